Source: an optimization exercise on an open RTL-to-GDS flow (aim: small area, a short achievable clock period and few clock cycles). Production flows keep margins and buffers that such runs may drop. Only simulation tests tie the RTL to the original design; equivalence was not proved. Order is by start time. A run may have started before the one above it ended, and the first run may already hold edits. Some runs may be left out. An edit can pass the tests and still lose a function that they never use. No activity file was given, so power comes from the tool's default toggle rates.

### config.mk
export PLATFORM = sky130hd
export DESIGN_NAME = scr1_pipe_ialu
export DESIGN_NICKNAME = scr1_pipe_ialu
export VERILOG_FILES = /design/flow/design.v
export SDC_FILE = /design/flow/constraint.sdc
export NUM_CORES = 4
export LEC_CHECK = 0
export CAP_MARGIN = 20
export CORE_MARGIN = 2
export CORE_UTILIZATION = 40
export SLEW_MARGIN = 20
### constraint.sdc
create_clock -name core_clock -period 17.0 [get_ports {clk}]
set_input_delay 3.4000 -clock core_clock [delete_from_list [all_inputs] [get_ports {clk}]]
set_output_delay 3.4000 -clock core_clock [all_outputs]
set_load 0.01 [all_outputs]
### design.v
localparam SCR1_IALU_CMD_ALL_NUM_E    = 23;
localparam SCR1_IALU_CMD_WIDTH_E      = $clog2(SCR1_IALU_CMD_ALL_NUM_E);
typedef enum logic [SCR1_IALU_CMD_WIDTH_E-1:0] {
    SCR1_IALU_CMD_NONE  = '0,    
    SCR1_IALU_CMD_AND,           
    SCR1_IALU_CMD_OR,            
    SCR1_IALU_CMD_XOR,           
    SCR1_IALU_CMD_ADD,           
    SCR1_IALU_CMD_SUB,           
    SCR1_IALU_CMD_SUB_LT,        
    SCR1_IALU_CMD_SUB_LTU,       
    SCR1_IALU_CMD_SUB_EQ,        
    SCR1_IALU_CMD_SUB_NE,        
    SCR1_IALU_CMD_SUB_GE,        
    SCR1_IALU_CMD_SUB_GEU,       
    SCR1_IALU_CMD_SLL,           
    SCR1_IALU_CMD_SRL,           
    SCR1_IALU_CMD_SRA,           
    SCR1_IALU_CMD_MUL,           
    SCR1_IALU_CMD_MULHU,         
    SCR1_IALU_CMD_MULHSU,        
    SCR1_IALU_CMD_MULH,          
    SCR1_IALU_CMD_DIV,           
    SCR1_IALU_CMD_DIVU,          
    SCR1_IALU_CMD_REM,           
    SCR1_IALU_CMD_REMU           
} type_scr1_ialu_cmd_sel_e;
/*verilator coverage_on*/
module scr1_pipe_ialu (
    input   logic                           clk,                         
    input   logic                           rst_n,                       
    input   logic                           exu2ialu_rvm_cmd_vd_i,       
    output  logic                           ialu2exu_rvm_res_rdy_o,      
    input   logic [32-1:0]          exu2ialu_main_op1_i,         
    input   logic [32-1:0]          exu2ialu_main_op2_i,         
    input   logic [SCR1_IALU_CMD_WIDTH_E-1:0] exu2ialu_cmd_i,            
    output  logic [32-1:0]          ialu2exu_main_res_o,         
    output  logic                           ialu2exu_cmp_res_o,          
    input   logic [32-1:0]          exu2ialu_addr_op1_i,         
    input   logic [32-1:0]          exu2ialu_addr_op2_i,         
    output  logic [32-1:0]          ialu2exu_addr_res_o          
);
localparam SCR1_MUL_WIDTH     = 32;
localparam SCR1_MUL_RES_WIDTH = 2 * 32;
localparam SCR1_MDU_SUM_WIDTH = 32 + 1;
localparam SCR1_DIV_WIDTH     = 1;
localparam SCR1_DIV_CNT_INIT  = 32'b1 << (32/SCR1_DIV_WIDTH - 2);
typedef struct packed {
    logic       z;       
    logic       s;       
    logic       o;       
    logic       c;       
} type_scr1_ialu_flags_s;
typedef enum logic [1:0] {
    SCR1_IALU_MDU_FSM_IDLE,
    SCR1_IALU_MDU_FSM_ITER,
    SCR1_IALU_MDU_FSM_CORR
} type_scr1_ialu_fsm_state;
typedef enum logic [1:0] {
   SCR1_IALU_MDU_NONE,
   SCR1_IALU_MDU_MUL,
   SCR1_IALU_MDU_DIV
} type_scr1_ialu_mdu_cmd;
logic        [32:0]                 main_sum_res;        
type_scr1_ialu_flags_s                      main_sum_flags;      
logic                                       main_sum_pos_ovflw;  
logic                                       main_sum_neg_ovflw;  
logic                                       main_ops_diff_sgn;   
logic                                       main_ops_non_zero;   
logic                                       ialu_cmd_shft;       
logic signed [32-1:0]               shft_op1;            
logic        [4:0]                          shft_op2;            
logic        [1:0]                          shft_cmd;            
logic        [32-1:0]               shft_res;            
logic                                       mdu_cmd_is_iter;     
logic                                       mdu_iter_req;        
logic                                       mdu_iter_rdy;        
logic                                       mdu_corr_req;        
logic                                       div_corr_req;        
logic                                       rem_corr_req;        
type_scr1_ialu_fsm_state                    mdu_fsm_ff;          
type_scr1_ialu_fsm_state                    mdu_fsm_next;        
logic                                       mdu_fsm_idle;        
logic                                       mdu_fsm_corr;        
type_scr1_ialu_mdu_cmd                      mdu_cmd;             
logic                                       mdu_cmd_mul;         
logic                                       mdu_cmd_div;         
logic        [1:0]                          mul_cmd;             
logic                                       mul_cmd_hi;          
logic        [1:0]                          div_cmd;             
logic                                       div_cmd_div;         
logic                                       div_cmd_rem;         
logic                                       mul_op1_is_sgn;      
logic                                       mul_op2_is_sgn;      
logic                                       mul_op1_sgn;         
logic                                       mul_op2_sgn;         
logic signed [32:0]                 mul_op1;             
logic signed [SCR1_MUL_WIDTH:0]             mul_op2;             
logic signed [SCR1_MUL_RES_WIDTH-1:0]       mul_res;             
logic                                       div_ops_are_sgn;
logic                                       div_op1_is_neg;
logic                                       div_op2_is_neg;
logic                                       div_res_rem_c;
logic        [32-1:0]               div_res_rem;
logic        [32-1:0]               div_res_quo;
logic                                       div_quo_bit;
logic                                       div_dvdnd_lo_upd;
logic        [32-1:0]               div_dvdnd_lo_ff;
logic        [32-1:0]               div_dvdnd_lo_next;
logic                                       mdu_sum_sub;         
logic signed [SCR1_MDU_SUM_WIDTH-1:0]       mdu_sum_op1;         
logic signed [SCR1_MDU_SUM_WIDTH-1:0]       mdu_sum_op2;         
logic signed [SCR1_MDU_SUM_WIDTH-1:0]       mdu_sum_res;         
logic                                       mdu_iter_cnt_en;
logic        [32-1:0]               mdu_iter_cnt;
logic        [32-1:0]               mdu_iter_cnt_next;
logic                                       mdu_res_upd;
logic                                       mdu_res_c_ff;
logic                                       mdu_res_c_next;
logic        [32-1:0]               mdu_res_hi_ff;
logic        [32-1:0]               mdu_res_hi_next;
logic        [32-1:0]               mdu_res_lo_ff;
logic        [32-1:0]               mdu_res_lo_next;
always_comb begin
    main_sum_res = (exu2ialu_cmd_i != SCR1_IALU_CMD_ADD)
                 ? ({1'b0, exu2ialu_main_op1_i} - {1'b0, exu2ialu_main_op2_i})    
                 : ({1'b0, exu2ialu_main_op1_i} + {1'b0, exu2ialu_main_op2_i});   
    main_sum_pos_ovflw = ~exu2ialu_main_op1_i[32-1]
                       &  exu2ialu_main_op2_i[32-1]
                       &  main_sum_res[32-1];
    main_sum_neg_ovflw =  exu2ialu_main_op1_i[32-1]
                       & ~exu2ialu_main_op2_i[32-1]
                       & ~main_sum_res[32-1];
    main_sum_flags.c = main_sum_res[32];
    main_sum_flags.z = ~|main_sum_res[32-1:0];
    main_sum_flags.s = main_sum_res[32-1];
    main_sum_flags.o = main_sum_pos_ovflw | main_sum_neg_ovflw;
end
assign ialu2exu_addr_res_o = exu2ialu_addr_op1_i + exu2ialu_addr_op2_i;
assign ialu_cmd_shft = (exu2ialu_cmd_i == SCR1_IALU_CMD_SLL)
                     | (exu2ialu_cmd_i == SCR1_IALU_CMD_SRL)
                     | (exu2ialu_cmd_i == SCR1_IALU_CMD_SRA);
assign shft_cmd      = ialu_cmd_shft
                     ? {(exu2ialu_cmd_i != SCR1_IALU_CMD_SLL),
                        (exu2ialu_cmd_i == SCR1_IALU_CMD_SRA)}
                     : 2'b00;
always_comb begin
    shft_op1 = exu2ialu_main_op1_i;
    shft_op2 = exu2ialu_main_op2_i[4:0];
    case (shft_cmd)
        2'b10   : shft_res = shft_op1  >> shft_op2;
        2'b11   : shft_res = shft_op1 >>> shft_op2;
        default : shft_res = shft_op1  << shft_op2;
    endcase
end
assign mdu_cmd_div = (exu2ialu_cmd_i == SCR1_IALU_CMD_DIV)
                   | (exu2ialu_cmd_i == SCR1_IALU_CMD_DIVU)
                   | (exu2ialu_cmd_i == SCR1_IALU_CMD_REM)
                   | (exu2ialu_cmd_i == SCR1_IALU_CMD_REMU);
assign mdu_cmd_mul = (exu2ialu_cmd_i == SCR1_IALU_CMD_MUL)
                   | (exu2ialu_cmd_i == SCR1_IALU_CMD_MULH)
                   | (exu2ialu_cmd_i == SCR1_IALU_CMD_MULHU)
                   | (exu2ialu_cmd_i == SCR1_IALU_CMD_MULHSU);
assign mdu_cmd     = mdu_cmd_div ? SCR1_IALU_MDU_DIV
                   : mdu_cmd_mul ? SCR1_IALU_MDU_MUL
                                 : SCR1_IALU_MDU_NONE;
assign main_ops_non_zero = |exu2ialu_main_op1_i & |exu2ialu_main_op2_i;
assign main_ops_diff_sgn = exu2ialu_main_op1_i[32-1]
                         ^ exu2ialu_main_op2_i[32-1];
    assign mdu_cmd_is_iter = mdu_cmd_div;
assign mdu_iter_req = mdu_cmd_is_iter ? (main_ops_non_zero & mdu_fsm_idle) : 1'b0;
assign mdu_iter_rdy = mdu_iter_cnt[0];
assign div_cmd_div = (div_cmd == 2'b00);
assign div_cmd_rem = div_cmd[1];
assign div_corr_req = div_cmd_div & main_ops_diff_sgn;
assign rem_corr_req = div_cmd_rem & |div_res_rem & (div_op1_is_neg ^ div_res_rem_c);
assign mdu_corr_req = mdu_cmd_div & (div_corr_req | rem_corr_req);
assign mdu_iter_cnt_en = exu2ialu_rvm_cmd_vd_i & ~ialu2exu_rvm_res_rdy_o;
always_ff @(posedge clk) begin
    if (mdu_iter_cnt_en) begin
        mdu_iter_cnt <= mdu_iter_cnt_next;
    end
end
assign mdu_iter_cnt_next = ~mdu_fsm_idle ? mdu_iter_cnt >> 1
                         : mdu_cmd_div   ? SCR1_DIV_CNT_INIT
                                         : mdu_iter_cnt;
always_ff @(posedge clk, negedge rst_n) begin
    if (~rst_n) begin
        mdu_fsm_ff <= SCR1_IALU_MDU_FSM_IDLE;
    end else begin
        mdu_fsm_ff <= mdu_fsm_next;
    end
end
/*verilator lint_off CASEINCOMPLETE*/
always_comb begin
    mdu_fsm_next = SCR1_IALU_MDU_FSM_IDLE;
    if (exu2ialu_rvm_cmd_vd_i) begin
        case (mdu_fsm_ff)
            SCR1_IALU_MDU_FSM_IDLE : begin
                mdu_fsm_next = mdu_iter_req  ? SCR1_IALU_MDU_FSM_ITER
                                             : SCR1_IALU_MDU_FSM_IDLE;
            end
            SCR1_IALU_MDU_FSM_ITER : begin
                mdu_fsm_next = ~mdu_iter_rdy ? SCR1_IALU_MDU_FSM_ITER
                             : mdu_corr_req  ? SCR1_IALU_MDU_FSM_CORR
                                             : SCR1_IALU_MDU_FSM_IDLE;
            end
            SCR1_IALU_MDU_FSM_CORR : begin
                mdu_fsm_next = SCR1_IALU_MDU_FSM_IDLE;
            end
        endcase
    end
end
assign mdu_fsm_idle = (mdu_fsm_ff == SCR1_IALU_MDU_FSM_IDLE);
assign mdu_fsm_corr = (mdu_fsm_ff == SCR1_IALU_MDU_FSM_CORR);
assign mul_cmd  = {((exu2ialu_cmd_i == SCR1_IALU_CMD_MULHU) | (exu2ialu_cmd_i == SCR1_IALU_CMD_MULHSU)),
                   ((exu2ialu_cmd_i == SCR1_IALU_CMD_MULHU) | (exu2ialu_cmd_i == SCR1_IALU_CMD_MULH))};
assign mul_cmd_hi     = |mul_cmd;
assign mul_op1_is_sgn = ~&mul_cmd;
assign mul_op2_is_sgn = ~mul_cmd[1];
assign mul_op1_sgn    = mul_op1_is_sgn & exu2ialu_main_op1_i[32-1];
assign mul_op2_sgn    = mul_op2_is_sgn & exu2ialu_main_op2_i[32-1];
assign mul_op1 = mdu_cmd_mul ? $signed({mul_op1_sgn, exu2ialu_main_op1_i}) : '0;
assign mul_op2 = mdu_cmd_mul ? $signed({mul_op2_sgn, exu2ialu_main_op2_i}) : '0;
assign mul_res = mdu_cmd_mul ? mul_op1 * mul_op2                           : $signed({64{1'b0}});
assign div_cmd  = {((exu2ialu_cmd_i == SCR1_IALU_CMD_REM)   | (exu2ialu_cmd_i == SCR1_IALU_CMD_REMU)),
                   ((exu2ialu_cmd_i == SCR1_IALU_CMD_REMU)  | (exu2ialu_cmd_i == SCR1_IALU_CMD_DIVU))};
assign div_ops_are_sgn = ~div_cmd[0];
assign div_op1_is_neg  = div_ops_are_sgn & exu2ialu_main_op1_i[32-1];
assign div_op2_is_neg  = div_ops_are_sgn & exu2ialu_main_op2_i[32-1];
always_comb begin
    div_res_rem_c = '0;
    div_res_rem   = '0;
    div_res_quo   = '0;
    div_quo_bit   = 1'b0;
    if (mdu_cmd_div & ~mdu_fsm_corr) begin
        div_res_rem_c = mdu_sum_res[SCR1_MDU_SUM_WIDTH-1];
        div_res_rem   = mdu_sum_res[SCR1_MDU_SUM_WIDTH-2:0];
        div_quo_bit   = ~(div_op1_is_neg ^ div_res_rem_c)
                      | (div_op1_is_neg & ({mdu_sum_res, div_dvdnd_lo_next} == '0));
        div_res_quo   = mdu_fsm_idle
                      ? {{31{1'b0}}, div_quo_bit}
                      : {mdu_res_lo_ff[32-2:0], div_quo_bit};
    end
end
assign div_dvdnd_lo_upd = exu2ialu_rvm_cmd_vd_i & ~ialu2exu_rvm_res_rdy_o;
always_ff @(posedge clk) begin
    if (div_dvdnd_lo_upd) begin
        div_dvdnd_lo_ff <= div_dvdnd_lo_next;
    end
end
assign div_dvdnd_lo_next = (~mdu_cmd_div | mdu_fsm_corr) ? '0
                         : mdu_fsm_idle                  ? exu2ialu_main_op1_i << 1
                                                         : div_dvdnd_lo_ff     << 1;
always_comb begin
    mdu_sum_sub    = 1'b0;
    mdu_sum_op1    = '0;
    mdu_sum_op2    = '0;
    case (mdu_cmd)
        SCR1_IALU_MDU_DIV : begin
            logic           sgn;
            logic           inv;
            sgn         = mdu_fsm_corr ? div_op1_is_neg ^ mdu_res_c_ff
                        : mdu_fsm_idle ? 1'b0
                                       : ~mdu_res_lo_ff[0];
            inv         = div_ops_are_sgn & main_ops_diff_sgn;
            mdu_sum_sub = ~inv ^ sgn;
            mdu_sum_op1 = mdu_fsm_corr ? $signed({1'b0, mdu_res_hi_ff})
                        : mdu_fsm_idle ? $signed({{31{div_op1_is_neg}},div_op1_is_neg, exu2ialu_main_op1_i[32-1]})
                                       : $signed({mdu_res_hi_ff, div_dvdnd_lo_ff[32-1]});
            mdu_sum_op2 = $signed({div_op2_is_neg, exu2ialu_main_op2_i});
        end
        default : begin end
    endcase
    mdu_sum_res = mdu_sum_sub
                ? (mdu_sum_op1 - mdu_sum_op2)
                : (mdu_sum_op1 + mdu_sum_op2);
end
assign mdu_res_upd = exu2ialu_rvm_cmd_vd_i & ~ialu2exu_rvm_res_rdy_o;
always_ff @(posedge clk) begin
    if (mdu_res_upd) begin
        mdu_res_c_ff  <= mdu_res_c_next;
        mdu_res_hi_ff <= mdu_res_hi_next;
        mdu_res_lo_ff <= mdu_res_lo_next;
    end
end
assign mdu_res_c_next  = mdu_cmd_div ? div_res_rem_c : mdu_res_c_ff;
assign mdu_res_hi_next = mdu_cmd_div ? div_res_rem
                                     : mdu_res_hi_ff;
assign mdu_res_lo_next = mdu_cmd_div ? div_res_quo
                                     : mdu_res_lo_ff;
always_comb begin
    ialu2exu_main_res_o    = '0;
    ialu2exu_cmp_res_o     = 1'b0;
    ialu2exu_rvm_res_rdy_o = 1'b1;
    case (exu2ialu_cmd_i)
        SCR1_IALU_CMD_AND : begin
            ialu2exu_main_res_o = exu2ialu_main_op1_i & exu2ialu_main_op2_i;
        end
        SCR1_IALU_CMD_OR : begin
            ialu2exu_main_res_o = exu2ialu_main_op1_i | exu2ialu_main_op2_i;
        end
        SCR1_IALU_CMD_XOR : begin
            ialu2exu_main_res_o = exu2ialu_main_op1_i ^ exu2ialu_main_op2_i;
        end
        SCR1_IALU_CMD_ADD : begin
            ialu2exu_main_res_o = main_sum_res[32-1:0];
        end
        SCR1_IALU_CMD_SUB : begin
            ialu2exu_main_res_o = main_sum_res[32-1:0];
        end
        SCR1_IALU_CMD_SUB_LT : begin
            ialu2exu_main_res_o = 32'({{31{1'b0}},main_sum_flags.s ^ main_sum_flags.o});
            ialu2exu_cmp_res_o  = main_sum_flags.s ^ main_sum_flags.o;
        end
        SCR1_IALU_CMD_SUB_LTU : begin
            ialu2exu_main_res_o = 32'(main_sum_flags.c);
            ialu2exu_cmp_res_o  = main_sum_flags.c;
        end
        SCR1_IALU_CMD_SUB_EQ : begin
            ialu2exu_main_res_o = 32'(main_sum_flags.z);
            ialu2exu_cmp_res_o  = main_sum_flags.z;
        end
        SCR1_IALU_CMD_SUB_NE : begin
            ialu2exu_main_res_o = 32'({{31{1'b0}},~main_sum_flags.z});
            ialu2exu_cmp_res_o  = ~main_sum_flags.z;
        end
        SCR1_IALU_CMD_SUB_GE : begin
            ialu2exu_main_res_o = 32'({{31{1'b0}}, ~(main_sum_flags.s ^ main_sum_flags.o)});
            ialu2exu_cmp_res_o  = ~(main_sum_flags.s ^ main_sum_flags.o);
        end
        SCR1_IALU_CMD_SUB_GEU : begin
            ialu2exu_main_res_o = 32'({{31{1'b0}}, ~main_sum_flags.c});
            ialu2exu_cmp_res_o  = ~main_sum_flags.c;
        end
        SCR1_IALU_CMD_SLL,
        SCR1_IALU_CMD_SRL,
        SCR1_IALU_CMD_SRA: begin
            ialu2exu_main_res_o = shft_res;
        end
        SCR1_IALU_CMD_MUL,
        SCR1_IALU_CMD_MULHU,
        SCR1_IALU_CMD_MULHSU,
        SCR1_IALU_CMD_MULH : begin
            ialu2exu_main_res_o = mul_cmd_hi
                                ? mul_res[SCR1_MUL_RES_WIDTH-1:32]
                                : mul_res[32-1:0];
        end
        SCR1_IALU_CMD_DIV,
        SCR1_IALU_CMD_DIVU,
        SCR1_IALU_CMD_REM,
        SCR1_IALU_CMD_REMU : begin
            case (mdu_fsm_ff)/*verilator lint_off CASEINCOMPLETE*/
                SCR1_IALU_MDU_FSM_IDLE : begin
                    ialu2exu_main_res_o    = (|exu2ialu_main_op2_i | div_cmd_rem)
                                           ? exu2ialu_main_op1_i
                                           : '1;
                    ialu2exu_rvm_res_rdy_o = ~mdu_iter_req;
                end
                SCR1_IALU_MDU_FSM_ITER : begin
                    ialu2exu_main_res_o    = div_cmd_rem ? div_res_rem : div_res_quo;
                    ialu2exu_rvm_res_rdy_o = mdu_iter_rdy & ~mdu_corr_req;
                end
                SCR1_IALU_MDU_FSM_CORR : begin
                    ialu2exu_main_res_o    = div_cmd_rem
                                           ? mdu_sum_res[32-1:0]
                                           : -mdu_res_lo_ff[32-1:0];
                    ialu2exu_rvm_res_rdy_o = 1'b1;
                end
            endcase
        end
        default : begin end
    endcase
end
endmodule
/*verilator coverage_off*/
### run.sh
#!/bin/bash
# synth_recipe.tcl (not shown) runs the flow's synth.tcl, then flattens the netlist and writes it again
# the make line also repeats each setting of config.mk as NAME=value (left out here)
make -C /OpenROAD-flow-scripts/flow DESIGN_CONFIG=/design/flow/config.mk WORK_HOME=/design/flow/orfs CLKGATE_MAP_FILE= SYNTH_SCRIPT=/design/flow/synth_recipe.tcl finish
==> summary.txt, run 1 <==
Logic synthesis
  – Synth area leaders: fa_1 (38%), ha_1 (8.0%), inv_1 (7.9%)
  – Register bit total from synthesis: 129
  – Mean post-synth cell area: 8.35 um2
  – EDFF count, synth: 127
  – Synth cell types: 95
  – Area leader, netlist: fa_1
  – Yosys warns: 1
  – Top FF cell, synth: edfxtp_1
  – Synth top area share: 38.5%
  – Cell Area, Synth: 58700 um2
  – Sequential-to-total area share from yosys stat: 6.58%
  – Post-Syn Instances: 7034
  – Async SR Flop Fraction: 1.55%
  – Synth Net Count: 8675

STA
  – Worst slew pin tran: 1150 ps
  – Hold Vio Cnt, Final: 0
  – Clock Skew: 17.5 ps
  – Fin Hold WS: 514 ps
  – RSZ-0062 raised after global routing: no
  – Slew Limit Headroom: 23.2%
  – Period utilisation layout: 98.5%
  – Fmax: 59.7 MHz
  – Fin crit period: 16740 ps
  – Final Max Slew Viols: 0
  – Setup violators final: 0

Routing
  – Total Wirelength: 235000 um
  – DR WL/cell: 25.8 um
  – DR pass1 iterations: 6
  – Iter 0 DRT Violations: 5168
  – Via count: 52032
  – Residual DRC: 0
  – Via density: 5.73
  – ANT nets after route: 0

Finish
  – Finished Layout Cells: 9078
  – Fin util: 44.7%
  – Fin area: 65100 um2
  – Commonest non-fill, non-tap cell in the layout: inv_1
  – Fillers: 14525
  – Share of layout cells above drive strength 1: 7.33%
  – Synth-to-Final Area Change: 10.9%
  – Nets: 8780
  – FF/Latch Area: 3870 um2
  – Footprint of the multi-input gates: 48800 um2
  – Commonest cells after routing, fill and taps aside: inv_1 (1242), fa_1 (1126), nand2_1 (823)

Clock tree
  – CTS root buf: clkbuf_16
  – CTS clk-pin slew, worst paths: 60 ps
  – Worst skew pair latency: 450 ps
  – Clk sinks: 129
  – CTS tree: built
  – Clk buf depth: 2
  – Cts bufs inserted: 17
  – Htree depth: 4

Critical path
  – Worst R2R Path Depth: 21
  – Crit-path leading delay family: adder cells
  – Critical path class: in -> out
  – CP max FO: 24
  – Largest stage delay, worst path: 570 ps
  – Crit end category: primary output
  – Slowest stage cell, crit path: fa_1
  – Critical R2R Launch: mdu_fsm_ff[0]
  – R2r endpoint: mdu_res_lo_ff[2]
  – Critical Path Start: exu2ialu_cmd_i[4]
  – Crit-path most repeated cell: fa_1
  – Critical Path AT: 13340 ps
  – Worst path depth: 36
  – CP required: 13600 ps
  – R2R setup slack: 7880 ps
  – Type of origin of the critical path: input pin
  – Buf/Inv on CP: 10

Global routing
  – Vias in the first global route: 53360
  – Initial antenna violation count: 20
  – Gr usage total: 31.2%
  – Gr ovfl total: 0
  – First-pass GRT wire length: 350000 um
  – Largest net degree at the start of global routing: 69

Floorplanning
  – Ports: 202
  – Starting Density: 40.3%
  – Row count: 140
  – Die width: 387 um
  – Core area: 146000 um2
  – Area of the die: 150000 um2
  – DIE HEIGHT: 387 um

Pwr
  – Combinational share of power: 84.0%
  – Sequential share of power: 7.8%
  – Pwr Total: 4520 uW
  – Worst vdd ir: 0.0000725 V
  – Net Sw Frac: 55.5%
  – Clk network pwr share: 8.2%
  – Sw Pwr: 2510 uW
  – Internal cell power: 2020 uW
  – Leak: 0.0312 uW
  – Cell Pwr Density: 69.5 nW/um2

Placed design
  – Final GP Congestion: 1.03
  – Final HPWL DP: 189000 um
  – Number of I/O port buffers: 201
  – Post-DP Area: 64400 um2
  – Placed cells: 9034

Min path
  – Worst Min Path Start: mdu_iter_cnt[16]
  – Worst hold stages: 1
  – WHS Endpoint: mdu_iter_cnt[15]
  – Worst Hold Class: reg -> reg

Run status
  – Status: finished clean

Job
  – Max cap viols: 0
==> what timing repair did <==
item | 4_1_cts | 5_1_grt
hold buffers | 0 | 0
pin swaps | 0 | 3
setup buffers | 0 | 3
gates resized for setup | 5 | 26
endpoints found under the setup margin | 2 | 21
==> power by group through the flow <==
stage          Combinational [uW]  Clock, uW  Sequential [uW]
3_3_place_gp                 3670          0              358
6_report                     3800        371              351
4_1_cts                      3710        375              351
2_1_floorplan                2100          0              357
5_1_grt                      4100        385              351
3_5_place_dp                 3690          0              358
==> logic make-up (layout without fill, tap and decap cells) <==
logic type                 Yosys count  after routing  synth area share, %
adders and majority gates         1505           1505                 46.5
buffers and inverters             1692           1810                 10.8
AOI/OAI and AO/OA                 1131           1131                 12.1
muxes                              104            104                 2.08
other                                0              9                    0
xor gates and xnor gates           212            212                 3.16
DFF                                129            129                 6.58
and+or+nand+nor                   2261           2261                 18.7
==> registers in the layout (all words and copies together) (netlist names) <==
| signal | count |
|---|---|
| mdu_res_hi_ff | 32 |
| mdu_res_lo_ff | 32 |
| mdu_fsm_ff | 2 |
| mdu_iter_cnt | 31 |
| div_dvdnd_lo_ff | 31 |
| mdu_res_c_ff | 1 |
==> layout make-up <==
| cell class | count | share of cell area, % |
|---|---|---|
| antenna | 9 | 0.0346 |
| clock buffer | 18 | 0.659 |
| clock inverter | 14 | 0.219 |
| inverter | 1248 | 7.19 |
| multi-input combinational | 5213 | 75.0 |
| sequential | 129 | 5.94 |
| tap | 1917 | 3.68 |
| timing repair buffer | 530 | 7.25 |
==> layer usage <==
layer | track usage [%] | share of wire (%) | up-vias
met4 | 16.3 | 6.1 | 8
met5 | 0 | 0.020 | -
met2 | 49.4 | 45 | 2583
met3 | 5.83 | 8.9 | 564
li1 | - | - | 22506
met1 | 40.8 | 40 | 26371
==> cell usage after synthesis, types with 28 or more instances <==
cell and count:
inv_1 1243, fa_1 1128, nand2_1 829, and2_1 520
clkbuf_1 414, nor2_1 397, a21oi_1 385, ha_1 377
o21ai_0 263, xnor2_1 149, edfxtp_1 127, and3_1 117
mux2i_1 85, nor3_1 84, nand3_1 80, a21o_1 71
xor2_1 63, nand2b_1 50, o211ai_1 46, a221oi_1 39
a31oi_1 38, nand4_1 36, a211oi_1 34, o22ai_1 34
nor4_1 33, buf_1 28
==> through the flow <==
step | setup TNS (ps) | setup WS, ps
5_1_grt | 0 | 7.00
3_3_place_gp | -89.3 | -89.3
4_1_cts | 0 | 28.3
6_report | 0 | 262
2_1_floorplan | 0 | 1520
3_5_place_dp | -44.8 | -44.8
==> how the worst max path moves through the flow <==
stage	endpoint	slack [ps]
floorplan	ialu2exu_main_res_o[24]	1520
global placement	ialu2exu_main_res_o[24]	-90
detailed placement	ialu2exu_main_res_o[24]	-40
CTS	ialu2exu_main_res_o[24]	30
global route	ialu2exu_main_res_o[22]	7
finish	ialu2exu_main_res_o[24]	260
Testbench counts, summed over its fixed seeds: cycles 48,913.
==> inputs of run 2 (changes only) <==
==> design.v (replaced) <==
localparam SCR1_IALU_CMD_ALL_NUM_E    = 23;
localparam SCR1_IALU_CMD_WIDTH_E      = $clog2(SCR1_IALU_CMD_ALL_NUM_E);
typedef enum logic [SCR1_IALU_CMD_WIDTH_E-1:0] {
    SCR1_IALU_CMD_NONE  = '0,    
    SCR1_IALU_CMD_AND,           
    SCR1_IALU_CMD_OR,            
    SCR1_IALU_CMD_XOR,           
    SCR1_IALU_CMD_ADD,           
    SCR1_IALU_CMD_SUB,           
    SCR1_IALU_CMD_SUB_LT,        
    SCR1_IALU_CMD_SUB_LTU,       
    SCR1_IALU_CMD_SUB_EQ,        
    SCR1_IALU_CMD_SUB_NE,        
    SCR1_IALU_CMD_SUB_GE,        
    SCR1_IALU_CMD_SUB_GEU,       
    SCR1_IALU_CMD_SLL,           
    SCR1_IALU_CMD_SRL,           
    SCR1_IALU_CMD_SRA,           
    SCR1_IALU_CMD_MUL,           
    SCR1_IALU_CMD_MULHU,         
    SCR1_IALU_CMD_MULHSU,        
    SCR1_IALU_CMD_MULH,          
    SCR1_IALU_CMD_DIV,           
    SCR1_IALU_CMD_DIVU,          
    SCR1_IALU_CMD_REM,           
    SCR1_IALU_CMD_REMU           
} type_scr1_ialu_cmd_sel_e;
module scr1_pipe_ialu (
    input   logic                           clk,
    input   logic                           rst_n,
    input   logic                           exu2ialu_rvm_cmd_vd_i,
    output  logic                           ialu2exu_rvm_res_rdy_o,
    input   logic [32-1:0]          exu2ialu_main_op1_i,
    input   logic [32-1:0]          exu2ialu_main_op2_i,
    input   logic [SCR1_IALU_CMD_WIDTH_E-1:0] exu2ialu_cmd_i,
    output  logic [32-1:0]          ialu2exu_main_res_o,
    output  logic                           ialu2exu_cmp_res_o,
    input   logic [32-1:0]          exu2ialu_addr_op1_i,
    input   logic [32-1:0]          exu2ialu_addr_op2_i,
    output  logic [32-1:0]          ialu2exu_addr_res_o
);
logic [31:0] op1, op2;
logic [4:0]  cmd;
assign op1 = exu2ialu_main_op1_i;
assign op2 = exu2ialu_main_op2_i;
assign cmd = exu2ialu_cmd_i;
assign ialu2exu_addr_res_o = exu2ialu_addr_op1_i + exu2ialu_addr_op2_i;
logic        sum_sub;
logic [32:0] sum_res;
logic        ltu, lt, eq;
assign sum_sub = (cmd != SCR1_IALU_CMD_ADD);
assign sum_res = {1'b0, op1} + {1'b0, op2 ^ {32{sum_sub}}} + {32'd0, sum_sub};
assign ltu     = ~sum_res[32];
assign lt      = ltu ^ op1[31] ^ op2[31];
assign eq      = (op1 == op2);
logic [31:0] shl_res, shr_res;
assign shl_res = op1 << op2[4:0];
assign shr_res = 32'($signed({(cmd == SCR1_IALU_CMD_SRA) & op1[31], op1}) >>> op2[4:0]);
logic cmd_mul, cmd_div, div_rem, div_sgn;
assign cmd_mul = (cmd == SCR1_IALU_CMD_MUL)  | (cmd == SCR1_IALU_CMD_MULHU)
               | (cmd == SCR1_IALU_CMD_MULHSU) | (cmd == SCR1_IALU_CMD_MULH);
assign cmd_div = (cmd == SCR1_IALU_CMD_DIV)  | (cmd == SCR1_IALU_CMD_DIVU)
               | (cmd == SCR1_IALU_CMD_REM)  | (cmd == SCR1_IALU_CMD_REMU);
assign div_rem = (cmd == SCR1_IALU_CMD_REM)  | (cmd == SCR1_IALU_CMD_REMU);
assign div_sgn = (cmd == SCR1_IALU_CMD_DIV)  | (cmd == SCR1_IALU_CMD_REM);
logic st_m1, st_m2, st_it, st_fix;
logic st_idle;
assign st_idle = ~(st_m1 | st_m2 | st_it | st_fix);
logic [33:0] x_ff;
logic [32:0] y_ff;
logic [32:0] z_ff;
logic        pl17_ff;
logic [4:0]  cnt_ff;
logic        fix_ff;              
logic        mul_a_sgn, mul_b_sgn;
logic [18:0] mul_y;               
logic [32:0] mul_mc;
logic [50:0] mul_p;
logic [31:0] mul_res;
assign mul_a_sgn = ((cmd == SCR1_IALU_CMD_MULH) | (cmd == SCR1_IALU_CMD_MULHSU)) & op1[31];
assign mul_b_sgn = (cmd == SCR1_IALU_CMD_MULH) & op2[31];
assign mul_y  = st_m2 ? {{3{y_ff[32]}}, y_ff[32:17]} : {y_ff[17:0], 1'b0};
assign mul_mc = st_m2 ? z_ff : 33'd0;
always_comb begin
    logic [34:0] a1, a2, pp;
    logic        b0, b1, b2, neg, one, two;
    logic [50:0] acc;
    a1  = {{2{x_ff[32]}}, x_ff[32:0]};
    a2  = {x_ff[32], x_ff[32:0], 1'b0};
    acc = 51'(-(51'd1 << 32));
    for (int i = 0; i < 9; i++) begin
        acc = acc - (51'd1 << (34 + 2*i));
    end
    acc = acc + {18'd0, ~mul_mc[32], mul_mc[31:0]};
    for (int i = 0; i < 9; i++) begin
        b0  = mul_y[2*i];
        b1  = mul_y[2*i+1];
        b2  = mul_y[2*i+2];
        neg = b2 & ~(b1 & b0);
        one = b1 ^ b0;
        two = (b2 & ~b1 & ~b0) | (~b2 & b1 & b0);
        pp  = ({35{one}} & a1) | ({35{two}} & a2);
        pp  = pp ^ {35{neg}};
        acc = acc + ({16'd0, ~pp[34], pp[33:0]} << (2*i)) + ({50'd0, neg} << (2*i));
    end
    mul_p = acc;
end
assign mul_res = (cmd == SCR1_IALU_CMD_MUL) ? {mul_p[13:0], pl17_ff, y_ff[16:0]} : mul_p[45:14];
logic        a_neg, b_neg;
logic [31:0] a_abs, b_abs;
logic [31:0] a_x, b_x;
logic [5:0]  a_lz, b_lz;
logic        b_zero;
logic        div_triv;
logic [5:0]  div_sh;
logic [33:0] div_d0;
assign a_neg  = div_sgn & op1[31];
assign b_neg  = div_sgn & op2[31];
assign a_abs  = a_neg ? -op1 : op1;
assign b_abs  = b_neg ? -op2 : op2;
assign a_x    = op1 ^ {32{a_neg}};
assign b_x    = op2 ^ {32{b_neg}};
always_comb begin
    a_lz = 6'd32;
    b_lz = 6'd32;
    for (int i = 0; i < 32; i++) begin
        if (a_x[i]) a_lz = 6'd31 - 6'(i);
        if (b_x[i]) b_lz = 6'd31 - 6'(i);
    end
end
assign b_zero = (op2 == 32'd0);
assign div_triv = b_zero | (a_lz > (b_lz + {5'd0, a_neg}));
assign div_sh   = (b_lz - a_lz + {5'd0, a_neg}) | 6'd1;
assign div_d0   = {2'b00, b_abs} << div_sh;
logic [34:0] div_t1, div_t2;
logic        div_q1, div_q2;
logic [31:0] div_r1, div_r2;
logic [31:0] div_qn;
logic        div_last;
logic [31:0] div_res_it;
logic [31:0] div_res_fix;
logic [31:0] div_res_triv;
assign div_t1 = {3'b000, z_ff[31:0]} - {1'b0, x_ff};
assign div_q1 = ~div_t1[34];
assign div_r1 = div_q1 ? div_t1[31:0] : z_ff[31:0];
assign div_t2 = {3'b000, div_r1} - {2'b00, x_ff[33:1]};
assign div_q2 = ~div_t2[34];
assign div_r2 = div_q2 ? div_t2[31:0] : div_r1;
assign div_qn = {y_ff[29:0], div_q1, div_q2};
assign div_last     = (cnt_ff == 5'd0);
assign div_res_it   = div_rem ? div_r2 : div_qn;
assign div_res_fix  = -(div_rem ? z_ff[31:0] : y_ff[31:0]);
assign div_res_triv = div_rem ? op1 : {32{b_zero}};
always_ff @(posedge clk) begin
    if (st_idle) begin
        x_ff   <= cmd_div ? div_d0 : {1'b0, mul_a_sgn, op1};
        y_ff   <= cmd_div ? 33'd0  : {mul_b_sgn, op2};
        z_ff   <= {1'b0, a_abs};
        cnt_ff <= 5'(div_sh >> 1);
        fix_ff <= div_rem ? a_neg : (a_neg ^ b_neg);
    end else if (st_m1) begin
        y_ff[16:0] <= mul_p[16:0];
        pl17_ff    <= mul_p[17];
        z_ff       <= mul_p[50:18];
    end else if (st_it) begin
        x_ff   <= {2'b00, x_ff[33:2]};
        y_ff   <= {1'b0, div_qn};
        z_ff   <= {1'b0, div_r2};
        cnt_ff <= cnt_ff - 5'd1;
    end
end
always_ff @(posedge clk, negedge rst_n) begin
    if (~rst_n) begin
        st_m1  <= 1'b0;
        st_m2  <= 1'b0;
        st_it  <= 1'b0;
        st_fix <= 1'b0;
    end else begin
        st_m1  <= exu2ialu_rvm_cmd_vd_i & st_idle & cmd_mul;
        st_m2  <= exu2ialu_rvm_cmd_vd_i & st_m1;
        st_it  <= exu2ialu_rvm_cmd_vd_i & ((st_idle & cmd_div & ~div_triv) | (st_it & ~div_last));
        st_fix <= exu2ialu_rvm_cmd_vd_i & st_it & div_last & fix_ff;
    end
end
always_comb begin
    ialu2exu_main_res_o    = '0;
    ialu2exu_cmp_res_o     = 1'b0;
    ialu2exu_rvm_res_rdy_o = 1'b1;
    case (cmd)
        SCR1_IALU_CMD_AND : ialu2exu_main_res_o = op1 & op2;
        SCR1_IALU_CMD_OR  : ialu2exu_main_res_o = op1 | op2;
        SCR1_IALU_CMD_XOR : ialu2exu_main_res_o = op1 ^ op2;
        SCR1_IALU_CMD_ADD,
        SCR1_IALU_CMD_SUB : ialu2exu_main_res_o = sum_res[31:0];
        SCR1_IALU_CMD_SUB_LT : begin
            ialu2exu_main_res_o = {31'd0, lt};
            ialu2exu_cmp_res_o  = lt;
        end
        SCR1_IALU_CMD_SUB_LTU : begin
            ialu2exu_main_res_o = {31'd0, ltu};
            ialu2exu_cmp_res_o  = ltu;
        end
        SCR1_IALU_CMD_SUB_EQ : begin
            ialu2exu_main_res_o = {31'd0, eq};
            ialu2exu_cmp_res_o  = eq;
        end
        SCR1_IALU_CMD_SUB_NE : begin
            ialu2exu_main_res_o = {31'd0, ~eq};
            ialu2exu_cmp_res_o  = ~eq;
        end
        SCR1_IALU_CMD_SUB_GE : begin
            ialu2exu_main_res_o = {31'd0, ~lt};
            ialu2exu_cmp_res_o  = ~lt;
        end
        SCR1_IALU_CMD_SUB_GEU : begin
            ialu2exu_main_res_o = {31'd0, ~ltu};
            ialu2exu_cmp_res_o  = ~ltu;
        end
        SCR1_IALU_CMD_SLL : ialu2exu_main_res_o = shl_res;
        SCR1_IALU_CMD_SRL,
        SCR1_IALU_CMD_SRA : ialu2exu_main_res_o = shr_res;
        SCR1_IALU_CMD_MUL,
        SCR1_IALU_CMD_MULHU,
        SCR1_IALU_CMD_MULHSU,
        SCR1_IALU_CMD_MULH : begin
            ialu2exu_main_res_o    = mul_res;
            ialu2exu_rvm_res_rdy_o = st_m2;
        end
        SCR1_IALU_CMD_DIV,
        SCR1_IALU_CMD_DIVU,
        SCR1_IALU_CMD_REM,
        SCR1_IALU_CMD_REMU : begin
            if (st_fix) begin
                ialu2exu_main_res_o    = div_res_fix;
            end else if (st_it) begin
                ialu2exu_main_res_o    = div_res_it;
                ialu2exu_rvm_res_rdy_o = div_last & ~fix_ff;
            end else begin
                ialu2exu_main_res_o    = div_res_triv;
                ialu2exu_rvm_res_rdy_o = div_triv;
            end
        end
        default : begin end
    endcase
end
endmodule
==> run 2 against run 1 <==
  * Wire length decreased by 14%
  * Synthesized cell count decreased by 25%
  * Critical endpoint is now ialu2exu_main_res_o[0]
  * Clock skew decreased by 1.3 ps
  * Via count decreased by 17%
==> summary.txt, run 2 <==
Clock tree
  – Clk buf depth: 2
  – Htree depth: 3
  – CTS tree: built
  – Clk sinks: 111
  – Post-CTS setup buffers: 0
  – CTS clk-pin slew, worst paths: 90 ps
  – CTS root buf: clkbuf_16
  – Number of buffers inserted by hold repair at cts: 0
  – Cts bufs inserted: 9
  – Post-cts resize count: 0
  – Worst skew pair latency: 390 ps

STA
  – RSZ-0062 raised after global routing: no
  – Final worst slack: 2450 ps
  – Fmax: 68.7 MHz
  – Worst slew pin tran: 1350 ps
  – Slew Limit Headroom: 9.73%
  – Setup TNS: 0 ps
  – Hold Vio Cnt, Final: 0
  – Fin crit period: 14550 ps
  – Period utilisation layout: 85.6%
  – Clock Skew: 16.2 ps
  – Setup violators final: 0
  – Final Max Slew Viols: 0

Global routing
  – Initial antenna violation count: 9
  – Gr usage total: 38.0%
  – Largest net degree at the start of global routing: 70
  – Gr ovfl total: 0
  – Vias in the first global route: 41028
  – First-pass GRT wire length: 292000 um

Finish
  – Fin util: 44.2%
  – Largest registers: x_ff (34), y_ff (33), z_ff (33)
  – Share of layout cells above drive strength 1: 6.35%
  – Nets: 5983
  – Max FFs per register: 34
  – Synth-to-Final Area Change: 9.23%
  – Fin area: 44300 um2
  – Commonest cells after routing, fill and taps aside: inv_1 (393), nand2_1 (387), ha_1 (362)
  – Reg with most FFs: x_ff
  – Commonest non-fill, non-tap cell in the layout: inv_1

Logic synthesis
  – Async SR Flop Fraction: 3.60%
  – Top FF cell, synth: edfxtp_1
  – Top post-synthesis cells by count: inv_1 (394), nand2_1 (388), ha_1 (363), nor2_1 (363), xnor2_1 (355)
  – Mean post-synth cell area: 7.68 um2
  – Area leader, netlist: fa_1
  – Synth top area share: 12.9%
  – EDFF count, synth: 106
  – Cell Area, Synth: 40600 um2
  – Synth area leaders: fa_1 (13%), ha_1 (11%), edfxtp_1 (7.8%)
  – Most frequent cell after synthesis: inv_1
  – Register bit total from synthesis: 111
  – Post-Syn Instances: 5281
  – Yosys warns: 1
  – Synth cell types: 91
  – Sequential-to-total area share from yosys stat: 8.14%
  – Synth Net Count: 6042

Floorplanning
  – Row count: 116
  – DIE HEIGHT: 322 um
  – Ports: 202
  – Area of the die: 104000 um2
  – Core area: 100000 um2
  – Die width: 322 um
  – Starting Density: 40.4%

Routing
  – Total Wirelength: 202000 um
  – DR WL/cell: 30.7 um
  – Iter 0 DRT Violations: 5615
  – Via count: 43204
  – ANT nets after route: 0
  – Via density: 6.56
  – DR pass1 iterations: 8
  – Residual DRC: 0

Min path
  – Worst hold stages: 2
  – WHS Endpoint: z_ff[32]
  – Worst Hold Class: reg -> reg
  – Worst Min Path Start: z_ff[32]

Critical path
  – Type of origin of the critical path: input pin
  – CP max FO: 31
  – Critical R2R Launch: st_m2
  – Critical Path AT: 11150 ps
  – Worst R2R Path Depth: 26
  – Crit end category: primary output
  – R2r endpoint: z_ff[29]
  – Critical Path Start: exu2ialu_cmd_i[1]
  – CP required: 13600 ps
  – Critical path class: in -> out
  – R2R setup slack: 7060 ps

Placed design
  – Final GP Congestion: 1.05
  – Post-DP Area: 44000 um2
  – Place WS: 2670 ps
  – Final HPWL DP: 157000 um
  – Number of I/O port buffers: 201

Run status
  – Status: finished clean

Job
  – Max cap viols: 0
## run 2: cell types whose count changed after synthesis, moves of 161 or more
cell     previous run  this run
fa_1             1128       262
and2_1            520        50
xor2_1             63       224
nand2_1           829       388
a22oi_1            16       330
xnor2_1           149       355
inv_1            1243       394
## run 2: logic make-up (layout without fill, tap and decap cells)
logic type / count (synthesis) / count (layout) / share of synthesized area [%]
adders and majority gates: 625 / 625 / 24.1
xor gates and xnor gates: 582 / 582 / 12.6
DFF: 111 / 111 / 8.14
other: 0 / 3 / 0
and+or+nand+nor: 1339 / 1339 / 15.4
muxes: 184 / 184 / 5.41
AOI/OAI and AO/OA: 1602 / 1602 / 26.4
buffers and inverters: 838 / 784 / 7.81
## run 2: routing by layer
| metal | wire, um | global-route usage [%] | up-vias |
|---|---|---|---|
| met5 | 34 | 0 | - |
| met4 | 11900 | 18.6 | 6 |
| met3 | 23200 | 9.08 | 542 |
| met2 | 86100 | 57.6 | 2906 |
| met1 | 81200 | 50.4 | 20972 |
| li1 | - | - | 18778 |
## run 2: worst max path at each step
stage | to | depth (start not counted) | slack [ps]
after floorplan | ialu2exu_main_res_o[0] | 20 | 5330
after global placement | ialu2exu_main_res_o[0] | 20 | 2710
after detailed placement | ialu2exu_main_res_o[0] | 20 | 2670
after CTS | ialu2exu_main_res_o[0] | 20 | 2640
after global routing | ialu2exu_main_res_o[0] | 20 | 2290
final | ialu2exu_main_res_o[0] | 20 | 2450
## run 2: final cells by class
cell class | instances | area (um2)
Clock inverter | 7 | 53.8
Multi-Input combinational cell | 4332 | 34300
Fill cell | 10237 | 56000
Clock buffer | 9 | 225
Antenna cell | 3 | 7.51
Inverter | 415 | 1560
Timing Repair Buffer | 353 | 3130
Sequential cell | 111 | 3310
Tap cell | 1357 | 1700
## run 2: critical path, stage by stage
cell and delay (ps):
clkdlybuf4s50_1 770, or4b_4 870, nor2_4 130, buf_4 480, xnor2_1 190, ha_1 290, nor2b_1 150, o21ai_0 180
a21boi_0 180, o21ai_0 350, a21oi_1 160, o41ai_2 930, o221a_2 430, o211ai_1 160, a2111oi_0 850, nor2_1 200
o221ai_1 270, a32o_1 390, nand4b_1 170, clkdlybuf4s50_1 550
## run 2: per-stage QoR
stage,hold WS (ps),std cells
global route,514,6585
global placement,465,6566
detailed placement,478,6566
CTS,491,6582
finish,493,6587
floorplan,447,5281
Testbench counts for the RTL of run 2, summed over its fixed seeds: cycles 22,713.
Power of run 2 is not shown: default switching activity piles up to over one toggle a cycle in this logic, so the estimate is an artifact.
==> inputs of run 3 (changes only) <==
--- a/design.v
+++ b/design.v
@@ -48,14 +48,28 @@
 logic        sum_sub;
 logic [32:0] sum_res;
 logic        ltu, lt, eq;
-assign sum_sub = (cmd != SCR1_IALU_CMD_ADD);
+assign sum_sub = cmd[3] | cmd[1] | cmd[0];
 assign sum_res = {1'b0, op1} + {1'b0, op2 ^ {32{sum_sub}}} + {32'd0, sum_sub};
 assign ltu     = ~sum_res[32];
 assign lt      = ltu ^ op1[31] ^ op2[31];
 assign eq      = (op1 == op2);
+logic        shft_left;
+logic [31:0] shft_in, shft_out, shft_rev;
+assign shft_left = ~cmd[1] & ~cmd[0];    
+always_comb begin
+    for (int i = 0; i < 32; i++) begin
+        shft_rev[i] = op1[31-i];
+    end
+end
+assign shft_in  = shft_left ? shft_rev : op1;
+assign shft_out = 32'($signed({(cmd == SCR1_IALU_CMD_SRA) & op1[31], shft_in}) >>> op2[4:0]);
 logic [31:0] shl_res, shr_res;
-assign shl_res = op1 << op2[4:0];
-assign shr_res = 32'($signed({(cmd == SCR1_IALU_CMD_SRA) & op1[31], op1}) >>> op2[4:0]);
+always_comb begin
+    for (int i = 0; i < 32; i++) begin
+        shl_res[i] = shft_out[31-i];
+    end
+end
+assign shr_res = shft_out;
 logic cmd_mul, cmd_div, div_rem, div_sgn;
 assign cmd_mul = (cmd == SCR1_IALU_CMD_MUL)  | (cmd == SCR1_IALU_CMD_MULHU)
                | (cmd == SCR1_IALU_CMD_MULHSU) | (cmd == SCR1_IALU_CMD_MULH);
--- a/config.mk
+++ b/config.mk
@@ -8,4 +8,5 @@
 export CAP_MARGIN = 20
 export CORE_MARGIN = 2
 export CORE_UTILIZATION = 40
+export SETUP_SLACK_MARGIN = 5
 export SLEW_MARGIN = 20
==> run 3 against run 2 <==
  * Still clean
  * Clock-buffer cell count is the same
  * First-iteration DRC count increased by 19%
  * Area after synthesis down 1.7%
  * Hold slack got worse by 37 ps
  * Utilization is 3.3 points higher
  * Clock skew rose by 2.8 ps
  * Non-clock buffer count rose by 140
  * Die area shrank 1.7%
==> summary.txt, run 3 <==
Run status
  – Status: finished clean

STA
  – Clock Skew: 18.9 ps
  – Worst slew pin tran: 1290 ps
  – Slew Limit Headroom: 13.1%
  – Fin Hold WS: 456 ps
  – Fin crit period: 11940 ps
  – Setup TNS: 0 ps
  – Period utilisation layout: 70.2%
  – Setup violators final: 0
  – Fmax: 83.7 MHz
  – Final worst slack: 5060 ps
  – Hold Vio Cnt, Final: 0
  – Final Max Slew Viols: 0
  – RSZ-0062 raised after global routing: yes

Finish
  – FF/Latch Area: 3310 um2
  – Synth-to-Final Area Change: 17.4%
  – Commonest non-fill, non-tap cell in the layout: inv_1
  – Fillers: 9732
  – Largest registers: x_ff (34), y_ff (33), z_ff (33)
  – Share of layout cells above drive strength 1: 12.2%
  – Nets: 5973
  – Footprint of the multi-input gates: 34800 um2
  – Max FFs per register: 34
  – Commonest cells after routing, fill and taps aside: inv_1 (395), xnor2_1 (352), ha_1 (351)
  – Reg with most FFs: x_ff

Routing
  – Via count: 43503
  – Residual DRC: 0
  – Iter 0 DRT Violations: 6686
  – ANT nets after route: 0
  – Total Wirelength: 201000 um
  – DR pass1 iterations: 8
  – Via density: 6.68
  – DR WL/cell: 30.9 um

Placed design
  – Final HPWL DP: 149000 um
  – Place WS: 3170 ps
  – Number of I/O port buffers: 201
  – Final GP Congestion: 1.07

Critical path
  – Crit-path most repeated cell: fa_1
  – Type of origin of the critical path: flip-flop
  – Critical path class: reg -> out
  – Critical R2R Launch: y_ff[3]
  – Worst R2R Path Depth: 33
  – Slowest stage cell, crit path: edfxtp_1
  – R2R setup slack: 8640 ps
  – Largest stage delay, worst path: 840 ps
  – Critical Path AT: 8540 ps
  – CP max FO: 8
  – CP required: 13600 ps
  – R2r endpoint: z_ff[32]
  – Crit end category: primary output

Logic synthesis
  – Register bit total from synthesis: 111
  – Most frequent cell after synthesis: inv_1
  – Mean post-synth cell area: 7.78 um2
  – Synth top area share: 13.2%
  – EDFF count, synth: 106
  – Sequential-to-total area share from yosys stat: 8.29%
  – Synth cell types: 103
  – Yosys warns: 1
  – Top FF cell, synth: edfxtp_1
  – Synth Net Count: 5885
  – Async SR Flop Fraction: 3.60%
  – Post-Syn Instances: 5125
  – Top post-synthesis cells by count: inv_1 (405), xnor2_1 (366), ha_1 (362)
  – Cell Area, Synth: 39800 um2
  – Area leader, netlist: fa_1
  – Synth area leaders: fa_1 (13%), ha_1 (11%), xnor2_1 (8.0%)

Min path
  – Worst Hold Class: reg -> reg
  – WHS Endpoint: z_ff[32]
  – Worst Min Path Start: z_ff[32]
  – Worst hold stages: 2

Floorplanning
  – Die width: 320 um
  – Ports: 202
  – DIE HEIGHT: 320 um
  – Core area: 98600 um2
  – Area of the die: 102000 um2
  – Starting Density: 40.4%
  – Row count: 115

Global routing
  – Vias in the first global route: 40422
  – Gr usage total: 37.8%
  – Largest net degree at the start of global routing: 61
  – Gr ovfl total: 0
  – Initial antenna violation count: 11
  – First-pass GRT wire length: 286000 um

Clock tree
  – Htree depth: 3
  – Clk sinks: 111
  – Number of buffers inserted by hold repair at cts: 0
  – Worst skew pair latency: 430 ps
  – Cts bufs inserted: 9
  – CTS clk-pin slew, worst paths: 90 ps
  – CTS root buf: clkbuf_16
  – Clk buf depth: 2
  – CTS tree: built

Job
  – Max cap viols: 0
[run 3: timing repair]
item                       CTS  global route
gates resized for setup    244           252
cloned                      12            10
pin swaps                   42            75
setup endpoints to repair   34            34
setup buffers               70            61
[run 3: kinds of logic after synthesis]
family | after synthesis | synth area share [%]
buf+inv | 834 | 8.07
flops | 111 | 8.29
mux | 194 | 5.31
xor+xnor | 583 | 12.9
compound gates | 1597 | 26.7
simple gates | 1182 | 14.2
fa+ha+maj | 624 | 24.5
[run 3: worst max-delay path: cells and delay by family, from the launching register on]
family | cells | cell delay [ps]
adders and majority gates | 6 | 2710
AOI/OAI and AO/OA | 11 | 2070
buffers and inverters | 8 | 1090
and+or+nand+nor | 6 | 980
DFF | 1 | 840
xor gates and xnor gates | 1 | 220
muxes | 1 | 170
[run 3: worst max-delay path by stage]
stage,cells after the start,slack (ps),from,endpoint
2_1_floorplan,30,5720,st_m2,ialu2exu_main_res_o[31]
3_3_place_gp,30,3250,st_m2,ialu2exu_main_res_o[20]
3_5_place_dp,33,3170,st_m2,ialu2exu_main_res_o[31]
4_1_cts,35,4950,st_m2,ialu2exu_main_res_o[31]
5_1_grt,32,4890,z_ff[0],ialu2exu_main_res_o[9]
6_report,33,5060,y_ff[3],ialu2exu_main_res_o[30]
[run 3: through the flow]
step                util (%)  area, um2  std cells
floorplan                  -      39800       5125
global placement        43.7      43100       6333
detailed placement      43.7      43100       6333
CTS                     45.9      45200       6431
global route            47.4      46800       6505
finish                  47.4      46800       6509
[run 3: layer usage]
layer / GRT usage, % / vias up / wire length, um
met2: 55.1 / 3179 / 83300
li1: - / 18589 / -
met1: 49.9 / 21035 / 78100
met3: 11.1 / 690 / 25900
met4: 20.6 / 10 / 14000
met5: 0.236 / - / 63
[run 3: layout make-up]
class / count / share of cell area (%)
antenna: 4 / 0.0214
clock buffer: 9 / 0.482
clock inverter: 7 / 0.174
inverter: 414 / 3.46
multi-input combinational: 4184 / 74.4
sequential: 111 / 7.08
tap: 1287 / 3.44
timing repair buffer: 493 / 11.0
Testbench counts for the RTL of run 3, summed over its fixed seeds: cycles 22,713.
Power of run 3 is left out for the same reason.
==> inputs of run 4 (changes only) <==
--- a/design.v
+++ b/design.v
@@ -81,20 +81,30 @@
 logic st_idle;
 assign st_idle = ~(st_m1 | st_m2 | st_it | st_fix);
 logic [33:0] x_ff;
-logic [32:0] y_ff;
+logic [36:0] y_ff;
 logic [32:0] z_ff;
-logic        pl17_ff;
 logic [4:0]  cnt_ff;
+logic        mul1_ff;             
 logic        fix_ff;              
 logic        mul_a_sgn, mul_b_sgn;
 logic [18:0] mul_y;               
 logic [32:0] mul_mc;
 logic [50:0] mul_p;
 logic [31:0] mul_res;
-assign mul_a_sgn = ((cmd == SCR1_IALU_CMD_MULH) | (cmd == SCR1_IALU_CMD_MULHSU)) & op1[31];
-assign mul_b_sgn = (cmd == SCR1_IALU_CMD_MULH) & op2[31];
-assign mul_y  = st_m2 ? {{3{y_ff[32]}}, y_ff[32:17]} : {y_ff[17:0], 1'b0};
-assign mul_mc = st_m2 ? z_ff : 33'd0;
+assign mul_a_sgn = ((cmd == SCR1_IALU_CMD_MUL) | (cmd == SCR1_IALU_CMD_MULH)
+                 |  (cmd == SCR1_IALU_CMD_MULHSU)) & op1[31];
+assign mul_b_sgn = ((cmd == SCR1_IALU_CMD_MUL) | (cmd == SCR1_IALU_CMD_MULH)) & op2[31];
+logic [32:0] mul_a33, mul_b33, mul_xs, mul_ys;
+logic        mul_a_small, mul_b_small, mul_swap;
+assign mul_a33     = {mul_a_sgn, op1};
+assign mul_b33     = {mul_b_sgn, op2};
+assign mul_a_small = (mul_a33[32:17] == '0) | (mul_a33[32:17] == '1);
+assign mul_b_small = (mul_b33[32:17] == '0) | (mul_b33[32:17] == '1);
+assign mul_swap    = ~mul_b_small & mul_a_small;
+assign mul_xs      = mul_swap ? mul_b33 : mul_a33;    
+assign mul_ys      = mul_swap ? mul_a33 : mul_b33;    
+assign mul_y  = y_ff[18:0];
+assign mul_mc = z_ff;
 always_comb begin
     logic [34:0] a1, a2, pp;
     logic        b0, b1, b2, neg, one, two;
@@ -119,7 +129,13 @@
     end
     mul_p = acc;
 end
-assign mul_res = (cmd == SCR1_IALU_CMD_MUL) ? {mul_p[13:0], pl17_ff, y_ff[16:0]} : mul_p[45:14];
+always_comb begin
+    if (st_m2) begin
+        mul_res = (cmd == SCR1_IALU_CMD_MUL) ? {mul_p[13:0], y_ff[36:19]} : mul_p[45:14];
+    end else begin
+        mul_res = (cmd == SCR1_IALU_CMD_MUL) ? mul_p[31:0] : {{13{mul_p[50]}}, mul_p[50:32]};
+    end
+end
 logic        a_neg, b_neg;
 logic [31:0] a_abs, b_abs;
 logic [31:0] a_x, b_x;
@@ -163,23 +179,28 @@
 assign div_qn = {y_ff[29:0], div_q1, div_q2};
 assign div_last     = (cnt_ff == 5'd0);
 assign div_res_it   = div_rem ? div_r2 : div_qn;
-assign div_res_fix  = -(div_rem ? z_ff[31:0] : y_ff[31:0]);
+assign div_res_fix  = div_t1[31:0];
 assign div_res_triv = div_rem ? op1 : {32{b_zero}};
 always_ff @(posedge clk) begin
     if (st_idle) begin
-        x_ff   <= cmd_div ? div_d0 : {1'b0, mul_a_sgn, op1};
-        y_ff   <= cmd_div ? 33'd0  : {mul_b_sgn, op2};
-        z_ff   <= {1'b0, a_abs};
+        x_ff   <= cmd_div ? div_d0 : {1'b0, mul_xs};
+        y_ff   <= cmd_div ? 37'd0  : {3'd0, mul_ys, 1'b0};
+        mul1_ff <= mul_a_small | mul_b_small;
+        z_ff   <= cmd_div ? {1'b0, a_abs} : 33'd0;
         cnt_ff <= 5'(div_sh >> 1);
         fix_ff <= div_rem ? a_neg : (a_neg ^ b_neg);
     end else if (st_m1) begin
-        y_ff[16:0] <= mul_p[16:0];
-        pl17_ff    <= mul_p[17];
+        y_ff       <= {mul_p[17:0], {3{y_ff[33]}}, y_ff[33:18]};
         z_ff       <= mul_p[50:18];
     end else if (st_it) begin
-        x_ff   <= {2'b00, x_ff[33:2]};
-        y_ff   <= {1'b0, div_qn};
-        z_ff   <= {1'b0, div_r2};
+        if (div_last & fix_ff) begin
+            x_ff <= {2'b00, div_res_it};
+            z_ff <= 33'd0;
+        end else begin
+            x_ff <= {2'b00, x_ff[33:2]};
+            z_ff <= {1'b0, div_r2};
+        end
+        y_ff   <= {5'd0, div_qn};
         cnt_ff <= cnt_ff - 5'd1;
     end
 end
@@ -191,7 +212,7 @@
         st_fix <= 1'b0;
     end else begin
         st_m1  <= exu2ialu_rvm_cmd_vd_i & st_idle & cmd_mul;
-        st_m2  <= exu2ialu_rvm_cmd_vd_i & st_m1;
+        st_m2  <= exu2ialu_rvm_cmd_vd_i & st_m1 & ~mul1_ff;
         st_it  <= exu2ialu_rvm_cmd_vd_i & ((st_idle & cmd_div & ~div_triv) | (st_it & ~div_last));
         st_fix <= exu2ialu_rvm_cmd_vd_i & st_it & div_last & fix_ff;
     end
@@ -238,7 +259,7 @@
         SCR1_IALU_CMD_MULHSU,
         SCR1_IALU_CMD_MULH : begin
             ialu2exu_main_res_o    = mul_res;
-            ialu2exu_rvm_res_rdy_o = st_m2;
+            ialu2exu_rvm_res_rdy_o = st_m2 | (st_m1 & mul1_ff);
         end
         SCR1_IALU_CMD_DIV,
         SCR1_IALU_CMD_DIVU,
--- a/config.mk
+++ b/config.mk
@@ -5,6 +5,7 @@
 export SDC_FILE = /design/flow/constraint.sdc
 export NUM_CORES = 4
 export LEC_CHECK = 0
+export ABC_AREA = 1
 export CAP_MARGIN = 20
 export CORE_MARGIN = 2
 export CORE_UTILIZATION = 40
==> run 4 against run 3 <==
  * Cell count grew 9.5%
  * Critical path depth shrank 7
  * First-iteration DRC count shrank 9.8%
  * Sequential share of layout area grew 0.71 points
  * Worst setup slack gained 15 ps
  * Die area shrank 2.0%
  * Cell area shrank 5.6%
  * Clock-buffer cell count grew 8
  * Synthesized cell count grew 13%
  * Register-to-register slack gained 680 ps
  * Critical path type unchanged
==> summary.txt, run 4 <==
Run status
  – Status: finished clean

Logic synthesis
  – Synth top area share: 13.4%
  – Sequential-to-total area share from yosys stat: 8.79%
  – Synth area leaders: fa_1 (13%), ha_1 (12%), xor2_1 (11%)
  – Synth Net Count: 6531
  – Synth cell types: 74
  – Register bit total from synthesis: 115
  – Cell Area, Synth: 39100 um2
  – Top FF cell, synth: edfxtp_1
  – Yosys warns: 1
  – Most frequent cell after synthesis: nand2_1
  – Post-Syn Instances: 5773
  – EDFF count, synth: 111
  – Async SR Flop Fraction: 3.48%
  – Area leader, netlist: fa_1
  – Mean post-synth cell area: 6.76 um2
  – Top post-synthesis cells by count: nand2_1 (1066), inv_1 (654), o21ai_0 (597)

Floorplanning
  – Ports: 202
  – Area of the die: 100000 um2
  – DIE HEIGHT: 316 um
  – Starting Density: 40.4%
  – Core area: 96700 um2
  – Row count: 114
  – Die width: 316 um

Critical path
  – CP max FO: 27
  – Type of origin of the critical path: flip-flop
  – Critical Path AT: 8530 ps
  – Largest stage delay, worst path: 660 ps
  – CP required: 13600 ps
  – Slowest stage cell, crit path: fa_1
  – Crit end category: primary output
  – R2R setup slack: 9320 ps
  – Critical path class: reg -> out
  – Crit-path most repeated cell: fa_1

STA
  – Slew Limit Headroom: 18.3%
  – Hold Vio Cnt, Final: 0
  – Worst slew pin tran: 1220 ps
  – Final Max Slew Viols: 0
  – Fmax: 83.8 MHz
  – Fin crit period: 11930 ps
  – Final worst slack: 5070 ps
  – RSZ-0062 raised after global routing: yes
  – Clock Skew: 15.1 ps
  – Setup violators final: 0
  – Period utilisation layout: 70.2%
  – Fin Hold WS: 457 ps
  – Setup TNS: 0 ps

Clock tree
  – Worst skew pair latency: 460 ps
  – Clk buf depth: 2
  – Cts bufs inserted: 17
  – CTS root buf: clkbuf_16
  – CTS clk-pin slew, worst paths: 60 ps
  – CTS tree: built
  – Htree depth: 4
  – Number of buffers inserted by hold repair at cts: 0
  – Clk sinks: 115

Finish
  – Commonest non-fill, non-tap cell in the layout: nand2_1
  – Nets: 6595
  – Finished Layout Cells: 7130
  – Largest registers: y_ff (37), x_ff (34), z_ff (33)
  – Share of layout cells above drive strength 1: 6.58%
  – Synth-to-Final Area Change: 13.0%
  – Commonest cells after routing, fill and taps aside: nand2_1 (1059), inv_1 (647), o21ai_0 (565)
  – Max FFs per register: 37
  – Reg with most FFs: y_ff

Job
  – Max cap viols: 0

Global routing
  – Vias in the first global route: 42785
  – First-pass GRT wire length: 306000 um
  – Initial antenna violation count: 14
  – Gr usage total: 42.4%
  – Largest net degree at the start of global routing: 69
  – Gr ovfl total: 0

Routing
  – Iter 0 DRT Violations: 6030
  – Residual DRC: 0
  – DR pass1 iterations: 6
  – DR WL/cell: 30.5 um
  – Total Wirelength: 217000 um
  – Via density: 6.30
  – Via count: 44942
  – ANT nets after route: 0

Placed design
  – Placed cells: 7054
  – Final GP Congestion: 1.10
  – Place WS: 3290 ps
  – Number of I/O port buffers: 201
  – Final HPWL DP: 169000 um

Min path
  – Worst Hold Class: reg -> reg
[run 4: cell count changes in the layout (fill, tap and decap cells not counted), moves of 72 or more]
cell / delta
inv_1: +252
a21o_1: -76
mux2i_1: -133
nor2_1: +87
buf_4: -85
nand2_1: +730
o22ai_1: +290
a21oi_1: +72
xor2_1: +290
o21ai_0: +290
a22oi_1: -323
xnor2_1: -295
[run 4: worst paths after layout]
check                      cells past startpoint     start                       to
setup / recovery                              26  y_ff[17]  ialu2exu_main_res_o[11]
hold / removal                                 1   mul1_ff                    st_m2
setup reg to reg                              27   y_ff[4]                 z_ff[24]
hold reg to reg                                1   mul1_ff                    st_m2
max in group asynchronous                      1     rst_n                    st_m1
min in group asynchronous                      1     rst_n                    st_it
[run 4: timing repair]
item	4_1_cts	5_1_grt
gates resized for setup	98	117
cloned	4	1
endpoints found under the setup margin	34	34
pin swaps	9	13
setup buffers	20	13
[run 4: logic make-up after synthesis]
kind of cell | Yosys count | synth area share, %
compound gates | 1659 | 24.8
xor+xnor | 563 | 12.6
buf+inv | 1060 | 10.4
mux | 12 | 0.311
simple gates | 1742 | 18.2
fa+ha+maj | 622 | 25.0
flops | 115 | 8.79
[run 4: layer usage]
metal	routed length (um)	global-route usage (%)	part of all wire, %
met1	77800	49.2	36
met2	93900	66.2	43
met5	109	0	0.050
met3	22400	10.0	10
met4	23200	35.4	11
[run 4: worst max-delay path, delay by kind of cell (launching register included)]
kind	cells	cell delay, ps
compound gates	7	1450
buf+inv	6	1360
simple gates	4	680
fa+ha+maj	7	3570
flops	1	520
xor+xnor	2	470
[run 4: stage by stage]
| stage | area, um2 | utilization (%) |
|---|---|---|
| 2_1_floorplan | 39100 | - |
| 3_3_place_gp | 42500 | 43.9 |
| 3_5_place_dp | 42500 | 43.9 |
| 4_1_cts | 43600 | 45.1 |
| 5_1_grt | 44100 | 45.6 |
| 6_report | 44100 | 45.6 |
[run 4: cell type report]
class	instances	area, um2
Tap cell	1276	1600
Sequential cell	115	3430
Fill cell	10236	52600
Clock inverter	15	195
Antenna cell	4	10.0
Timing Repair inverter	1	5.00
Timing Repair Buffer	369	3490
Clock buffer	17	425
Inverter	732	2810
Multi-Input combinational cell	4601	32200
Testbench counts for the RTL of run 4, summed over its fixed seeds: cycles 20,636.
Power of run 4 is left out for the same reason.
==> inputs of run 5 (changes only) <==
--- a/design.v
+++ b/design.v
@@ -159,7 +159,15 @@
     end
 end
 assign b_zero = (op2 == 32'd0);
-assign div_triv = b_zero | (a_lz > (b_lz + {5'd0, a_neg}));
+logic [32:0] triv_a, triv_sm;
+assign triv_a = a_neg ? {a_x, 1'b1} : {1'b0, a_x};
+always_comb begin
+    triv_sm = triv_a;
+    for (int k = 1; k < 33; k = k * 2) begin
+        triv_sm = triv_sm | (triv_sm >> k);
+    end
+end
+assign div_triv = b_zero | (|({1'b0, b_x} & ~triv_sm));
 assign div_sh   = (b_lz - a_lz + {5'd0, a_neg}) | 6'd1;
 assign div_d0   = {2'b00, b_abs} << div_sh;
 logic [34:0] div_t1, div_t2;
==> flow/run.sh (new file) <==
#!/bin/bash
set -euo pipefail
bash standard.sh SETUP_SLACK_MARGIN=6 finish > standard_flow.log 2>&1
==> standard.sh (new file) <==
#!/bin/bash
# synth_recipe.tcl (not shown) runs the flow's synth.tcl, then flattens the netlist and writes it again
# the make line also repeats each setting of config.mk as NAME=value (left out here)
make -C /OpenROAD-flow-scripts/flow DESIGN_CONFIG=/design/flow/config.mk WORK_HOME=/design/flow/orfs CLKGATE_MAP_FILE= SYNTH_SCRIPT=/design/flow/synth_recipe.tcl "${@:-finish}"
--- a/config.mk
+++ b/config.mk
@@ -9,5 +9,4 @@
 export CAP_MARGIN = 20
 export CORE_MARGIN = 2
 export CORE_UTILIZATION = 40
-export SETUP_SLACK_MARGIN = 5
 export SLEW_MARGIN = 20
removed: run.sh
==> run 5 against run 4 <==
  * Still clean
  * First-iteration DRC count up 1.5%
  * Synthesized cell count grew 2.7%
  * Wire length up 5.2%
  * Cell area grew 9.7%
  * Critical endpoint is now ialu2exu_main_res_o[19]
  * Highest routed layer unchanged
==> summary.txt, run 5 <==
Run status
  – Status: finished clean

Finish
  – Largest registers: y_ff (37), x_ff (34), z_ff (33)
  – Footprint of the multi-input gates: 34600 um2
  – Commonest cells after routing, fill and taps aside: nand2_1 (1123), inv_1 (593), o21ai_0 (495)
  – Fillers: 9985
  – Share of layout cells above drive strength 1: 13.4%
  – Reg with most FFs: y_ff
  – Fin util: 49.2%
  – Synth-to-Final Area Change: 22.2%
  – Nets: 6880
  – Fin area: 48400 um2
  – Max FFs per register: 37
  – Commonest non-fill, non-tap cell in the layout: nand2_1
  – FF/Latch Area: 3430 um2

STA
  – Period utilisation layout: 65.4%
  – Setup TNS: 0 ps
  – Fin crit period: 11130 ps
  – Slew Limit Headroom: 19.2%
  – Hold Vio Cnt, Final: 0
  – Final Max Slew Viols: 0
  – Fmax: 89.9 MHz
  – Clock Skew: 20.5 ps
  – Worst slew pin tran: 1200 ps
  – RSZ-0062 raised after global routing: yes
  – Setup violators final: 0
  – Final worst slack: 5870 ps

Floorplanning
  – Starting Density: 40.3%
  – DIE HEIGHT: 319 um
  – Area of the die: 102000 um2
  – Die width: 319 um
  – Core area: 98300 um2
  – Ports: 202
  – Row count: 115

Critical path
  – CP max FO: 7
  – Worst R2R Path Depth: 39
  – Crit-path cells: clkdlybuf4s50_1, clkinvlp_4, o21ai_0, nand2_1, nand2_1, inv_1, nand2_1, o21ai_0, nand2_1, o21ai_0, a221oi_1, nand2_1, o2111ai_2, a21oi_1, o21ai_1, clkdlybuf4s15_1
  – Crit-path most repeated cell: nand2_1
  – Crit end category: primary output
  – Critical path class: in -> out
  – Critical Path AT: 7730 ps
  – CP required: 13600 ps
  – Type of origin of the critical path: input pin
  – Largest stage delay, worst path: 860 ps
  – Slowest stage cell, crit path: clkdlybuf4s50_1

Clock tree
  – CTS root buf: clkbuf_16
  – CTS tree: built
  – Htree depth: 4
  – CTS clk-pin slew, worst paths: 70 ps
  – Cts bufs inserted: 17
  – Worst skew pair latency: 470 ps
  – Clk buf depth: 2
  – Clk sinks: 115

Logic synthesis
  – Register bit total from synthesis: 115
  – Area leader, netlist: fa_1
  – Mean post-synth cell area: 6.68 um2
  – Adder and majority cell fraction of the synthesized area: 24.4%
  – Yosys warns: 1
  – Post-synthesis mux area share: 0.281%
  – Async SR Flop Fraction: 3.48%
  – Synth Area in XOR/XNOR: 12.0%
  – Top FF cell, synth: edfxtp_1
  – Top post-synthesis cells by count: nand2_1 (1177), inv_1 (622), o21ai_0 (573)
  – Synth Net Count: 6682
  – Cell Area, Synth: 39600 um2
  – EDFF count, synth: 111
  – Sequential-to-total area share from yosys stat: 8.67%
  – Most frequent cell after synthesis: nand2_1
  – Post-Syn Instances: 5931
  – Synth Area in Compound Gates: 24.3%
  – Synth top area share: 13.2%
  – Largest family of logic cells by synthesized area: adder cells
  – Synth area leaders: fa_1 (13%), nand2_1 (11%), ha_1 (11%)
  – Synth cell types: 64
  – Simple-gate area share of the yosys netlist: 20.3%

Global routing
  – Initial antenna violation count: 9
  – First-pass GRT wire length: 316000 um
  – Gr usage total: 42.7%
  – Vias in the first global route: 44510
  – Gr ovfl total: 0
  – Largest net degree at the start of global routing: 81

Routing
  – DR pass1 iterations: 8
  – ANT nets after route: 0
  – Iter 0 DRT Violations: 6119
  – Residual DRC: 0
  – Via density: 6.36
  – DR WL/cell: 30.8 um
  – Total Wirelength: 229000 um
  – Via count: 47276

Placed design
  – Number of I/O port buffers: 201
  – Final HPWL DP: 169000 um
  – Post-DP Area: 43000 um2
  – Final GP Congestion: 1.06
  – Place WS: 4290 ps

Min path
  – Worst Hold Class: reg -> reg
  – Worst hold stages: 1

Job
  – Max cap viols: 0
-- run 5: worst paths after layout --
kind                                    startpoint  slack [ps]                      end
max in group asynchronous                    rst_n       13430                    st_m1
min in group asynchronous                    rst_n        3250                    st_it
min reg2reg                                mul1_ff         530                    st_m2
min                                        mul1_ff         530                    st_m2
max reg2reg                                y_ff[4]        9940                 z_ff[29]
max                        exu2ialu_main_op1_i[14]        5870  ialu2exu_main_res_o[19]
-- run 5: stage by stage --
step / hold WS [ps] / std cells
after floorplan: 415 / 5931
after global placement: 520 / 7222
after detailed placement: 503 / 7222
after CTS: 514 / 7338
after global routing: 514 / 7429
final: 526 / 7434
-- run 5: layer usage --
layer	global-route usage, %	wire [um]	vias to the layer above
met5	0	52	-
met4	35.6	24300	10
met3	8.90	24700	975
met2	66.1	97900	3370
met1	50.8	81800	22355
li1	-	-	20566
-- run 5: logic make-up (layout without fill, tap and decap cells) --
family / Yosys count / after routing
DFF: 115 / 115
other: 0 / 5
adders and majority gates: 615 / 615
muxes: 11 / 11
buffers and inverters: 1041 / 1249
and+or+nand+nor: 1959 / 1962
AOI/OAI and AO/OA: 1646 / 1646
xor gates and xnor gates: 544 / 544
-- run 5: layout make-up --
| type | instances | share of cell area [%] |
|---|---|---|
| Multi-Input combinational cell | 4778 | 71.4 |
| Antenna cell | 5 | 0.0259 |
| Tap cell | 1287 | 3.33 |
| Sequential cell | 115 | 7.10 |
| Clock buffer | 19 | 0.915 |
| Inverter | 709 | 5.87 |
| Timing Repair inverter | 2 | 0.0284 |
| Clock inverter | 13 | 0.377 |
| Timing Repair Buffer | 506 | 10.9 |
-- run 5: critical path, delay by kind of cell --
family	cells	cell delay [ps]
and+or+nand+nor	5	510
buffers and inverters	4	1730
AOI/OAI and AO/OA	7	2090
-- run 5: repair_timing --
item,CTS,global route
endpoints found under the setup margin,34,41
hold buffers,0,0
resized for setup,482,364
setup buffers,69,79
cloned,15,11
pin swaps,66,135
endpoints found under the hold margin,0,0
Testbench counts for the RTL of run 5, summed over its fixed seeds: cycles 20,636.
Power of run 5 is left out for the same reason.
==> inputs of run 6 (changes only) <==
--- a/design.v
+++ b/design.v
@@ -103,11 +103,29 @@
 assign mul_swap    = ~mul_b_small & mul_a_small;
 assign mul_xs      = mul_swap ? mul_b33 : mul_a33;    
 assign mul_ys      = mul_swap ? mul_a33 : mul_b33;    
+logic [18:0] enc_y;
+logic [26:0] enc_sel;
+logic [26:0] sel_ff;              
+assign enc_y = st_idle ? {mul_ys[17:0], 1'b0} : {{3{y_ff[33]}}, y_ff[33:18]};
+always_comb begin
+    logic b0, b1, b2;
+    for (int i = 0; i < 9; i++) begin
+        b0 = enc_y[2*i];
+        b1 = enc_y[2*i+1];
+        b2 = enc_y[2*i+2];
+        enc_sel[3*i+2] = b2 & ~(b1 & b0);
+        enc_sel[3*i+1] = (b2 & ~b1 & ~b0) | (~b2 & b1 & b0);
+        enc_sel[3*i]   = b1 ^ b0;
+    end
+end
+always_ff @(posedge clk) begin
+    sel_ff <= enc_sel;
+end
 assign mul_y  = y_ff[18:0];
 assign mul_mc = z_ff;
 always_comb begin
     logic [34:0] a1, a2, pp;
-    logic        b0, b1, b2, neg, one, two;
+    logic        neg, one, two;
     logic [50:0] acc;
     a1  = {{2{x_ff[32]}}, x_ff[32:0]};
     a2  = {x_ff[32], x_ff[32:0], 1'b0};
@@ -117,12 +135,9 @@
     end
     acc = acc + {18'd0, ~mul_mc[32], mul_mc[31:0]};
     for (int i = 0; i < 9; i++) begin
-        b0  = mul_y[2*i];
-        b1  = mul_y[2*i+1];
-        b2  = mul_y[2*i+2];
-        neg = b2 & ~(b1 & b0);
-        one = b1 ^ b0;
-        two = (b2 & ~b1 & ~b0) | (~b2 & b1 & b0);
+        neg = sel_ff[3*i+2];
+        two = sel_ff[3*i+1];
+        one = sel_ff[3*i];
         pp  = ({35{one}} & a1) | ({35{two}} & a2);
         pp  = pp ^ {35{neg}};
         acc = acc + ({16'd0, ~pp[34], pp[33:0]} << (2*i)) + ({50'd0, neg} << (2*i));
@@ -225,65 +240,45 @@
         st_fix <= exu2ialu_rvm_cmd_vd_i & st_it & div_last & fix_ff;
     end
 end
-always_comb begin
-    ialu2exu_main_res_o    = '0;
-    ialu2exu_cmp_res_o     = 1'b0;
+logic s_and, s_or, s_xor, s_sum, s_cmp, s_shl, s_shr;
+logic s_mul, s_dit, s_dfix, s_dtriv;
+logic cmp_inv, cmp_bit;
+logic [31:0] res_early;
+assign s_and   = (cmd == SCR1_IALU_CMD_AND);
+assign s_or    = (cmd == SCR1_IALU_CMD_OR);
+assign s_xor   = (cmd == SCR1_IALU_CMD_XOR);
+assign s_sum   = (cmd == SCR1_IALU_CMD_ADD) | (cmd == SCR1_IALU_CMD_SUB);
+assign s_cmp   = (cmd >= SCR1_IALU_CMD_SUB_LT) & (cmd <= SCR1_IALU_CMD_SUB_GEU);
+assign s_shl   = (cmd == SCR1_IALU_CMD_SLL);
+assign s_shr   = (cmd == SCR1_IALU_CMD_SRL) | (cmd == SCR1_IALU_CMD_SRA);
+assign s_mul   = cmd_mul;
+assign s_dit   = cmd_div & st_it;
+assign s_dfix  = cmd_div & st_fix;
+assign s_dtriv = cmd_div & ~st_it & ~st_fix;
+assign cmp_inv = (cmd == SCR1_IALU_CMD_SUB_NE) | (cmd == SCR1_IALU_CMD_SUB_GE)
+               | (cmd == SCR1_IALU_CMD_SUB_GEU);
+assign cmp_bit = cmp_inv ^ ((((cmd == SCR1_IALU_CMD_SUB_LT)  | (cmd == SCR1_IALU_CMD_SUB_GE))  & lt)
+                          | (((cmd == SCR1_IALU_CMD_SUB_LTU) | (cmd == SCR1_IALU_CMD_SUB_GEU)) & ltu)
+                          | (((cmd == SCR1_IALU_CMD_SUB_EQ)  | (cmd == SCR1_IALU_CMD_SUB_NE))  & eq));
+assign res_early = ({32{s_and}}   & (op1 & op2))
+                 | ({32{s_or}}    & (op1 | op2))
+                 | ({32{s_xor}}   & (op1 ^ op2))
+                 | ({32{s_shl}}   & shl_res)
+                 | ({32{s_shr}}   & shr_res)
+                 | ({32{s_dfix}}  & div_res_fix)
+                 | ({32{s_dtriv}} & div_res_triv);
+assign ialu2exu_main_res_o = res_early
+                           | ({32{s_sum}} & sum_res[31:0])
+                           | ({32{s_mul}} & mul_res)
+                           | ({32{s_dit}} & div_res_it)
+                           | {31'd0, s_cmp & cmp_bit};
+assign ialu2exu_cmp_res_o  = s_cmp & cmp_bit;
+always_comb begin
     ialu2exu_rvm_res_rdy_o = 1'b1;
-    case (cmd)
-        SCR1_IALU_CMD_AND : ialu2exu_main_res_o = op1 & op2;
-        SCR1_IALU_CMD_OR  : ialu2exu_main_res_o = op1 | op2;
-        SCR1_IALU_CMD_XOR : ialu2exu_main_res_o = op1 ^ op2;
-        SCR1_IALU_CMD_ADD,
-        SCR1_IALU_CMD_SUB : ialu2exu_main_res_o = sum_res[31:0];
-        SCR1_IALU_CMD_SUB_LT : begin
-            ialu2exu_main_res_o = {31'd0, lt};
-            ialu2exu_cmp_res_o  = lt;
-        end
-        SCR1_IALU_CMD_SUB_LTU : begin
-            ialu2exu_main_res_o = {31'd0, ltu};
-            ialu2exu_cmp_res_o  = ltu;
-        end
-        SCR1_IALU_CMD_SUB_EQ : begin
-            ialu2exu_main_res_o = {31'd0, eq};
-            ialu2exu_cmp_res_o  = eq;
-        end
-        SCR1_IALU_CMD_SUB_NE : begin
-            ialu2exu_main_res_o = {31'd0, ~eq};
-            ialu2exu_cmp_res_o  = ~eq;
-        end
-        SCR1_IALU_CMD_SUB_GE : begin
-            ialu2exu_main_res_o = {31'd0, ~lt};
-            ialu2exu_cmp_res_o  = ~lt;
-        end
-        SCR1_IALU_CMD_SUB_GEU : begin
-            ialu2exu_main_res_o = {31'd0, ~ltu};
-            ialu2exu_cmp_res_o  = ~ltu;
-        end
-        SCR1_IALU_CMD_SLL : ialu2exu_main_res_o = shl_res;
-        SCR1_IALU_CMD_SRL,
-        SCR1_IALU_CMD_SRA : ialu2exu_main_res_o = shr_res;
-        SCR1_IALU_CMD_MUL,
-        SCR1_IALU_CMD_MULHU,
-        SCR1_IALU_CMD_MULHSU,
-        SCR1_IALU_CMD_MULH : begin
-            ialu2exu_main_res_o    = mul_res;
-            ialu2exu_rvm_res_rdy_o = st_m2 | (st_m1 & mul1_ff);
-        end
-        SCR1_IALU_CMD_DIV,
-        SCR1_IALU_CMD_DIVU,
-        SCR1_IALU_CMD_REM,
-        SCR1_IALU_CMD_REMU : begin
-            if (st_fix) begin
-                ialu2exu_main_res_o    = div_res_fix;
-            end else if (st_it) begin
-                ialu2exu_main_res_o    = div_res_it;
-                ialu2exu_rvm_res_rdy_o = div_last & ~fix_ff;
-            end else begin
-                ialu2exu_main_res_o    = div_res_triv;
-                ialu2exu_rvm_res_rdy_o = div_triv;
-            end
-        end
-        default : begin end
-    endcase
+    if (cmd_mul) begin
+        ialu2exu_rvm_res_rdy_o = st_m2 | (st_m1 & mul1_ff);
+    end else if (cmd_div) begin
+        ialu2exu_rvm_res_rdy_o = st_fix | (st_it & div_last & ~fix_ff) | (~st_it & div_triv);
+    end
 end
 endmodule
==> flow/run.sh (replaced) <==
#!/bin/bash
set -euo pipefail
bash standard.sh SETUP_SLACK_MARGIN=6 "BUFFER_PORTS_ARGS=-buffer_cell sky130_fd_sc_hd__buf_4" finish > standard_flow.log 2>&1
==> run 6 against run 5 <==
  * Still clean on timing, DRC and antenna
  * Via count fell by 4.1%
  * Register-to-register slack lost 480 ps
  * Utilization shrank 3.2 points
  * Critical endpoint is now ialu2exu_main_res_o[28]
==> summary.txt, run 6 <==
Run status
  – Status: finished clean

Finish
  – Share of layout cells above drive strength 1: 11.8%
  – Fillers: 10238
  – Footprint of the multi-input gates: 32900 um2
  – Commonest cells after routing, fill and taps aside: nand2_1 (1171), inv_1 (613), o21ai_0 (551)
  – Max FFs per register: 37
  – FF/Latch Area: 3990 um2
  – Synth-to-Final Area Change: 14.2%
  – Nets: 6660
  – Reg with most FFs: y_ff
  – Commonest non-fill, non-tap cell in the layout: nand2_1
  – Largest registers: y_ff (37), x_ff (34), z_ff (33)

Clock tree
  – Worst skew pair latency: 470 ps
  – Htree depth: 4
  – CTS tree: built
  – Clk sinks: 142
  – Cts bufs inserted: 17
  – Clk buf depth: 2
  – CTS root buf: clkbuf_16
  – CTS clk-pin slew, worst paths: 80 ps
  – Number of buffers inserted by hold repair at cts: 0

Global routing
  – Gr usage total: 42.5%
  – First-pass GRT wire length: 313000 um
  – Vias in the first global route: 43445
  – Initial antenna violation count: 11
  – Gr ovfl total: 0
  – Largest net degree at the start of global routing: 71

Logic synthesis
  – Synth area leaders: fa_1 (13%), nand2_1 (11%), ha_1 (11%)
  – Top FF cell, synth: edfxtp_1
  – Synth cell types: 71
  – EDFF count, synth: 111
  – Post-Syn Instances: 5846
  – Synth top area share: 13.3%
  – Yosys warns: 1
  – Synth Net Count: 6597
  – Most frequent cell after synthesis: nand2_1
  – Mean post-synth cell area: 6.77 um2
  – Register bit total from synthesis: 142
  – Async SR Flop Fraction: 2.82%
  – Cell Area, Synth: 39600 um2
  – Area leader, netlist: fa_1
  – Sequential-to-total area share from yosys stat: 10.0%
  – Top post-synthesis cells by count: nand2_1 (1187), inv_1 (628), o21ai_0 (586)

STA
  – Setup violators final: 0
  – Fin crit period: 11020 ps
  – Period utilisation layout: 64.8%
  – RSZ-0062 raised after global routing: yes
  – Worst slew pin tran: 1240 ps
  – Fmax: 90.8 MHz
  – Clock Skew: 18.9 ps
  – Slew Limit Headroom: 16.6%
  – Setup TNS: 0 ps
  – Hold Vio Cnt, Final: 0
  – Final Max Slew Viols: 0

Floorplanning
  – Core area: 98300 um2
  – Ports: 202
  – Area of the die: 101000 um2
  – DIE HEIGHT: 319 um
  – Starting Density: 40.3%
  – Die width: 319 um
  – Row count: 115

Critical path
  – Largest stage delay, worst path: 970 ps
  – Critical R2R Launch: x_ff[2]
  – CP max FO: 39
  – Type of origin of the critical path: input pin
  – Crit-path most repeated cell: buf_4
  – Crit-path cells: buf_4, inv_4, nor2_1, nor2_1, nor2_2, buf_4, clkinv_1, buf_4, nand2_2, nand2_8, clkinv_8, o21ai_0, nand4_1, nor4_1, nand3_1, buf_4
  – CP required: 13600 ps
  – Slowest stage cell, crit path: clkinv_1
  – Critical path class: in -> out
  – Critical Path AT: 7620 ps
  – Critical Path Start: exu2ialu_cmd_i[1]
  – Crit end category: primary output

Routing
  – Iter 0 DRT Violations: 5607
  – Residual DRC: 0
  – Total Wirelength: 224000 um
  – DR WL/cell: 31.1 um
  – DR pass1 iterations: 10
  – ANT nets after route: 0
  – Via count: 45341
  – Via density: 6.28

Placed design
  – Final HPWL DP: 173000 um
  – Final GP Congestion: 1.11
  – Number of I/O port buffers: 201

Min path
  – Worst Hold Class: reg -> reg
  – Worst Min Path Start: mul1_ff

Job
  – Max cap viols: 0
==> run 6: cell count changes after synthesis, moves of 27 or more <==
cell	before	now
dfxtp_1	0	27
a21oi_1	417	366
nor2_1	421	366
buf_1	24	71
clkbuf_1	291	243
clkinv_1	73	45
==> run 6: area by class of cell <==
type                       count  share of cell area (%)
clock inverter                15                   0.304
multi-input combinational   4679                    72.7
inverter                     688                    6.04
clock buffer                  17                   0.941
antenna                        9                  0.0498
timing repair inverter         6                  0.0747
tap                         1287                    3.56
timing repair buffer         375                    7.46
sequential                   142                    8.83
==> run 6: worst paths after layout <==
kind                       depth (start not counted)  slack (ps)                       to
min                                                1         480                    st_m2
max in group asynchronous                          1       14110                    st_m1
max                                               16        5980  ialu2exu_main_res_o[28]
max reg2reg                                       30        9460                  x_ff[9]
min reg2reg                                        1         480                    st_m2
min in group asynchronous                          1        2750                    st_m1
==> run 6: per-stage QoR <==
step | hold slack [ps] | std cells | worst slack, ps | utilization [%] | instance area [um2]
3_3_place_gp | 462 | 7104 | 4460 | 43.0 | 42200
5_1_grt | 494 | 7210 | 5930 | 46.0 | 45200
2_1_floorplan | 413 | 5846 | 6650 | - | 39600
3_5_place_dp | 464 | 7104 | 4440 | 43.0 | 42200
4_1_cts | 481 | 7147 | 5960 | 44.2 | 43500
6_report | 481 | 7218 | 5980 | 46.0 | 45200
==> run 6: kinds of logic after synthesis <==
logic type                 after synthesis  synth area share, %
and+or+nand+nor                       1898                 19.7
AOI/OAI and AO/OA                     1618                 23.8
buffers and inverters                 1026                 9.92
adders and majority gates              615                 24.4
xor gates and xnor gates               532                 11.8
DFF                                    142                 10.0
muxes                                   15                0.379
==> run 6: timing repair <==
item,4_1_cts,5_1_grt
pin swaps,11,84
hold endpoints to repair,0,0
resized for setup,156,251
buffers inserted,10,51
endpoints found under the setup margin,35,64
gates cloned,1,11
==> run 6: metal layers <==
metal	GRT usage [%]	wire, um	vias to the layer above
li1	-	-	19923
met1	51.8	83300	21603
met2	66.0	97300	2950
met3	8.06	21700	857
met4	33.0	22100	8
met5	0	52	-
==> run 6: critical path, delay by kind of cell <==
family          cells  cell delay (ps)
buf+inv             7             2540
simple gates        8             1480
compound gates      1               90
Testbench counts for the RTL of run 6, summed over its fixed seeds: cycles 20,636.
Power of run 6 is left out for the same reason.
==> inputs of run 7 (changes only) <==
==> flow/run.sh (replaced) <==
#!/bin/bash
set -euo pipefail
PORTS="BUFFER_PORTS_ARGS=-buffer_cell sky130_fd_sc_hd__buf_4"
bash standard.sh SETUP_SLACK_MARGIN=6 "$PORTS" cts > standard_flow_cts.log 2>&1
bash standard.sh SETUP_SLACK_MARGIN=0 "$PORTS" finish > standard_flow_finish.log 2>&1
--- a/config.mk
+++ b/config.mk
@@ -8,5 +8,5 @@
 export ABC_AREA = 1
 export CAP_MARGIN = 20
 export CORE_MARGIN = 2
-export CORE_UTILIZATION = 40
+export CORE_UTILIZATION = 55
 export SLEW_MARGIN = 20
==> run 7 against run 6 <==
  * Still clean on timing, DRC and antenna
  * Sequential share of layout area rose by 0.51 points
  * First-iteration DRC count rose by 32%
  * Clock-buffer cell count rose by 1
  * Via count rose by 2.7%
  * Sequential cell count did not move
  * Critical path type is now reg -> out
  * Largest cell class unchanged
==> summary.txt, run 7 <==
Job
  – Max cap viols: 0

Clock tree
  – Worst skew pair latency: 460 ps
  – Clk buf depth: 2
  – Htree depth: 4
  – CTS tree: built
  – CTS root buf: clkbuf_16
  – Number of buffers inserted by hold repair at cts: 0
  – Cts bufs inserted: 17
  – Clk sinks: 142
  – CTS clk-pin slew, worst paths: 70 ps

Routing
  – Via density: 6.85
  – Iter 0 DRT Violations: 7383
  – DR WL/cell: 30.7 um
  – Residual DRC: 0
  – DR pass1 iterations: 9
  – ANT nets after route: 0
  – Total Wirelength: 209000 um
  – Via count: 46584

Floorplanning
  – Area of the die: 74100 um2
  – DIE HEIGHT: 272 um
  – Die width: 272 um
  – Starting Density: 55.5%
  – Row count: 98
  – Ports: 202
  – Core area: 71400 um2

Min path
  – Worst Hold Class: reg -> reg

Logic synthesis
  – Synth top area share: 13.3%
  – Cell Area, Synth: 39600 um2
  – Simple-gate area share of the yosys netlist: 19.7%
  – EDFF count, synth: 111
  – Area leader, netlist: fa_1
  – Synth area leaders: fa_1 (13%), nand2_1 (11%), ha_1 (11%)
  – Register bit total from synthesis: 142
  – Synth cell types: 71
  – Most frequent cell after synthesis: nand2_1
  – Adder and majority cell fraction of the synthesized area: 24.4%
  – Async SR Flop Fraction: 2.82%
  – Largest family of logic cells by synthesized area: adder cells
  – Post-synthesis mux area share: 0.379%
  – Yosys warns: 1
  – Top FF cell, synth: edfxtp_1
  – Synth Area in XOR/XNOR: 11.8%
  – Synth Net Count: 6597
  – Top post-synthesis cells by count: nand2_1 (1187), inv_1 (628), o21ai_0 (586)
  – Mean post-synth cell area: 6.77 um2
  – Post-Syn Instances: 5846
  – Sequential-to-total area share from yosys stat: 10.0%
  – Synth Area in Compound Gates: 23.8%

Placed design
  – Number of I/O port buffers: 201
  – Final HPWL DP: 158000 um
  – Place WS: 5080 ps
  – Final GP Congestion: 1.20

Finish
  – Commonest non-fill, non-tap cell in the layout: nand2_1
  – Max FFs per register: 37
  – Commonest cells after routing, fill and taps aside: nand2_1 (1184), inv_1 (621), o21ai_0 (577)
  – Largest registers: y_ff (37), x_ff (34), z_ff (33)
  – Share of layout cells above drive strength 1: 7.80%
  – Nets: 6573
  – Fin util: 59.8%
  – Reg with most FFs: y_ff
  – Synth-to-Final Area Change: 7.81%

Global routing
  – Gr usage total: 55.0%
  – Largest net degree at the start of global routing: 70
  – Vias in the first global route: 43446
  – Gr ovfl total: 0
  – First-pass GRT wire length: 298000 um
  – Initial antenna violation count: 30

STA
  – Clock Skew: 12.5 ps
  – Final worst slack: 5600 ps
  – Fin crit period: 11400 ps
  – Final Max Slew Viols: 0
  – Setup violators final: 0
  – RSZ-0062 raised after global routing: no
  – Worst slew pin tran: 1410 ps
  – Period utilisation layout: 67.0%
  – Hold Vio Cnt, Final: 0
  – Fmax: 87.7 MHz
  – Slew Limit Headroom: 5.40%
  – Setup TNS: 0 ps

Critical path
  – CP required: 13600 ps
  – Critical Path AT: 8000 ps
  – Crit end category: primary output
  – Slowest stage cell, crit path: o311ai_1
  – Type of origin of the critical path: flip-flop
  – CP max FO: 19
  – Largest stage delay, worst path: 540 ps
  – Buf/Inv on CP: 7
  – Crit-path leading delay family: adder cells
  – R2R setup slack: 8850 ps
  – Critical path class: reg -> out

Run status
  – Status: finished clean
[run 7: final cells by class]
cell class,count,area [um2]
Antenna cell,20,50.0
Clock buffer,18,429
Clock inverter,14,159
Fill cell,6849,28700
Inverter,688,2650
Multi-Input combinational cell,4678,31900
Sequential cell,142,3980
Tap cell,950,1190
Timing Repair Buffer,294,2300
Timing Repair inverter,1,7.51
[run 7: worst paths after layout]
path	from	endpoint	cells after the start
max	x_ff[26]	ialu2exu_main_res_o[15]	28
min	mul1_ff	st_m2	1
max reg2reg	x_ff[24]	x_ff[30]	31
min reg2reg	mul1_ff	st_m2	1
max in group asynchronous	rst_n	st_m1	1
min in group asynchronous	rst_n	st_it	1
[run 7: what timing repair did]
item	in CTS	in global routing
gates resized for setup	78	0
buffers inserted	8	0
endpoints found under the setup margin	33	0
[run 7: worst register-to-register path: cells and delay by family (launching register included)]
family | cells | cell delay [ps]
AOI/OAI and AO/OA | 16 | 4600
xor gates and xnor gates | 1 | 90
adders and majority gates | 3 | 1170
and+or+nand+nor | 7 | 790
DFF | 1 | 450
buffers and inverters | 4 | 770
[run 7: kinds of logic after synthesis]
logic type	after synthesis
AO/OA/AOI/OAI	1618
buffers and inverters	1026
AND/OR/NAND/NOR	1898
adder cells (fa/ha/maj)	615
flip-flops	142
multiplexers	15
XOR/XNOR	532
[run 7: per-stage QoR]
| stage | instance area, um2 | hold slack (ps) | std cells |
|---|---|---|---|
| 3_5_place_dp | 41600 | 441 | 6743 |
| 3_3_place_gp | 41600 | 439 | 6743 |
| 6_report | 42700 | 457 | 6805 |
| 5_1_grt | 42600 | 468 | 6786 |
| 2_1_floorplan | 39600 | 413 | 5846 |
| 4_1_cts | 42500 | 455 | 6784 |
[run 7: per-layer routing]
metal  global-route usage (%)  vias to the layer above  routed length (um)
met5                    0.642                        -                 178
met4                     51.6                       16               25100
met3                     21.4                     1305               30100
met2                     80.1                     4083               84900
met1                     61.4                    21398               68400
li1                         -                    19782                   -
Power of run 7 is left out for the same reason.
==> inputs of run 8 (changes only) <==
==> flow/run.sh (replaced) <==
#!/bin/bash
set -euo pipefail
PORTS="BUFFER_PORTS_ARGS=-buffer_cell sky130_fd_sc_hd__buf_4"
bash standard.sh SETUP_SLACK_MARGIN=6.5 "$PORTS" cts > standard_flow_cts.log 2>&1
bash standard.sh SETUP_SLACK_MARGIN=0 "$PORTS" finish > standard_flow_finish.log 2>&1
==> run 8 against run 7 <==
  * Still clean
  * Area after synthesis did not move
  * Cell area increased by 4.8%
  * Sequential share of layout area down 0.39 points
  * Sequential cell count stayed put
  * Critical path depth is 3 lower
  * Hold slack hardly changed
  * Global-route usage up 1.5 points
  * Utilization up 2.9 points
  * Cell count increased by 1.3%
  * First-iteration DRC count grew 2.9%
  * Critical endpoint is now ialu2exu_main_res_o[2]
  * Highest routed layer unchanged
==> summary.txt, run 8 <==
Run status
  – Status: finished clean

Clock tree
  – CTS clk-pin slew, worst paths: 70 ps
  – Htree depth: 4
  – Cts bufs inserted: 17
  – Worst skew pair latency: 470 ps
  – Number of buffers inserted by hold repair at cts: 0
  – CTS root buf: clkbuf_16
  – Clk sinks: 142
  – CTS tree: built
  – Clk buf depth: 2

Logic synthesis
  – Top FF cell, synth: edfxtp_1
  – Post-Syn Instances: 5846
  – Most frequent cell after synthesis: nand2_1
  – Register bit total from synthesis: 142
  – Synth top area share: 13.3%
  – Yosys warns: 1
  – Synth Net Count: 6597
  – Synth area leaders: fa_1 (13%), nand2_1 (11%), ha_1 (11%)
  – Mean post-synth cell area: 6.77 um2
  – Async SR Flop Fraction: 2.82%
  – Area leader, netlist: fa_1
  – Synth cell types: 71
  – Top post-synthesis cells by count: nand2_1 (1187), inv_1 (628), o21ai_0 (586)
  – EDFF count, synth: 111
  – Cell Area, Synth: 39600 um2
  – Sequential-to-total area share from yosys stat: 10.0%

Job
  – Max cap viols: 0

Critical path
  – Worst R2R Path Depth: 30
  – CP max FO: 10
  – R2R setup slack: 9420 ps
  – Critical R2R Launch: x_ff[24]
  – Crit end category: primary output
  – Critical path class: reg -> out
  – Critical Path AT: 7820 ps
  – Type of origin of the critical path: flip-flop
  – CP required: 13600 ps
  – R2r endpoint: x_ff[30]

Finish
  – Largest registers: y_ff (37), x_ff (34), z_ff (33)
  – Reg with most FFs: y_ff
  – Commonest non-fill, non-tap cell in the layout: nand2_1
  – Nets: 6659
  – Commonest cells after routing, fill and taps aside: nand2_1 (1173), inv_1 (612), o21ai_0 (557)
  – Fin util: 62.6%
  – Share of layout cells above drive strength 1: 11.3%
  – Synth-to-Final Area Change: 13.0%
  – Max FFs per register: 37

Routing
  – Via count: 47647
  – Total Wirelength: 214000 um
  – Via density: 6.91
  – DR pass1 iterations: 10
  – ANT nets after route: 0
  – Iter 0 DRT Violations: 7595
  – Residual DRC: 0
  – DR WL/cell: 31.0 um

Floorplanning
  – Core area: 71400 um2
  – Starting Density: 55.5%
  – Ports: 202
  – Area of the die: 74100 um2
  – Die width: 272 um
  – Row count: 98
  – DIE HEIGHT: 272 um

STA
  – Fmax: 89.1 MHz
  – Clock Skew: 13.0 ps
  – Final Max Slew Viols: 0
  – Worst slew pin tran: 1310 ps
  – Final worst slack: 5780 ps
  – Fin Hold WS: 457 ps
  – Fin crit period: 11220 ps
  – Slew Limit Headroom: 11.6%
  – Setup TNS: 0 ps
  – Hold Vio Cnt, Final: 0
  – RSZ-0062 raised after global routing: no
  – Setup violators final: 0
  – Period utilisation layout: 66.0%

Global routing
  – Initial antenna violation count: 28
  – First-pass GRT wire length: 306000 um
  – Vias in the first global route: 44654
  – Gr ovfl total: 0
  – Gr usage total: 56.5%
  – Largest net degree at the start of global routing: 70

Min path
  – WHS Endpoint: st_m2
  – Worst Hold Class: reg -> reg
  – Worst hold stages: 1
  – Worst Min Path Start: mul1_ff

Placed design
  – Final GP Congestion: 1.20
  – Final HPWL DP: 158000 um
  – Number of I/O port buffers: 201
  – Place WS: 5080 ps
-- run 8: cell types whose count changed in the layout (fill, tap and decap cells not counted), sizes merged --
cell	delta
buf	+71
bufbuf	+7
clkbuf	+1
clkinv	+5
clkinvlp	+3
diode	+1
inv	-3
nand2	+2
-- run 8: timing repair --
| item | in CTS | in global routing |
|---|---|---|
| buffers inserted | 77 | 0 |
| gates resized for setup | 349 | 0 |
| endpoints found under the setup margin | 50 | 0 |
-- run 8: cell type report --
| class | count | area (um2) |
|---|---|---|
| fill | 6457 | 26700 |
| clock buffer | 18 | 429 |
| timing repair inverter | 6 | 47.5 |
| antenna | 21 | 52.6 |
| multi-input combinational | 4680 | 32600 |
| timing repair buffer | 373 | 3490 |
| tap | 950 | 1190 |
| sequential | 142 | 4000 |
| inverter | 688 | 2710 |
| clock inverter | 14 | 159 |
-- run 8: layer usage --
metal	up-vias	GRT usage [%]	part of all wire [%]
met5	-	2.31	0.046
met4	14	56.0	13
met3	1513	22.3	15
met2	4361	81.4	40
met1	21786	62.2	32
li1	19973	-	-
-- run 8: worst max path at each step --
stage                            from                      end  slack [ps]  cells after the start
global placement    exu2ialu_cmd_i[0]  ialu2exu_main_res_o[18]        5090                     26
finish                        x_ff[7]   ialu2exu_main_res_o[2]        5780                     25
global route        exu2ialu_cmd_i[1]                 x_ff[28]        5650                     55
detailed placement  exu2ialu_cmd_i[0]  ialu2exu_main_res_o[18]        5080                     26
floorplan           exu2ialu_cmd_i[0]  ialu2exu_main_res_o[22]        6650                     27
CTS                           x_ff[7]  ialu2exu_main_res_o[21]        6430                     29
-- run 8: cells by family after synthesis --
kind of cell	count (synthesis)	synth area share [%]
simple gates	1898	19.7
flops	142	10.0
xor+xnor	532	11.8
buf+inv	1026	9.92
fa+ha+maj	615	24.4
mux	15	0.379
compound gates	1618	23.8
-- run 8: through the flow --
step / std cells / cell area [um2]
finish: 6892 / 44700
global route: 6873 / 44700
CTS: 6868 / 44600
detailed placement: 6743 / 41600
global placement: 6743 / 41600
floorplan: 5846 / 39600
-- run 8: worst max-delay path, stage by stage, from the launching register on --
cell,delay [ps]
edfxtp_1,430
clkinv_2,150
bufbuf_16,320
o22ai_1,190
xor2_1,100
fa_1,520
inv_1,70
fa_1,500
fa_1,490
inv_1,50
fa_1,440
ha_1,300
ha_1,380
nand2_1,70
inv_1,60
a21oi_2,120
o21ai_0,580
nand3_1,140
nand2_1,130
a21oi_1,160
xnor2_1,800
inv_1,320
o211ai_1,250
o21ai_0,160
o2111ai_1,400
buf_4,200
Power of run 8 is left out for the same reason.
==> inputs of run 9 (changes only) <==
==> flow/run.sh (replaced) <==
#!/bin/bash
set -euo pipefail
PORTS="BUFFER_PORTS_ARGS=-buffer_cell sky130_fd_sc_hd__buf_4"
bash standard.sh SETUP_SLACK_MARGIN=6 "$PORTS" cts > standard_flow_cts.log 2>&1
bash standard.sh SETUP_SLACK_MARGIN=5 "$PORTS" finish > standard_flow_finish.log 2>&1
==> run 9 against run 8 <==
  * Cell area is 4.6% lower
  * Largest cell class unchanged
  * Non-clock buffer count is 79 lower
  * Register-to-register slack worse by 570 ps
  * Global-route usage is 1.5 points lower
  * Wire length is 2.4% lower
  * Still clean on timing, DRC and antenna
  * Critical path type unchanged
  * First-iteration DRC count is 2.8% lower
  * Via count is 2.2% lower
==> summary.txt, run 9 <==
Run status
  – Status: finished clean

Logic synthesis
  – Cell Area, Synth: 39600 um2
  – Synth Net Count: 6597
  – Most frequent cell after synthesis: nand2_1
  – EDFF count, synth: 111
  – Mean post-synth cell area: 6.77 um2
  – Area leader, netlist: fa_1
  – Synth area leaders: fa_1 (13%), nand2_1 (11%), ha_1 (11%)
  – Async SR Flop Fraction: 2.82%
  – Top post-synthesis cells by count: nand2_1 (1187), inv_1 (628), o21ai_0 (586)
  – Synth cell types: 71
  – Sequential-to-total area share from yosys stat: 10.0%
  – Register bit total from synthesis: 142
  – Yosys warns: 1
  – Synth top area share: 13.3%
  – Top FF cell, synth: edfxtp_1
  – Post-Syn Instances: 5846

Floorplanning
  – Die width: 272 um
  – Area of the die: 74100 um2
  – DIE HEIGHT: 272 um
  – Row count: 98
  – Starting Density: 55.5%
  – Core area: 71400 um2
  – Ports: 202

Finish
  – Max FFs per register: 37
  – Fillers: 6849
  – Finished Layout Cells: 6805
  – Nets: 6573
  – Commonest non-fill, non-tap cell in the layout: nand2_1
  – Footprint of the multi-input gates: 31900 um2
  – Reg with most FFs: y_ff
  – Commonest cells after routing, fill and taps aside: nand2_1 (1184), inv_1 (621), o21ai_0 (577)
  – Largest registers: y_ff (37), x_ff (34), z_ff (33)
  – Synth-to-Final Area Change: 7.81%
  – FF/Latch Area: 3980 um2
  – Share of layout cells above drive strength 1: 7.80%

Placed design
  – Placed cells: 6743
  – Final HPWL DP: 158000 um
  – Number of I/O port buffers: 201
  – Final GP Congestion: 1.20

Routing
  – Via count: 46584
  – Residual DRC: 0
  – ANT nets after route: 0
  – DR pass1 iterations: 9
  – Via density: 6.85
  – Iter 0 DRT Violations: 7383
  – DR WL/cell: 30.7 um
  – Total Wirelength: 209000 um

Critical path
  – Largest stage delay, worst path: 540 ps
  – CP max FO: 19
  – Critical Path AT: 8000 ps
  – CP required: 13600 ps
  – Crit end category: primary output
  – Critical path class: reg -> out
  – Type of origin of the critical path: flip-flop
  – Slowest stage cell, crit path: o311ai_1

STA
  – RSZ-0062 raised after global routing: no
  – Setup violators final: 0
  – Fmax: 87.7 MHz
  – Slew Limit Headroom: 5.40%
  – Setup TNS: 0 ps
  – Period utilisation layout: 67.0%
  – Fin Hold WS: 457 ps
  – Clock Skew: 12.5 ps
  – Hold Vio Cnt, Final: 0
  – Final Max Slew Viols: 0
  – Worst slew pin tran: 1410 ps
  – Fin crit period: 11400 ps

Clock tree
  – CTS tree: built
  – Clk buf depth: 2
  – Worst skew pair latency: 460 ps
  – Clk sinks: 142
  – Htree depth: 4
  – Cts bufs inserted: 17
  – CTS root buf: clkbuf_16
  – CTS clk-pin slew, worst paths: 70 ps

Global routing
  – Largest net degree at the start of global routing: 70
  – Vias in the first global route: 43446
  – Initial antenna violation count: 30
  – Gr usage total: 55.0%
  – Gr ovfl total: 0
  – First-pass GRT wire length: 298000 um

Min path
  – Worst Hold Class: reg -> reg

Job
  – Max cap viols: 0
-- run 9: cell counts after synthesis --
Identical to the previous run, type by type.
-- run 9: what timing repair did --
item,CTS,global route
setup endpoints to repair,33,0
gates resized for setup,78,0
hold buffers,0,0
hold endpoints to repair,0,0
buffers inserted,8,0
-- run 9: area by class of cell --
type | instances | share of cell area [%]
diodes | 20 | 0.117
clock buffers | 18 | 1.01
clock inverters | 14 | 0.372
inverters | 688 | 6.20
multi-input cells | 4678 | 74.8
flip-flops and latches | 142 | 9.34
well taps | 950 | 2.79
repair buffers | 294 | 5.40
repair inverters | 1 | 0.0176
-- run 9: per-layer routing --
metal | track usage, % | part of all wire (%) | vias up
li1 | - | - | 19782
met1 | 61.4 | 33 | 21398
met2 | 80.1 | 41 | 4083
met3 | 21.4 | 14 | 1305
met4 | 51.6 | 12 | 16
met5 | 0.642 | 0.085 | -
-- run 9: logic make-up (layout without fill, tap and decap cells) --
kind of cell / Yosys count / after routing / synth area share (%)
and+or+nand+nor: 1898 / 1898 / 19.7
AOI/OAI and AO/OA: 1618 / 1618 / 23.8
buffers and inverters: 1026 / 1015 / 9.92
adders and majority gates: 615 / 615 / 24.4
xor gates and xnor gates: 532 / 532 / 11.8
DFF: 142 / 142 / 10.0
muxes: 15 / 15 / 0.379
other: 0 / 20 / 0
-- run 9: through the flow --
step / area [um2] / worst slack [ps] / utilization, %
2_1_floorplan: 39600 / 6650 / -
3_3_place_gp: 41600 / 5090 / 58.3
3_5_place_dp: 41600 / 5080 / 58.3
4_1_cts: 42500 / 6000 / 59.6
5_1_grt: 42600 / 5020 / 59.7
6_report: 42700 / 5600 / 59.8
-- run 9: critical path, delay by kind of cell (launching register included) --
family | cells | cell delay [ps]
buffers and inverters | 7 | 1230
AND/OR/NAND/NOR | 7 | 1030
AO/OA/AOI/OAI | 6 | 1370
XOR/XNOR | 2 | 660
flip-flops | 1 | 380
adder cells (fa/ha/maj) | 6 | 2850
-- run 9: path summary, 6_finish.rpt --
path                       startpoint                      end  slack, ps  depth (start not counted)
max in group asynchronous       rst_n                    st_m1      14160                          1
min                           mul1_ff                    st_m2        460                          1
min in group asynchronous       rst_n                    st_it       2720                          1
min reg2reg                   mul1_ff                    st_m2        460                          1
max reg2reg                  x_ff[24]                 x_ff[30]       8850                         31
max                          x_ff[26]  ialu2exu_main_res_o[15]       5600                         28
Power of run 9 is left out for the same reason.
==> inputs of run 10 (changes only) <==
==> flow/run.sh (replaced) <==
#!/bin/bash
set -euo pipefail
PORTS="BUFFER_PORTS_ARGS=-buffer_cell sky130_fd_sc_hd__buf_2"
bash standard.sh SETUP_SLACK_MARGIN=6 "$PORTS" cts > standard_flow_cts.log 2>&1
bash standard.sh SETUP_SLACK_MARGIN=0 "$PORTS" finish > standard_flow_finish.log 2>&1
==> run 10 against run 9 <==
  * Sequential cell count did not move
  * First-iteration DRC count fell by 7.1%
  * Clock skew rose by 0.89 ps
  * Non-clock buffer count rose by 16
  * Critical path type unchanged
==> summary.txt, run 10 <==
Run status
  – Status: finished clean

Routing
  – Via density: 6.76
  – DR pass1 iterations: 10
  – Iter 0 DRT Violations: 6862
  – Residual DRC: 0
  – ANT nets after route: 0
  – Via count: 46185
  – Total Wirelength: 204000 um
  – DR WL/cell: 29.8 um

Critical path
  – Crit-path most repeated cell: nand2_1
  – Largest stage delay, worst path: 520 ps
  – Critical path class: reg -> out
  – Critical R2R Launch: x_ff[30]
  – Crit end category: primary output
  – CP max FO: 12
  – Type of origin of the critical path: flip-flop
  – R2R setup slack: 9310 ps
  – Slowest stage cell, crit path: fa_1
  – Worst R2R Path Depth: 29
  – R2r endpoint: x_ff[30]
  – Critical Path AT: 8050 ps
  – CP required: 13600 ps

Floorplanning
  – Starting Density: 55.5%
  – Row count: 98
  – Area of the die: 74100 um2
  – Ports: 202
  – DIE HEIGHT: 272 um
  – Die width: 272 um
  – Core area: 71400 um2

Finish
  – Reg with most FFs: y_ff
  – Largest registers: y_ff (37), x_ff (34), z_ff (33)
  – Commonest cells after routing, fill and taps aside: nand2_1 (1184), inv_1 (618), o21ai_0 (570)
  – Finished Layout Cells: 6831
  – Fillers: 6954
  – Commonest non-fill, non-tap cell in the layout: nand2_1
  – Nets: 6596
  – Share of layout cells above drive strength 1: 8.25%
  – Max FFs per register: 37
  – Synth-to-Final Area Change: 6.86%

Logic synthesis
  – Most frequent cell after synthesis: nand2_1
  – EDFF count, synth: 111
  – Register bit total from synthesis: 142
  – Top post-synthesis cells by count: nand2_1 (1187), inv_1 (628), o21ai_0 (586)
  – Async SR Flop Fraction: 2.82%
  – Synth top area share: 13.3%
  – Synth Net Count: 6597
  – Area leader, netlist: fa_1
  – Sequential-to-total area share from yosys stat: 10.0%
  – Yosys warns: 1
  – Top FF cell, synth: edfxtp_1
  – Synth area leaders: fa_1 (13%), nand2_1 (11%), ha_1 (11%)
  – Mean post-synth cell area: 6.77 um2
  – Cell Area, Synth: 39600 um2
  – Synth cell types: 71
  – Post-Syn Instances: 5846

Clock tree
  – CTS tree: built
  – CTS clk-pin slew, worst paths: 70 ps
  – Worst skew pair latency: 460 ps
  – CTS root buf: clkbuf_16
  – Htree depth: 4
  – Clk buf depth: 2
  – Cts bufs inserted: 17
  – Clk sinks: 142

Global routing
  – Largest net degree at the start of global routing: 89
  – First-pass GRT wire length: 290000 um
  – Vias in the first global route: 42492
  – Gr ovfl total: 0
  – Gr usage total: 53.6%
  – Initial antenna violation count: 31

Placed design
  – Final HPWL DP: 154000 um
  – Placed cells: 6740
  – Number of I/O port buffers: 201
  – Final GP Congestion: 1.16

Job
  – Max cap viols: 0

STA
  – Worst slew pin tran: 1250 ps
  – Slew Limit Headroom: 16.6%
  – Clock Skew: 13.4 ps
  – Fin crit period: 11450 ps
  – Period utilisation layout: 67.4%
  – Fmax: 87.3 MHz
  – Setup TNS: 0 ps
  – Setup violators final: 0
  – Final Max Slew Viols: 0
  – RSZ-0062 raised after global routing: no
  – Hold Vio Cnt, Final: 0

Min path
  – Worst Min Path Start: mul1_ff
  – WHS Endpoint: st_m2
  – Worst Hold Class: reg -> reg
  – Worst hold stages: 1
[run 10: cells by family (layout without fill, tap and decap cells)]
family	after synthesis	after routing	share of synthesized area [%]
adders and majority gates	615	615	24.4
and+or+nand+nor	1898	1899	19.7
muxes	15	15	0.379
buffers and inverters	1026	1037	9.92
DFF	142	142	10.0
AOI/OAI and AO/OA	1618	1618	23.8
other	0	23	0
xor gates and xnor gates	532	532	11.8
[run 10: per-stage QoR]
stage               instance area [um2]  setup WS, ps  hold WS [ps]  utilization (%)
finish                            42300          5550           452             59.3
global route                      42200          5270           484             59.2
CTS                               42100          5960           453             59.0
detailed placement                41100          4840           442             57.6
global placement                  41100          4910           425             57.6
floorplan                         39600          6650           413                -
[run 10: per-layer routing]
| layer | global-route usage [%] | vias to the layer above | share of wire (%) |
|---|---|---|---|
| met5 | 0 | - | 0.031 |
| met1 | 60.5 | 21500 | 34 |
| li1 | - | 19849 | - |
| met2 | 78.5 | 3661 | 41 |
| met3 | 19.2 | 1165 | 13 |
| met4 | 50.7 | 10 | 12 |
[run 10: worst max-delay path: cells and delay by family (launching register included)]
| family | cells | cell delay [ps] |
|---|---|---|
| xor+xnor | 2 | 760 |
| fa+ha+maj | 6 | 2770 |
| buf+inv | 4 | 790 |
| flops | 1 | 330 |
| compound gates | 6 | 1610 |
| simple gates | 11 | 1320 |
[run 10: final cells by class]
| type | instances | area (um2) | area share (%) |
|---|---|---|---|
| multi-input combinational | 4679 | 31900 | 75.3 |
| sequential | 142 | 3980 | 9.42 |
| inverter | 688 | 2670 | 6.31 |
| timing repair buffer | 310 | 1900 | 4.50 |
| tap | 950 | 1190 | 2.81 |
| clock buffer | 18 | 439 | 1.04 |
| clock inverter | 14 | 151 | 0.358 |
| antenna | 23 | 57.6 | 0.136 |
| timing repair inverter | 7 | 45.0 | 0.107 |
[run 10: worst max path at each step]
| stage | to | cells after the start | from | slack, ps |
|---|---|---|---|---|
| 4_1_cts | ialu2exu_main_res_o[28] | 28 | exu2ialu_main_op2_i[0] | 5960 |
| 5_1_grt | x_ff[28] | 55 | exu2ialu_cmd_i[0] | 5270 |
| 2_1_floorplan | ialu2exu_main_res_o[22] | 27 | exu2ialu_cmd_i[0] | 6650 |
| 6_report | ialu2exu_main_res_o[1] | 29 | x_ff[0] | 5550 |
| 3_3_place_gp | ialu2exu_main_res_o[30] | 29 | exu2ialu_cmd_i[0] | 4910 |
| 3_5_place_dp | ialu2exu_main_res_o[28] | 28 | exu2ialu_cmd_i[0] | 4840 |
[run 10: repair_timing]
action,CTS,global route
buffers inserted,24,0
endpoints found under the setup margin,33,0
hold buffers,0,0
resized for setup,78,0
Power of run 10 is left out for the same reason.
==> inputs of run 11 (changes only) <==
--- a/design.v
+++ b/design.v
@@ -87,8 +87,6 @@
 logic        mul1_ff;             
 logic        fix_ff;              
 logic        mul_a_sgn, mul_b_sgn;
-logic [18:0] mul_y;               
-logic [32:0] mul_mc;
 logic [50:0] mul_p;
 logic [31:0] mul_res;
 assign mul_a_sgn = ((cmd == SCR1_IALU_CMD_MUL) | (cmd == SCR1_IALU_CMD_MULH)
@@ -121,29 +119,998 @@
 always_ff @(posedge clk) begin
     sel_ff <= enc_sel;
 end
-assign mul_y  = y_ff[18:0];
-assign mul_mc = z_ff;
-always_comb begin
-    logic [34:0] a1, a2, pp;
-    logic        neg, one, two;
-    logic [50:0] acc;
-    a1  = {{2{x_ff[32]}}, x_ff[32:0]};
-    a2  = {x_ff[32], x_ff[32:0], 1'b0};
-    acc = 51'(-(51'd1 << 32));
-    for (int i = 0; i < 9; i++) begin
-        acc = acc - (51'd1 << (34 + 2*i));
-    end
-    acc = acc + {18'd0, ~mul_mc[32], mul_mc[31:0]};
-    for (int i = 0; i < 9; i++) begin
-        neg = sel_ff[3*i+2];
-        two = sel_ff[3*i+1];
-        one = sel_ff[3*i];
-        pp  = ({35{one}} & a1) | ({35{two}} & a2);
-        pp  = pp ^ {35{neg}};
-        acc = acc + ({16'd0, ~pp[34], pp[33:0]} << (2*i)) + ({50'd0, neg} << (2*i));
-    end
-    mul_p = acc;
-end
+logic [34:0] mul_a1, mul_a2;
+logic [34:0] mul_pp0;
+logic [34:0] mul_pp1;
+logic [34:0] mul_pp2;
+logic [34:0] mul_pp3;
+logic [34:0] mul_pp4;
+logic [34:0] mul_pp5;
+logic [34:0] mul_pp6;
+logic [34:0] mul_pp7;
+logic [34:0] mul_pp8;
+logic mul_ha0_s, mul_ha0_c;
+logic mul_ha1_s, mul_ha1_c;
+logic mul_fa0_s, mul_fa0_c;
+logic mul_ha2_s, mul_ha2_c;
+logic mul_ha3_s, mul_ha3_c;
+logic mul_ha4_s, mul_ha4_c;
+logic mul_ha5_s, mul_ha5_c;
+logic mul_ha6_s, mul_ha6_c;
+logic mul_ha7_s, mul_ha7_c;
+logic mul_ha8_s, mul_ha8_c;
+logic mul_ha9_s, mul_ha9_c;
+logic mul_ha10_s, mul_ha10_c;
+logic mul_ha11_s, mul_ha11_c;
+logic mul_ha12_s, mul_ha12_c;
+logic mul_ha13_s, mul_ha13_c;
+logic mul_ha14_s, mul_ha14_c;
+logic mul_ha15_s, mul_ha15_c;
+logic mul_ha16_s, mul_ha16_c;
+logic mul_ha17_s, mul_ha17_c;
+logic mul_ha18_s, mul_ha18_c;
+logic mul_ha19_s, mul_ha19_c;
+logic mul_ha20_s, mul_ha20_c;
+logic mul_ha21_s, mul_ha21_c;
+logic mul_ha22_s, mul_ha22_c;
+logic mul_ha23_s, mul_ha23_c;
+logic mul_fa1_s, mul_fa1_c;
+logic mul_ha24_s, mul_ha24_c;
+logic mul_fa2_s, mul_fa2_c;
+logic mul_ha25_s, mul_ha25_c;
+logic mul_fa3_s, mul_fa3_c;
+logic mul_fa4_s, mul_fa4_c;
+logic mul_ha26_s, mul_ha26_c;
+logic mul_fa5_s, mul_fa5_c;
+logic mul_fa6_s, mul_fa6_c;
+logic mul_ha27_s, mul_ha27_c;
+logic mul_fa7_s, mul_fa7_c;
+logic mul_fa8_s, mul_fa8_c;
+logic mul_fa9_s, mul_fa9_c;
+logic mul_fa10_s, mul_fa10_c;
+logic mul_fa11_s, mul_fa11_c;
+logic mul_fa12_s, mul_fa12_c;
+logic mul_fa13_s, mul_fa13_c;
+logic mul_fa14_s, mul_fa14_c;
+logic mul_fa15_s, mul_fa15_c;
+logic mul_fa16_s, mul_fa16_c;
+logic mul_fa17_s, mul_fa17_c;
+logic mul_fa18_s, mul_fa18_c;
+logic mul_fa19_s, mul_fa19_c;
+logic mul_fa20_s, mul_fa20_c;
+logic mul_fa21_s, mul_fa21_c;
+logic mul_fa22_s, mul_fa22_c;
+logic mul_fa23_s, mul_fa23_c;
+logic mul_fa24_s, mul_fa24_c;
+logic mul_fa25_s, mul_fa25_c;
+logic mul_fa26_s, mul_fa26_c;
+logic mul_fa27_s, mul_fa27_c;
+logic mul_fa28_s, mul_fa28_c;
+logic mul_fa29_s, mul_fa29_c;
+logic mul_fa30_s, mul_fa30_c;
+logic mul_fa31_s, mul_fa31_c;
+logic mul_fa32_s, mul_fa32_c;
+logic mul_fa33_s, mul_fa33_c;
+logic mul_fa34_s, mul_fa34_c;
+logic mul_fa35_s, mul_fa35_c;
+logic mul_fa36_s, mul_fa36_c;
+logic mul_fa37_s, mul_fa37_c;
+logic mul_fa38_s, mul_fa38_c;
+logic mul_fa39_s, mul_fa39_c;
+logic mul_fa40_s, mul_fa40_c;
+logic mul_fa41_s, mul_fa41_c;
+logic mul_fa42_s, mul_fa42_c;
+logic mul_fa43_s, mul_fa43_c;
+logic mul_fa44_s, mul_fa44_c;
+logic mul_fa45_s, mul_fa45_c;
+logic mul_fa46_s, mul_fa46_c;
+logic mul_fa47_s, mul_fa47_c;
+logic mul_fa48_s, mul_fa48_c;
+logic mul_fa49_s, mul_fa49_c;
+logic mul_fa50_s, mul_fa50_c;
+logic mul_fa51_s, mul_fa51_c;
+logic mul_fa52_s, mul_fa52_c;
+logic mul_fa53_s, mul_fa53_c;
+logic mul_fa54_s, mul_fa54_c;
+logic mul_fa55_s, mul_fa55_c;
+logic mul_fa56_s, mul_fa56_c;
+logic mul_fa57_s, mul_fa57_c;
+logic mul_fa58_s, mul_fa58_c;
+logic mul_fa59_s, mul_fa59_c;
+logic mul_fa60_s, mul_fa60_c;
+logic mul_fa61_s, mul_fa61_c;
+logic mul_fa62_s, mul_fa62_c;
+logic mul_fa63_s, mul_fa63_c;
+logic mul_fa64_s, mul_fa64_c;
+logic mul_fa65_s, mul_fa65_c;
+logic mul_fa66_s, mul_fa66_c;
+logic mul_fa67_s, mul_fa67_c;
+logic mul_fa68_s, mul_fa68_c;
+logic mul_fa69_s, mul_fa69_c;
+logic mul_fa70_s, mul_fa70_c;
+logic mul_fa71_s, mul_fa71_c;
+logic mul_fa72_s, mul_fa72_c;
+logic mul_fa73_s, mul_fa73_c;
+logic mul_fa74_s, mul_fa74_c;
+logic mul_fa75_s, mul_fa75_c;
+logic mul_fa76_s, mul_fa76_c;
+logic mul_fa77_s, mul_fa77_c;
+logic mul_fa78_s, mul_fa78_c;
+logic mul_fa79_s, mul_fa79_c;
+logic mul_fa80_s, mul_fa80_c;
+logic mul_fa81_s, mul_fa81_c;
+logic mul_ha28_s, mul_ha28_c;
+logic mul_fa82_s, mul_fa82_c;
+logic mul_ha29_s, mul_ha29_c;
+logic mul_ha30_s, mul_ha30_c;
+logic mul_ha31_s, mul_ha31_c;
+logic mul_fa83_s, mul_fa83_c;
+logic mul_ha32_s, mul_ha32_c;
+logic mul_fa84_s, mul_fa84_c;
+logic mul_ha33_s, mul_ha33_c;
+logic mul_fa85_s, mul_fa85_c;
+logic mul_fa86_s, mul_fa86_c;
+logic mul_fa87_s, mul_fa87_c;
+logic mul_fa88_s, mul_fa88_c;
+logic mul_fa89_s, mul_fa89_c;
+logic mul_fa90_s, mul_fa90_c;
+logic mul_fa91_s, mul_fa91_c;
+logic mul_fa92_s, mul_fa92_c;
+logic mul_fa93_s, mul_fa93_c;
+logic mul_fa94_s, mul_fa94_c;
+logic mul_fa95_s, mul_fa95_c;
+logic mul_fa96_s, mul_fa96_c;
+logic mul_fa97_s, mul_fa97_c;
+logic mul_fa98_s, mul_fa98_c;
+logic mul_fa99_s, mul_fa99_c;
+logic mul_fa100_s, mul_fa100_c;
+logic mul_fa101_s, mul_fa101_c;
+logic mul_fa102_s, mul_fa102_c;
+logic mul_fa103_s, mul_fa103_c;
+logic mul_fa104_s, mul_fa104_c;
+logic mul_fa105_s, mul_fa105_c;
+logic mul_fa106_s, mul_fa106_c;
+logic mul_fa107_s, mul_fa107_c;
+logic mul_fa108_s, mul_fa108_c;
+logic mul_fa109_s, mul_fa109_c;
+logic mul_fa110_s, mul_fa110_c;
+logic mul_fa111_s, mul_fa111_c;
+logic mul_fa112_s, mul_fa112_c;
+logic mul_fa113_s, mul_fa113_c;
+logic mul_fa114_s, mul_fa114_c;
+logic mul_fa115_s, mul_fa115_c;
+logic mul_fa116_s, mul_fa116_c;
+logic mul_fa117_s, mul_fa117_c;
+logic mul_fa118_s, mul_fa118_c;
+logic mul_fa119_s, mul_fa119_c;
+logic mul_fa120_s, mul_fa120_c;
+logic mul_fa121_s, mul_fa121_c;
+logic mul_fa122_s, mul_fa122_c;
+logic mul_fa123_s, mul_fa123_c;
+logic mul_fa124_s, mul_fa124_c;
+logic mul_fa125_s, mul_fa125_c;
+logic mul_fa126_s, mul_fa126_c;
+logic mul_fa127_s, mul_fa127_c;
+logic mul_fa128_s, mul_fa128_c;
+logic mul_fa129_s, mul_fa129_c;
+logic mul_fa130_s, mul_fa130_c;
+logic mul_fa131_s, mul_fa131_c;
+logic mul_fa132_s, mul_fa132_c;
+logic mul_fa133_s, mul_fa133_c;
+logic mul_fa134_s, mul_fa134_c;
+logic mul_fa135_s, mul_fa135_c;
+logic mul_fa136_s, mul_fa136_c;
+logic mul_fa137_s, mul_fa137_c;
+logic mul_fa138_s, mul_fa138_c;
+logic mul_fa139_s, mul_fa139_c;
+logic mul_fa140_s, mul_fa140_c;
+logic mul_fa141_s, mul_fa141_c;
+logic mul_fa142_s, mul_fa142_c;
+logic mul_fa143_s, mul_fa143_c;
+logic mul_fa144_s, mul_fa144_c;
+logic mul_fa145_s, mul_fa145_c;
+logic mul_fa146_s, mul_fa146_c;
+logic mul_fa147_s, mul_fa147_c;
+logic mul_fa148_s, mul_fa148_c;
+logic mul_fa149_s, mul_fa149_c;
+logic mul_fa150_s, mul_fa150_c;
+logic mul_fa151_s, mul_fa151_c;
+logic mul_fa152_s, mul_fa152_c;
+logic mul_fa153_s, mul_fa153_c;
+logic mul_fa154_s, mul_fa154_c;
+logic mul_fa155_s, mul_fa155_c;
+logic mul_ha34_s, mul_ha34_c;
+logic mul_fa156_s, mul_fa156_c;
+logic mul_ha35_s, mul_ha35_c;
+logic mul_ha36_s, mul_ha36_c;
+logic mul_ha37_s, mul_ha37_c;
+logic mul_fa157_s, mul_fa157_c;
+logic mul_fa158_s, mul_fa158_c;
+logic mul_fa159_s, mul_fa159_c;
+logic mul_fa160_s, mul_fa160_c;
+logic mul_fa161_s, mul_fa161_c;
+logic mul_fa162_s, mul_fa162_c;
+logic mul_fa163_s, mul_fa163_c;
+logic mul_fa164_s, mul_fa164_c;
+logic mul_fa165_s, mul_fa165_c;
+logic mul_fa166_s, mul_fa166_c;
+logic mul_fa167_s, mul_fa167_c;
+logic mul_fa168_s, mul_fa168_c;
+logic mul_fa169_s, mul_fa169_c;
+logic mul_fa170_s, mul_fa170_c;
+logic mul_fa171_s, mul_fa171_c;
+logic mul_fa172_s, mul_fa172_c;
+logic mul_fa173_s, mul_fa173_c;
+logic mul_fa174_s, mul_fa174_c;
+logic mul_fa175_s, mul_fa175_c;
+logic mul_fa176_s, mul_fa176_c;
+logic mul_fa177_s, mul_fa177_c;
+logic mul_fa178_s, mul_fa178_c;
+logic mul_fa179_s, mul_fa179_c;
+logic mul_fa180_s, mul_fa180_c;
+logic mul_fa181_s, mul_fa181_c;
+logic mul_fa182_s, mul_fa182_c;
+logic mul_fa183_s, mul_fa183_c;
+logic mul_fa184_s, mul_fa184_c;
+logic mul_fa185_s, mul_fa185_c;
+logic mul_fa186_s, mul_fa186_c;
+logic mul_fa187_s, mul_fa187_c;
+logic mul_fa188_s, mul_fa188_c;
+logic mul_fa189_s, mul_fa189_c;
+logic mul_fa190_s, mul_fa190_c;
+logic mul_fa191_s, mul_fa191_c;
+logic mul_fa192_s, mul_fa192_c;
+logic mul_fa193_s, mul_fa193_c;
+logic mul_fa194_s, mul_fa194_c;
+logic mul_fa195_s, mul_fa195_c;
+logic mul_fa196_s, mul_fa196_c;
+logic mul_fa197_s, mul_fa197_c;
+logic mul_fa198_s, mul_fa198_c;
+logic mul_fa199_s, mul_fa199_c;
+logic mul_ha38_s, mul_ha38_c;
+logic mul_ha39_s, mul_ha39_c;
+logic mul_ha40_s, mul_ha40_c;
+logic mul_fa200_s, mul_fa200_c;
+logic mul_fa201_s, mul_fa201_c;
+logic mul_fa202_s, mul_fa202_c;
+logic mul_fa203_s, mul_fa203_c;
+logic mul_fa204_s, mul_fa204_c;
+logic mul_fa205_s, mul_fa205_c;
+logic mul_fa206_s, mul_fa206_c;
+logic mul_fa207_s, mul_fa207_c;
+logic mul_fa208_s, mul_fa208_c;
+logic mul_fa209_s, mul_fa209_c;
+logic mul_fa210_s, mul_fa210_c;
+logic mul_fa211_s, mul_fa211_c;
+logic mul_fa212_s, mul_fa212_c;
+logic mul_fa213_s, mul_fa213_c;
+logic mul_fa214_s, mul_fa214_c;
+logic mul_fa215_s, mul_fa215_c;
+logic mul_fa216_s, mul_fa216_c;
+logic mul_fa217_s, mul_fa217_c;
+logic mul_fa218_s, mul_fa218_c;
+logic mul_fa219_s, mul_fa219_c;
+logic mul_fa220_s, mul_fa220_c;
+logic mul_fa221_s, mul_fa221_c;
+logic mul_fa222_s, mul_fa222_c;
+logic mul_fa223_s, mul_fa223_c;
+logic mul_fa224_s, mul_fa224_c;
+logic mul_fa225_s, mul_fa225_c;
+logic mul_fa226_s, mul_fa226_c;
+logic mul_fa227_s, mul_fa227_c;
+logic mul_fa228_s, mul_fa228_c;
+logic mul_fa229_s, mul_fa229_c;
+logic mul_fa230_s, mul_fa230_c;
+logic mul_fa231_s, mul_fa231_c;
+logic mul_fa232_s, mul_fa232_c;
+logic mul_fa233_s, mul_fa233_c;
+logic mul_fa234_s, mul_fa234_c;
+logic mul_fa235_s, mul_fa235_c;
+logic mul_fa236_s, mul_fa236_c;
+logic mul_fa237_s, mul_fa237_c;
+logic mul_fa238_s, mul_fa238_c;
+logic mul_fa239_s, mul_fa239_c;
+logic mul_fa240_s, mul_fa240_c;
+logic mul_fa241_s, mul_fa241_c;
+logic mul_fa242_s, mul_fa242_c;
+logic mul_fa243_s, mul_fa243_c;
+logic mul_fa244_s, mul_fa244_c;
+logic mul_fa245_s, mul_fa245_c;
+logic mul_fa246_s, mul_fa246_c;
+logic mul_ha41_s, mul_ha41_c;
+logic [50:0] mul_r0, mul_r1;
+assign mul_a1 = {{2{x_ff[32]}}, x_ff[32:0]};
+assign mul_a2 = {x_ff[32], x_ff[32:0], 1'b0};
+assign mul_pp0 = (({35{sel_ff[0]}} & mul_a1) | ({35{sel_ff[1]}} & mul_a2)) ^ {35{sel_ff[2]}};
+assign mul_pp1 = (({35{sel_ff[3]}} & mul_a1) | ({35{sel_ff[4]}} & mul_a2)) ^ {35{sel_ff[5]}};
+assign mul_pp2 = (({35{sel_ff[6]}} & mul_a1) | ({35{sel_ff[7]}} & mul_a2)) ^ {35{sel_ff[8]}};
+assign mul_pp3 = (({35{sel_ff[9]}} & mul_a1) | ({35{sel_ff[10]}} & mul_a2)) ^ {35{sel_ff[11]}};
+assign mul_pp4 = (({35{sel_ff[12]}} & mul_a1) | ({35{sel_ff[13]}} & mul_a2)) ^ {35{sel_ff[14]}};
+assign mul_pp5 = (({35{sel_ff[15]}} & mul_a1) | ({35{sel_ff[16]}} & mul_a2)) ^ {35{sel_ff[17]}};
+assign mul_pp6 = (({35{sel_ff[18]}} & mul_a1) | ({35{sel_ff[19]}} & mul_a2)) ^ {35{sel_ff[20]}};
+assign mul_pp7 = (({35{sel_ff[21]}} & mul_a1) | ({35{sel_ff[22]}} & mul_a2)) ^ {35{sel_ff[23]}};
+assign mul_pp8 = (({35{sel_ff[24]}} & mul_a1) | ({35{sel_ff[25]}} & mul_a2)) ^ {35{sel_ff[26]}};
+assign mul_ha0_s = mul_pp0[14] ^ mul_pp1[12];
+assign mul_ha0_c = mul_pp0[14] & mul_pp1[12];
+assign mul_ha1_s = mul_pp0[15] ^ mul_pp1[13];
+assign mul_ha1_c = mul_pp0[15] & mul_pp1[13];
+assign mul_fa0_s = mul_pp0[16] ^ mul_pp1[14] ^ mul_pp2[12];
+assign mul_fa0_c = (mul_pp0[16] & mul_pp1[14]) | (mul_pp0[16] & mul_pp2[12]) | (mul_pp1[14] & mul_pp2[12]);
+assign mul_ha2_s = mul_pp0[17] ^ mul_pp1[15];
+assign mul_ha2_c = mul_pp0[17] & mul_pp1[15];
+assign mul_ha3_s = mul_pp0[18] ^ mul_pp1[16];
+assign mul_ha3_c = mul_pp0[18] & mul_pp1[16];
+assign mul_ha4_s = mul_pp0[19] ^ mul_pp1[17];
+assign mul_ha4_c = mul_pp0[19] & mul_pp1[17];
+assign mul_ha5_s = mul_pp0[20] ^ mul_pp1[18];
+assign mul_ha5_c = mul_pp0[20] & mul_pp1[18];
+assign mul_ha6_s = mul_pp0[21] ^ mul_pp1[19];
+assign mul_ha6_c = mul_pp0[21] & mul_pp1[19];
+assign mul_ha7_s = mul_pp0[22] ^ mul_pp1[20];
+assign mul_ha7_c = mul_pp0[22] & mul_pp1[20];
+assign mul_ha8_s = mul_pp0[23] ^ mul_pp1[21];
+assign mul_ha8_c = mul_pp0[23] & mul_pp1[21];
+assign mul_ha9_s = mul_pp0[24] ^ mul_pp1[22];
+assign mul_ha9_c = mul_pp0[24] & mul_pp1[22];
+assign mul_ha10_s = mul_pp0[25] ^ mul_pp1[23];
+assign mul_ha10_c = mul_pp0[25] & mul_pp1[23];
+assign mul_ha11_s = mul_pp0[26] ^ mul_pp1[24];
+assign mul_ha11_c = mul_pp0[26] & mul_pp1[24];
+assign mul_ha12_s = mul_pp0[27] ^ mul_pp1[25];
+assign mul_ha12_c = mul_pp0[27] & mul_pp1[25];
+assign mul_ha13_s = mul_pp0[28] ^ mul_pp1[26];
+assign mul_ha13_c = mul_pp0[28] & mul_pp1[26];
+assign mul_ha14_s = mul_pp0[29] ^ mul_pp1[27];
+assign mul_ha14_c = mul_pp0[29] & mul_pp1[27];
+assign mul_ha15_s = mul_pp0[30] ^ mul_pp1[28];
+assign mul_ha15_c = mul_pp0[30] & mul_pp1[28];
+assign mul_ha16_s = mul_pp0[31] ^ mul_pp1[29];
+assign mul_ha16_c = mul_pp0[31] & mul_pp1[29];
+assign mul_ha17_s = mul_pp0[32] ^ mul_pp1[30];
+assign mul_ha17_c = mul_pp0[32] & mul_pp1[30];
+assign mul_ha18_s = mul_pp0[33] ^ mul_pp1[31];
+assign mul_ha18_c = mul_pp0[33] & mul_pp1[31];
+assign mul_ha19_s = mul_pp0[34] ^ mul_pp1[32];
+assign mul_ha19_c = mul_pp0[34] & mul_pp1[32];
+assign mul_ha20_s = mul_pp0[34] ^ mul_pp1[33];
+assign mul_ha20_c = mul_pp0[34] & mul_pp1[33];
+assign mul_ha21_s = ~mul_pp0[34] ^ ~mul_pp1[34];
+assign mul_ha21_c = ~mul_pp0[34] & ~mul_pp1[34];
+assign mul_ha22_s = mul_pp0[8] ^ mul_pp1[6];
+assign mul_ha22_c = mul_pp0[8] & mul_pp1[6];
+assign mul_ha23_s = mul_pp0[9] ^ mul_pp1[7];
+assign mul_ha23_c = mul_pp0[9] & mul_pp1[7];
+assign mul_fa1_s = mul_pp0[10] ^ mul_pp1[8] ^ mul_pp2[6];
+assign mul_fa1_c = (mul_pp0[10] & mul_pp1[8]) | (mul_pp0[10] & mul_pp2[6]) | (mul_pp1[8] & mul_pp2[6]);
+assign mul_ha24_s = mul_pp3[4] ^ mul_pp4[2];
+assign mul_ha24_c = mul_pp3[4] & mul_pp4[2];
+assign mul_fa2_s = mul_pp0[11] ^ mul_pp1[9] ^ mul_pp2[7];
+assign mul_fa2_c = (mul_pp0[11] & mul_pp1[9]) | (mul_pp0[11] & mul_pp2[7]) | (mul_pp1[9] & mul_pp2[7]);
+assign mul_ha25_s = mul_pp3[5] ^ mul_pp4[3];
+assign mul_ha25_c = mul_pp3[5] & mul_pp4[3];
+assign mul_fa3_s = mul_pp0[12] ^ mul_pp1[10] ^ mul_pp2[8];
+assign mul_fa3_c = (mul_pp0[12] & mul_pp1[10]) | (mul_pp0[12] & mul_pp2[8]) | (mul_pp1[10] & mul_pp2[8]);
+assign mul_fa4_s = mul_pp3[6] ^ mul_pp4[4] ^ mul_pp5[2];
+assign mul_fa4_c = (mul_pp3[6] & mul_pp4[4]) | (mul_pp3[6] & mul_pp5[2]) | (mul_pp4[4] & mul_pp5[2]);
+assign mul_ha26_s = mul_pp6[0] ^ sel_ff[20];
+assign mul_ha26_c = mul_pp6[0] & sel_ff[20];
+assign mul_fa5_s = mul_pp0[13] ^ mul_pp1[11] ^ mul_pp2[9];
+assign mul_fa5_c = (mul_pp0[13] & mul_pp1[11]) | (mul_pp0[13] & mul_pp2[9]) | (mul_pp1[11] & mul_pp2[9]);
+assign mul_fa6_s = mul_pp3[7] ^ mul_pp4[5] ^ mul_pp5[3];
+assign mul_fa6_c = (mul_pp3[7] & mul_pp4[5]) | (mul_pp3[7] & mul_pp5[3]) | (mul_pp4[5] & mul_pp5[3]);
+assign mul_ha27_s = mul_pp6[1] ^ z_ff[13];
+assign mul_ha27_c = mul_pp6[1] & z_ff[13];
+assign mul_fa7_s = mul_ha0_s ^ mul_pp2[10] ^ mul_pp3[8];
+assign mul_fa7_c = (mul_ha0_s & mul_pp2[10]) | (mul_ha0_s & mul_pp3[8]) | (mul_pp2[10] & mul_pp3[8]);
+assign mul_fa8_s = mul_pp4[6] ^ mul_pp5[4] ^ mul_pp6[2];
+assign mul_fa8_c = (mul_pp4[6] & mul_pp5[4]) | (mul_pp4[6] & mul_pp6[2]) | (mul_pp5[4] & mul_pp6[2]);
+assign mul_fa9_s = mul_pp7[0] ^ sel_ff[23] ^ z_ff[14];
+assign mul_fa9_c = (mul_pp7[0] & sel_ff[23]) | (mul_pp7[0] & z_ff[14]) | (sel_ff[23] & z_ff[14]);
+assign mul_fa10_s = mul_ha0_c ^ mul_ha1_s ^ mul_pp2[11];
+assign mul_fa10_c = (mul_ha0_c & mul_ha1_s) | (mul_ha0_c & mul_pp2[11]) | (mul_ha1_s & mul_pp2[11]);
+assign mul_fa11_s = mul_pp3[9] ^ mul_pp4[7] ^ mul_pp5[5];
+assign mul_fa11_c = (mul_pp3[9] & mul_pp4[7]) | (mul_pp3[9] & mul_pp5[5]) | (mul_pp4[7] & mul_pp5[5]);
+assign mul_fa12_s = mul_pp6[3] ^ mul_pp7[1] ^ z_ff[15];
+assign mul_fa12_c = (mul_pp6[3] & mul_pp7[1]) | (mul_pp6[3] & z_ff[15]) | (mul_pp7[1] & z_ff[15]);
+assign mul_fa13_s = mul_ha1_c ^ mul_fa0_s ^ mul_pp3[10];
+assign mul_fa13_c = (mul_ha1_c & mul_fa0_s) | (mul_ha1_c & mul_pp3[10]) | (mul_fa0_s & mul_pp3[10]);
+assign mul_fa14_s = mul_pp4[8] ^ mul_pp5[6] ^ mul_pp6[4];
+assign mul_fa14_c = (mul_pp4[8] & mul_pp5[6]) | (mul_pp4[8] & mul_pp6[4]) | (mul_pp5[6] & mul_pp6[4]);
+assign mul_fa15_s = mul_pp7[2] ^ (mul_pp8[0] | z_ff[16]) ^ sel_ff[26];
+assign mul_fa15_c = (mul_pp7[2] & (mul_pp8[0] | z_ff[16])) | (mul_pp7[2] & sel_ff[26]) | ((mul_pp8[0] | z_ff[16]) & sel_ff[26]);
+assign mul_fa16_s = mul_fa0_c ^ mul_ha2_s ^ mul_pp2[13];
+assign mul_fa16_c = (mul_fa0_c & mul_ha2_s) | (mul_fa0_c & mul_pp2[13]) | (mul_ha2_s & mul_pp2[13]);
+assign mul_fa17_s = mul_pp3[11] ^ mul_pp4[9] ^ mul_pp5[7];
+assign mul_fa17_c = (mul_pp3[11] & mul_pp4[9]) | (mul_pp3[11] & mul_pp5[7]) | (mul_pp4[9] & mul_pp5[7]);
+assign mul_fa18_s = mul_pp6[5] ^ mul_pp7[3] ^ (mul_pp8[1] | z_ff[17]);
+assign mul_fa18_c = (mul_pp6[5] & mul_pp7[3]) | (mul_pp6[5] & (mul_pp8[1] | z_ff[17])) | (mul_pp7[3] & (mul_pp8[1] | z_ff[17]));
+assign mul_fa19_s = mul_ha2_c ^ mul_ha3_s ^ mul_pp2[14];
+assign mul_fa19_c = (mul_ha2_c & mul_ha3_s) | (mul_ha2_c & mul_pp2[14]) | (mul_ha3_s & mul_pp2[14]);
+assign mul_fa20_s = mul_pp3[12] ^ mul_pp4[10] ^ mul_pp5[8];
+assign mul_fa20_c = (mul_pp3[12] & mul_pp4[10]) | (mul_pp3[12] & mul_pp5[8]) | (mul_pp4[10] & mul_pp5[8]);
+assign mul_fa21_s = mul_pp6[6] ^ mul_pp7[4] ^ (mul_pp8[2] | z_ff[18]);
+assign mul_fa21_c = (mul_pp6[6] & mul_pp7[4]) | (mul_pp6[6] & (mul_pp8[2] | z_ff[18])) | (mul_pp7[4] & (mul_pp8[2] | z_ff[18]));
+assign mul_fa22_s = mul_ha3_c ^ mul_ha4_s ^ mul_pp2[15];
+assign mul_fa22_c = (mul_ha3_c & mul_ha4_s) | (mul_ha3_c & mul_pp2[15]) | (mul_ha4_s & mul_pp2[15]);
+assign mul_fa23_s = mul_pp3[13] ^ mul_pp4[11] ^ mul_pp5[9];
+assign mul_fa23_c = (mul_pp3[13] & mul_pp4[11]) | (mul_pp3[13] & mul_pp5[9]) | (mul_pp4[11] & mul_pp5[9]);
+assign mul_fa24_s = mul_pp6[7] ^ mul_pp7[5] ^ (mul_pp8[3] | z_ff[19]);
+assign mul_fa24_c = (mul_pp6[7] & mul_pp7[5]) | (mul_pp6[7] & (mul_pp8[3] | z_ff[19])) | (mul_pp7[5] & (mul_pp8[3] | z_ff[19]));
+assign mul_fa25_s = mul_ha4_c ^ mul_ha5_s ^ mul_pp2[16];
+assign mul_fa25_c = (mul_ha4_c & mul_ha5_s) | (mul_ha4_c & mul_pp2[16]) | (mul_ha5_s & mul_pp2[16]);
+assign mul_fa26_s = mul_pp3[14] ^ mul_pp4[12] ^ mul_pp5[10];
+assign mul_fa26_c = (mul_pp3[14] & mul_pp4[12]) | (mul_pp3[14] & mul_pp5[10]) | (mul_pp4[12] & mul_pp5[10]);
+assign mul_fa27_s = mul_pp6[8] ^ mul_pp7[6] ^ (mul_pp8[4] | z_ff[20]);
+assign mul_fa27_c = (mul_pp6[8] & mul_pp7[6]) | (mul_pp6[8] & (mul_pp8[4] | z_ff[20])) | (mul_pp7[6] & (mul_pp8[4] | z_ff[20]));
+assign mul_fa28_s = mul_ha5_c ^ mul_ha6_s ^ mul_pp2[17];
+assign mul_fa28_c = (mul_ha5_c & mul_ha6_s) | (mul_ha5_c & mul_pp2[17]) | (mul_ha6_s & mul_pp2[17]);
+assign mul_fa29_s = mul_pp3[15] ^ mul_pp4[13] ^ mul_pp5[11];
+assign mul_fa29_c = (mul_pp3[15] & mul_pp4[13]) | (mul_pp3[15] & mul_pp5[11]) | (mul_pp4[13] & mul_pp5[11]);
+assign mul_fa30_s = mul_pp6[9] ^ mul_pp7[7] ^ (mul_pp8[5] | z_ff[21]);
+assign mul_fa30_c = (mul_pp6[9] & mul_pp7[7]) | (mul_pp6[9] & (mul_pp8[5] | z_ff[21])) | (mul_pp7[7] & (mul_pp8[5] | z_ff[21]));
+assign mul_fa31_s = mul_ha6_c ^ mul_ha7_s ^ mul_pp2[18];
+assign mul_fa31_c = (mul_ha6_c & mul_ha7_s) | (mul_ha6_c & mul_pp2[18]) | (mul_ha7_s & mul_pp2[18]);
+assign mul_fa32_s = mul_pp3[16] ^ mul_pp4[14] ^ mul_pp5[12];
+assign mul_fa32_c = (mul_pp3[16] & mul_pp4[14]) | (mul_pp3[16] & mul_pp5[12]) | (mul_pp4[14] & mul_pp5[12]);
+assign mul_fa33_s = mul_pp6[10] ^ mul_pp7[8] ^ (mul_pp8[6] | z_ff[22]);
+assign mul_fa33_c = (mul_pp6[10] & mul_pp7[8]) | (mul_pp6[10] & (mul_pp8[6] | z_ff[22])) | (mul_pp7[8] & (mul_pp8[6] | z_ff[22]));
+assign mul_fa34_s = mul_ha7_c ^ mul_ha8_s ^ mul_pp2[19];
+assign mul_fa34_c = (mul_ha7_c & mul_ha8_s) | (mul_ha7_c & mul_pp2[19]) | (mul_ha8_s & mul_pp2[19]);
+assign mul_fa35_s = mul_pp3[17] ^ mul_pp4[15] ^ mul_pp5[13];
+assign mul_fa35_c = (mul_pp3[17] & mul_pp4[15]) | (mul_pp3[17] & mul_pp5[13]) | (mul_pp4[15] & mul_pp5[13]);
+assign mul_fa36_s = mul_pp6[11] ^ mul_pp7[9] ^ (mul_pp8[7] | z_ff[23]);
+assign mul_fa36_c = (mul_pp6[11] & mul_pp7[9]) | (mul_pp6[11] & (mul_pp8[7] | z_ff[23])) | (mul_pp7[9] & (mul_pp8[7] | z_ff[23]));
+assign mul_fa37_s = mul_ha8_c ^ mul_ha9_s ^ mul_pp2[20];
+assign mul_fa37_c = (mul_ha8_c & mul_ha9_s) | (mul_ha8_c & mul_pp2[20]) | (mul_ha9_s & mul_pp2[20]);
+assign mul_fa38_s = mul_pp3[18] ^ mul_pp4[16] ^ mul_pp5[14];
+assign mul_fa38_c = (mul_pp3[18] & mul_pp4[16]) | (mul_pp3[18] & mul_pp5[14]) | (mul_pp4[16] & mul_pp5[14]);
+assign mul_fa39_s = mul_pp6[12] ^ mul_pp7[10] ^ (mul_pp8[8] | z_ff[24]);
+assign mul_fa39_c = (mul_pp6[12] & mul_pp7[10]) | (mul_pp6[12] & (mul_pp8[8] | z_ff[24])) | (mul_pp7[10] & (mul_pp8[8] | z_ff[24]));
+assign mul_fa40_s = mul_ha9_c ^ mul_ha10_s ^ mul_pp2[21];
+assign mul_fa40_c = (mul_ha9_c & mul_ha10_s) | (mul_ha9_c & mul_pp2[21]) | (mul_ha10_s & mul_pp2[21]);
+assign mul_fa41_s = mul_pp3[19] ^ mul_pp4[17] ^ mul_pp5[15];
+assign mul_fa41_c = (mul_pp3[19] & mul_pp4[17]) | (mul_pp3[19] & mul_pp5[15]) | (mul_pp4[17] & mul_pp5[15]);
+assign mul_fa42_s = mul_pp6[13] ^ mul_pp7[11] ^ (mul_pp8[9] | z_ff[25]);
+assign mul_fa42_c = (mul_pp6[13] & mul_pp7[11]) | (mul_pp6[13] & (mul_pp8[9] | z_ff[25])) | (mul_pp7[11] & (mul_pp8[9] | z_ff[25]));
+assign mul_fa43_s = mul_ha10_c ^ mul_ha11_s ^ mul_pp2[22];
+assign mul_fa43_c = (mul_ha10_c & mul_ha11_s) | (mul_ha10_c & mul_pp2[22]) | (mul_ha11_s & mul_pp2[22]);
+assign mul_fa44_s = mul_pp3[20] ^ mul_pp4[18] ^ mul_pp5[16];
+assign mul_fa44_c = (mul_pp3[20] & mul_pp4[18]) | (mul_pp3[20] & mul_pp5[16]) | (mul_pp4[18] & mul_pp5[16]);
+assign mul_fa45_s = mul_pp6[14] ^ mul_pp7[12] ^ (mul_pp8[10] | z_ff[26]);
+assign mul_fa45_c = (mul_pp6[14] & mul_pp7[12]) | (mul_pp6[14] & (mul_pp8[10] | z_ff[26])) | (mul_pp7[12] & (mul_pp8[10] | z_ff[26]));
+assign mul_fa46_s = mul_ha11_c ^ mul_ha12_s ^ mul_pp2[23];
+assign mul_fa46_c = (mul_ha11_c & mul_ha12_s) | (mul_ha11_c & mul_pp2[23]) | (mul_ha12_s & mul_pp2[23]);
+assign mul_fa47_s = mul_pp3[21] ^ mul_pp4[19] ^ mul_pp5[17];
+assign mul_fa47_c = (mul_pp3[21] & mul_pp4[19]) | (mul_pp3[21] & mul_pp5[17]) | (mul_pp4[19] & mul_pp5[17]);
+assign mul_fa48_s = mul_pp6[15] ^ mul_pp7[13] ^ (mul_pp8[11] | z_ff[27]);
+assign mul_fa48_c = (mul_pp6[15] & mul_pp7[13]) | (mul_pp6[15] & (mul_pp8[11] | z_ff[27])) | (mul_pp7[13] & (mul_pp8[11] | z_ff[27]));
+assign mul_fa49_s = mul_ha12_c ^ mul_ha13_s ^ mul_pp2[24];
+assign mul_fa49_c = (mul_ha12_c & mul_ha13_s) | (mul_ha12_c & mul_pp2[24]) | (mul_ha13_s & mul_pp2[24]);
+assign mul_fa50_s = mul_pp3[22] ^ mul_pp4[20] ^ mul_pp5[18];
+assign mul_fa50_c = (mul_pp3[22] & mul_pp4[20]) | (mul_pp3[22] & mul_pp5[18]) | (mul_pp4[20] & mul_pp5[18]);
+assign mul_fa51_s = mul_pp6[16] ^ mul_pp7[14] ^ (mul_pp8[12] | z_ff[28]);
+assign mul_fa51_c = (mul_pp6[16] & mul_pp7[14]) | (mul_pp6[16] & (mul_pp8[12] | z_ff[28])) | (mul_pp7[14] & (mul_pp8[12] | z_ff[28]));
+assign mul_fa52_s = mul_ha13_c ^ mul_ha14_s ^ mul_pp2[25];
+assign mul_fa52_c = (mul_ha13_c & mul_ha14_s) | (mul_ha13_c & mul_pp2[25]) | (mul_ha14_s & mul_pp2[25]);
+assign mul_fa53_s = mul_pp3[23] ^ mul_pp4[21] ^ mul_pp5[19];
+assign mul_fa53_c = (mul_pp3[23] & mul_pp4[21]) | (mul_pp3[23] & mul_pp5[19]) | (mul_pp4[21] & mul_pp5[19]);
+assign mul_fa54_s = mul_pp6[17] ^ mul_pp7[15] ^ (mul_pp8[13] | z_ff[29]);
+assign mul_fa54_c = (mul_pp6[17] & mul_pp7[15]) | (mul_pp6[17] & (mul_pp8[13] | z_ff[29])) | (mul_pp7[15] & (mul_pp8[13] | z_ff[29]));
+assign mul_fa55_s = mul_ha14_c ^ mul_ha15_s ^ mul_pp2[26];
+assign mul_fa55_c = (mul_ha14_c & mul_ha15_s) | (mul_ha14_c & mul_pp2[26]) | (mul_ha15_s & mul_pp2[26]);
+assign mul_fa56_s = mul_pp3[24] ^ mul_pp4[22] ^ mul_pp5[20];
+assign mul_fa56_c = (mul_pp3[24] & mul_pp4[22]) | (mul_pp3[24] & mul_pp5[20]) | (mul_pp4[22] & mul_pp5[20]);
+assign mul_fa57_s = mul_pp6[18] ^ mul_pp7[16] ^ (mul_pp8[14] | z_ff[30]);
+assign mul_fa57_c = (mul_pp6[18] & mul_pp7[16]) | (mul_pp6[18] & (mul_pp8[14] | z_ff[30])) | (mul_pp7[16] & (mul_pp8[14] | z_ff[30]));
+assign mul_fa58_s = mul_ha15_c ^ mul_ha16_s ^ mul_pp2[27];
+assign mul_fa58_c = (mul_ha15_c & mul_ha16_s) | (mul_ha15_c & mul_pp2[27]) | (mul_ha16_s & mul_pp2[27]);
+assign mul_fa59_s = mul_pp3[25] ^ mul_pp4[23] ^ mul_pp5[21];
+assign mul_fa59_c = (mul_pp3[25] & mul_pp4[23]) | (mul_pp3[25] & mul_pp5[21]) | (mul_pp4[23] & mul_pp5[21]);
+assign mul_fa60_s = mul_pp6[19] ^ mul_pp7[17] ^ (mul_pp8[15] | z_ff[31]);
+assign mul_fa60_c = (mul_pp6[19] & mul_pp7[17]) | (mul_pp6[19] & (mul_pp8[15] | z_ff[31])) | (mul_pp7[17] & (mul_pp8[15] | z_ff[31]));
+assign mul_fa61_s = mul_ha16_c ^ mul_ha17_s ^ mul_pp2[28];
+assign mul_fa61_c = (mul_ha16_c & mul_ha17_s) | (mul_ha16_c & mul_pp2[28]) | (mul_ha17_s & mul_pp2[28]);
+assign mul_fa62_s = mul_pp3[26] ^ mul_pp4[24] ^ mul_pp5[22];
+assign mul_fa62_c = (mul_pp3[26] & mul_pp4[24]) | (mul_pp3[26] & mul_pp5[22]) | (mul_pp4[24] & mul_pp5[22]);
+assign mul_fa63_s = mul_pp6[20] ^ mul_pp7[18] ^ (mul_pp8[16] | z_ff[32]);
+assign mul_fa63_c = (mul_pp6[20] & mul_pp7[18]) | (mul_pp6[20] & (mul_pp8[16] | z_ff[32])) | (mul_pp7[18] & (mul_pp8[16] | z_ff[32]));
+assign mul_fa64_s = mul_ha17_c ^ mul_ha18_s ^ mul_pp2[29];
+assign mul_fa64_c = (mul_ha17_c & mul_ha18_s) | (mul_ha17_c & mul_pp2[29]) | (mul_ha18_s & mul_pp2[29]);
+assign mul_fa65_s = mul_pp3[27] ^ mul_pp4[25] ^ mul_pp5[23];
+assign mul_fa65_c = (mul_pp3[27] & mul_pp4[25]) | (mul_pp3[27] & mul_pp5[23]) | (mul_pp4[25] & mul_pp5[23]);
+assign mul_fa66_s = mul_pp6[21] ^ mul_pp7[19] ^ (mul_pp8[17] | z_ff[32]);
+assign mul_fa66_c = (mul_pp6[21] & mul_pp7[19]) | (mul_pp6[21] & (mul_pp8[17] | z_ff[32])) | (mul_pp7[19] & (mul_pp8[17] | z_ff[32]));
+assign mul_fa67_s = mul_ha18_c ^ mul_ha19_s ^ mul_pp2[30];
+assign mul_fa67_c = (mul_ha18_c & mul_ha19_s) | (mul_ha18_c & mul_pp2[30]) | (mul_ha19_s & mul_pp2[30]);
+assign mul_fa68_s = mul_pp3[28] ^ mul_pp4[26] ^ mul_pp5[24];
+assign mul_fa68_c = (mul_pp3[28] & mul_pp4[26]) | (mul_pp3[28] & mul_pp5[24]) | (mul_pp4[26] & mul_pp5[24]);
+assign mul_fa69_s = mul_pp6[22] ^ mul_pp7[20] ^ (mul_pp8[18] | z_ff[32]);
+assign mul_fa69_c = (mul_pp6[22] & mul_pp7[20]) | (mul_pp6[22] & (mul_pp8[18] | z_ff[32])) | (mul_pp7[20] & (mul_pp8[18] | z_ff[32]));
+assign mul_fa70_s = mul_ha19_c ^ mul_ha20_s ^ mul_pp2[31];
+assign mul_fa70_c = (mul_ha19_c & mul_ha20_s) | (mul_ha19_c & mul_pp2[31]) | (mul_ha20_s & mul_pp2[31]);
+assign mul_fa71_s = mul_pp3[29] ^ mul_pp4[27] ^ mul_pp5[25];
+assign mul_fa71_c = (mul_pp3[29] & mul_pp4[27]) | (mul_pp3[29] & mul_pp5[25]) | (mul_pp4[27] & mul_pp5[25]);
+assign mul_fa72_s = mul_pp6[23] ^ mul_pp7[21] ^ (mul_pp8[19] | z_ff[32]);
+assign mul_fa72_c = (mul_pp6[23] & mul_pp7[21]) | (mul_pp6[23] & (mul_pp8[19] | z_ff[32])) | (mul_pp7[21] & (mul_pp8[19] | z_ff[32]));
+assign mul_fa73_s = mul_ha20_c ^ mul_ha21_s ^ mul_pp2[32];
+assign mul_fa73_c = (mul_ha20_c & mul_ha21_s) | (mul_ha20_c & mul_pp2[32]) | (mul_ha21_s & mul_pp2[32]);
+assign mul_fa74_s = mul_pp3[30] ^ mul_pp4[28] ^ mul_pp5[26];
+assign mul_fa74_c = (mul_pp3[30] & mul_pp4[28]) | (mul_pp3[30] & mul_pp5[26]) | (mul_pp4[28] & mul_pp5[26]);
+assign mul_fa75_s = mul_pp6[24] ^ mul_pp7[22] ^ (mul_pp8[20] | z_ff[32]);
+assign mul_fa75_c = (mul_pp6[24] & mul_pp7[22]) | (mul_pp6[24] & (mul_pp8[20] | z_ff[32])) | (mul_pp7[22] & (mul_pp8[20] | z_ff[32]));
+assign mul_fa76_s = mul_ha21_c ^ mul_pp2[33] ^ mul_pp3[31];
+assign mul_fa76_c = (mul_ha21_c & mul_pp2[33]) | (mul_ha21_c & mul_pp3[31]) | (mul_pp2[33] & mul_pp3[31]);
+assign mul_fa77_s = mul_pp4[29] ^ mul_pp5[27] ^ mul_pp6[25];
+assign mul_fa77_c = (mul_pp4[29] & mul_pp5[27]) | (mul_pp4[29] & mul_pp6[25]) | (mul_pp5[27] & mul_pp6[25]);
+assign mul_fa78_s = mul_pp7[23] ^ (mul_pp8[21] | z_ff[32]) ^ 1'b1;
+assign mul_fa78_c = (mul_pp7[23] & (mul_pp8[21] | z_ff[32])) | (mul_pp7[23] & 1'b1) | ((mul_pp8[21] | z_ff[32]) & 1'b1);
+assign mul_fa79_s = ~mul_pp2[34] ^ mul_pp3[32] ^ mul_pp4[30];
+assign mul_fa79_c = (~mul_pp2[34] & mul_pp3[32]) | (~mul_pp2[34] & mul_pp4[30]) | (mul_pp3[32] & mul_pp4[30]);
+assign mul_fa80_s = mul_pp5[28] ^ mul_pp6[26] ^ mul_pp7[24];
+assign mul_fa80_c = (mul_pp5[28] & mul_pp6[26]) | (mul_pp5[28] & mul_pp7[24]) | (mul_pp6[26] & mul_pp7[24]);
+assign mul_fa81_s = mul_pp3[33] ^ mul_pp4[31] ^ mul_pp5[29];
+assign mul_fa81_c = (mul_pp3[33] & mul_pp4[31]) | (mul_pp3[33] & mul_pp5[29]) | (mul_pp4[31] & mul_pp5[29]);
+assign mul_ha28_s = mul_pp6[27] ^ mul_pp7[25];
+assign mul_ha28_c = mul_pp6[27] & mul_pp7[25];
+assign mul_fa82_s = ~mul_pp3[34] ^ mul_pp4[32] ^ mul_pp5[30];
+assign mul_fa82_c = (~mul_pp3[34] & mul_pp4[32]) | (~mul_pp3[34] & mul_pp5[30]) | (mul_pp4[32] & mul_pp5[30]);
+assign mul_ha29_s = mul_pp4[33] ^ mul_pp5[31];
+assign mul_ha29_c = mul_pp4[33] & mul_pp5[31];
+assign mul_ha30_s = mul_pp0[4] ^ mul_pp1[2];
+assign mul_ha30_c = mul_pp0[4] & mul_pp1[2];
+assign mul_ha31_s = mul_pp0[5] ^ mul_pp1[3];
+assign mul_ha31_c = mul_pp0[5] & mul_pp1[3];
+assign mul_fa83_s = mul_pp0[6] ^ mul_pp1[4] ^ mul_pp2[2];
+assign mul_fa83_c = (mul_pp0[6] & mul_pp1[4]) | (mul_pp0[6] & mul_pp2[2]) | (mul_pp1[4] & mul_pp2[2]);
+assign mul_ha32_s = mul_pp3[0] ^ sel_ff[11];
+assign mul_ha32_c = mul_pp3[0] & sel_ff[11];
+assign mul_fa84_s = mul_pp0[7] ^ mul_pp1[5] ^ mul_pp2[3];
+assign mul_fa84_c = (mul_pp0[7] & mul_pp1[5]) | (mul_pp0[7] & mul_pp2[3]) | (mul_pp1[5] & mul_pp2[3]);
+assign mul_ha33_s = mul_pp3[1] ^ z_ff[7];
+assign mul_ha33_c = mul_pp3[1] & z_ff[7];
+assign mul_fa85_s = mul_ha22_s ^ mul_pp2[4] ^ mul_pp3[2];
+assign mul_fa85_c = (mul_ha22_s & mul_pp2[4]) | (mul_ha22_s & mul_pp3[2]) | (mul_pp2[4] & mul_pp3[2]);
+assign mul_fa86_s = mul_pp4[0] ^ sel_ff[14] ^ z_ff[8];
+assign mul_fa86_c = (mul_pp4[0] & sel_ff[14]) | (mul_pp4[0] & z_ff[8]) | (sel_ff[14] & z_ff[8]);
+assign mul_fa87_s = mul_ha22_c ^ mul_ha23_s ^ mul_pp2[5];
+assign mul_fa87_c = (mul_ha22_c & mul_ha23_s) | (mul_ha22_c & mul_pp2[5]) | (mul_ha23_s & mul_pp2[5]);
+assign mul_fa88_s = mul_pp3[3] ^ mul_pp4[1] ^ z_ff[9];
+assign mul_fa88_c = (mul_pp3[3] & mul_pp4[1]) | (mul_pp3[3] & z_ff[9]) | (mul_pp4[1] & z_ff[9]);
+assign mul_fa89_s = mul_ha23_c ^ mul_fa1_s ^ mul_ha24_s;
+assign mul_fa89_c = (mul_ha23_c & mul_fa1_s) | (mul_ha23_c & mul_ha24_s) | (mul_fa1_s & mul_ha24_s);
+assign mul_fa90_s = mul_pp5[0] ^ sel_ff[17] ^ z_ff[10];
+assign mul_fa90_c = (mul_pp5[0] & sel_ff[17]) | (mul_pp5[0] & z_ff[10]) | (sel_ff[17] & z_ff[10]);
+assign mul_fa91_s = mul_fa1_c ^ mul_ha24_c ^ mul_fa2_s;
+assign mul_fa91_c = (mul_fa1_c & mul_ha24_c) | (mul_fa1_c & mul_fa2_s) | (mul_ha24_c & mul_fa2_s);
+assign mul_fa92_s = mul_ha25_s ^ mul_pp5[1] ^ z_ff[11];
+assign mul_fa92_c = (mul_ha25_s & mul_pp5[1]) | (mul_ha25_s & z_ff[11]) | (mul_pp5[1] & z_ff[11]);
+assign mul_fa93_s = mul_fa2_c ^ mul_ha25_c ^ mul_fa3_s;
+assign mul_fa93_c = (mul_fa2_c & mul_ha25_c) | (mul_fa2_c & mul_fa3_s) | (mul_ha25_c & mul_fa3_s);
+assign mul_fa94_s = mul_fa4_s ^ mul_ha26_s ^ z_ff[12];
+assign mul_fa94_c = (mul_fa4_s & mul_ha26_s) | (mul_fa4_s & z_ff[12]) | (mul_ha26_s & z_ff[12]);
+assign mul_fa95_s = mul_fa3_c ^ mul_fa4_c ^ mul_ha26_c;
+assign mul_fa95_c = (mul_fa3_c & mul_fa4_c) | (mul_fa3_c & mul_ha26_c) | (mul_fa4_c & mul_ha26_c);
+assign mul_fa96_s = mul_fa5_s ^ mul_fa6_s ^ mul_ha27_s;
+assign mul_fa96_c = (mul_fa5_s & mul_fa6_s) | (mul_fa5_s & mul_ha27_s) | (mul_fa6_s & mul_ha27_s);
+assign mul_fa97_s = mul_fa5_c ^ mul_fa6_c ^ mul_ha27_c;
+assign mul_fa97_c = (mul_fa5_c & mul_fa6_c) | (mul_fa5_c & mul_ha27_c) | (mul_fa6_c & mul_ha27_c);
+assign mul_fa98_s = mul_fa7_s ^ mul_fa8_s ^ mul_fa9_s;
+assign mul_fa98_c = (mul_fa7_s & mul_fa8_s) | (mul_fa7_s & mul_fa9_s) | (mul_fa8_s & mul_fa9_s);
+assign mul_fa99_s = mul_fa7_c ^ mul_fa8_c ^ mul_fa9_c;
+assign mul_fa99_c = (mul_fa7_c & mul_fa8_c) | (mul_fa7_c & mul_fa9_c) | (mul_fa8_c & mul_fa9_c);
+assign mul_fa100_s = mul_fa10_s ^ mul_fa11_s ^ mul_fa12_s;
+assign mul_fa100_c = (mul_fa10_s & mul_fa11_s) | (mul_fa10_s & mul_fa12_s) | (mul_fa11_s & mul_fa12_s);
+assign mul_fa101_s = mul_fa10_c ^ mul_fa11_c ^ mul_fa12_c;
+assign mul_fa101_c = (mul_fa10_c & mul_fa11_c) | (mul_fa10_c & mul_fa12_c) | (mul_fa11_c & mul_fa12_c);
+assign mul_fa102_s = mul_fa13_s ^ mul_fa14_s ^ mul_fa15_s;
+assign mul_fa102_c = (mul_fa13_s & mul_fa14_s) | (mul_fa13_s & mul_fa15_s) | (mul_fa14_s & mul_fa15_s);
+assign mul_fa103_s = mul_fa13_c ^ mul_fa14_c ^ mul_fa15_c;
+assign mul_fa103_c = (mul_fa13_c & mul_fa14_c) | (mul_fa13_c & mul_fa15_c) | (mul_fa14_c & mul_fa15_c);
+assign mul_fa104_s = mul_fa16_s ^ mul_fa17_s ^ mul_fa18_s;
+assign mul_fa104_c = (mul_fa16_s & mul_fa17_s) | (mul_fa16_s & mul_fa18_s) | (mul_fa17_s & mul_fa18_s);
+assign mul_fa105_s = mul_fa16_c ^ mul_fa17_c ^ mul_fa18_c;
+assign mul_fa105_c = (mul_fa16_c & mul_fa17_c) | (mul_fa16_c & mul_fa18_c) | (mul_fa17_c & mul_fa18_c);
+assign mul_fa106_s = mul_fa19_s ^ mul_fa20_s ^ mul_fa21_s;
+assign mul_fa106_c = (mul_fa19_s & mul_fa20_s) | (mul_fa19_s & mul_fa21_s) | (mul_fa20_s & mul_fa21_s);
+assign mul_fa107_s = mul_fa19_c ^ mul_fa20_c ^ mul_fa21_c;
+assign mul_fa107_c = (mul_fa19_c & mul_fa20_c) | (mul_fa19_c & mul_fa21_c) | (mul_fa20_c & mul_fa21_c);
+assign mul_fa108_s = mul_fa22_s ^ mul_fa23_s ^ mul_fa24_s;
+assign mul_fa108_c = (mul_fa22_s & mul_fa23_s) | (mul_fa22_s & mul_fa24_s) | (mul_fa23_s & mul_fa24_s);
+assign mul_fa109_s = mul_fa22_c ^ mul_fa23_c ^ mul_fa24_c;
+assign mul_fa109_c = (mul_fa22_c & mul_fa23_c) | (mul_fa22_c & mul_fa24_c) | (mul_fa23_c & mul_fa24_c);
+assign mul_fa110_s = mul_fa25_s ^ mul_fa26_s ^ mul_fa27_s;
+assign mul_fa110_c = (mul_fa25_s & mul_fa26_s) | (mul_fa25_s & mul_fa27_s) | (mul_fa26_s & mul_fa27_s);
+assign mul_fa111_s = mul_fa25_c ^ mul_fa26_c ^ mul_fa27_c;
+assign mul_fa111_c = (mul_fa25_c & mul_fa26_c) | (mul_fa25_c & mul_fa27_c) | (mul_fa26_c & mul_fa27_c);
+assign mul_fa112_s = mul_fa28_s ^ mul_fa29_s ^ mul_fa30_s;
+assign mul_fa112_c = (mul_fa28_s & mul_fa29_s) | (mul_fa28_s & mul_fa30_s) | (mul_fa29_s & mul_fa30_s);
+assign mul_fa113_s = mul_fa28_c ^ mul_fa29_c ^ mul_fa30_c;
+assign mul_fa113_c = (mul_fa28_c & mul_fa29_c) | (mul_fa28_c & mul_fa30_c) | (mul_fa29_c & mul_fa30_c);
+assign mul_fa114_s = mul_fa31_s ^ mul_fa32_s ^ mul_fa33_s;
+assign mul_fa114_c = (mul_fa31_s & mul_fa32_s) | (mul_fa31_s & mul_fa33_s) | (mul_fa32_s & mul_fa33_s);
+assign mul_fa115_s = mul_fa31_c ^ mul_fa32_c ^ mul_fa33_c;
+assign mul_fa115_c = (mul_fa31_c & mul_fa32_c) | (mul_fa31_c & mul_fa33_c) | (mul_fa32_c & mul_fa33_c);
+assign mul_fa116_s = mul_fa34_s ^ mul_fa35_s ^ mul_fa36_s;
+assign mul_fa116_c = (mul_fa34_s & mul_fa35_s) | (mul_fa34_s & mul_fa36_s) | (mul_fa35_s & mul_fa36_s);
+assign mul_fa117_s = mul_fa34_c ^ mul_fa35_c ^ mul_fa36_c;
+assign mul_fa117_c = (mul_fa34_c & mul_fa35_c) | (mul_fa34_c & mul_fa36_c) | (mul_fa35_c & mul_fa36_c);
+assign mul_fa118_s = mul_fa37_s ^ mul_fa38_s ^ mul_fa39_s;
+assign mul_fa118_c = (mul_fa37_s & mul_fa38_s) | (mul_fa37_s & mul_fa39_s) | (mul_fa38_s & mul_fa39_s);
+assign mul_fa119_s = mul_fa37_c ^ mul_fa38_c ^ mul_fa39_c;
+assign mul_fa119_c = (mul_fa37_c & mul_fa38_c) | (mul_fa37_c & mul_fa39_c) | (mul_fa38_c & mul_fa39_c);
+assign mul_fa120_s = mul_fa40_s ^ mul_fa41_s ^ mul_fa42_s;
+assign mul_fa120_c = (mul_fa40_s & mul_fa41_s) | (mul_fa40_s & mul_fa42_s) | (mul_fa41_s & mul_fa42_s);
+assign mul_fa121_s = mul_fa40_c ^ mul_fa41_c ^ mul_fa42_c;
+assign mul_fa121_c = (mul_fa40_c & mul_fa41_c) | (mul_fa40_c & mul_fa42_c) | (mul_fa41_c & mul_fa42_c);
+assign mul_fa122_s = mul_fa43_s ^ mul_fa44_s ^ mul_fa45_s;
+assign mul_fa122_c = (mul_fa43_s & mul_fa44_s) | (mul_fa43_s & mul_fa45_s) | (mul_fa44_s & mul_fa45_s);
+assign mul_fa123_s = mul_fa43_c ^ mul_fa44_c ^ mul_fa45_c;
+assign mul_fa123_c = (mul_fa43_c & mul_fa44_c) | (mul_fa43_c & mul_fa45_c) | (mul_fa44_c & mul_fa45_c);
+assign mul_fa124_s = mul_fa46_s ^ mul_fa47_s ^ mul_fa48_s;
+assign mul_fa124_c = (mul_fa46_s & mul_fa47_s) | (mul_fa46_s & mul_fa48_s) | (mul_fa47_s & mul_fa48_s);
+assign mul_fa125_s = mul_fa46_c ^ mul_fa47_c ^ mul_fa48_c;
+assign mul_fa125_c = (mul_fa46_c & mul_fa47_c) | (mul_fa46_c & mul_fa48_c) | (mul_fa47_c & mul_fa48_c);
+assign mul_fa126_s = mul_fa49_s ^ mul_fa50_s ^ mul_fa51_s;
+assign mul_fa126_c = (mul_fa49_s & mul_fa50_s) | (mul_fa49_s & mul_fa51_s) | (mul_fa50_s & mul_fa51_s);
+assign mul_fa127_s = mul_fa49_c ^ mul_fa50_c ^ mul_fa51_c;
+assign mul_fa127_c = (mul_fa49_c & mul_fa50_c) | (mul_fa49_c & mul_fa51_c) | (mul_fa50_c & mul_fa51_c);
+assign mul_fa128_s = mul_fa52_s ^ mul_fa53_s ^ mul_fa54_s;
+assign mul_fa128_c = (mul_fa52_s & mul_fa53_s) | (mul_fa52_s & mul_fa54_s) | (mul_fa53_s & mul_fa54_s);
+assign mul_fa129_s = mul_fa52_c ^ mul_fa53_c ^ mul_fa54_c;
+assign mul_fa129_c = (mul_fa52_c & mul_fa53_c) | (mul_fa52_c & mul_fa54_c) | (mul_fa53_c & mul_fa54_c);
+assign mul_fa130_s = mul_fa55_s ^ mul_fa56_s ^ mul_fa57_s;
+assign mul_fa130_c = (mul_fa55_s & mul_fa56_s) | (mul_fa55_s & mul_fa57_s) | (mul_fa56_s & mul_fa57_s);
+assign mul_fa131_s = mul_fa55_c ^ mul_fa56_c ^ mul_fa57_c;
+assign mul_fa131_c = (mul_fa55_c & mul_fa56_c) | (mul_fa55_c & mul_fa57_c) | (mul_fa56_c & mul_fa57_c);
+assign mul_fa132_s = mul_fa58_s ^ mul_fa59_s ^ mul_fa60_s;
+assign mul_fa132_c = (mul_fa58_s & mul_fa59_s) | (mul_fa58_s & mul_fa60_s) | (mul_fa59_s & mul_fa60_s);
+assign mul_fa133_s = mul_fa58_c ^ mul_fa59_c ^ mul_fa60_c;
+assign mul_fa133_c = (mul_fa58_c & mul_fa59_c) | (mul_fa58_c & mul_fa60_c) | (mul_fa59_c & mul_fa60_c);
+assign mul_fa134_s = mul_fa61_s ^ mul_fa62_s ^ mul_fa63_s;
+assign mul_fa134_c = (mul_fa61_s & mul_fa62_s) | (mul_fa61_s & mul_fa63_s) | (mul_fa62_s & mul_fa63_s);
+assign mul_fa135_s = mul_fa61_c ^ mul_fa62_c ^ mul_fa63_c;
+assign mul_fa135_c = (mul_fa61_c & mul_fa62_c) | (mul_fa61_c & mul_fa63_c) | (mul_fa62_c & mul_fa63_c);
+assign mul_fa136_s = mul_fa64_s ^ mul_fa65_s ^ mul_fa66_s;
+assign mul_fa136_c = (mul_fa64_s & mul_fa65_s) | (mul_fa64_s & mul_fa66_s) | (mul_fa65_s & mul_fa66_s);
+assign mul_fa137_s = mul_fa64_c ^ mul_fa65_c ^ mul_fa66_c;
+assign mul_fa137_c = (mul_fa64_c & mul_fa65_c) | (mul_fa64_c & mul_fa66_c) | (mul_fa65_c & mul_fa66_c);
+assign mul_fa138_s = mul_fa67_s ^ mul_fa68_s ^ mul_fa69_s;
+assign mul_fa138_c = (mul_fa67_s & mul_fa68_s) | (mul_fa67_s & mul_fa69_s) | (mul_fa68_s & mul_fa69_s);
+assign mul_fa139_s = mul_fa67_c ^ mul_fa68_c ^ mul_fa69_c;
+assign mul_fa139_c = (mul_fa67_c & mul_fa68_c) | (mul_fa67_c & mul_fa69_c) | (mul_fa68_c & mul_fa69_c);
+assign mul_fa140_s = mul_fa70_s ^ mul_fa71_s ^ mul_fa72_s;
+assign mul_fa140_c = (mul_fa70_s & mul_fa71_s) | (mul_fa70_s & mul_fa72_s) | (mul_fa71_s & mul_fa72_s);
+assign mul_fa141_s = mul_fa70_c ^ mul_fa71_c ^ mul_fa72_c;
+assign mul_fa141_c = (mul_fa70_c & mul_fa71_c) | (mul_fa70_c & mul_fa72_c) | (mul_fa71_c & mul_fa72_c);
+assign mul_fa142_s = mul_fa73_s ^ mul_fa74_s ^ mul_fa75_s;
+assign mul_fa142_c = (mul_fa73_s & mul_fa74_s) | (mul_fa73_s & mul_fa75_s) | (mul_fa74_s & mul_fa75_s);
+assign mul_fa143_s = mul_fa73_c ^ mul_fa74_c ^ mul_fa75_c;
+assign mul_fa143_c = (mul_fa73_c & mul_fa74_c) | (mul_fa73_c & mul_fa75_c) | (mul_fa74_c & mul_fa75_c);
+assign mul_fa144_s = mul_fa76_s ^ mul_fa77_s ^ mul_fa78_s;
+assign mul_fa144_c = (mul_fa76_s & mul_fa77_s) | (mul_fa76_s & mul_fa78_s) | (mul_fa77_s & mul_fa78_s);
+assign mul_fa145_s = mul_fa76_c ^ mul_fa77_c ^ mul_fa78_c;
+assign mul_fa145_c = (mul_fa76_c & mul_fa77_c) | (mul_fa76_c & mul_fa78_c) | (mul_fa77_c & mul_fa78_c);
+assign mul_fa146_s = mul_fa79_s ^ mul_fa80_s ^ (mul_pp8[22] | z_ff[32]);
+assign mul_fa146_c = (mul_fa79_s & mul_fa80_s) | (mul_fa79_s & (mul_pp8[22] | z_ff[32])) | (mul_fa80_s & (mul_pp8[22] | z_ff[32]));
+assign mul_fa147_s = mul_fa79_c ^ mul_fa80_c ^ mul_fa81_s;
+assign mul_fa147_c = (mul_fa79_c & mul_fa80_c) | (mul_fa79_c & mul_fa81_s) | (mul_fa80_c & mul_fa81_s);
+assign mul_fa148_s = mul_ha28_s ^ (mul_pp8[23] | z_ff[32]) ^ 1'b1;
+assign mul_fa148_c = (mul_ha28_s & (mul_pp8[23] | z_ff[32])) | (mul_ha28_s & 1'b1) | ((mul_pp8[23] | z_ff[32]) & 1'b1);
+assign mul_fa149_s = mul_fa81_c ^ mul_ha28_c ^ mul_fa82_s;
+assign mul_fa149_c = (mul_fa81_c & mul_ha28_c) | (mul_fa81_c & mul_fa82_s) | (mul_ha28_c & mul_fa82_s);
+assign mul_fa150_s = mul_pp6[28] ^ mul_pp7[26] ^ (mul_pp8[24] | z_ff[32]);
+assign mul_fa150_c = (mul_pp6[28] & mul_pp7[26]) | (mul_pp6[28] & (mul_pp8[24] | z_ff[32])) | (mul_pp7[26] & (mul_pp8[24] | z_ff[32]));
+assign mul_fa151_s = mul_fa82_c ^ mul_ha29_s ^ mul_pp6[29];
+assign mul_fa151_c = (mul_fa82_c & mul_ha29_s) | (mul_fa82_c & mul_pp6[29]) | (mul_ha29_s & mul_pp6[29]);
+assign mul_fa152_s = mul_pp7[27] ^ (mul_pp8[25] | z_ff[32]) ^ 1'b1;
+assign mul_fa152_c = (mul_pp7[27] & (mul_pp8[25] | z_ff[32])) | (mul_pp7[27] & 1'b1) | ((mul_pp8[25] | z_ff[32]) & 1'b1);
+assign mul_fa153_s = mul_ha29_c ^ ~mul_pp4[34] ^ mul_pp5[32];
+assign mul_fa153_c = (mul_ha29_c & ~mul_pp4[34]) | (mul_ha29_c & mul_pp5[32]) | (~mul_pp4[34] & mul_pp5[32]);
+assign mul_fa154_s = mul_pp6[30] ^ mul_pp7[28] ^ (mul_pp8[26] | z_ff[32]);
+assign mul_fa154_c = (mul_pp6[30] & mul_pp7[28]) | (mul_pp6[30] & (mul_pp8[26] | z_ff[32])) | (mul_pp7[28] & (mul_pp8[26] | z_ff[32]));
+assign mul_fa155_s = mul_pp5[33] ^ mul_pp6[31] ^ mul_pp7[29];
+assign mul_fa155_c = (mul_pp5[33] & mul_pp6[31]) | (mul_pp5[33] & mul_pp7[29]) | (mul_pp6[31] & mul_pp7[29]);
+assign mul_ha34_s = (mul_pp8[27] | z_ff[32]) ^ 1'b1;
+assign mul_ha34_c = (mul_pp8[27] | z_ff[32]) & 1'b1;
+assign mul_fa156_s = ~mul_pp5[34] ^ mul_pp6[32] ^ mul_pp7[30];
+assign mul_fa156_c = (~mul_pp5[34] & mul_pp6[32]) | (~mul_pp5[34] & mul_pp7[30]) | (mul_pp6[32] & mul_pp7[30]);
+assign mul_ha35_s = mul_pp6[33] ^ mul_pp7[31];
+assign mul_ha35_c = mul_pp6[33] & mul_pp7[31];
+assign mul_ha36_s = mul_pp0[2] ^ mul_pp1[0];
+assign mul_ha36_c = mul_pp0[2] & mul_pp1[0];
+assign mul_ha37_s = mul_pp0[3] ^ mul_pp1[1];
+assign mul_ha37_c = mul_pp0[3] & mul_pp1[1];
+assign mul_fa157_s = mul_ha30_s ^ mul_pp2[0] ^ sel_ff[8];
+assign mul_fa157_c = (mul_ha30_s & mul_pp2[0]) | (mul_ha30_s & sel_ff[8]) | (mul_pp2[0] & sel_ff[8]);
+assign mul_fa158_s = mul_ha30_c ^ mul_ha31_s ^ mul_pp2[1];
+assign mul_fa158_c = (mul_ha30_c & mul_ha31_s) | (mul_ha30_c & mul_pp2[1]) | (mul_ha31_s & mul_pp2[1]);
+assign mul_fa159_s = mul_ha31_c ^ mul_fa83_s ^ mul_ha32_s;
+assign mul_fa159_c = (mul_ha31_c & mul_fa83_s) | (mul_ha31_c & mul_ha32_s) | (mul_fa83_s & mul_ha32_s);
+assign mul_fa160_s = mul_fa83_c ^ mul_ha32_c ^ mul_fa84_s;
+assign mul_fa160_c = (mul_fa83_c & mul_ha32_c) | (mul_fa83_c & mul_fa84_s) | (mul_ha32_c & mul_fa84_s);
+assign mul_fa161_s = mul_fa84_c ^ mul_ha33_c ^ mul_fa85_s;
+assign mul_fa161_c = (mul_fa84_c & mul_ha33_c) | (mul_fa84_c & mul_fa85_s) | (mul_ha33_c & mul_fa85_s);
+assign mul_fa162_s = mul_fa85_c ^ mul_fa86_c ^ mul_fa87_s;
+assign mul_fa162_c = (mul_fa85_c & mul_fa86_c) | (mul_fa85_c & mul_fa87_s) | (mul_fa86_c & mul_fa87_s);
+assign mul_fa163_s = mul_fa87_c ^ mul_fa88_c ^ mul_fa89_s;
+assign mul_fa163_c = (mul_fa87_c & mul_fa88_c) | (mul_fa87_c & mul_fa89_s) | (mul_fa88_c & mul_fa89_s);
+assign mul_fa164_s = mul_fa89_c ^ mul_fa90_c ^ mul_fa91_s;
+assign mul_fa164_c = (mul_fa89_c & mul_fa90_c) | (mul_fa89_c & mul_fa91_s) | (mul_fa90_c & mul_fa91_s);
+assign mul_fa165_s = mul_fa91_c ^ mul_fa92_c ^ mul_fa93_s;
+assign mul_fa165_c = (mul_fa91_c & mul_fa92_c) | (mul_fa91_c & mul_fa93_s) | (mul_fa92_c & mul_fa93_s);
+assign mul_fa166_s = mul_fa93_c ^ mul_fa94_c ^ mul_fa95_s;
+assign mul_fa166_c = (mul_fa93_c & mul_fa94_c) | (mul_fa93_c & mul_fa95_s) | (mul_fa94_c & mul_fa95_s);
+assign mul_fa167_s = mul_fa95_c ^ mul_fa96_c ^ mul_fa97_s;
+assign mul_fa167_c = (mul_fa95_c & mul_fa96_c) | (mul_fa95_c & mul_fa97_s) | (mul_fa96_c & mul_fa97_s);
+assign mul_fa168_s = mul_fa97_c ^ mul_fa98_c ^ mul_fa99_s;
+assign mul_fa168_c = (mul_fa97_c & mul_fa98_c) | (mul_fa97_c & mul_fa99_s) | (mul_fa98_c & mul_fa99_s);
+assign mul_fa169_s = mul_fa99_c ^ mul_fa100_c ^ mul_fa101_s;
+assign mul_fa169_c = (mul_fa99_c & mul_fa100_c) | (mul_fa99_c & mul_fa101_s) | (mul_fa100_c & mul_fa101_s);
+assign mul_fa170_s = mul_fa101_c ^ mul_fa102_c ^ mul_fa103_s;
+assign mul_fa170_c = (mul_fa101_c & mul_fa102_c) | (mul_fa101_c & mul_fa103_s) | (mul_fa102_c & mul_fa103_s);
+assign mul_fa171_s = mul_fa103_c ^ mul_fa104_c ^ mul_fa105_s;
+assign mul_fa171_c = (mul_fa103_c & mul_fa104_c) | (mul_fa103_c & mul_fa105_s) | (mul_fa104_c & mul_fa105_s);
+assign mul_fa172_s = mul_fa105_c ^ mul_fa106_c ^ mul_fa107_s;
+assign mul_fa172_c = (mul_fa105_c & mul_fa106_c) | (mul_fa105_c & mul_fa107_s) | (mul_fa106_c & mul_fa107_s);
+assign mul_fa173_s = mul_fa107_c ^ mul_fa108_c ^ mul_fa109_s;
+assign mul_fa173_c = (mul_fa107_c & mul_fa108_c) | (mul_fa107_c & mul_fa109_s) | (mul_fa108_c & mul_fa109_s);
+assign mul_fa174_s = mul_fa109_c ^ mul_fa110_c ^ mul_fa111_s;
+assign mul_fa174_c = (mul_fa109_c & mul_fa110_c) | (mul_fa109_c & mul_fa111_s) | (mul_fa110_c & mul_fa111_s);
+assign mul_fa175_s = mul_fa111_c ^ mul_fa112_c ^ mul_fa113_s;
+assign mul_fa175_c = (mul_fa111_c & mul_fa112_c) | (mul_fa111_c & mul_fa113_s) | (mul_fa112_c & mul_fa113_s);
+assign mul_fa176_s = mul_fa113_c ^ mul_fa114_c ^ mul_fa115_s;
+assign mul_fa176_c = (mul_fa113_c & mul_fa114_c) | (mul_fa113_c & mul_fa115_s) | (mul_fa114_c & mul_fa115_s);
+assign mul_fa177_s = mul_fa115_c ^ mul_fa116_c ^ mul_fa117_s;
+assign mul_fa177_c = (mul_fa115_c & mul_fa116_c) | (mul_fa115_c & mul_fa117_s) | (mul_fa116_c & mul_fa117_s);
+assign mul_fa178_s = mul_fa117_c ^ mul_fa118_c ^ mul_fa119_s;
+assign mul_fa178_c = (mul_fa117_c & mul_fa118_c) | (mul_fa117_c & mul_fa119_s) | (mul_fa118_c & mul_fa119_s);
+assign mul_fa179_s = mul_fa119_c ^ mul_fa120_c ^ mul_fa121_s;
+assign mul_fa179_c = (mul_fa119_c & mul_fa120_c) | (mul_fa119_c & mul_fa121_s) | (mul_fa120_c & mul_fa121_s);
+assign mul_fa180_s = mul_fa121_c ^ mul_fa122_c ^ mul_fa123_s;
+assign mul_fa180_c = (mul_fa121_c & mul_fa122_c) | (mul_fa121_c & mul_fa123_s) | (mul_fa122_c & mul_fa123_s);
+assign mul_fa181_s = mul_fa123_c ^ mul_fa124_c ^ mul_fa125_s;
+assign mul_fa181_c = (mul_fa123_c & mul_fa124_c) | (mul_fa123_c & mul_fa125_s) | (mul_fa124_c & mul_fa125_s);
+assign mul_fa182_s = mul_fa125_c ^ mul_fa126_c ^ mul_fa127_s;
+assign mul_fa182_c = (mul_fa125_c & mul_fa126_c) | (mul_fa125_c & mul_fa127_s) | (mul_fa126_c & mul_fa127_s);
+assign mul_fa183_s = mul_fa127_c ^ mul_fa128_c ^ mul_fa129_s;
+assign mul_fa183_c = (mul_fa127_c & mul_fa128_c) | (mul_fa127_c & mul_fa129_s) | (mul_fa128_c & mul_fa129_s);
+assign mul_fa184_s = mul_fa129_c ^ mul_fa130_c ^ mul_fa131_s;
+assign mul_fa184_c = (mul_fa129_c & mul_fa130_c) | (mul_fa129_c & mul_fa131_s) | (mul_fa130_c & mul_fa131_s);
+assign mul_fa185_s = mul_fa131_c ^ mul_fa132_c ^ mul_fa133_s;
+assign mul_fa185_c = (mul_fa131_c & mul_fa132_c) | (mul_fa131_c & mul_fa133_s) | (mul_fa132_c & mul_fa133_s);
+assign mul_fa186_s = mul_fa133_c ^ mul_fa134_c ^ mul_fa135_s;
+assign mul_fa186_c = (mul_fa133_c & mul_fa134_c) | (mul_fa133_c & mul_fa135_s) | (mul_fa134_c & mul_fa135_s);
+assign mul_fa187_s = mul_fa135_c ^ mul_fa136_c ^ mul_fa137_s;
+assign mul_fa187_c = (mul_fa135_c & mul_fa136_c) | (mul_fa135_c & mul_fa137_s) | (mul_fa136_c & mul_fa137_s);
+assign mul_fa188_s = mul_fa137_c ^ mul_fa138_c ^ mul_fa139_s;
+assign mul_fa188_c = (mul_fa137_c & mul_fa138_c) | (mul_fa137_c & mul_fa139_s) | (mul_fa138_c & mul_fa139_s);
+assign mul_fa189_s = mul_fa139_c ^ mul_fa140_c ^ mul_fa141_s;
+assign mul_fa189_c = (mul_fa139_c & mul_fa140_c) | (mul_fa139_c & mul_fa141_s) | (mul_fa140_c & mul_fa141_s);
+assign mul_fa190_s = mul_fa141_c ^ mul_fa142_c ^ mul_fa143_s;
+assign mul_fa190_c = (mul_fa141_c & mul_fa142_c) | (mul_fa141_c & mul_fa143_s) | (mul_fa142_c & mul_fa143_s);
+assign mul_fa191_s = mul_fa143_c ^ mul_fa144_c ^ mul_fa145_s;
+assign mul_fa191_c = (mul_fa143_c & mul_fa144_c) | (mul_fa143_c & mul_fa145_s) | (mul_fa144_c & mul_fa145_s);
+assign mul_fa192_s = mul_fa145_c ^ mul_fa146_c ^ mul_fa147_s;
+assign mul_fa192_c = (mul_fa145_c & mul_fa146_c) | (mul_fa145_c & mul_fa147_s) | (mul_fa146_c & mul_fa147_s);
+assign mul_fa193_s = mul_fa147_c ^ mul_fa148_c ^ mul_fa149_s;
+assign mul_fa193_c = (mul_fa147_c & mul_fa148_c) | (mul_fa147_c & mul_fa149_s) | (mul_fa148_c & mul_fa149_s);
+assign mul_fa194_s = mul_fa149_c ^ mul_fa150_c ^ mul_fa151_s;
+assign mul_fa194_c = (mul_fa149_c & mul_fa150_c) | (mul_fa149_c & mul_fa151_s) | (mul_fa150_c & mul_fa151_s);
+assign mul_fa195_s = mul_fa151_c ^ mul_fa152_c ^ mul_fa153_s;
+assign mul_fa195_c = (mul_fa151_c & mul_fa152_c) | (mul_fa151_c & mul_fa153_s) | (mul_fa152_c & mul_fa153_s);
+assign mul_fa196_s = mul_fa153_c ^ mul_fa154_c ^ mul_fa155_s;
+assign mul_fa196_c = (mul_fa153_c & mul_fa154_c) | (mul_fa153_c & mul_fa155_s) | (mul_fa154_c & mul_fa155_s);
+assign mul_fa197_s = mul_fa155_c ^ mul_ha34_c ^ mul_fa156_s;
+assign mul_fa197_c = (mul_fa155_c & mul_ha34_c) | (mul_fa155_c & mul_fa156_s) | (mul_ha34_c & mul_fa156_s);
+assign mul_fa198_s = mul_fa156_c ^ mul_ha35_s ^ (mul_pp8[29] | z_ff[32]);
+assign mul_fa198_c = (mul_fa156_c & mul_ha35_s) | (mul_fa156_c & (mul_pp8[29] | z_ff[32])) | (mul_ha35_s & (mul_pp8[29] | z_ff[32]));
+assign mul_fa199_s = mul_ha35_c ^ ~mul_pp6[34] ^ mul_pp7[32];
+assign mul_fa199_c = (mul_ha35_c & ~mul_pp6[34]) | (mul_ha35_c & mul_pp7[32]) | (~mul_pp6[34] & mul_pp7[32]);
+assign mul_ha38_s = mul_pp7[33] ^ (mul_pp8[31] | z_ff[32]);
+assign mul_ha38_c = mul_pp7[33] & (mul_pp8[31] | z_ff[32]);
+assign mul_ha39_s = mul_pp0[0] ^ sel_ff[2];
+assign mul_ha39_c = mul_pp0[0] & sel_ff[2];
+assign mul_ha40_s = mul_pp0[1] ^ z_ff[1];
+assign mul_ha40_c = mul_pp0[1] & z_ff[1];
+assign mul_fa200_s = mul_ha36_s ^ sel_ff[5] ^ z_ff[2];
+assign mul_fa200_c = (mul_ha36_s & sel_ff[5]) | (mul_ha36_s & z_ff[2]) | (sel_ff[5] & z_ff[2]);
+assign mul_fa201_s = mul_ha36_c ^ mul_ha37_s ^ z_ff[3];
+assign mul_fa201_c = (mul_ha36_c & mul_ha37_s) | (mul_ha36_c & z_ff[3]) | (mul_ha37_s & z_ff[3]);
+assign mul_fa202_s = mul_ha37_c ^ mul_fa157_s ^ z_ff[4];
+assign mul_fa202_c = (mul_ha37_c & mul_fa157_s) | (mul_ha37_c & z_ff[4]) | (mul_fa157_s & z_ff[4]);
+assign mul_fa203_s = mul_fa157_c ^ mul_fa158_s ^ z_ff[5];
+assign mul_fa203_c = (mul_fa157_c & mul_fa158_s) | (mul_fa157_c & z_ff[5]) | (mul_fa158_s & z_ff[5]);
+assign mul_fa204_s = mul_fa158_c ^ mul_fa159_s ^ z_ff[6];
+assign mul_fa204_c = (mul_fa158_c & mul_fa159_s) | (mul_fa158_c & z_ff[6]) | (mul_fa159_s & z_ff[6]);
+assign mul_fa205_s = mul_fa159_c ^ mul_fa160_s ^ mul_ha33_s;
+assign mul_fa205_c = (mul_fa159_c & mul_fa160_s) | (mul_fa159_c & mul_ha33_s) | (mul_fa160_s & mul_ha33_s);
+assign mul_fa206_s = mul_fa160_c ^ mul_fa161_s ^ mul_fa86_s;
+assign mul_fa206_c = (mul_fa160_c & mul_fa161_s) | (mul_fa160_c & mul_fa86_s) | (mul_fa161_s & mul_fa86_s);
+assign mul_fa207_s = mul_fa161_c ^ mul_fa162_s ^ mul_fa88_s;
+assign mul_fa207_c = (mul_fa161_c & mul_fa162_s) | (mul_fa161_c & mul_fa88_s) | (mul_fa162_s & mul_fa88_s);
+assign mul_fa208_s = mul_fa162_c ^ mul_fa163_s ^ mul_fa90_s;
+assign mul_fa208_c = (mul_fa162_c & mul_fa163_s) | (mul_fa162_c & mul_fa90_s) | (mul_fa163_s & mul_fa90_s);
+assign mul_fa209_s = mul_fa163_c ^ mul_fa164_s ^ mul_fa92_s;
+assign mul_fa209_c = (mul_fa163_c & mul_fa164_s) | (mul_fa163_c & mul_fa92_s) | (mul_fa164_s & mul_fa92_s);
+assign mul_fa210_s = mul_fa164_c ^ mul_fa165_s ^ mul_fa94_s;
+assign mul_fa210_c = (mul_fa164_c & mul_fa165_s) | (mul_fa164_c & mul_fa94_s) | (mul_fa165_s & mul_fa94_s);
+assign mul_fa211_s = mul_fa165_c ^ mul_fa166_s ^ mul_fa96_s;
+assign mul_fa211_c = (mul_fa165_c & mul_fa166_s) | (mul_fa165_c & mul_fa96_s) | (mul_fa166_s & mul_fa96_s);
+assign mul_fa212_s = mul_fa166_c ^ mul_fa167_s ^ mul_fa98_s;
+assign mul_fa212_c = (mul_fa166_c & mul_fa167_s) | (mul_fa166_c & mul_fa98_s) | (mul_fa167_s & mul_fa98_s);
+assign mul_fa213_s = mul_fa167_c ^ mul_fa168_s ^ mul_fa100_s;
+assign mul_fa213_c = (mul_fa167_c & mul_fa168_s) | (mul_fa167_c & mul_fa100_s) | (mul_fa168_s & mul_fa100_s);
+assign mul_fa214_s = mul_fa168_c ^ mul_fa169_s ^ mul_fa102_s;
+assign mul_fa214_c = (mul_fa168_c & mul_fa169_s) | (mul_fa168_c & mul_fa102_s) | (mul_fa169_s & mul_fa102_s);
+assign mul_fa215_s = mul_fa169_c ^ mul_fa170_s ^ mul_fa104_s;
+assign mul_fa215_c = (mul_fa169_c & mul_fa170_s) | (mul_fa169_c & mul_fa104_s) | (mul_fa170_s & mul_fa104_s);
+assign mul_fa216_s = mul_fa170_c ^ mul_fa171_s ^ mul_fa106_s;
+assign mul_fa216_c = (mul_fa170_c & mul_fa171_s) | (mul_fa170_c & mul_fa106_s) | (mul_fa171_s & mul_fa106_s);
+assign mul_fa217_s = mul_fa171_c ^ mul_fa172_s ^ mul_fa108_s;
+assign mul_fa217_c = (mul_fa171_c & mul_fa172_s) | (mul_fa171_c & mul_fa108_s) | (mul_fa172_s & mul_fa108_s);
+assign mul_fa218_s = mul_fa172_c ^ mul_fa173_s ^ mul_fa110_s;
+assign mul_fa218_c = (mul_fa172_c & mul_fa173_s) | (mul_fa172_c & mul_fa110_s) | (mul_fa173_s & mul_fa110_s);
+assign mul_fa219_s = mul_fa173_c ^ mul_fa174_s ^ mul_fa112_s;
+assign mul_fa219_c = (mul_fa173_c & mul_fa174_s) | (mul_fa173_c & mul_fa112_s) | (mul_fa174_s & mul_fa112_s);
+assign mul_fa220_s = mul_fa174_c ^ mul_fa175_s ^ mul_fa114_s;
+assign mul_fa220_c = (mul_fa174_c & mul_fa175_s) | (mul_fa174_c & mul_fa114_s) | (mul_fa175_s & mul_fa114_s);
+assign mul_fa221_s = mul_fa175_c ^ mul_fa176_s ^ mul_fa116_s;
+assign mul_fa221_c = (mul_fa175_c & mul_fa176_s) | (mul_fa175_c & mul_fa116_s) | (mul_fa176_s & mul_fa116_s);
+assign mul_fa222_s = mul_fa176_c ^ mul_fa177_s ^ mul_fa118_s;
+assign mul_fa222_c = (mul_fa176_c & mul_fa177_s) | (mul_fa176_c & mul_fa118_s) | (mul_fa177_s & mul_fa118_s);
+assign mul_fa223_s = mul_fa177_c ^ mul_fa178_s ^ mul_fa120_s;
+assign mul_fa223_c = (mul_fa177_c & mul_fa178_s) | (mul_fa177_c & mul_fa120_s) | (mul_fa178_s & mul_fa120_s);
+assign mul_fa224_s = mul_fa178_c ^ mul_fa179_s ^ mul_fa122_s;
+assign mul_fa224_c = (mul_fa178_c & mul_fa179_s) | (mul_fa178_c & mul_fa122_s) | (mul_fa179_s & mul_fa122_s);
+assign mul_fa225_s = mul_fa179_c ^ mul_fa180_s ^ mul_fa124_s;
+assign mul_fa225_c = (mul_fa179_c & mul_fa180_s) | (mul_fa179_c & mul_fa124_s) | (mul_fa180_s & mul_fa124_s);
+assign mul_fa226_s = mul_fa180_c ^ mul_fa181_s ^ mul_fa126_s;
+assign mul_fa226_c = (mul_fa180_c & mul_fa181_s) | (mul_fa180_c & mul_fa126_s) | (mul_fa181_s & mul_fa126_s);
+assign mul_fa227_s = mul_fa181_c ^ mul_fa182_s ^ mul_fa128_s;
+assign mul_fa227_c = (mul_fa181_c & mul_fa182_s) | (mul_fa181_c & mul_fa128_s) | (mul_fa182_s & mul_fa128_s);
+assign mul_fa228_s = mul_fa182_c ^ mul_fa183_s ^ mul_fa130_s;
+assign mul_fa228_c = (mul_fa182_c & mul_fa183_s) | (mul_fa182_c & mul_fa130_s) | (mul_fa183_s & mul_fa130_s);
+assign mul_fa229_s = mul_fa183_c ^ mul_fa184_s ^ mul_fa132_s;
+assign mul_fa229_c = (mul_fa183_c & mul_fa184_s) | (mul_fa183_c & mul_fa132_s) | (mul_fa184_s & mul_fa132_s);
+assign mul_fa230_s = mul_fa184_c ^ mul_fa185_s ^ mul_fa134_s;
+assign mul_fa230_c = (mul_fa184_c & mul_fa185_s) | (mul_fa184_c & mul_fa134_s) | (mul_fa185_s & mul_fa134_s);
+assign mul_fa231_s = mul_fa185_c ^ mul_fa186_s ^ mul_fa136_s;
+assign mul_fa231_c = (mul_fa185_c & mul_fa186_s) | (mul_fa185_c & mul_fa136_s) | (mul_fa186_s & mul_fa136_s);
+assign mul_fa232_s = mul_fa186_c ^ mul_fa187_s ^ mul_fa138_s;
+assign mul_fa232_c = (mul_fa186_c & mul_fa187_s) | (mul_fa186_c & mul_fa138_s) | (mul_fa187_s & mul_fa138_s);
+assign mul_fa233_s = mul_fa187_c ^ mul_fa188_s ^ mul_fa140_s;
+assign mul_fa233_c = (mul_fa187_c & mul_fa188_s) | (mul_fa187_c & mul_fa140_s) | (mul_fa188_s & mul_fa140_s);
+assign mul_fa234_s = mul_fa188_c ^ mul_fa189_s ^ mul_fa142_s;
+assign mul_fa234_c = (mul_fa188_c & mul_fa189_s) | (mul_fa188_c & mul_fa142_s) | (mul_fa189_s & mul_fa142_s);
+assign mul_fa235_s = mul_fa189_c ^ mul_fa190_s ^ mul_fa144_s;
+assign mul_fa235_c = (mul_fa189_c & mul_fa190_s) | (mul_fa189_c & mul_fa144_s) | (mul_fa190_s & mul_fa144_s);
+assign mul_fa236_s = mul_fa190_c ^ mul_fa191_s ^ mul_fa146_s;
+assign mul_fa236_c = (mul_fa190_c & mul_fa191_s) | (mul_fa190_c & mul_fa146_s) | (mul_fa191_s & mul_fa146_s);
+assign mul_fa237_s = mul_fa191_c ^ mul_fa192_s ^ mul_fa148_s;
+assign mul_fa237_c = (mul_fa191_c & mul_fa192_s) | (mul_fa191_c & mul_fa148_s) | (mul_fa192_s & mul_fa148_s);
+assign mul_fa238_s = mul_fa192_c ^ mul_fa193_s ^ mul_fa150_s;
+assign mul_fa238_c = (mul_fa192_c & mul_fa193_s) | (mul_fa192_c & mul_fa150_s) | (mul_fa193_s & mul_fa150_s);
+assign mul_fa239_s = mul_fa193_c ^ mul_fa194_s ^ mul_fa152_s;
+assign mul_fa239_c = (mul_fa193_c & mul_fa194_s) | (mul_fa193_c & mul_fa152_s) | (mul_fa194_s & mul_fa152_s);
+assign mul_fa240_s = mul_fa194_c ^ mul_fa195_s ^ mul_fa154_s;
+assign mul_fa240_c = (mul_fa194_c & mul_fa195_s) | (mul_fa194_c & mul_fa154_s) | (mul_fa195_s & mul_fa154_s);
+assign mul_fa241_s = mul_fa195_c ^ mul_fa196_s ^ mul_ha34_s;
+assign mul_fa241_c = (mul_fa195_c & mul_fa196_s) | (mul_fa195_c & mul_ha34_s) | (mul_fa196_s & mul_ha34_s);
+assign mul_fa242_s = mul_fa196_c ^ mul_fa197_s ^ (mul_pp8[28] | z_ff[32]);
+assign mul_fa242_c = (mul_fa196_c & mul_fa197_s) | (mul_fa196_c & (mul_pp8[28] | z_ff[32])) | (mul_fa197_s & (mul_pp8[28] | z_ff[32]));
+assign mul_fa243_s = mul_fa197_c ^ mul_fa198_s ^ 1'b1;
+assign mul_fa243_c = (mul_fa197_c & mul_fa198_s) | (mul_fa197_c & 1'b1) | (mul_fa198_s & 1'b1);
+assign mul_fa244_s = mul_fa198_c ^ mul_fa199_s ^ (mul_pp8[30] | z_ff[32]);
+assign mul_fa244_c = (mul_fa198_c & mul_fa199_s) | (mul_fa198_c & (mul_pp8[30] | z_ff[32])) | (mul_fa199_s & (mul_pp8[30] | z_ff[32]));
+assign mul_fa245_s = mul_fa199_c ^ mul_ha38_s ^ 1'b1;
+assign mul_fa245_c = (mul_fa199_c & mul_ha38_s) | (mul_fa199_c & 1'b1) | (mul_ha38_s & 1'b1);
+assign mul_fa246_s = mul_ha38_c ^ ~mul_pp7[34] ^ (mul_pp8[32] | z_ff[32]);
+assign mul_fa246_c = (mul_ha38_c & ~mul_pp7[34]) | (mul_ha38_c & (mul_pp8[32] | z_ff[32])) | (~mul_pp7[34] & (mul_pp8[32] | z_ff[32]));
+assign mul_ha41_s = (mul_pp8[33] | z_ff[32]) ^ 1'b1;
+assign mul_ha41_c = (mul_pp8[33] | z_ff[32]) & 1'b1;
+assign mul_r0[0] = mul_ha39_s;
+assign mul_r1[0] = z_ff[0];
+assign mul_r0[1] = mul_ha39_c;
+assign mul_r1[1] = mul_ha40_s;
+assign mul_r0[2] = mul_ha40_c;
+assign mul_r1[2] = mul_fa200_s;
+assign mul_r0[3] = mul_fa200_c;
+assign mul_r1[3] = mul_fa201_s;
+assign mul_r0[4] = mul_fa201_c;
+assign mul_r1[4] = mul_fa202_s;
+assign mul_r0[5] = mul_fa202_c;
+assign mul_r1[5] = mul_fa203_s;
+assign mul_r0[6] = mul_fa203_c;
+assign mul_r1[6] = mul_fa204_s;
+assign mul_r0[7] = mul_fa204_c;
+assign mul_r1[7] = mul_fa205_s;
+assign mul_r0[8] = mul_fa205_c;
+assign mul_r1[8] = mul_fa206_s;
+assign mul_r0[9] = mul_fa206_c;
+assign mul_r1[9] = mul_fa207_s;
+assign mul_r0[10] = mul_fa207_c;
+assign mul_r1[10] = mul_fa208_s;
+assign mul_r0[11] = mul_fa208_c;
+assign mul_r1[11] = mul_fa209_s;
+assign mul_r0[12] = mul_fa209_c;
+assign mul_r1[12] = mul_fa210_s;
+assign mul_r0[13] = mul_fa210_c;
+assign mul_r1[13] = mul_fa211_s;
+assign mul_r0[14] = mul_fa211_c;
+assign mul_r1[14] = mul_fa212_s;
+assign mul_r0[15] = mul_fa212_c;
+assign mul_r1[15] = mul_fa213_s;
+assign mul_r0[16] = mul_fa213_c;
+assign mul_r1[16] = mul_fa214_s;
+assign mul_r0[17] = mul_fa214_c;
+assign mul_r1[17] = mul_fa215_s;
+assign mul_r0[18] = mul_fa215_c;
+assign mul_r1[18] = mul_fa216_s;
+assign mul_r0[19] = mul_fa216_c;
+assign mul_r1[19] = mul_fa217_s;
+assign mul_r0[20] = mul_fa217_c;
+assign mul_r1[20] = mul_fa218_s;
+assign mul_r0[21] = mul_fa218_c;
+assign mul_r1[21] = mul_fa219_s;
+assign mul_r0[22] = mul_fa219_c;
+assign mul_r1[22] = mul_fa220_s;
+assign mul_r0[23] = mul_fa220_c;
+assign mul_r1[23] = mul_fa221_s;
+assign mul_r0[24] = mul_fa221_c;
+assign mul_r1[24] = mul_fa222_s;
+assign mul_r0[25] = mul_fa222_c;
+assign mul_r1[25] = mul_fa223_s;
+assign mul_r0[26] = mul_fa223_c;
+assign mul_r1[26] = mul_fa224_s;
+assign mul_r0[27] = mul_fa224_c;
+assign mul_r1[27] = mul_fa225_s;
+assign mul_r0[28] = mul_fa225_c;
+assign mul_r1[28] = mul_fa226_s;
+assign mul_r0[29] = mul_fa226_c;
+assign mul_r1[29] = mul_fa227_s;
+assign mul_r0[30] = mul_fa227_c;
+assign mul_r1[30] = mul_fa228_s;
+assign mul_r0[31] = mul_fa228_c;
+assign mul_r1[31] = mul_fa229_s;
+assign mul_r0[32] = mul_fa229_c;
+assign mul_r1[32] = mul_fa230_s;
+assign mul_r0[33] = mul_fa230_c;
+assign mul_r1[33] = mul_fa231_s;
+assign mul_r0[34] = mul_fa231_c;
+assign mul_r1[34] = mul_fa232_s;
+assign mul_r0[35] = mul_fa232_c;
+assign mul_r1[35] = mul_fa233_s;
+assign mul_r0[36] = mul_fa233_c;
+assign mul_r1[36] = mul_fa234_s;
+assign mul_r0[37] = mul_fa234_c;
+assign mul_r1[37] = mul_fa235_s;
+assign mul_r0[38] = mul_fa235_c;
+assign mul_r1[38] = mul_fa236_s;
+assign mul_r0[39] = mul_fa236_c;
+assign mul_r1[39] = mul_fa237_s;
+assign mul_r0[40] = mul_fa237_c;
+assign mul_r1[40] = mul_fa238_s;
+assign mul_r0[41] = mul_fa238_c;
+assign mul_r1[41] = mul_fa239_s;
+assign mul_r0[42] = mul_fa239_c;
+assign mul_r1[42] = mul_fa240_s;
+assign mul_r0[43] = mul_fa240_c;
+assign mul_r1[43] = mul_fa241_s;
+assign mul_r0[44] = mul_fa241_c;
+assign mul_r1[44] = mul_fa242_s;
+assign mul_r0[45] = mul_fa242_c;
+assign mul_r1[45] = mul_fa243_s;
+assign mul_r0[46] = mul_fa243_c;
+assign mul_r1[46] = mul_fa244_s;
+assign mul_r0[47] = mul_fa244_c;
+assign mul_r1[47] = mul_fa245_s;
+assign mul_r0[48] = mul_fa245_c;
+assign mul_r1[48] = mul_fa246_s;
+assign mul_r0[49] = mul_fa246_c;
+assign mul_r1[49] = mul_ha41_s;
+assign mul_r0[50] = mul_ha41_c;
+assign mul_r1[50] = ~mul_pp8[34];
+assign mul_p = mul_r0 + mul_r1;
 always_comb begin
     if (st_m2) begin
         mul_res = (cmd == SCR1_IALU_CMD_MUL) ? {mul_p[13:0], y_ff[36:19]} : mul_p[45:14];
==> run 11 against run 10 <==
  * Maximum frequency fell by 2.1%
  * Cell area rose by 0.25%
  * Cell count rose by 2.4%
  * Register-to-register slack got worse by 630 ps
  * Hold slack got worse by 14 ps
  * Sequential cell count did not move
==> summary.txt, run 11 <==
Run status
  – Status: finished clean

Placed design
  – Final HPWL DP: 156000 um
  – Number of I/O port buffers: 201
  – Final GP Congestion: 1.22

STA
  – Setup violators final: 0
  – Fin Hold WS: 438 ps
  – Worst slew pin tran: 1430 ps
  – RSZ-0062 raised after global routing: no
  – Slew Limit Headroom: 4.26%
  – Clock Skew: 14.0 ps
  – Period utilisation layout: 68.8%
  – Setup TNS: 0 ps
  – Fin crit period: 11700 ps
  – Final Max Slew Viols: 0
  – Fmax: 85.5 MHz
  – Hold Vio Cnt, Final: 0

Clock tree
  – Clk buf depth: 2
  – Number of buffers inserted by hold repair at cts: 0
  – Htree depth: 4
  – Worst skew pair latency: 470 ps
  – CTS clk-pin slew, worst paths: 70 ps
  – Clk sinks: 142
  – CTS tree: built
  – Cts bufs inserted: 17
  – CTS root buf: clkbuf_16

Logic synthesis
  – Adder and majority cell fraction of the synthesized area: 21.9%
  – Sequential-to-total area share from yosys stat: 10.1%
  – Async SR Flop Fraction: 2.82%
  – Synth Area in Compound Gates: 24.3%
  – Post-synthesis mux area share: 0.405%
  – Synth Area in XOR/XNOR: 11.8%
  – Area leader, netlist: fa_1
  – Synth top area share: 12.2%
  – Yosys warns: 1
  – Post-Syn Instances: 6010
  – Simple-gate area share of the yosys netlist: 20.1%
  – EDFF count, synth: 111
  – Synth area leaders: fa_1 (12%), nand2_1 (11%), xor2_1 (10%)
  – Synth Net Count: 6693
  – Top FF cell, synth: edfxtp_1
  – Largest family of logic cells by synthesized area: compound AO/OA/AOI/OAI gates
  – Register bit total from synthesis: 142
  – Top post-synthesis cells by count: nand2_1 (1189), inv_1 (788), o21ai_0 (598)
  – Synth cell types: 71
  – Mean post-synth cell area: 6.57 um2
  – Cell Area, Synth: 39500 um2
  – Most frequent cell after synthesis: nand2_1

Critical path
  – Critical path class: reg -> out
  – Critical Path Start: x_ff[27]
  – Slowest stage cell, crit path: a21boi_1
  – Largest stage delay, worst path: 560 ps
  – Crit-path most repeated cell: nand2_1
  – Crit end category: primary output
  – R2r endpoint: x_ff[22]
  – Critical Path AT: 8300 ps
  – Critical R2R Launch: x_ff[27]
  – CP max FO: 28
  – Worst R2R Path Depth: 32
  – Type of origin of the critical path: flip-flop
  – R2R setup slack: 8680 ps
  – CP required: 13600 ps

Finish
  – Commonest non-fill, non-tap cell in the layout: nand2_1
  – Nets: 6693
  – Max FFs per register: 37
  – Fin util: 59.4%
  – Footprint of the multi-input gates: 31300 um2
  – Share of layout cells above drive strength 1: 8.15%
  – FF/Latch Area: 3980 um2
  – Commonest cells after routing, fill and taps aside: nand2_1 (1187), inv_1 (783), o21ai_0 (579)
  – Largest registers: y_ff (37), x_ff (34), z_ff (33)
  – Fillers: 7008
  – Synth-to-Final Area Change: 7.30%
  – Reg with most FFs: y_ff

Global routing
  – Gr usage total: 55.1%
  – Initial antenna violation count: 31
  – Gr ovfl total: 0
  – Largest net degree at the start of global routing: 71
  – Vias in the first global route: 43733
  – First-pass GRT wire length: 298000 um

Job
  – Max cap viols: 0

Routing
  – ANT nets after route: 0
  – DR pass1 iterations: 17
  – Residual DRC: 0
  – Total Wirelength: 208000 um
  – Via density: 6.81
  – Iter 0 DRT Violations: 7978
  – DR WL/cell: 29.8 um
  – Via count: 47613

Floorplanning
  – Die width: 272 um
  – Starting Density: 55.4%
  – Ports: 202
  – Area of the die: 74000 um2
  – Row count: 98
  – Core area: 71400 um2
  – DIE HEIGHT: 272 um

Min path
  – Worst hold stages: 1
  – Worst Hold Class: reg -> reg
  – Worst Min Path Start: mul1_ff
  – WHS Endpoint: st_m2
run 11: kinds of logic after synthesis:
family,count (synthesis)
muxes,16
AOI/OAI and AO/OA,1654
buffers and inverters,1190
adders and majority gates,549
xor gates and xnor gates,528
DFF,142
and+or+nand+nor,1931
run 11: layout make-up:
cell class	instances	area share [%]
diodes	21	0.124
clock buffers	17	1.00
clock inverters	15	0.410
inverters	846	7.54
multi-input cells	4679	73.7
flip-flops and latches	142	9.39
well taps	950	2.80
repair buffers	323	4.98
repair inverters	1	0.0118
run 11: routing by layer:
metal,share of wire (%),GRT usage [%]
met1,33,62.0
met2,40,78.1
met3,15,24.7
met5,0.066,0.0642
met4,12,49.6
run 11: stage by stage:
step | instances | instance area [um2] | setup WS, ps
final | 6994 | 42400 | 5300
after global routing | 6973 | 42300 | 5060
after CTS | 6968 | 42200 | 6000
after detailed placement | 6918 | 41200 | 5080
after global placement | 6918 | 41200 | 5140
after floorplan | 6010 | 39500 | 6230
run 11: worst max-delay path by stage:
stage / slack [ps] / endpoint / depth (start not counted)
3_5_place_dp: 5080 / ialu2exu_main_res_o[23] / 27
4_1_cts: 6000 / ialu2exu_main_res_o[9] / 27
3_3_place_gp: 5140 / ialu2exu_main_res_o[23] / 27
2_1_floorplan: 6230 / ialu2exu_main_res_o[30] / 33
5_1_grt: 5060 / ialu2exu_main_res_o[30] / 33
6_report: 5300 / ialu2exu_main_res_o[23] / 32
run 11: worst max-delay path, delay by kind of cell (launching register included):
kind	cells	cell delay (ps)
buffers and inverters	6	1350
DFF	1	410
AOI/OAI and AO/OA	13	3630
xor gates and xnor gates	1	220
and+or+nand+nor	10	1460
adders and majority gates	2	740
run 11: timing repair:
action                                 4_1_cts  5_1_grt
setup endpoints to repair                   34        0
gates resized for setup                     68        0
endpoints found under the hold margin        0        0
buffers inserted                            14        0
Testbench counts for the RTL of run 11, summed over its fixed seeds: cycles 20,636.
Power of run 11 is left out for the same reason.
==> inputs of run 12 (changes only) <==
==> design.v: back to that of run 6 <==
==> flow/run.sh (replaced) <==
#!/bin/bash
set -euo pipefail
bash standard.sh SETUP_SLACK_MARGIN=6 "BUFFER_PORTS_ARGS=-buffer_cell sky130_fd_sc_hd__buf_2" finish > standard_flow.log 2>&1
==> run 12 against run 11 <==
  * Critical path type is now in -> out
  * Critical path depth down 16
  * Maximum frequency up 5.6%
  * Highest routed layer unchanged
  * Critical endpoint is now ialu2exu_main_res_o[12]
  * Non-clock buffer count up 9
  * Global-route usage down 1.4 points
==> summary.txt, run 12 <==
Run status
  – Status: finished clean

Critical path
  – Crit-path most repeated cell: o21ai_0
  – R2r endpoint: x_ff[25]
  – Worst setup path end: ialu2exu_main_res_o[12]
  – Crit-path cells: buf_2, inv_1, o21ai_0, nand2_1, o21ai_0, nand2_1, o21ai_0, nand2_1, o21ai_0, o311ai_0, nor2_1, a2111oi_0, nand3_2, a31oi_2, o21ai_4, buf_2
  – Critical path class: in -> out
  – Slowest stage cell, crit path: o311ai_0
  – Largest stage delay, worst path: 820 ps
  – R2R setup slack: 9810 ps
  – Critical Path Start: exu2ialu_main_op1_i[20]
  – Crit end category: primary output
  – CP max FO: 9
  – Critical R2R Launch: x_ff[3]
  – Type of origin of the critical path: input pin
  – Worst R2R Path Depth: 28
  – Critical Path AT: 7680 ps
  – CP required: 13600 ps

Clock tree
  – CTS clk-pin slew, worst paths: 70 ps
  – Htree depth: 4
  – CTS root buf: clkbuf_16
  – Cts bufs inserted: 17
  – Worst skew pair latency: 460 ps
  – Number of buffers inserted by hold repair at cts: 0
  – Clk sinks: 142
  – Clk buf depth: 2
  – CTS tree: built

Floorplanning
  – Row count: 98
  – DIE HEIGHT: 272 um
  – Core area: 71400 um2
  – Starting Density: 55.5%
  – Area of the die: 74100 um2
  – Ports: 202
  – Die width: 272 um

Finish
  – Reg with most FFs: y_ff
  – Fillers: 6853
  – Synth-to-Final Area Change: 8.90%
  – Nets: 6624
  – Commonest non-fill, non-tap cell in the layout: nand2_1
  – Commonest cells after routing, fill and taps aside: nand2_1 (1179), inv_1 (615), o21ai_0 (551)
  – Largest registers: y_ff (37), x_ff (34), z_ff (33)
  – Max FFs per register: 37
  – Share of layout cells above drive strength 1: 9.80%

Logic synthesis
  – Synth area leaders: fa_1 (13%), nand2_1 (11%), ha_1 (11%)
  – Post-synthesis mux area share: 0.379%
  – Synth Area in Compound Gates: 23.8%
  – Synth Net Count: 6597
  – Most frequent cell after synthesis: nand2_1
  – Top FF cell, synth: edfxtp_1
  – EDFF count, synth: 111
  – Top post-synthesis cells by count: nand2_1 (1187), inv_1 (628), o21ai_0 (586)
  – Cell Area, Synth: 39600 um2
  – Area leader, netlist: fa_1
  – Synth Area in XOR/XNOR: 11.8%
  – Mean post-synth cell area: 6.77 um2
  – Yosys warns: 1
  – Simple-gate area share of the yosys netlist: 19.7%
  – Async SR Flop Fraction: 2.82%
  – Post-Syn Instances: 5846
  – Synth top area share: 13.3%
  – Adder and majority cell fraction of the synthesized area: 24.4%
  – Largest family of logic cells by synthesized area: adder cells
  – Sequential-to-total area share from yosys stat: 10.0%
  – Synth cell types: 71
  – Register bit total from synthesis: 142

Routing
  – Total Wirelength: 205000 um
  – DR pass1 iterations: 9
  – DR WL/cell: 29.9 um
  – Via count: 46380
  – Residual DRC: 0
  – ANT nets after route: 0
  – Via density: 6.76
  – Iter 0 DRT Violations: 6436

Global routing
  – Vias in the first global route: 42492
  – Initial antenna violation count: 29
  – Gr ovfl total: 0
  – Largest net degree at the start of global routing: 89
  – First-pass GRT wire length: 290000 um
  – Gr usage total: 53.6%

Placed design
  – Place WS: 4840 ps
  – Final GP Congestion: 1.16
  – Number of I/O port buffers: 201
  – Final HPWL DP: 154000 um

STA
  – Clock Skew: 14.4 ps
  – Setup violators final: 0
  – Setup TNS: 0 ps
  – Final Max Slew Viols: 0
  – Period utilisation layout: 65.2%
  – RSZ-0062 raised after global routing: yes
  – Fin crit period: 11080 ps
  – Hold Vio Cnt, Final: 0
  – Slew Limit Headroom: 14.3%
  – Fmax: 90.2 MHz
  – Worst slew pin tran: 1280 ps
  – Final worst slack: 5920 ps

Job
  – Max cap viols: 0

Min path
  – Worst Hold Class: reg -> reg
## run 12: critical path: cells and delay by family
kind / cells / cell delay [ps]
AOI/OAI and AO/OA: 8 / 2510
and+or+nand+nor: 5 / 620
buffers and inverters: 3 / 1150
## run 12: cell type report
class	count	area (um2)	share of cell area, %
diodes	29	72.6	0.168
clock buffers	18	439	1.02
clock inverters	14	151	0.351
inverters	688	2700	6.26
multi-input cells	4680	32300	74.9
flip-flops and latches	142	3990	9.25
well taps	950	1190	2.76
repair buffers	332	2200	5.12
repair inverters	12	78.8	0.183
## run 12: kinds of logic (layout without fill, tap and decap cells)
family / count (synthesis) / after routing
fa+ha+maj: 615 / 615
xor+xnor: 532 / 532
other cells: 0 / 29
simple gates: 1898 / 1900
flops: 142 / 142
compound gates: 1618 / 1618
mux: 15 / 15
buf+inv: 1026 / 1064
## run 12: timing repair
item | in CTS | in global routing
pin swaps | 2 | 13
resized for setup | 78 | 144
gates cloned | 8 | 6
buffers inserted | 24 | 22
setup endpoints to repair | 33 | 57
## run 12: worst min path at each step
stage | slack, ps | depth (start not counted) | from | to
floorplan | 410 | 1 | mul1_ff | st_m2
finish | 450 | 1 | mul1_ff | st_m2
global placement | 420 | 1 | mul1_ff | st_m2
global route | 480 | 1 | mul1_ff | st_m2
CTS | 450 | 1 | mul1_ff | st_m2
detailed placement | 440 | 1 | mul1_ff | st_m2
## run 12: stage by stage
| stage | cells | instance area (um2) | hold WS, ps | utilization [%] |
|---|---|---|---|---|
| 2_1_floorplan | 5846 | 39600 | 413 | - |
| 3_3_place_gp | 6740 | 41100 | 425 | 57.6 |
| 3_5_place_dp | 6740 | 41100 | 442 | 57.6 |
| 4_1_cts | 6804 | 42100 | 453 | 59.0 |
| 5_1_grt | 6836 | 43000 | 484 | 60.3 |
| 6_report | 6865 | 43100 | 451 | 60.4 |
## run 12: metal layers
layer	GRT usage, %	wire (um)
met1	60.5	68000
met2	78.5	83600
met3	19.2	28000
met4	50.7	25400
met5	0	131
Testbench counts for the RTL of run 12, summed over its fixed seeds: cycles 20,636.
Power of run 12 is left out for the same reason.
==> inputs of run 13 (changes only) <==
==> flow/run.sh (replaced) <==
#!/bin/bash
set -euo pipefail
PORTS="BUFFER_PORTS_ARGS=-buffer_cell sky130_fd_sc_hd__buf_2"
bash standard.sh SETUP_SLACK_MARGIN=6 "$PORTS" cts > standard_flow_cts.log 2>&1
bash standard.sh SETUP_SLACK_MARGIN=0 "$PORTS" finish > standard_flow_finish.log 2>&1
--- a/config.mk
+++ b/config.mk
@@ -8,5 +8,5 @@
 export ABC_AREA = 1
 export CAP_MARGIN = 20
 export CORE_MARGIN = 2
-export CORE_UTILIZATION = 55
+export CORE_UTILIZATION = 62
 export SLEW_MARGIN = 20
==> run 13 against run 12 <==
  * Clock-buffer cell count stayed put
  * Sequential cell count stayed put
  * Cell area is 2.6% lower
  * Die area is 11% lower
  * Cell count is 2.2% lower
  * Hold slack better by 10 ps
  * Register-to-register slack worse by 1100 ps
  * Synthesized cell count stayed put
  * Highest routed layer unchanged
==> summary.txt, run 13 <==
Run status
  – Status: finished clean

Global routing
  – Gr usage total: 60.8%
  – GRT Max-Usage Layer: met2
  – Met1 Use GR: 66.5%
  – Vias in the first global route: 44917
  – First-pass GRT wire length: 296000 um
  – Met3 Use GR: 28.6%
  – Largest net degree at the start of global routing: 71
  – Initial antenna violation count: 30
  – Gr ovfl total: 0
  – GR Util met2: 85.1%

STA
  – Slew Limit Headroom: 7.40%
  – Final Max Slew Viols: 0
  – Final worst slack: 5020 ps
  – Setup TNS: 0 ps
  – Setup violators final: 0
  – Period utilisation layout: 70.5%
  – RSZ-0062 raised after global routing: no
  – Fin crit period: 11980 ps
  – Fmax: 83.5 MHz
  – Hold Vio Cnt, Final: 0
  – Clock Skew: 15.8 ps
  – Worst slew pin tran: 1370 ps

Clock tree
  – Cts bufs inserted: 17
  – Worst skew pair latency: 440 ps
  – CTS tree: built
  – CTS root buf: clkbuf_16
  – Htree depth: 4
  – CTS clk-pin slew, worst paths: 70 ps
  – Clk sinks: 142
  – Number of buffers inserted by hold repair at cts: 0
  – Clk buf depth: 2

Finish
  – Reg with most FFs: y_ff
  – Max FFs per register: 37
  – Commonest cells after routing, fill and taps aside: nand2_1 (1183), inv_1 (618), o21ai_0 (578)
  – Share of layout cells above drive strength 1: 8.04%
  – Fillers: 5477
  – Synth-to-Final Area Change: 6.12%
  – Nets: 6583
  – Commonest non-fill, non-tap cell in the layout: nand2_1
  – Largest registers: y_ff (37), x_ff (34), z_ff (33)

Routing
  – Via count: 48184
  – ANT nets after route: 0
  – Via density: 7.18
  – Residual DRC: 0
  – Iter 0 DRT Violations: 9580
  – DR WL/cell: 30.7 um
  – Total Wirelength: 206000 um
  – DR pass1 iterations: 17

Critical path
  – Critical Path AT: 8580 ps
  – Largest stage delay, worst path: 610 ps
  – CP required: 13600 ps
  – Critical path class: reg -> out
  – CP max FO: 35
  – Crit end category: primary output
  – Slowest stage cell, crit path: o21ai_0
  – Type of origin of the critical path: flip-flop
  – R2R setup slack: 8680 ps
  – Worst R2R Path Depth: 30

Logic synthesis
  – Area leader, netlist: fa_1
  – Synth top area share: 13.3%
  – Synth Net Count: 6597
  – Cell Area, Synth: 39600 um2
  – Synth area leaders: fa_1 (13%), nand2_1 (11%), ha_1 (11%)
  – Most frequent cell after synthesis: nand2_1
  – Sequential-to-total area share from yosys stat: 10.0%
  – Mean post-synth cell area: 6.77 um2
  – Top FF cell, synth: edfxtp_1
  – Register bit total from synthesis: 142
  – Async SR Flop Fraction: 2.82%
  – Synth cell types: 71
  – EDFF count, synth: 111
  – Yosys warns: 1
  – Post-Syn Instances: 5846
  – Top post-synthesis cells by count: nand2_1 (1187), inv_1 (628), o21ai_0 (586)

Job
  – Max cap viols: 0

Floorplanning
  – Ports: 202
  – DIE HEIGHT: 257 um
  – Core area: 63100 um2
  – Row count: 92
  – Die width: 257 um
  – Starting Density: 62.7%
  – Area of the die: 65900 um2

Placed design
  – Final HPWL DP: 152000 um
  – Number of I/O port buffers: 201
  – Place WS: 5050 ps
  – Final GP Congestion: 1.21

Min path
  – Worst Hold Class: reg -> reg
  – Worst hold stages: 1
run 13: cell counts after synthesis:
No cell type changed its count.
run 13: what timing repair did:
item | 4_1_cts | 5_1_grt
hold endpoints to repair | 0 | 0
endpoints found under the setup margin | 33 | 0
setup buffers | 20 | 0
resized for setup | 74 | 0
run 13: layout make-up:
type	instances	area [um2]	area share (%)
Clock buffer	18	439	1.05
Antenna cell	23	57.6	0.137
Timing Repair inverter	7	45.0	0.107
Timing Repair Buffer	298	1770	4.22
Sequential cell	142	3990	9.50
Tap cell	846	1060	2.52
Clock inverter	14	109	0.259
Multi-Input combinational cell	4678	31800	75.8
Inverter	688	2680	6.37
run 13: routing by layer:
| layer | wire length, um | vias up | share of wire, % |
|---|---|---|---|
| met3 | 34000 | 1802 | 16 |
| met4 | 27900 | 18 | 14 |
| met5 | 286 | - | 0.14 |
| met2 | 80100 | 4840 | 39 |
| li1 | - | 19805 | - |
| met1 | 63800 | 21719 | 31 |
run 13: critical path: cells and delay by family (launching register included):
| family | cells | cell delay, ps |
|---|---|---|
| flops | 1 | 370 |
| fa+ha+maj | 3 | 1170 |
| buf+inv | 4 | 960 |
| compound gates | 16 | 4390 |
| simple gates | 9 | 1060 |
| xor+xnor | 1 | 120 |
run 13: cell families (layout without fill, tap and decap cells):
kind of cell | Yosys count | after routing | share of synthesized area, %
AO/OA/AOI/OAI | 1618 | 1618 | 23.8
XOR/XNOR | 532 | 532 | 11.8
adder cells (fa/ha/maj) | 615 | 615 | 24.4
buffers and inverters | 1026 | 1025 | 9.92
flip-flops | 142 | 142 | 10.0
multiplexers | 15 | 15 | 0.379
other | 0 | 23 | 0
AND/OR/NAND/NOR | 1898 | 1898 | 19.7
run 13: per-stage QoR:
stage                     utilization [%]  std cells  hold WS [ps]  area [um2]
after floorplan                         -       5846           413       39600
after global placement               64.9       6632           434       41000
after detailed placement             64.9       6632           436       41000
after CTS                            66.4       6691           455       41900
after global routing                 66.5       6693           472       41900
final                                66.6       6714           461       42000
run 13: path summary, 6_finish.rpt:
kind | from | end
setup reg to reg | x_ff[3] | x_ff[14]
min in group asynchronous | rst_n | st_it
hold reg to reg | mul1_ff | st_m2
max in group asynchronous | rst_n | st_m1
hold / removal | mul1_ff | st_m2
setup / recovery | x_ff[3] | ialu2exu_main_res_o[30]
Power of run 13 is left out for the same reason.

-- separate check: timing with driven ports --
In the flow no input, the clock included, has a driving cell. The finished layouts below were timed again as built, in two steps.
Step 1, drivers: a clkbuf_16 drives clk and a buf_2 each remaining input, both assumed.
Step 2, shift: input delay + t, output delay - t, t = (earliest + latest rising clock arrival at the registers) / 2. This alone moves slack from input paths to output paths.
Three values: no drivers, after step 1, after step 2; two values: the first two.
run	shift t [ns]	slack for setup (ns)	hold slack, ns	worst data-port slew with drivers (ns)
run 1	0.503	0.262 / 0.235 / 0.235	0.514 / 0.514 / 0.514	0.17
run 2	0.441	2.450 / 2.395 / 2.395	0.493 / 0.493 / 0.493	0.07
run 3	0.483	5.058 / 4.994 / 5.045	0.456 / 0.456 / 0.456	0.07
run 4	0.518	5.072 / 5.007 / 5.062	0.457 / 0.457 / 0.457	0.05
run 5	0.523	5.874 / 5.844 / 5.844	0.526 / 0.526 / 0.526	0.07
run 6	0.526	5.982 / 5.948 / 5.948	0.481 / 0.481 / 0.481	0.23
run 7	0.520	5.604 / 5.541 / 5.208	0.457 / 0.457 / 0.457	0.05
run 8	0.522	5.776 / 5.714 / 5.884	0.457 / 0.457 / 0.457	0.06
run 9	0.520	5.604 / 5.541 / 5.208	0.457 / 0.457 / 0.457	0.05
run 10	0.545	5.549 / 5.454 / 5.495	0.452 / 0.452 / 0.452	0.04
run 11	0.529	5.297 / 5.231 / 5.700	0.438 / 0.438 / 0.438	0.07
run 12	0.550	5.915 / 5.897 / 5.897	0.451 / 0.451 / 0.451	0.05
run 13	0.530	5.018 / 4.925 / 5.455	0.461 / 0.461 / 0.461	0.06
After both steps setup and hold are still met in every run listed.
